What follows belongs to an exercise in optimizing a design on an open flow for small area, a short achievable clock period and few clock cycles per item; a production flow would make more cautious choices. RTL that was checked went through simulation tests only; none was proved equivalent to the original. The runs stand in the order in which they began. Some may have run side by side, so a run need not build on the results above it, and the first need not be the original design. Some runs may be left out. An edit can pass the tests and still lose a function that they never use. For runs 2 to 5, 10 to 14, 18, 20 and 25, only the layout was checked, not whether the RTL still works. Power is estimated from default activity; no workload was simulated.

[flow/run.sh]
#!/bin/bash
# synth_recipe.tcl (not shown) runs the flow's synth.tcl, then flattens the netlist and writes it again
# the make line also repeats each setting of config.mk as NAME=value (left out here)
make -C /OpenROAD-flow-scripts/flow DESIGN_CONFIG=/design/flow/config.mk WORK_HOME=/design/flow/orfs CLKGATE_MAP_FILE= SYNTH_SCRIPT=/design/flow/synth_recipe.tcl finish
[flow/config.mk]
export PLATFORM = sky130hd
export DESIGN_NAME = lz77_decomp_stream
export DESIGN_NICKNAME = lz77_decomp_stream
export VERILOG_FILES = /design/flow/design.v
export SDC_FILE = /design/flow/constraint.sdc
export NUM_CORES = 4
export LEC_CHECK = 0
export CAP_MARGIN = 20
export CORE_MARGIN = 2
export CORE_UTILIZATION = 40
export SLEW_MARGIN = 20
[flow/constraint.sdc]
create_clock -name core_clock -period 7.0 [get_ports {clk}]
set_input_delay 1.4000 -clock core_clock [delete_from_list [all_inputs] [get_ports {clk}]]
set_output_delay 1.4000 -clock core_clock [all_outputs]
set_load 0.01 [all_outputs]
[flow/design.v]
`timescale 1ns / 1ps
module lz77_decomp_core (
    input  logic        clk,
    input  logic        rst_n,
    input  logic        tok_valid,
    input  logic [7:0]  tok_dist,
    input  logic [3:0]  tok_len,
    input  logic [7:0]  tok_lit,
    input  logic        tok_last,
    output logic        tok_pop,
    input  logic        out_room,      
    output logic        out_push,
    output logic [7:0]  out_byte,
    output logic        out_last
);
    localparam int GBITS = 5;                  
    localparam int NGRP  = 256 >> GBITS;
    logic [7:0] hist [0:255];
    logic       c1_v, c1_copy, c1_last, c1_d1;
    logic [7:0] c1_lit;
    logic [7:0] sel;
    logic [3:0] k;                             
    logic       c2_v, c2_copy, c2_last, c2_byp;
    logic [7:0] c2_lit;
    logic [7-GBITS:0] c2_hi;
    logic [7:0] part [0:NGRP-1];
    logic shift, f2, f1;
    assign shift = c2_v && out_room;           
    assign f2    = !c2_v || out_room;          
    assign f1    = !c1_v || f2;                
    logic c2v_next;
    assign c2v_next = f2 ? c1_v : c2_v;
    logic n_copy;
    assign n_copy  = (k < tok_len);
    assign tok_pop = f1 && tok_valid && !n_copy;
    always_ff @(posedge clk) begin
        if (!rst_n) begin
            c1_v <= 1'b0;
            c2_v <= 1'b0;
            k    <= '0;
        end else begin
            if (f1) begin
                c1_v <= tok_valid;
                if (tok_valid) begin
                    if (n_copy) k <= k + 1'b1;
                    else        k <= '0;
                end
            end
            if (f2) c2_v <= c1_v;
        end
    end
    always_ff @(posedge clk) begin
        if (f1) begin
            c1_copy <= n_copy;
            c1_last <= tok_last && !n_copy;
            c1_lit  <= tok_lit;
            c1_d1   <= (tok_dist == 8'd1);
            sel     <= tok_dist - 8'd1 - {7'd0, c2v_next};
        end
        if (f2) begin
            c2_copy <= c1_copy;
            c2_last <= c1_last;
            c2_lit  <= c1_lit;
            c2_byp  <= c1_d1 && c2_v;
            c2_hi   <= sel[7:GBITS];
            for (int g = 0; g < NGRP; g++)
                part[g] <= hist[(g << GBITS) + sel[GBITS-1:0]];
        end
    end
    logic [7:0] nbyte;
    always_comb begin
        if (!c2_copy)    nbyte = c2_lit;
        else if (c2_byp) nbyte = hist[0];
        else             nbyte = part[c2_hi];
    end
    always_ff @(posedge clk) begin
        if (shift) begin
            hist[0] <= nbyte;
            for (int i = 1; i < 256; i++) hist[i] <= hist[i-1];
        end
    end
    assign out_push = shift;
    assign out_byte = nbyte;
    assign out_last = c2_last;
endmodule
`timescale 1ns/1ps
module lz77_decomp_stream (
    input  logic        clk,
    input  logic        rst_n,
    input  logic [19:0] s_axis_tdata,
    input  logic        s_axis_tvalid,
    output logic        s_axis_tready,
    input  logic        s_axis_tlast,
    output logic [7:0]  m_axis_tdata,
    output logic        m_axis_tvalid,
    input  logic        m_axis_tready,
    output logic        m_axis_tlast
);
    logic [20:0] q [0:1];
    logic        wp, rp;
    logic [1:0]  qcount;
    logic        in_rdy;
    assign s_axis_tready = in_rdy;
    logic push_tok, pop_tok;
    assign push_tok = s_axis_tvalid && in_rdy;
    logic [1:0] qcount_next;
    always_comb begin
        qcount_next = qcount + {1'b0, push_tok} - {1'b0, pop_tok};
    end
    always_ff @(posedge clk) begin
        if (!rst_n) begin
            wp     <= 1'b0;
            rp     <= 1'b0;
            qcount <= '0;
            in_rdy <= 1'b0;
        end else begin
            if (push_tok) wp <= !wp;
            if (pop_tok)  rp <= !rp;
            qcount <= qcount_next;
            in_rdy <= (qcount_next != 2'd2);
        end
    end
    always_ff @(posedge clk) begin
        if (in_rdy && !wp) q[0] <= {s_axis_tlast, s_axis_tdata};
        if (in_rdy &&  wp) q[1] <= {s_axis_tlast, s_axis_tdata};
    end
    logic [20:0] head;
    assign head = q[rp];
    logic       out_room, out_push, out_last;
    logic [7:0] out_byte;
    lz77_decomp_core u_core (
        .clk       (clk),
        .rst_n     (rst_n),
        .tok_valid (qcount != 2'd0),
        .tok_dist  (head[19:12]),
        .tok_len   (head[11:8]),
        .tok_lit   (head[7:0]),
        .tok_last  (head[20]),
        .tok_pop   (pop_tok),
        .out_room  (out_room),
        .out_push  (out_push),
        .out_byte  (out_byte),
        .out_last  (out_last)
    );
    logic       o_v, s_v;
    logic [8:0] o_d, s_d;
    assign out_room      = !s_v;
    assign m_axis_tvalid = o_v;
    assign m_axis_tdata  = o_d[7:0];
    assign m_axis_tlast  = o_d[8];
    logic pop;
    assign pop = o_v && m_axis_tready;
    always_ff @(posedge clk) begin
        if (!rst_n) begin
            o_v <= 1'b0;
            s_v <= 1'b0;
        end else begin
            if (!o_v || pop) begin
                o_v <= s_v || out_push;
                s_v <= s_v && out_push;
            end else begin
                s_v <= s_v || out_push;
            end
        end
    end
    always_ff @(posedge clk) begin
        if (!o_v || pop) begin
            if (s_v) o_d <= s_d;
            else     o_d <= {out_last, out_byte};
        end
        if (out_push && (s_v || (o_v && !pop))) s_d <= {out_last, out_byte};
    end
endmodule
==> summary.md, run 1 <==
| Metric | Value |
|---|---|
| Clk buf depth | 3 |
| Setup violations, final | 0 |
| Dpl hpwl | 132000 um |
| Crit path max fanout | 38 |
| RSZ-0062 raised after global routing | false |
| Leak | 0.0298 uW |
| Netlist cell types | 59 |
| Initial antenna violation count | 13 |
| Final Cycle Share | 0.592 |
| 1st-iter DRT viols | 8946 |
| Number of fill cells | 17020 |
| CTS tree | done |
| Share of layout cells above drive strength 1 | 0.103 |
| Yosys warning count | 5 |
| Multi-input logic area | 13700 sq um |
| H-tree depth | 4 |
| DRC Markers | 0 |
| Routed len/inst | 33.7 um |
| Number of I/O pins | 36 |
| Peak supply drop | 349 uV |
| Die width | 455 um |
| GP Congestion | 0.863 |
| Clk root buf | clkbuf_16 |
| Clock power frac | 0.338 |
| Worst rel slew slack | 0.198 |
| Register area | 66500 sq um |
| Post-synth EDFFs | 2205 |
| Placed inst area | 84800 sq um |
| Gate power share | 0.176 |
| Area fraction of the dominant cell type after synthesis | 0.814 |
| Worst skew pair latency | 870 ps |
| Mapped Area | 81300 sq um |
| Layout Nets | 4560 |
| Mean Syn Cell Area | 18.1 sq um |
| Vias per Instance | 6.53 |
| Sw frac | 0.299 |
| GRT overflow | 0 |
| Fin Clk Skew | 37.0 ps |
| First-pass GRT wire length | 346000 um |
| Final hold vios | 0 |
| Largest net degree at the start of global routing | 183 |
| Worst EP required | 7740 ps |
| Port Buffers | 35 |
| Setup crit start kind | flip-flop |
| Max Slew Vio Count | 0 |
| Tot GR Track Use | 0.234 |
| Post-synthesis register bit count | 2218 |
| Effective utilization at floorplan | 0.402 |
| Synth Flop Type | edfxtp_1 |
| Synth Area in Compound Gates | 0.0868 |
| PwrDens | 374 nW/um^2 |
| Simple-gate share of the synthesized area | 0.0712 |
| Crit Path Category | reg2reg |
| Design area | 91700 sq um |
| Clk sinks | 2218 |
| Run status | complete, no violations |
| CTS Hold Bufs | 0 |
| Commonest cells post-synth | edfxtp_1 (2205), a22oi_1 (710), and3_1 (342) |
| Post-Syn Nets | 4525 |
| Hold/Removal Path Class | reg2reg |
| Post-DRT Antenna Nets | 0 |
| Least-Margin Pin Slew | 1200 ps |
| Post-Synth Adder-Cell Area | 0.00123 |
| Number of standard cells after synthesis | 4492 |
| Area Growth Syn to Fin | 12.8% |
| Area leader, netlist | edfxtp_1 |
| Placed Cells incl. Taps | 6981 |
| Die ar. | 207000 sq um |
| Final WL | 249000 um |
| Fmax | 241 MHz |
| CTS resizes | 0 |
| Max-Cap Viols | 0 |
| Xor-xnor portion of the synthesized cell area | 0.00140 |
| Post-synthesis sequential area ratio | 0.817 |
| Mux share of post-synthesis cell area | 0.00548 |
| Critical path arrival | 4890 ps |
| FP Rows | 165 |
| Non-Filler Instances | 7380 |
| Final Critical Period | 4140 ps |
| Post-synth ARST share | 0 |
| Sw power | 10200 uW |
| Sequential Power Share | 0.486 |
| First drt pass iteration count | 7 |
| Via count | 48228 |
| Count leader, synth | edfxtp_1 |
| Post CTS Setup Buffer Count | 0 |
| Largest family of logic cells by synthesized area | compound AO/OA/AOI/OAI gates |
| Synth top area cells | edfxtp_1 (81%), a22oi_1 (6.6%), and3_1 (2.6%), nand3_1 (1.5%), nand4_1 (1.2%) |
| Vias in the first global route | 45716 |
| Clock Pin Slew Worst Setup and Hold Paths | 60 ps |
| Pint | 24100 uW |
| Die Ht | 455 um |
| Endpoint class of the critical path | flip-flop |
| Setup TNS | 0 ps |
| Core Box Area | 202000 sq um |
| Num CTS Buffers | 216 |
==> final cells by class <==
type,count,share of cell area
Timing Repair Buffer,129,0.0133
Multi-Input combinational cell,1949,0.149
Sequential cell,2218,0.725
Clock buffer,273,0.0631
Clock inverter,120,0.0126
Tap cell,2672,0.0364
Inverter,13,0.000532
Antenna cell,6,0.000164
==> worst max-delay path, cell delays in order, from the launching register on <==
cell and delay, ps:
edfxtp_1 630, nor3_2 220, buf_4 470, buf_4 670
and2_4 970, buf_4 550, a2111oi_0 210, nand3_1 110
or4_1 120
==> through the flow <==
step	utilization	setup slack [ps]	total power [uW]	hold slack (ps)
after detailed placement	0.419	3000	22800	405
final	0.454	2860	34300	417
after CTS	0.454	2990	34200	419
after global routing	0.454	2880	35100	424
after floorplan	-	-24530	20500	400
after global placement	0.419	3090	22700	403
==> layer usage <==
metal,track usage,part of all wire,up-vias
li1,-,-,18834
met1,0.338,0.39,25105
met2,0.356,0.45,3800
met3,0.0477,0.13,485
met4,0.0761,0.033,4
met5,0,0.000068,-
==> cell usage in the layout (no fill, tap or decap), drive strengths merged, types with 20 or more instances in the layout <==
master	Yosys	routed
clkinv	0	87
and3	342	342
nor2	20	20
a2111oi	112	112
a21oi	22	22
nand2	21	21
mux2i	22	22
clkbuf	234	273
and2	39	39
or4	62	62
nand4	156	156
clkdlybuf4s50	0	35
buf	78	94
edfxtp	2205	2205
nand3b	34	34
a22oi	710	710
nand3	239	239
==> flip-flops by register name (all words and copies together) (netlist names), 2 cells and up <==
name,cells
u_core.hist,2048
u_core.part,64
q,42
o_d,9
s_d,9
u_core.c1_lit,8
u_core.c2_lit,8
u_core.sel,8
u_core.k,4
u_core.c2_hi,3
qcount,2
==> path summary, 6_finish.rpt <==
check	startpoint	to	slack, ps	depth (start not counted)
max	u_core.sel[4]	u_core.part[5][6]	2860	8
min	u_core.hist[105][1]	u_core.hist[106][1]	420	0
max reg2reg	u_core.sel[4]	u_core.part[5][6]	2860	8
min reg2reg	u_core.hist[105][1]	u_core.hist[106][1]	420	0
==> cell families (layout without fill, tap and decap cells) <==
kind of cell	count (synthesis)	count (layout)
other	0	6
flip-flops	2218	2218
buffers and inverters	325	535
AND/OR/NAND/NOR	966	966
adder cells (fa/ha/maj)	8	8
AO/OA/AOI/OAI	921	921
XOR/XNOR	13	13
multiplexers	41	41
==> power by group through the flow <==
stage / Sequential (uW) / Combinational, uW / Clock, uW
floorplan: 17300 / 3130 / 0
global placement: 16900 / 5840 / 0
detailed placement: 16900 / 5910 / 0
CTS: 16600 / 5900 / 11700
global route: 16700 / 6230 / 12200
finish: 16700 / 6040 / 11600
Testbench counts, summed over its fixed seeds: cycles 77,538, bytes 77,498.
==> run 2: changes to the inputs <==
--- a/flow/design.v
+++ b/flow/design.v
@@ -14,16 +14,20 @@
     output logic        out_last
 );
     localparam int GBITS = 5;                  
+    localparam int GSIZE = 1 << GBITS;
     localparam int NGRP  = 256 >> GBITS;
     logic [7:0] hist [0:255];
-    logic       c1_v, c1_copy, c1_last, c1_d1;
-    logic [7:0] c1_lit;
-    logic [7:0] sel;
-    logic [3:0] k;                             
-    logic       c2_v, c2_copy, c2_last, c2_byp;
-    logic [7:0] c2_lit;
-    logic [7-GBITS:0] c2_hi;
-    logic [7:0] part [0:NGRP-1];
+    logic             c1_v, c1_copy, c1_last, c1_d1;
+    logic [7:0]       c1_lit;
+    logic [GSIZE-1:0] lo_oh;                   
+    logic [7-GBITS:0] c1_hi;                   
+    logic [3:0]       k;                       
+    logic             c2_v, c2_last;
+    logic [NGRP-1:0]  c2_gsel;                 
+    logic             c2_psel;                 
+    logic             c2_lsel;                 
+    logic [7:0]       c2_lit;
+    logic [7:0]       part [0:NGRP-1];
     logic shift, f2, f1;
     assign shift = c2_v && out_room;           
     assign f2    = !c2_v || out_room;          
@@ -33,6 +37,8 @@
     logic n_copy;
     assign n_copy  = (k < tok_len);
     assign tok_pop = f1 && tok_valid && !n_copy;
+    logic [7:0] sel_n;
+    assign sel_n = tok_dist - 8'd1 - {7'd0, c2v_next};
     always_ff @(posedge clk) begin
         if (!rst_n) begin
             c1_v <= 1'b0;
@@ -55,23 +61,31 @@
             c1_last <= tok_last && !n_copy;
             c1_lit  <= tok_lit;
             c1_d1   <= (tok_dist == 8'd1);
-            sel     <= tok_dist - 8'd1 - {7'd0, c2v_next};
+            c1_hi   <= sel_n[7:GBITS];
+            for (int j = 0; j < GSIZE; j++)
+                lo_oh[j] <= (sel_n[GBITS-1:0] == j);
         end
         if (f2) begin
-            c2_copy <= c1_copy;
             c2_last <= c1_last;
             c2_lit  <= c1_lit;
-            c2_byp  <= c1_d1 && c2_v;
-            c2_hi   <= sel[7:GBITS];
+            c2_lsel <= !c1_copy;
+            c2_psel <= c1_copy && c1_d1 && c2_v;
             for (int g = 0; g < NGRP; g++)
-                part[g] <= hist[(g << GBITS) + sel[GBITS-1:0]];
+                c2_gsel[g] <= c1_copy && !(c1_d1 && c2_v) && (c1_hi == g);
+            for (int g = 0; g < NGRP; g++) begin
+                logic [7:0] acc;
+                acc = '0;
+                for (int j = 0; j < GSIZE; j++)
+                    acc = acc | (hist[g * GSIZE + j] & {8{lo_oh[j]}});
+                part[g] <= acc;
+            end
         end
     end
     logic [7:0] nbyte;
     always_comb begin
-        if (!c2_copy)    nbyte = c2_lit;
-        else if (c2_byp) nbyte = hist[0];
-        else             nbyte = part[c2_hi];
+        nbyte = (c2_lit & {8{c2_lsel}}) | (hist[0] & {8{c2_psel}});
+        for (int g = 0; g < NGRP; g++)
+            nbyte = nbyte | (part[g] & {8{c2_gsel[g]}});
     end
     always_ff @(posedge clk) begin
         if (shift) begin
--- a/flow/config.mk
+++ b/flow/config.mk
@@ -8,4 +8,5 @@
 export CAP_MARGIN = 20
 export CORE_MARGIN = 2
 export CORE_UTILIZATION = 40
+export SETUP_SLACK_MARGIN = 4.0
 export SLEW_MARGIN = 20
==> summary.md, run 2 <==
| Metric | Value |
|---|---|
| Run status | complete, no violations |
| Post-synthesis register bit count | 2250 |
| Worst skew pair latency | 860 ps |
| Critical path's slowest cell | edfxtp_1 |
| PwrDens | 342 nW/um^2 |
| Area fraction of the dominant cell type after synthesis | 0.840 |
| Clock Pin Slew Worst Setup and Hold Paths | 60 ps |
| Port Buffers | 35 |
| Worst EP required | 5600 ps |
| Share of layout cells above drive strength 1 | 0.109 |
| Largest Register | u_core.hist |
| CTS Hold Bufs | 0 |
| Vias in the first global route | 43027 |
| Synth Flop Type | edfxtp_1 |
| Mapped Area | 80000 sq um |
| Post-synth EDFFs | 2237 |
| Placed inst area | 83600 sq um |
| First-pass GRT wire length | 316000 um |
| Post-synthesis sequential area ratio | 0.843 |
| Worst hold slack | 403 ps |
| Design area | 90600 sq um |
| DRC Markers | 0 |
| Non-Filler Instances | 7014 |
| Yosys warning count | 5 |
| Largest register FFs | 2048 |
| H-tree depth | 4 |
| Number of I/O pins | 36 |
| Routed len/inst | 32.2 um |
| Die ar. | 204000 sq um |
| Placed Cells incl. Taps | 6608 |
| CP bufs+invs | 1 |
| GP Congestion | 0.808 |
| 1st-iter DRT viols | 7465 |
| Fmax | 337 MHz |
| Clk buf depth | 3 |
| First drt pass iteration count | 6 |
| Endpoint class of the critical path | output pin |
| Post-Syn Nets | 4100 |
| Leak | 0.0277 uW |
| Setup TNS | 0 ps |
| Critical path arrival | 1570 ps |
| Final hold vios | 0 |
| Vias per Instance | 6.37 |
| Tot GR Track Use | 0.215 |
| Max-Cap Viols | 0 |
| Commonest cells after routing, fill and taps aside | edfxtp_1 (2237), a22oi_1 (1048), nand4_1 (265), clkbuf_16 (215), buf_4 (85) |
| CTS tree | done |
| Crit-path cells | clkdlybuf4s15_1 |
| Number of standard cells after synthesis | 4067 |
| Synth top area cells | edfxtp_1 (84%), a22oi_1 (9.8%), nand4_1 (2.1%), or4_1 (0.63%), buf_1 (0.59%) |
| Fin Clk Skew | 69.1 ps |
| FP Rows | 164 |
| Family with the most delay on the worst path | flip-flops |
| Final Critical Period | 2970 ps |
| Peak supply drop | 238 uV |
| GRT overflow | 0 |
| Num CTS Buffers | 213 |
| Area Growth Syn to Fin | 13.2% |
| RSZ-0062 raised after global routing | true |
| Setup crit start kind | flip-flop |
| Layout Nets | 4208 |
| CP max stage delay | 370 ps |
| Final Cycle Share | 0.424 |
| Largest net degree at the start of global routing | 208 |
| Die width | 451 um |
| Clk sinks | 2250 |
| Netlist cell types | 53 |
| Mean Syn Cell Area | 19.7 sq um |
| Crit Path Category | reg2out |
| Worst rel slew slack | 0.191 |
| Final WL | 226000 um |
| Core Box Area | 199000 sq um |
| Top flop regs | u_core.hist (2048), u_core.part (64), q (42) |
| Crit path max fanout | 1 |
| Area leader, netlist | edfxtp_1 |
| Commonest cells post-synth | edfxtp_1 (2237), a22oi_1 (1048), nand4_1 (265) |
| Die Ht | 451 um |
| Most common cell after layout, fill and taps aside | edfxtp_1 |
| Max Slew Vio Count | 0 |
| Effective utilization at floorplan | 0.402 |
| Final Core Density | 0.455 |
| Setup violations, final | 0 |
| Post-DRT Antenna Nets | 0 |
| Via count | 44677 |
| Hold/Removal Path Class | reg2reg |
| Post-synth ARST share | 0 |
| Least-Margin Pin Slew | 1210 ps |
| Clk root buf | clkbuf_16 |
| Initial antenna violation count | 5 |
| Dpl hpwl | 114000 um |
| Count leader, synth | edfxtp_1 |
-- run 2: metrics by stage --
stage               setup slack, ps  total power [uW]
floorplan                    -24450             19000
global placement               3670             19700
detailed placement             3640             19700
CTS                            4000             31100
global route                   3910             31900
finish                         4030             31000
-- run 2: repair_timing --
| item | 4_1_cts | 5_1_grt |
|---|---|---|
| cloned | 0 | 1 |
| pin swaps | 3 | 1 |
| setup endpoints to repair | 175 | 750 |
| gates resized for setup | 26 | 3 |
| buffers inserted | 3 | 4 |
-- run 2: per-layer routing --
metal  GRT usage  up-vias  share of wire
met3      0.0404      407           0.11
met2       0.326     3018           0.46
met5           0        -        0.00023
met1       0.313    23579           0.40
li1            -    17665              -
met4      0.0673        8          0.031
-- run 2: final cells by class --
| class | count | area [sq um] |
|---|---|---|
| Fill cell | 16723 | 109000 |
| Sequential cell | 2250 | 67400 |
| Multi-Input combinational cell | 1566 | 11600 |
| Clock buffer | 251 | 5520 |
| Tap cell | 2656 | 3320 |
| Clock inverter | 145 | 1370 |
| Timing Repair Buffer | 136 | 1290 |
| Inverter | 8 | 35.0 |
| Antenna cell | 2 | 5.00 |
-- run 2: final timing paths --
kind                       startpoint                  end  slack [ps]  cells after the start
setup / recovery               o_d[1]      m_axis_tdata[1]        4030                      1
hold / removal    u_core.hist[234][1]  u_core.hist[235][1]         400                      0
setup reg to reg                   rp               in_rdy        4130                     13
hold reg to reg   u_core.hist[234][1]  u_core.hist[235][1]         400                      0
-- run 2: cells by family (layout without fill, tap and decap cells) --
family | after synthesis | after routing | share of synthesized area
fa+ha+maj | 8 | 8 | 0.00125
compound gates | 1089 | 1089 | 0.102
flops | 2250 | 2250 | 0.843
xor+xnor | 10 | 10 | 0.00161
simple gates | 427 | 428 | 0.0348
other cells | 0 | 2 | 0
mux | 31 | 31 | 0.00449
buf+inv | 252 | 540 | 0.0127
-- run 2: power breakdown --
group | internal (uW) | switching [uW] | total (uW)
Clock | 6350 | 5120 | 11500
Sequential | 16000 | 725 | 16800
Combinational | 821 | 1960 | 2780
Total | 23200 | 7800 | 31000
==> run 3: changes to the inputs <==
--- a/flow/config.mk
+++ b/flow/config.mk
@@ -8,5 +8,6 @@
 export CAP_MARGIN = 20
 export CORE_MARGIN = 2
 export CORE_UTILIZATION = 40
+export CTS_BUF_LIST = sky130_fd_sc_hd__clkbuf_4
 export SETUP_SLACK_MARGIN = 4.0
 export SLEW_MARGIN = 20
==> summary.md, run 3 <==
| Metric | Value |
|---|---|
| Mux share of post-synthesis cell area | 0.00449 |
| Final Critical Period | 3300 ps |
| Multi-input logic area | 11600 sq um |
| Die Ht | 451 um |
| Clock power frac | 0.359 |
| Die width | 451 um |
| Tot GR Track Use | 0.220 |
| Endpoint class of the critical path | output pin |
| First-pass GRT wire length | 325000 um |
| Num CTS Buffers | 582 |
| Vias in the first global route | 46482 |
| FP Rows | 164 |
| Post-synth EDFFs | 2237 |
| Netlist cell types | 53 |
| Crit-path cells | buf_6 |
| Core Box Area | 199000 sq um |
| Count leader, synth | edfxtp_1 |
| Clk buf depth | 4 |
| Area Growth Syn to Fin | 13.2% |
| Setup crit start kind | flip-flop |
| Mean Syn Cell Area | 19.7 sq um |
| Top flop regs | u_core.hist (2048), u_core.part (64), q (42) |
| Design area | 90600 sq um |
| Sw frac | 0.262 |
| Commonest cells after routing, fill and taps aside | edfxtp_1 (2237), a22oi_1 (1048), clkbuf_4 (794), nand4_1 (265), buf_4 (84) |
| Fin Clk Skew | 168 ps |
| Max Slew Vio Count | 0 |
| Setup slack, reg-to-reg | 4040 ps |
| Least-Margin Pin Slew | 1240 ps |
| Worst reg2reg endpoint | o_d[2] |
| Synth Area in Compound Gates | 0.102 |
| Clk sinks | 2250 |
| 1st-iter DRT viols | 7279 |
| Largest register FFs | 2048 |
| Post-synth ARST share | 0 |
| Largest net degree at the start of global routing | 191 |
| RSZ-0062 raised after global routing | true |
| Synth top area cells | edfxtp_1 (84%), a22oi_1 (9.8%), nand4_1 (2.1%), or4_1 (0.63%), buf_1 (0.59%) |
| Initial antenna violation count | 8 |
| CTS tree | done |
| Placed inst area | 83600 sq um |
| Setup violations, final | 0 |
| GRT overflow | 0 |
| Area leader, netlist | edfxtp_1 |
| R2R Path Start | u_core.c2_gsel[4] |
| Family with the most delay on the worst path | flip-flops |
| PwrDens | 337 nW/um^2 |
| DRC Markers | 0 |
| Number of fill cells | 17002 |
| Final hold vios | 0 |
| Sequential Power Share | 0.549 |
| H-tree depth | 6 |
| Mapped Area | 80000 sq um |
| Setup TNS | 0 ps |
| Effective utilization at floorplan | 0.402 |
| Largest Register | u_core.hist |
| Setup WS pre-CTS | 3640 ps |
| Share of layout cells above drive strength 1 | 0.207 |
| Max-Cap Viols | 0 |
| Crit. Startpoint | o_d[5] |
| Final WL | 231000 um |
| First drt pass iteration count | 6 |
| CP bufs+invs | 1 |
| Peak supply drop | 163 uV |
| Critical path's slowest cell | edfxtp_1 |
| Yosys warning count | 5 |
| Crit Path Category | reg2out |
| GP Congestion | 0.808 |
| Critical path arrival | 1900 ps |
| Run status | complete, no violations |
| Final Cycle Share | 0.471 |
| Commonest cells post-synth | edfxtp_1 (2237), a22oi_1 (1048), nand4_1 (265) |
| Post-route worst setup slack | 3700 ps |
| Register area | 67400 sq um |
| Fmax | 303 MHz |
| Simple-gate share of the synthesized area | 0.0348 |
| Post-DRT Antenna Nets | 0 |
| Leak | 0.0284 uW |
| Routed len/inst | 30.7 um |
| Layout Nets | 4581 |
| Total power | 30500 uW |
| Xor-xnor portion of the synthesized cell area | 0.00161 |
| Clk root buf | clkbuf_4 |
| Worst skew pair latency | 1400 ps |
| Largest family of logic cells by synthesized area | compound AO/OA/AOI/OAI gates |
| Via count | 46929 |
| Gate power share | 0.092 |
| Port Buffers | 35 |
| Worst rel slew slack | 0.175 |
| Area fraction of the dominant cell type after synthesis | 0.840 |
| Worst hold endpoint | u_core.hist[227][1] |
| Clock Pin Slew Worst Setup and Hold Paths | 70 ps |
| Pint | 22500 uW |
| Most common cell after layout, fill and taps aside | edfxtp_1 |
| Synth Flop Type | edfxtp_1 |
| CTS Hold Bufs | 0 |
| Post-synthesis sequential area ratio | 0.843 |
| Post-synthesis register bit count | 2250 |
| Dpl hpwl | 114000 um |
| Vias per Instance | 6.22 |
| FF-to-FF path depth | 4 |
| Hold/Removal Path Class | reg2reg |
| Crit path max fanout | 1 |
| Post-Syn Nets | 4100 |
| Hold Path Stages | 0 |
| Die ar. | 204000 sq um |
| CP max stage delay | 400 ps |
| Worst EP required | 5600 ps |
| Hold_sp | u_core.hist[226][1] |
| Number of standard cells after synthesis | 4067 |
| Post-Synth Adder-Cell Area | 0.00125 |
| Number of I/O pins | 36 |
| Sw power | 7980 uW |
-- run 3: cell counts after synthesis --
Identical to the previous run, type by type.
-- run 3: cells by family (layout without fill, tap and decap cells) --
| kind of cell | Yosys count | count (layout) |
|---|---|---|
| xor+xnor | 10 | 10 |
| compound gates | 1089 | 1089 |
| fa+ha+maj | 8 | 8 |
| buf+inv | 252 | 1062 |
| simple gates | 427 | 428 |
| other cells | 0 | 6 |
| flops | 2250 | 2250 |
| mux | 31 | 31 |
-- run 3: how the worst max path moves through the flow --
stage                             end  cells after the start  slack, ps
finish                m_axis_tdata[5]                      1       3700
global route          m_axis_tdata[5]                      1       3610
CTS                   m_axis_tdata[5]                      1       3540
detailed placement   u_core.lo_oh[21]                      8       3640
global placement               in_rdy                     11       3670
floorplan           u_core.hist[0][0]                      1     -24450
-- run 3: timing repair --
item | CTS | global route
setup endpoints to repair | 401 | 46
resized for setup | 68 | 3
buffers inserted | 10 | 0
cloned | 2 | 0
pin swaps | 3 | 0
-- run 3: metrics by stage --
| step | hold slack, ps | utilization | cells |
|---|---|---|---|
| 2_1_floorplan | 400 | - | 4067 |
| 3_5_place_dp | 408 | 0.419 | 6608 |
| 6_report | 325 | 0.455 | 7540 |
| 4_1_cts | 333 | 0.454 | 7534 |
| 3_3_place_gp | 404 | 0.419 | 6608 |
| 5_1_grt | 336 | 0.455 | 7539 |
-- run 3: power by group through the flow --
stage	Clock (uW)	Sequential, uW	Combinational (uW)
after floorplan	0	17400	1570
after global placement	0	17000	2710
after detailed placement	0	17000	2730
after CTS	11200	16700	2770
after global routing	11800	16800	2940
final	11000	16800	2800
-- run 3: routing by layer --
metal / GRT usage / vias to the layer above / routed length, um
met3: 0.0559 / 501 / 27900
met4: 0.0868 / 12 / 7720
met5: 0 / - / 77
met2: 0.329 / 3426 / 105000
li1: - / 18667 / -
met1: 0.310 / 24323 / 90800
-- run 3: final cells by class --
| type | instances | share of cell area |
|---|---|---|
| Timing Repair Buffer | 140 | 0.0151 |
| Clock inverter | 120 | 0.00905 |
| Sequential cell | 2250 | 0.745 |
| Inverter | 8 | 0.000387 |
| Tap cell | 2656 | 0.0367 |
| Multi-Input combinational cell | 1566 | 0.128 |
| Clock buffer | 794 | 0.0658 |
| Antenna cell | 6 | 0.000166 |
==> run 4: changes to the inputs <==
--- a/flow/design.v
+++ b/flow/design.v
@@ -35,7 +35,7 @@
     logic c2v_next;
     assign c2v_next = f2 ? c1_v : c2_v;
     logic n_copy;
-    assign n_copy  = (k < tok_len);
+    assign n_copy  = (k != tok_len);
     assign tok_pop = f1 && tok_valid && !n_copy;
     logic [7:0] sel_n;
     assign sel_n = tok_dist - 8'd1 - {7'd0, c2v_next};
@@ -110,55 +110,47 @@
     input  logic        m_axis_tready,
     output logic        m_axis_tlast
 );
-    logic [20:0] q [0:1];
-    logic        wp, rp;
-    logic [1:0]  qcount;
-    logic        in_rdy;
-    assign s_axis_tready = in_rdy;
-    logic push_tok, pop_tok;
-    assign push_tok = s_axis_tvalid && in_rdy;
-    logic [1:0] qcount_next;
-    always_comb begin
-        qcount_next = qcount + {1'b0, push_tok} - {1'b0, pop_tok};
-    end
+    logic [20:0] h_d, s_d;
+    logic        h_v, s_v;
+    assign s_axis_tready = !s_v;
+    logic acc, pop_tok;
+    assign acc = s_axis_tvalid && !s_v;
     always_ff @(posedge clk) begin
         if (!rst_n) begin
-            wp     <= 1'b0;
-            rp     <= 1'b0;
-            qcount <= '0;
-            in_rdy <= 1'b0;
+            h_v <= 1'b0;
+            s_v <= 1'b0;
         end else begin
-            if (push_tok) wp <= !wp;
-            if (pop_tok)  rp <= !rp;
-            qcount <= qcount_next;
-            in_rdy <= (qcount_next != 2'd2);
+            if (pop_tok || !h_v) begin
+                h_v <= s_v || acc;
+                s_v <= 1'b0;
+            end else begin
+                s_v <= s_v || acc;
+            end
         end
     end
     always_ff @(posedge clk) begin
-        if (in_rdy && !wp) q[0] <= {s_axis_tlast, s_axis_tdata};
-        if (in_rdy &&  wp) q[1] <= {s_axis_tlast, s_axis_tdata};
+        if (pop_tok || !h_v) h_d <= s_v ? s_d : {s_axis_tlast, s_axis_tdata};
+        if (!s_v)            s_d <= {s_axis_tlast, s_axis_tdata};
     end
-    logic [20:0] head;
-    assign head = q[rp];
     logic       out_room, out_push, out_last;
     logic [7:0] out_byte;
     lz77_decomp_core u_core (
         .clk       (clk),
         .rst_n     (rst_n),
-        .tok_valid (qcount != 2'd0),
-        .tok_dist  (head[19:12]),
-        .tok_len   (head[11:8]),
-        .tok_lit   (head[7:0]),
-        .tok_last  (head[20]),
+        .tok_valid (h_v),
+        .tok_dist  (h_d[19:12]),
+        .tok_len   (h_d[11:8]),
+        .tok_lit   (h_d[7:0]),
+        .tok_last  (h_d[20]),
         .tok_pop   (pop_tok),
         .out_room  (out_room),
         .out_push  (out_push),
         .out_byte  (out_byte),
         .out_last  (out_last)
     );
-    logic       o_v, s_v;
-    logic [8:0] o_d, s_d;
-    assign out_room      = !s_v;
+    logic       o_v, k_v;
+    logic [8:0] o_d, k_d;
+    assign out_room      = !k_v;
     assign m_axis_tvalid = o_v;
     assign m_axis_tdata  = o_d[7:0];
     assign m_axis_tlast  = o_d[8];
@@ -167,21 +159,18 @@
     always_ff @(posedge clk) begin
         if (!rst_n) begin
             o_v <= 1'b0;
-            s_v <= 1'b0;
+            k_v <= 1'b0;
         end else begin
             if (!o_v || pop) begin
-                o_v <= s_v || out_push;
-                s_v <= s_v && out_push;
+                o_v <= k_v || out_push;
+                k_v <= 1'b0;
             end else begin
-                s_v <= s_v || out_push;
+                k_v <= k_v || out_push;
             end
         end
     end
     always_ff @(posedge clk) begin
-        if (!o_v || pop) begin
-            if (s_v) o_d <= s_d;
-            else     o_d <= {out_last, out_byte};
-        end
-        if (out_push && (s_v || (o_v && !pop))) s_d <= {out_last, out_byte};
+        if (!o_v || pop) o_d <= k_v ? k_d : {out_last, out_byte};
+        if (!k_v)        k_d <= {out_last, out_byte};
     end
 endmodule
--- a/flow/config.mk
+++ b/flow/config.mk
@@ -8,6 +8,5 @@
 export CAP_MARGIN = 20
 export CORE_MARGIN = 2
 export CORE_UTILIZATION = 40
-export CTS_BUF_LIST = sky130_fd_sc_hd__clkbuf_4
-export SETUP_SLACK_MARGIN = 4.0
+export SETUP_SLACK_MARGIN = 4.4
 export SLEW_MARGIN = 20
==> summary.md, run 4 <==
| Metric | Value |
|---|---|
| Run status | complete, no violations |
| Synth top area cells | edfxtp_1 (83%), a22oi_1 (9.8%), nand4_1 (2.1%), buf_6 (1.5%), dfxtp_1 (1.0%) |
| 1st-iter DRT viols | 7346 |
| DRC Markers | 0 |
| Post-synthesis register bit count | 2247 |
| PwrDens | 322 nW/um^2 |
| Initial antenna violation count | 1 |
| Setup violations, final | 0 |
| Mapped Area | 80100 sq um |
| Xor-xnor portion of the synthesized cell area | 0.00131 |
| Final Cycle Share | 0.403 |
| H-tree depth | 4 |
| Largest family of logic cells by synthesized area | compound AO/OA/AOI/OAI gates |
| Port Buffers | 35 |
| Worst EP required | 5600 ps |
| Mean Syn Cell Area | 19.9 sq um |
| R2R Path Start | u_core.lo_oh[18] |
| Family with the most delay on the worst path | flip-flops |
| Tot GR Track Use | 0.212 |
| Setup TNS | 0 ps |
| Simple-gate share of the synthesized area | 0.0318 |
| Leak | 0.0278 uW |
| Area leader, netlist | edfxtp_1 |
| Share of layout cells above drive strength 1 | 0.106 |
| Post-Synth Adder-Cell Area | 0.000469 |
| Least-Margin Pin Slew | 1210 ps |
| Clk buf depth | 3 |
| Setup crit start kind | flip-flop |
| Commonest cells post-synth | edfxtp_1 (2207), a22oi_1 (1048), nand4_1 (265) |
| Crit-path cells | buf_12 -> inv_4 -> buf_6 |
| Worst hold slack | 422 ps |
| First-pass GRT wire length | 312000 um |
| Critical path's slowest cell | dfxtp_4 |
| Crit path max fanout | 5 |
| Final Critical Period | 2820 ps |
| Post-synth ARST share | 0 |
| Final WL | 224000 um |
| Die ar. | 204000 sq um |
| Critical path arrival | 1420 ps |
| Clk sinks | 2247 |
| Largest Register | u_core.hist |
| Endpoint class of the critical path | output pin |
| Num CTS Buffers | 213 |
| Clk root buf | clkbuf_16 |
| Die width | 452 um |
| Yosys warning count | 4 |
| First drt pass iteration count | 6 |
| CTS tree | done |
| RSZ-0062 raised after global routing | true |
| Via count | 44342 |
| Multi-input logic area | 11200 sq um |
| Worst rel slew slack | 0.196 |
| Post-synthesis sequential area ratio | 0.837 |
| Final hold vios | 0 |
| Crit. Startpoint | s_v |
| Post-Syn Nets | 4062 |
| Worst skew pair latency | 840 ps |
| CP max stage delay | 350 ps |
| Setup slack, reg-to-reg | 4410 ps |
| Fin Clk Skew | 28.4 ps |
| Largest register FFs | 2048 |
| Effective utilization at floorplan | 0.402 |
| Max Slew Vio Count | 0 |
| Most common cell after layout, fill and taps aside | edfxtp_1 |
| Area Growth Syn to Fin | 12.2% |
| Hold_sp | u_core.c1_lit[6] |
| Die Ht | 452 um |
| Synth Area in Compound Gates | 0.101 |
| FP Rows | 164 |
| Crit Path Category | reg2out |
| Routed len/inst | 32.0 um |
| Top flop regs | u_core.hist (2048), u_core.part (64), u_core.lo_oh (32) |
| GRT overflow | 0 |
| Placed Cells incl. Taps | 6576 |
| Max-Cap Viols | 0 |
| Dpl hpwl | 111000 um |
| Number of I/O pins | 36 |
| Post-DRT Antenna Nets | 0 |
| Fmax | 355 MHz |
| Number of fill cells | 16859 |
| Layout Nets | 4181 |
| Commonest cells after routing, fill and taps aside | edfxtp_1 (2207), a22oi_1 (1048), nand4_1 (265), clkbuf_16 (220), buf_4 (69) |
| Register area | 67100 sq um |
| Post-synth EDFFs | 2207 |
| Mux share of post-synthesis cell area | 0.00447 |
| Total power | 28900 uW |
| Area fraction of the dominant cell type after synthesis | 0.827 |
| Number of standard cells after synthesis | 4034 |
| Core Box Area | 199000 sq um |
| Netlist cell types | 35 |
| Clock Pin Slew Worst Setup and Hold Paths | 60 ps |
| Vias in the first global route | 42060 |
| Non-Filler Instances | 6987 |
| Hold/Removal Path Class | reg2reg |
| Count leader, synth | edfxtp_1 |
| Synth Flop Type | edfxtp_1 |
| Peak supply drop | 275 uV |
| CP bufs+invs | 3 |
| GP Congestion | 0.809 |
| Largest net degree at the start of global routing | 215 |
| Vias per Instance | 6.35 |
[run 4: changes by cell type in the layout (fill, tap and decap cells not counted), moves of 9 or more]
cell	previous run	this run
nor3_1	20	6
edfxtp_1	2237	2207
nor2_1	18	49
buf_4	84	69
dfxtp_1	8	36
clkinv_1	81	38
mux2_2	19	30
inv_2	17	0
clkbuf_1	0	50
mux2i_1	10	1
clkbuf_4	794	0
clkinv_2	6	38
nor3_2	11	0
clkbuf_16	0	220
[run 4: kinds of logic after synthesis]
| family | count (synthesis) |
|---|---|
| AOI/OAI and AO/OA | 1074 |
| xor gates and xnor gates | 12 |
| adders and majority gates | 3 |
| buffers and inverters | 245 |
| DFF | 2247 |
| muxes | 32 |
| and+or+nand+nor | 421 |
[run 4: per-stage QoR]
step | cell area (sq um) | worst slack [ps] | util
2_1_floorplan | 80100 | -24430 | -
3_3_place_gp | 82800 | 3910 | 0.415
3_5_place_dp | 82800 | 3830 | 0.415
4_1_cts | 89800 | 3850 | 0.450
5_1_grt | 89900 | 4120 | 0.451
6_report | 89900 | 4180 | 0.451
[run 4: what timing repair did]
| item | in CTS | in global routing |
|---|---|---|
| setup buffers | 11 | 5 |
| gates resized for setup | 58 | 19 |
| gates cloned | 0 | 1 |
| hold buffers | 0 | 0 |
| setup endpoints to repair | 1705 | 103 |
[run 4: worst paths after layout]
| kind | endpoint | cells past startpoint |
|---|---|---|
| hold / removal | u_core.c2_lit[6] | 0 |
| hold reg to reg | u_core.c2_lit[6] | 0 |
| setup / recovery | s_axis_tready | 3 |
| setup reg to reg | u_core.part[3][0] | 4 |
[run 4: power by group]
group,internal [uW],switching [uW]
clock network,6470,5010
logic,465,1020
registers,15400,532
[run 4: cell type report]
type                    instances  share of cell area
multi-input cells            1542               0.124
flip-flops and latches       2247               0.746
repair buffers                142              0.0163
clock buffers                 270              0.0632
diodes                          6            0.000167
clock inverters               117              0.0128
well taps                    2656              0.0370
inverters                       7            0.000320
[run 4: per-layer routing]
metal / GRT usage / vias to the layer above / wire length, um
met5: 0 / - / 0
met4: 0.0561 / 0 / 5800
met3: 0.0368 / 397 / 23700
met2: 0.335 / 2972 / 105000
met1: 0.305 / 23481 / 89400
li1: - / 17492 / -
[run 4: worst reg2reg max path, stage by stage, from the launching register on]
cell and delay [ps]:
edfxtp_1 840, buf_12 480, a22oi_1 350, nand4_1 120, or4_1 530
==> run 5: changes to the inputs <==
--- a/flow/design.v
+++ b/flow/design.v
@@ -16,7 +16,12 @@
     localparam int GBITS = 5;                  
     localparam int GSIZE = 1 << GBITS;
     localparam int NGRP  = 256 >> GBITS;
+    localparam int SEG = 16;
     logic [7:0] hist [0:255];
+    logic [$clog2(SEG)-1:0] rot;
+    logic                   started;   
+    logic                   ok;
+    assign ok = (rot == '0);
     logic             c1_v, c1_copy, c1_last, c1_d1;
     logic [7:0]       c1_lit;
     logic [GSIZE-1:0] lo_oh;                   
@@ -29,8 +34,8 @@
     logic [7:0]       c2_lit;
     logic [7:0]       part [0:NGRP-1];
     logic shift, f2, f1;
-    assign shift = c2_v && out_room;           
-    assign f2    = !c2_v || out_room;          
+    assign shift = c2_v && out_room && ok;     
+    assign f2    = ok && (!c2_v || out_room);  
     assign f1    = !c1_v || f2;                
     logic c2v_next;
     assign c2v_next = f2 ? c1_v : c2_v;
@@ -41,10 +46,14 @@
     assign sel_n = tok_dist - 8'd1 - {7'd0, c2v_next};
     always_ff @(posedge clk) begin
         if (!rst_n) begin
-            c1_v <= 1'b0;
-            c2_v <= 1'b0;
-            k    <= '0;
+            c1_v    <= 1'b0;
+            c2_v    <= 1'b0;
+            k       <= '0;
+            rot     <= '0;
+            started <= 1'b0;
         end else begin
+            if (shift)        started <= 1'b1;
+            if (!shift && started) rot <= rot + 1'b1;
             if (f1) begin
                 c1_v <= tok_valid;
                 if (tok_valid) begin
@@ -88,9 +97,11 @@
             nbyte = nbyte | (part[g] & {8{c2_gsel[g]}});
     end
     always_ff @(posedge clk) begin
-        if (shift) begin
-            hist[0] <= nbyte;
-            for (int i = 1; i < 256; i++) hist[i] <= hist[i-1];
+        for (int i = 0; i < 256; i++) begin
+            if (i % SEG != 0)  hist[i] <= hist[i-1];
+            else if (!shift)   hist[i] <= hist[i+SEG-1];
+            else if (i == 0)   hist[i] <= nbyte;
+            else               hist[i] <= hist[i-1];
         end
     end
     assign out_push = shift;
==> summary.md, run 5 <==
| Metric | Value |
|---|---|
| Placed Cells incl. Taps | 6076 |
| Final hold vios | 0 |
| Worst rel slew slack | 0.222 |
| Final Cycle Share | 0.394 |
| Initial antenna violation count | 2 |
| Setup TNS | 0 ps |
| Num CTS Buffers | 198 |
| Area leader, netlist | dfxtp_1 |
| GP Congestion | 0.812 |
| Setup crit start kind | flip-flop |
| Max Slew Vio Count | 0 |
| Hold/Removal Path Class | reg2reg |
| Leak | 0.0262 uW |
| Total power | 25300 uW |
| First-pass GRT wire length | 259000 um |
| Clk sinks | 2252 |
| Synth top area cells | dfxtp_1 (69%), a22oi_1 (13%), edfxtp_1 (7.9%), nand4_1 (2.8%), mux2_2 (1.7%) |
| Area fraction of the dominant cell type after synthesis | 0.692 |
| Number of antenna diodes | 0 |
| Share of layout cells above drive strength 1 | 0.120 |
| Port Buffers | 35 |
| Routed len/inst | 28.2 um |
| Die width | 393 um |
| Post-DRT Antenna Nets | 0 |
| Worst hold slack | 314 ps |
| Non-Filler Instances | 6458 |
| Max-Cap Viols | 0 |
| Crit Path Category | reg2out |
| Post-Syn Nets | 4238 |
| Worst reg2reg endpoint | u_core.part[2][7] |
| Clock Pin Slew Worst Setup and Hold Paths | 70 ps |
| Crit path max fanout | 1 |
| Fmax | 363 MHz |
| Final WL | 182000 um |
| Vias in the first global route | 37392 |
| Setup violations, final | 0 |
| Commonest cells after routing, fill and taps aside | dfxtp_1 (2089), a22oi_1 (1048), nand4_1 (267), clkbuf_16 (204), edfxtp_1 (159) |
| CTS Hold Bufs | 0 |
| CP max stage delay | 370 ps |
| PwrDens | 362 nW/um^2 |
| CP bufs+invs | 1 |
| Tot GR Track Use | 0.230 |
| Mapped Area | 60500 sq um |
| Count leader, synth | dfxtp_1 |
| Run status | complete, no violations |
| Via count | 37108 |
| Layout Nets | 4307 |
| Netlist cell types | 46 |
| Crit-path cells | buf_2 |
| CTS tree | done |
| Critical path arrival | 1360 ps |
| Routed wl met3 | 14600 um |
| Largest register FFs | 2048 |
| FF-to-FF path depth | 5 |
| Largest net degree at the start of global routing | 65 |
| Post-synth EDFFs | 159 |
| Number of standard cells after synthesis | 4208 |
| Post-synthesis register bit count | 2252 |
| Number of I/O pins | 36 |
| Family with the most delay on the worst path | flip-flops |
| Mean Syn Cell Area | 14.4 sq um |
| DRC Markers | 0 |
| Final Critical Period | 2760 ps |
| Dpl hpwl | 95100 um |
| Least-Margin Pin Slew | 1170 ps |
| Critical path's slowest cell | edfxtp_1 |
| FP Rows | 142 |
| Hold_sp | u_core.hist[238][2] |
| 1st-iter DRT viols | 4053 |
| WL met2 | 83300 um |
| Most common cell after layout, fill and taps aside | dfxtp_1 |
| First drt pass iteration count | 6 |
| GRT overflow | 0 |
| Area Growth Syn to Fin | 15.3% |
| Worst EP required | 5600 ps |
| Setup WS pre-CTS | 3960 ps |
| Fin Clk Skew | 41.6 ps |
| Effective utilization at floorplan | 0.404 |
| Routed met1 length | 78900 um |
| R2R Path Start | u_core.lo_oh[25] |
| Commonest cells post-synth | dfxtp_1 (2093), a22oi_1 (1049), nand4_1 (267) |
| Worst skew pair latency | 840 ps |
| Vias per Instance | 5.75 |
| Core Box Area | 150000 sq um |
| Setup slack, reg-to-reg | 4390 ps |
| Post-route worst setup slack | 4240 ps |
| Yosys warning count | 4 |
| Worst hold endpoint | u_core.hist[239][2] |
| Hold Path Stages | 0 |
| Top flop regs | u_core.hist (2048), u_core.part (64), u_core.lo_oh (32) |
| H-tree depth | 4 |
| Largest Register | u_core.hist |
| RSZ-0062 raised after global routing | true |
| Post-synth ARST share | 0 |
| Post-synthesis sequential area ratio | 0.771 |
| Die Ht | 393 um |
| Clk root buf | clkbuf_16 |
| Clk buf depth | 3 |
| Peak supply drop | 334 uV |
| Synth Flop Type | dfxtp_1 |
| Die ar. | 154000 sq um |
| Endpoint class of the critical path | output pin |
| Top Layer Used | met4 |
-- run 5: cells by family (layout without fill, tap and decap cells) --
kind of cell | Yosys count | count (layout) | synth area share
adder cells (fa/ha/maj) | 5 | 5 | 0.00103
XOR/XNOR | 15 | 15 | 0.00217
buffers and inverters | 264 | 496 | 0.0181
AND/OR/NAND/NOR | 434 | 436 | 0.0437
multiplexers | 158 | 158 | 0.0294
flip-flops | 2252 | 2252 | 0.771
AO/OA/AOI/OAI | 1080 | 1080 | 0.134
-- run 5: final cells by class --
cell class,instances,area [sq um]
clock buffers,306,5910
clock inverters,59,594
fillers,13157,80200
inverters,10,41.3
multi-input cells,1694,12900
flip-flops and latches,2252,46700
well taps,2016,2520
repair buffers,121,1100
-- run 5: per-layer routing --
metal | GRT usage | up-vias
met5 | 0 | -
met4 | 0.0798 | 0
met3 | 0.0394 | 369
met2 | 0.365 | 1789
met1 | 0.317 | 18921
li1 | - | 16029
-- run 5: worst max-delay path by stage --
stage,startpoint,end,slack [ps],cells after the start
2_1_floorplan,u_core.rot[0],u_core.c2_gsel[0],4310,4
3_3_place_gp,rst_n,u_core.k[3],3950,3
3_5_place_dp,rst_n,u_core.k[3],3960,3
4_1_cts,o_d[7],m_axis_tdata[7],4180,1
5_1_grt,o_d[7],m_axis_tdata[7],4190,1
6_report,o_d[2],m_axis_tdata[2],4240,1
-- run 5: what timing repair did --
action | in CTS | in global routing
cloned | 0 | 2
gates resized for setup | 70 | 42
buffers inserted | 5 | 10
pin swaps | 4 | 10
setup endpoints to repair | 189 | 141
-- run 5: power breakdown --
group	leakage (uW)	internal, uW	switching, uW
Combinational	0.00426	183	900
Clock	0.00321	6050	4780
Sequential	0.0187	13200	186
Total	0.0262	19400	5860
-- run 5: worst register-to-register path, stage by stage (launching register included) --
cell,delay [ps]
edfxtp_1,540
buf_4,390
buf_4,450
a22oi_1,310
nand4_1,130
or4_1,530
-- run 5: per-stage QoR --
step,util,instance area [sq um]
after floorplan,-,60500
after global placement,0.419,62900
after detailed placement,0.420,62900
after CTS,0.464,69500
after global routing,0.465,69800
final,0.465,69800
==> run 6: changes to the inputs <==
--- a/flow/design.v
+++ b/flow/design.v
@@ -18,7 +18,7 @@
     localparam int NGRP  = 256 >> GBITS;
     localparam int SEG = 16;
     logic [7:0] hist [0:255];
-    logic [$clog2(SEG)-1:0] rot;
+    logic [3:0]             rot;       
     logic                   started;   
     logic                   ok;
     assign ok = (rot == '0);
==> summary.md, run 6 <==
| Metric | Value |
|---|---|
| Crit path max fanout | 1 |
| Setup violations, final | 0 |
| Pint | 19400 uW |
| Fmax | 363 MHz |
| Largest register FFs | 2048 |
| Post-DRT Antenna Nets | 0 |
| Family with the most delay on the worst path | flip-flops |
| Setup crit start kind | flip-flop |
| Fin Clk Skew | 41.6 ps |
| Die ar. | 154000 sq um |
| Initial antenna violation count | 2 |
| CP max stage delay | 370 ps |
| Routed len/inst | 28.2 um |
| Top flop regs | u_core.hist (2048), u_core.part (64), u_core.lo_oh (32) |
| Number of antenna diodes | 0 |
| Die Ht | 393 um |
| Crit-path cells | buf_2 |
| Critical path's slowest cell | edfxtp_1 |
| Post-synth EDFFs | 159 |
| CP bufs+invs | 1 |
| Number of I/O pins | 36 |
| Port Buffers | 35 |
| CTS tree | done |
| Post-synthesis sequential area ratio | 0.771 |
| Worst reg2reg endpoint | u_core.part[2][7] |
| Least-Margin Pin Slew | 1170 ps |
| Hold Path Stages | 0 |
| Final hold vios | 0 |
| Gate power share | 0.043 |
| Leak | 0.0262 uW |
| Sequential Power Share | 0.529 |
| Clock power frac | 0.429 |
| Worst rel slew slack | 0.222 |
| CTS Hold Bufs | 0 |
| R2R Path Start | u_core.lo_oh[25] |
| Count leader, synth | dfxtp_1 |
| Non-Filler Instances | 6458 |
| Die width | 393 um |
| Dpl hpwl | 95100 um |
| Share of layout cells above drive strength 1 | 0.120 |
| Total power | 25300 uW |
| Setup slack, reg-to-reg | 4390 ps |
| Layout Nets | 4307 |
| Via count | 37108 |
| Worst hold slack | 314 ps |
| Peak supply drop | 334 uV |
| Num CTS Buffers | 198 |
| 1st-iter DRT viols | 4053 |
| Mean Syn Cell Area | 14.4 sq um |
| Final WL | 182000 um |
| Worst EP required | 5600 ps |
| Crit Path Category | reg2out |
| Area fraction of the dominant cell type after synthesis | 0.692 |
| Placed Cells incl. Taps | 6076 |
| Worst skew pair latency | 840 ps |
| Hold_sp | u_core.hist[238][2] |
| Critical path arrival | 1360 ps |
| Commonest cells after routing, fill and taps aside | dfxtp_1 (2089), a22oi_1 (1048), nand4_1 (267), clkbuf_16 (204), edfxtp_1 (159) |
| Tot GR Track Use | 0.230 |
| Most common cell after layout, fill and taps aside | dfxtp_1 |
| DRC Markers | 0 |
| Vias per Instance | 5.75 |
| RSZ-0062 raised after global routing | true |
| Clk root buf | clkbuf_16 |
| First-pass GRT wire length | 259000 um |
| Hold/Removal Path Class | reg2reg |
| Vias in the first global route | 37392 |
| Synth top area cells | dfxtp_1 (69%), a22oi_1 (13%), edfxtp_1 (7.9%), nand4_1 (2.8%), mux2_2 (1.7%) |
| Post-synthesis register bit count | 2252 |
| PwrDens | 362 nW/um^2 |
| FF-to-FF path depth | 5 |
| Final Cycle Share | 0.394 |
| Effective utilization at floorplan | 0.404 |
| Crit. Startpoint | o_d[2] |
| First drt pass iteration count | 6 |
| Sw power | 5860 uW |
| Setup TNS | 0 ps |
| Core Box Area | 150000 sq um |
| Final Critical Period | 2760 ps |
| Area leader, netlist | dfxtp_1 |
| H-tree depth | 4 |
| Clk buf depth | 3 |
| Run status | complete, no violations |
| Post-synth ARST share | 0 |
| Clk sinks | 2252 |
| Endpoint class of the critical path | output pin |
| Post-route worst setup slack | 4240 ps |
| Max-Cap Viols | 0 |
| FP Rows | 142 |
| Number of standard cells after synthesis | 4208 |
| Area Growth Syn to Fin | 15.3% |
| Largest net degree at the start of global routing | 65 |
| Yosys warning count | 4 |
| Post-Syn Nets | 4238 |
| Largest Register | u_core.hist |
| Sw frac | 0.232 |
| Clock Pin Slew Worst Setup and Hold Paths | 70 ps |
| GP Congestion | 0.812 |
| Setup WS pre-CTS | 3960 ps |
| Max Slew Vio Count | 0 |
| Mapped Area | 60500 sq um |
| GRT overflow | 0 |
| Worst hold endpoint | u_core.hist[239][2] |
| Synth Flop Type | dfxtp_1 |
| Netlist cell types | 46 |
| Commonest cells post-synth | dfxtp_1 (2093), a22oi_1 (1049), nand4_1 (267) |
run 6: cell counts after synthesis:
Identical to the previous run, type by type.
run 6: power groups by stage:
stage	logic (uW)	clock network [uW]	registers [uW]
floorplan	441	0	13500
global placement	1010	0	13600
detailed placement	1020	0	13600
CTS	1030	10900	13400
global route	1080	11400	13400
finish	1080	10800	13400
run 6: cell type report:
| class | instances | area (sq um) |
|---|---|---|
| clock buffer | 306 | 5910 |
| clock inverter | 59 | 594 |
| fill | 13157 | 80200 |
| inverter | 10 | 41.3 |
| multi-input combinational | 1694 | 12900 |
| sequential | 2252 | 46700 |
| tap | 2016 | 2520 |
| timing repair buffer | 121 | 1100 |
run 6: metal layers:
metal  global-route usage  vias up  part of all wire
li1                     -    16029                 -
met4               0.0798        0             0.031
met3               0.0394      369             0.080
met5                    0        -                 0
met1                0.317    18921              0.43
met2                0.365     1789              0.46
run 6: metrics by stage:
step,utilization,instance area (sq um)
after floorplan,-,60500
after global placement,0.419,62900
after detailed placement,0.420,62900
after CTS,0.464,69500
after global routing,0.465,69800
final,0.465,69800
run 6: how the worst max path moves through the flow:
stage	endpoint	slack, ps	cells after the start
after detailed placement	u_core.k[3]	3960	3
final	m_axis_tdata[2]	4240	1
after global placement	u_core.k[3]	3950	3
after global routing	m_axis_tdata[7]	4190	1
after floorplan	u_core.c2_gsel[0]	4310	4
after CTS	m_axis_tdata[7]	4180	1
run 6: kinds of logic (layout without fill, tap and decap cells):
logic type               after synthesis  in the layout  share of synthesized area
AO/OA/AOI/OAI                       1080           1080                      0.134
XOR/XNOR                              15             15                    0.00217
adder cells (fa/ha/maj)                5              5                    0.00103
buffers and inverters                264            496                     0.0181
flip-flops                          2252           2252                      0.771
multiplexers                         158            158                     0.0294
AND/OR/NAND/NOR                      434            436                     0.0437
run 6: repair_timing:
item | CTS | global route
endpoints found under the setup margin | 189 | 141
pin swaps | 4 | 10
setup buffers | 5 | 10
gates cloned | 0 | 2
resized for setup | 70 | 42
Testbench counts for the RTL of run 6, summed over its fixed seeds: cycles 77,530, bytes 77,498.
==> run 7: changes to the inputs <==
--- a/flow/config.mk
+++ b/flow/config.mk
@@ -8,5 +8,7 @@
 export CAP_MARGIN = 20
 export CORE_MARGIN = 2
 export CORE_UTILIZATION = 40
+export CTS_CLUSTER_DIAMETER = 100
+export CTS_CLUSTER_SIZE = 30
 export SETUP_SLACK_MARGIN = 4.4
 export SLEW_MARGIN = 20
==> summary.md, run 7 <==
| Metric | Value |
|---|---|
| Run status | complete, no violations |
| Fin Clk Skew | 31.9 ps |
| Post-route worst setup slack | 4310 ps |
| GP Congestion | 0.812 |
| Crit path max fanout | 1 |
| Area Growth Syn to Fin | 8.58% |
| Clk buf depth | 3 |
| Layout Nets | 4194 |
| Num CTS Buffers | 85 |
| Number of standard cells after synthesis | 4208 |
| Die Ht | 393 um |
| DRC Markers | 0 |
| PwrDens | 315 nW/um^2 |
| Vias per Instance | 5.80 |
| GR Util met3 | 0.0357 |
| Setup violations, final | 0 |
| Least-Margin Pin Slew | 1150 ps |
| Most common cell after layout, fill and taps aside | dfxtp_1 |
| Worst rel slew slack | 0.233 |
| Area leader, netlist | dfxtp_1 |
| Commonest cells post-synth | dfxtp_1 (2093), a22oi_1 (1049), nand4_1 (267) |
| Clk root buf | clkbuf_16 |
| Dpl hpwl | 95100 um |
| Post-synth ARST share | 0 |
| Die ar. | 154000 sq um |
| Endpoint class of the critical path | output pin |
| Largest Register | u_core.hist |
| Initial antenna violation count | 4 |
| Final Critical Period | 2690 ps |
| CTS tree | done |
| Non-Filler Instances | 6236 |
| Met1 usage | 0.316 |
| Crit Path Category | reg2out |
| GRT overflow | 0 |
| 1st-iter DRT viols | 3974 |
| Tot GR Track Use | 0.225 |
| CP max stage delay | 390 ps |
| Largest net degree at the start of global routing | 65 |
| Post-DRT Antenna Nets | 0 |
| Placed Cells incl. Taps | 6076 |
| Vias in the first global route | 36072 |
| Peak supply drop | 197 uV |
| Netlist cell types | 46 |
| FP Rows | 142 |
| RSZ-0062 raised after global routing | true |
| Setup crit start kind | flip-flop |
| Commonest cells after routing, fill and taps aside | dfxtp_1 (2088), a22oi_1 (1048), nand4_1 (267), edfxtp_1 (159), mux2_2 (89) |
| Worst skew pair latency | 750 ps |
| Post-synthesis register bit count | 2252 |
| Number of antenna diodes | 0 |
| First drt pass iteration count | 8 |
| CP bufs+invs | 1 |
| Yosys warning count | 4 |
| Setup WS pre-CTS | 3960 ps |
| Critical path's slowest cell | edfxtp_1 |
| H-tree depth | 3 |
| CTS Hold Bufs | 0 |
| Leak | 0.0241 uW |
| Number of I/O pins | 36 |
| Post-Syn Nets | 4238 |
| Share of layout cells above drive strength 1 | 0.0763 |
| Final Core Density | 0.438 |
| Max Slew Vio Count | 0 |
| Port Buffers | 35 |
| Count leader, synth | dfxtp_1 |
| Clk sinks | 2252 |
| Synth Flop Type | dfxtp_1 |
| First-pass GRT wire length | 254000 um |
| Final WL | 179000 um |
| Effective utilization at floorplan | 0.404 |
| Worst EP required | 5600 ps |
| Setup TNS | 0 ps |
| Crit-path cells | buf_2 |
| Mean Syn Cell Area | 14.4 sq um |
| Synth top area cells | dfxtp_1 (69%), a22oi_1 (13%), edfxtp_1 (7.9%), nand4_1 (2.8%), mux2_2 (1.7%) |
| Mapped Area | 60500 sq um |
| Family with the most delay on the worst path | flip-flops |
| GR peak layer | met2 |
| Met2 Track Usage GR | 0.361 |
| Final hold vios | 0 |
| Top flop regs | u_core.hist (2048), u_core.part (64), u_core.lo_oh (32) |
| Routed len/inst | 28.7 um |
| Post-synth EDFFs | 159 |
| Critical path arrival | 1290 ps |
| Clock Pin Slew Worst Setup and Hold Paths | 110 ps |
| Core Box Area | 150000 sq um |
| Via count | 36180 |
| Die width | 393 um |
| Final Cycle Share | 0.384 |
| Max-Cap Viols | 0 |
| Largest register FFs | 2048 |
| Hold/Removal Path Class | reg2reg |
| Area fraction of the dominant cell type after synthesis | 0.692 |
| Post-synthesis sequential area ratio | 0.771 |
| Fmax | 372 MHz |
==> run 7: cell count changes in the layout (fill, tap and decap cells not counted), sizes merged <==
| cell | previous run | this run |
|---|---|---|
| clkinvlp | 3 | 1 |
| clkinv | 43 | 3 |
| bufinv | 6 | 0 |
| inv | 17 | 12 |
| clkbuf | 306 | 137 |
==> run 7: metal layers <==
| layer | up-vias | wire, um | part of all wire |
|---|---|---|---|
| li1 | 15670 | - | - |
| met1 | 18629 | 78500 | 0.44 |
| met2 | 1599 | 82600 | 0.46 |
| met3 | 282 | 13100 | 0.073 |
| met5 | - | 0 | 0 |
| met4 | 0 | 4970 | 0.028 |
==> run 7: report_power, final <==
part / switching [uW] / leakage, uW / internal [uW] / total (uW)
Combinational: 902 / 0.00426 / 185 / 1090
Clock: 3850 / 0.00117 / 2380 / 6230
Sequential: 186 / 0.0187 / 13200 / 13400
==> run 7: layout make-up <==
class	instances	area, sq um
fillers	13521	84200
well taps	2016	2520
flip-flops and latches	2252	46700
inverters	10	41.3
clock buffers	137	2360
repair buffers	121	1080
clock inverters	6	85.1
multi-input cells	1694	12900
==> run 7: stage by stage <==
stage	hold slack (ps)	instance area [sq um]	power (uW)
after global routing	335	65700	21200
final	334	65700	20700
after global placement	333	62900	14700
after detailed placement	336	62900	14700
after floorplan	331	60500	14000
after CTS	331	65500	20700
==> run 7: logic make-up after synthesis <==
group,after synthesis,synth area share
mux,158,0.0294
fa+ha+maj,5,0.00103
flops,2252,0.771
compound gates,1080,0.134
simple gates,434,0.0437
xor+xnor,15,0.00217
buf+inv,264,0.0181
==> run 7: final timing paths <==
| kind | from | endpoint | slack, ps | cells past startpoint |
|---|---|---|---|---|
| setup / recovery | o_d[2] | m_axis_tdata[2] | 4310 | 1 |
| hold / removal | u_core.hist[132][4] | u_core.hist[133][4] | 330 | 0 |
| setup reg to reg | u_core.rot[0] | u_core.lo_oh[25] | 4390 | 12 |
| hold reg to reg | u_core.hist[132][4] | u_core.hist[133][4] | 330 | 0 |
==> run 7: what timing repair did <==
action,CTS,global route
buffers inserted,5,10
gates resized for setup,69,41
pin swaps,4,11
endpoints found under the setup margin,190,147
cloned,0,2
==> run 8: changes to the inputs <==
--- a/flow/config.mk
+++ b/flow/config.mk
@@ -7,7 +7,7 @@
 export LEC_CHECK = 0
 export CAP_MARGIN = 20
 export CORE_MARGIN = 2
-export CORE_UTILIZATION = 40
+export CORE_UTILIZATION = 55
 export CTS_CLUSTER_DIAMETER = 100
 export CTS_CLUSTER_SIZE = 30
 export SETUP_SLACK_MARGIN = 4.4
==> summary.md, run 8 <==
| Metric | Value |
|---|---|
| Synth top area cells | dfxtp_1 (69%), a22oi_1 (13%), edfxtp_1 (7.9%), nand4_1 (2.8%), mux2_2 (1.7%) |
| Non-Filler Instances | 5629 |
| Largest register FFs | 2048 |
| Post-Syn Nets | 4238 |
| Setup TNS | 0 ps |
| Yosys warning count | 4 |
| Worst reg2reg endpoint | o_d[5] |
| Hold Path Stages | 0 |
| Count leader, synth | dfxtp_1 |
| Num CTS Buffers | 85 |
| Final Core Density | 0.596 |
| Dpl hpwl | 93300 um |
| Post-synth EDFFs | 159 |
| Mapped Area | 60500 sq um |
| Clk buf depth | 3 |
| Placed Cells incl. Taps | 5480 |
| FP Rows | 121 |
| Final Critical Period | 2770 ps |
| RSZ-0062 raised after global routing | true |
| Mean Syn Cell Area | 14.4 sq um |
| Initial antenna violation count | 2 |
| Max-Cap Viols | 0 |
| Area Growth Syn to Fin | 7.27% |
| Commonest cells after routing, fill and taps aside | dfxtp_1 (2088), a22oi_1 (1048), nand4_1 (267), edfxtp_1 (159), mux2_2 (89) |
| Worst skew pair latency | 730 ps |
| Worst hold endpoint | u_core.hist[216][1] |
| Routed len/inst | 31.4 um |
| Leak | 0.0241 uW |
| CTS Hold Bufs | 0 |
| Vias in the first global route | 35639 |
| Effective utilization at floorplan | 0.555 |
| Share of layout cells above drive strength 1 | 0.0757 |
| GRT overflow | 0 |
| Commonest cells post-synth | dfxtp_1 (2093), a22oi_1 (1049), nand4_1 (267) |
| Tot GR Track Use | 0.308 |
| Netlist cell types | 46 |
| Post-synth ARST share | 0 |
| Area leader, netlist | dfxtp_1 |
| Final hold vios | 0 |
| Port Buffers | 35 |
| Area fraction of the dominant cell type after synthesis | 0.692 |
| FF-to-FF path depth | 3 |
| H-tree depth | 3 |
| Worst EP required | 5600 ps |
| Post-synthesis sequential area ratio | 0.771 |
| Post-synthesis register bit count | 2252 |
| First drt pass iteration count | 6 |
| Vias per Instance | 6.37 |
| Die Ht | 336 um |
| Peak supply drop | 268 uV |
| Critical path arrival | 1370 ps |
| R2R Path Start | u_core.c2_gsel[5] |
| Setup slack, reg-to-reg | 4380 ps |
| Family with the most delay on the worst path | flip-flops |
| Number of I/O pins | 36 |
| DRC Markers | 0 |
| Final Cycle Share | 0.395 |
| Largest Register | u_core.hist |
| Fin Clk Skew | 28.6 ps |
| Design area | 64900 sq um |
| Core Box Area | 109000 sq um |
| Layout Nets | 4197 |
| CTS tree | done |
| Worst rel slew slack | 0.201 |
| Number of fill cells | 8573 |
| Hold_sp | u_core.hist[215][1] |
| Via count | 35865 |
| Crit path max fanout | 1 |
| Crit-path cells | buf_6 |
| Hold/Removal Path Class | reg2reg |
| PwrDens | 318 nW/um^2 |
| Fmax | 362 MHz |
| Die ar. | 113000 sq um |
| CP max stage delay | 490 ps |
| Synth Flop Type | dfxtp_1 |
| Largest net degree at the start of global routing | 61 |
| Setup crit start kind | flip-flop |
| Endpoint class of the critical path | output pin |
| GP Congestion | 0.797 |
| Clock Pin Slew Worst Setup and Hold Paths | 110 ps |
| Clk sinks | 2252 |
| Most common cell after layout, fill and taps aside | dfxtp_1 |
| Clk root buf | clkbuf_16 |
| Run status | complete, no violations |
| Least-Margin Pin Slew | 1200 ps |
| Final WL | 177000 um |
| Top flop regs | u_core.hist (2048), u_core.part (64), u_core.lo_oh (32) |
| Critical path's slowest cell | edfxtp_1 |
| Setup violations, final | 0 |
| First-pass GRT wire length | 251000 um |
| 1st-iter DRT viols | 4128 |
| Post-DRT Antenna Nets | 0 |
| Die width | 336 um |
| Max Slew Vio Count | 0 |
| Number of standard cells after synthesis | 4208 |
| CP bufs+invs | 1 |
| Placed inst area | 62200 sq um |
| Crit Path Category | reg2out |
==> run 8: cell counts after synthesis <==
No cell type changed its count.
==> run 8: how the worst max path moves through the flow <==
stage / start / endpoint / slack, ps / cells past startpoint
2_1_floorplan: u_core.rot[0] / u_core.c2_gsel[0] / 4310 / 4
3_3_place_gp: rst_n / u_core.k[3] / 3920 / 3
3_5_place_dp: rst_n / u_core.k[3] / 3920 / 3
4_1_cts: o_d[7] / m_axis_tdata[7] / 4210 / 1
5_1_grt: o_d[7] / m_axis_tdata[7] / 4210 / 1
6_report: o_d[7] / m_axis_tdata[7] / 4230 / 1
==> run 8: metrics by stage <==
step	power [uW]	hold slack (ps)	setup WS [ps]
4_1_cts	20600	326	4210
5_1_grt	21100	333	4210
2_1_floorplan	14000	331	4310
3_3_place_gp	14700	333	3920
6_report	20600	326	4230
3_5_place_dp	14700	336	3920
==> run 8: logic make-up (layout without fill, tap and decap cells) <==
logic type / after synthesis / in the layout / synth area share
xor+xnor: 15 / 15 / 0.00217
buf+inv: 264 / 270 / 0.0181
mux: 158 / 158 / 0.0294
other cells: 0 / 1 / 0
compound gates: 1080 / 1080 / 0.134
fa+ha+maj: 5 / 5 / 0.00103
flops: 2252 / 2252 / 0.771
simple gates: 434 / 434 / 0.0437
==> run 8: layer usage <==
layer	track usage	up-vias	share of wire
li1	-	15649	-
met1	0.439	18455	0.44
met2	0.498	1458	0.46
met3	0.0377	301	0.065
met4	0.0834	2	0.029
met5	0	-	0.000045
==> run 8: what timing repair did <==
item	CTS	global route
pin swaps	1	8
setup buffers	11	2
gates cloned	1	0
endpoints found under the setup margin	187	59
resized for setup	74	37
==> run 8: final cells by class <==
cell class                      instances  area [sq um]  area share
Clock buffer                          128          2330      0.0359
Clock inverter                          6          73.8     0.00114
Sequential cell                      2252         46700       0.719
Antenna cell                            1          2.50   0.0000385
Timing Repair Buffer                  126          1150      0.0177
Tap cell                             1414          1770      0.0273
Multi-Input combinational cell       1692         12900       0.198
Inverter                               10          41.3    0.000636
==> run 8: where the power goes <==
group          internal, uW  switching, uW
registers             13200            124
logic                   198            967
clock network          2360           3800
==> run 9: changes to the inputs <==
--- a/flow/config.mk
+++ b/flow/config.mk
@@ -7,8 +7,8 @@
 export LEC_CHECK = 0
 export CAP_MARGIN = 20
 export CORE_MARGIN = 2
-export CORE_UTILIZATION = 55
+export CORE_UTILIZATION = 40
 export CTS_CLUSTER_DIAMETER = 100
-export CTS_CLUSTER_SIZE = 30
+export CTS_CLUSTER_SIZE = 24
 export SETUP_SLACK_MARGIN = 4.4
 export SLEW_MARGIN = 20
==> summary.md, run 9 <==
| Metric | Value |
|---|---|
| Worst rel slew slack | 0.245 |
| Final Core Density | 0.441 |
| Tot GR Track Use | 0.227 |
| First-pass GRT wire length | 256000 um |
| Sw power | 4990 uW |
| Layout Nets | 4207 |
| Simple-gate share of the synthesized area | 0.0437 |
| Post-synthesis sequential area ratio | 0.771 |
| Crit Path Category | reg2out |
| Top flop regs | u_core.hist (2048), u_core.part (64), u_core.lo_oh (32) |
| RSZ-0062 raised after global routing | true |
| Post-synth EDFFs | 159 |
| Yosys warning count | 4 |
| GRT overflow | 0 |
| FP Rows | 142 |
| Largest family of logic cells by synthesized area | compound AO/OA/AOI/OAI gates |
| CP max stage delay | 380 ps |
| Worst hold slack | 323 ps |
| Critical path's slowest cell | edfxtp_1 |
| Number of fill cells | 13473 |
| 1st-iter DRT viols | 3981 |
| Met1 usage | 0.317 |
| Post-DRT Antenna Nets | 0 |
| Least-Margin Pin Slew | 1130 ps |
| Sequential Power Share | 0.631 |
| Family with the most delay on the worst path | flip-flops |
| Clk sinks | 2252 |
| GR peak layer | met2 |
| R2R Path Start | u_core.rot[0] |
| Post-synth ARST share | 0 |
| Port Buffers | 35 |
| Crit path max fanout | 1 |
| Post-route worst setup slack | 4310 ps |
| Leak | 0.0243 uW |
| Synth Flop Type | dfxtp_1 |
| GP Congestion | 0.812 |
| Hold/Removal Path Class | reg2reg |
| GR Util met3 | 0.0362 |
| Synth top area cells | dfxtp_1 (69%), a22oi_1 (13%), edfxtp_1 (7.9%), nand4_1 (2.8%), mux2_2 (1.7%) |
| Setup slack, reg-to-reg | 4360 ps |
| Pint | 16200 uW |
| Commonest cells post-synth | dfxtp_1 (2093), a22oi_1 (1049), nand4_1 (267) |
| Netlist cell types | 46 |
| Clock power frac | 0.318 |
| Hold_sp | u_core.hist[132][4] |
| Mux share of post-synthesis cell area | 0.0294 |
| Setup violations, final | 0 |
| Fin Clk Skew | 32.2 ps |
| Most common cell after layout, fill and taps aside | dfxtp_1 |
| Met2 Track Usage GR | 0.361 |
| Area leader, netlist | dfxtp_1 |
| Vias per Instance | 5.80 |
| Commonest cells after routing, fill and taps aside | dfxtp_1 (2089), a22oi_1 (1048), nand4_1 (267), edfxtp_1 (159), clkbuf_16 (104) |
| Xor-xnor portion of the synthesized cell area | 0.00217 |
| Sw frac | 0.236 |
| CP bufs+invs | 1 |
| Final WL | 180000 um |
| Core Box Area | 150000 sq um |
| Critical path arrival | 1290 ps |
| Fmax | 372 MHz |
| Vias in the first global route | 36432 |
| Endpoint class of the critical path | output pin |
| Worst hold endpoint | u_core.hist[133][4] |
| Setup TNS | 0 ps |
| Clk root buf | clkbuf_16 |
| Crit-path cells | buf_2 |
| FF-to-FF path depth | 12 |
| Placed Cells incl. Taps | 6076 |
| Number of antenna diodes | 0 |
| DRC Markers | 0 |
| Worst skew pair latency | 760 ps |
| Num CTS Buffers | 103 |
| Die width | 393 um |
| Hold Path Stages | 0 |
| Worst EP required | 5600 ps |
| Initial antenna violation count | 3 |
| Run status | complete, no violations |
| Synth Area in Compound Gates | 0.134 |
| PwrDens | 320 nW/um^2 |
| Routed len/inst | 28.7 um |
| Largest net degree at the start of global routing | 65 |
| Peak supply drop | 193 uV |
| Largest register FFs | 2048 |
| Non-Filler Instances | 6250 |
| Mean Syn Cell Area | 14.4 sq um |
| Setup crit start kind | flip-flop |
| Clk buf depth | 3 |
| Worst reg2reg endpoint | u_core.lo_oh[12] |
| Mapped Area | 60500 sq um |
| Area Growth Syn to Fin | 9.21% |
| Count leader, synth | dfxtp_1 |
| Post-Synth Adder-Cell Area | 0.00103 |
| Share of layout cells above drive strength 1 | 0.0798 |
| Die ar. | 154000 sq um |
| Final Cycle Share | 0.384 |
| Dpl hpwl | 95100 um |
| Largest Register | u_core.hist |
| Post-synthesis register bit count | 2252 |
| Die Ht | 393 um |
| Post-Syn Nets | 4238 |
| Final hold vios | 0 |
| Area fraction of the dominant cell type after synthesis | 0.692 |
| Number of standard cells after synthesis | 4208 |
| H-tree depth | 3 |
| CTS tree | done |
| Via count | 36280 |
| Setup WS pre-CTS | 3960 ps |
| Max Slew Vio Count | 0 |
| Max-Cap Viols | 0 |
| Number of I/O pins | 36 |
| Final Critical Period | 2690 ps |
| Effective utilization at floorplan | 0.404 |
| Gate power share | 0.051 |
| Clock Pin Slew Worst Setup and Hold Paths | 90 ps |
| First drt pass iteration count | 6 |
run 9: changes by cell type in the layout (fill, tap and decap cells not counted), sizes merged:
cell,before,now
and2,3,5
buf,101,91
bufbuf,1,0
bufinv,0,1
clkbuf,128,159
clkinv,1,2
diode,1,0
inv,14,10
run 9: layout make-up:
class | count | area (sq um) | area share
timing repair buffer | 116 | 1040 | 0.0157
multi-input combinational | 1694 | 12900 | 0.195
tap | 2016 | 2520 | 0.0382
sequential | 2252 | 46700 | 0.706
clock inverter | 4 | 77.6 | 0.00117
inverter | 10 | 41.3 | 0.000625
clock buffer | 158 | 2810 | 0.0424
run 9: metal layers:
metal,vias up,part of all wire
li1,15694,-
met1,18618,0.44
met2,1629,0.46
met3,337,0.076
met4,2,0.033
met5,-,0.000072
run 9: power groups by stage:
stage	logic [uW]	clock network, uW	registers, uW
after CTS	1030	6780	13300
after global placement	1010	0	13600
after detailed placement	1020	0	13600
after global routing	1080	7250	13400
after floorplan	441	0	13500
final	1080	6720	13300
run 9: logic make-up (layout without fill, tap and decap cells):
logic type               after synthesis  count (layout)
buffers and inverters                264             288
adder cells (fa/ha/maj)                5               5
multiplexers                         158             158
AND/OR/NAND/NOR                      434             436
XOR/XNOR                              15              15
flip-flops                          2252            2252
AO/OA/AOI/OAI                       1080            1080
run 9: repair_timing:
| item | CTS | global route |
|---|---|---|
| resized for setup | 68 | 41 |
| setup buffers | 5 | 5 |
| endpoints found under the setup margin | 190 | 61 |
| cloned | 2 | 0 |
| hold buffers | 0 | 0 |
| pin swaps | 1 | 22 |
run 9: how the worst max path moves through the flow:
stage / start / to / slack [ps] / depth (start not counted)
4_1_cts: s_v / s_axis_tready / 4180 / 2
5_1_grt: o_d[7] / m_axis_tdata[7] / 4230 / 1
3_3_place_gp: rst_n / u_core.k[3] / 3950 / 3
6_report: o_d[2] / m_axis_tdata[2] / 4310 / 1
2_1_floorplan: u_core.rot[0] / u_core.c2_gsel[0] / 4310 / 4
3_5_place_dp: rst_n / u_core.k[3] / 3960 / 3
run 9: metrics by stage:
stage	instance area (sq um)	total power, uW
2_1_floorplan	60500	14000
3_3_place_gp	62900	14700
3_5_place_dp	62900	14700
4_1_cts	65900	21200
5_1_grt	66100	21700
6_report	66100	21100
==> run 10: changes to the inputs <==
--- a/flow/design.v
+++ b/flow/design.v
@@ -16,9 +16,9 @@
     localparam int GBITS = 5;                  
     localparam int GSIZE = 1 << GBITS;
     localparam int NGRP  = 256 >> GBITS;
-    localparam int SEG = 16;
+    localparam int SEG = 32;
     logic [7:0] hist [0:255];
-    logic [3:0]             rot;       
+    logic [4:0]             rot;       
     logic                   started;   
     logic                   ok;
     assign ok = (rot == '0);
@@ -30,9 +30,7 @@
     logic             c2_v, c2_last;
     logic [NGRP-1:0]  c2_gsel;                 
     logic             c2_psel;                 
-    logic             c2_lsel;                 
-    logic [7:0]       c2_lit;
-    logic [7:0]       part [0:NGRP-1];
+    logic [7:0]       part [0:NGRP-1];         
     logic shift, f2, f1;
     assign shift = c2_v && out_room && ok;     
     assign f2    = ok && (!c2_v || out_room);  
@@ -42,8 +40,12 @@
     logic n_copy;
     assign n_copy  = (k != tok_len);
     assign tok_pop = f1 && tok_valid && !n_copy;
-    logic [7:0] sel_n;
-    assign sel_n = tok_dist - 8'd1 - {7'd0, c2v_next};
+    logic [7:0]       dm1, dm2;
+    logic [GSIZE-1:0] oh1;
+    assign dm1 = tok_dist - 8'd1;
+    assign dm2 = tok_dist - 8'd2;
+    always_comb
+        for (int j = 0; j < GSIZE; j++) oh1[j] = (dm1[GBITS-1:0] == j);
     always_ff @(posedge clk) begin
         if (!rst_n) begin
             c1_v    <= 1'b0;
@@ -70,29 +72,27 @@
             c1_last <= tok_last && !n_copy;
             c1_lit  <= tok_lit;
             c1_d1   <= (tok_dist == 8'd1);
-            c1_hi   <= sel_n[7:GBITS];
-            for (int j = 0; j < GSIZE; j++)
-                lo_oh[j] <= (sel_n[GBITS-1:0] == j);
+            c1_hi   <= c2v_next ? dm2[7:GBITS] : dm1[7:GBITS];
+            lo_oh   <= c2v_next ? {oh1[0], oh1[GSIZE-1:1]} : oh1;
         end
         if (f2) begin
             c2_last <= c1_last;
-            c2_lit  <= c1_lit;
-            c2_lsel <= !c1_copy;
             c2_psel <= c1_copy && c1_d1 && c2_v;
             for (int g = 0; g < NGRP; g++)
-                c2_gsel[g] <= c1_copy && !(c1_d1 && c2_v) && (c1_hi == g);
+                c2_gsel[g] <= c1_copy ? (!(c1_d1 && c2_v) && (c1_hi == g)) : (g == 0);
             for (int g = 0; g < NGRP; g++) begin
                 logic [7:0] acc;
                 acc = '0;
                 for (int j = 0; j < GSIZE; j++)
                     acc = acc | (hist[g * GSIZE + j] & {8{lo_oh[j]}});
-                part[g] <= acc;
+                if (g == 0 && !c1_copy) part[g] <= c1_lit;
+                else                    part[g] <= acc;
             end
         end
     end
     logic [7:0] nbyte;
     always_comb begin
-        nbyte = (c2_lit & {8{c2_lsel}}) | (hist[0] & {8{c2_psel}});
+        nbyte = hist[0] & {8{c2_psel}};
         for (int g = 0; g < NGRP; g++)
             nbyte = nbyte | (part[g] & {8{c2_gsel[g]}});
     end
@@ -123,19 +123,23 @@
 );
     logic [20:0] h_d, s_d;
     logic        h_v, s_v;
-    assign s_axis_tready = !s_v;
+    logic        in_rdy;                  
+    assign s_axis_tready = in_rdy;
     logic acc, pop_tok;
-    assign acc = s_axis_tvalid && !s_v;
+    assign acc = s_axis_tvalid && in_rdy;
     always_ff @(posedge clk) begin
         if (!rst_n) begin
-            h_v <= 1'b0;
-            s_v <= 1'b0;
+            h_v    <= 1'b0;
+            s_v    <= 1'b0;
+            in_rdy <= 1'b1;
         end else begin
             if (pop_tok || !h_v) begin
-                h_v <= s_v || acc;
-                s_v <= 1'b0;
+                h_v    <= s_v || acc;
+                s_v    <= 1'b0;
+                in_rdy <= 1'b1;
             end else begin
-                s_v <= s_v || acc;
+                s_v    <= s_v || acc;
+                in_rdy <= !(s_v || acc);
             end
         end
     end
--- a/flow/config.mk
+++ b/flow/config.mk
@@ -10,5 +10,5 @@
 export CORE_UTILIZATION = 40
 export CTS_CLUSTER_DIAMETER = 100
 export CTS_CLUSTER_SIZE = 24
-export SETUP_SLACK_MARGIN = 4.4
+export SETUP_SLACK_MARGIN = 4.6
 export SLEW_MARGIN = 20
==> summary.md, run 10 <==
| Metric | Value |
|---|---|
| Run status | complete, no violations |
| Via count | 35785 |
| Worst hold slack | 338 ps |
| Post-synth EDFFs | 150 |
| Setup TNS | 0 ps |
| Post-DRT Antenna Nets | 0 |
| Setup crit start kind | flip-flop |
| Number of I/O pins | 36 |
| Area fraction of the dominant cell type after synthesis | 0.703 |
| Hold Path Stages | 0 |
| Routed len/inst | 28.5 um |
| Clk sinks | 2245 |
| RSZ-0062 raised after global routing | true |
| Num CTS Buffers | 103 |
| Die Ht | 390 um |
| Core Box Area | 148000 sq um |
| Area leader, netlist | dfxtp_1 |
| GP Congestion | 0.827 |
| Synth Flop Type | dfxtp_1 |
| Fin Clk Skew | 22.2 ps |
| Vias in the first global route | 35939 |
| Vias per Instance | 5.83 |
| Final WL | 175000 um |
| Fmax | 376 MHz |
| FP Rows | 141 |
| Mean Syn Cell Area | 14.3 sq um |
| Worst EP required | 5600 ps |
| PwrDens | 317 nW/um^2 |
| Commonest cells after routing, fill and taps aside | dfxtp_1 (2090), a22oi_1 (1016), nand4_1 (248), edfxtp_1 (150), clkbuf_16 (104) |
| H-tree depth | 3 |
| Port Buffers | 35 |
| Number of standard cells after synthesis | 4173 |
| Setup WS pre-CTS | 3950 ps |
| Critical Path Stages | 1 |
| Hold/Removal Path Class | reg2reg |
| Final Core Density | 0.441 |
| Post-synth ARST share | 0 |
| Final Cycle Share | 0.380 |
| Post-route worst setup slack | 4340 ps |
| Max Slew Vio Count | 0 |
| Die width | 390 um |
| Tot GR Track Use | 0.224 |
| Netlist cell types | 50 |
| Least-Margin Pin Slew | 1150 ps |
| GRT overflow | 0 |
| Layout Nets | 4173 |
| Count leader, synth | dfxtp_1 |
| Final hold vios | 0 |
| Crit-path cells | buf_2 |
| CP bufs+invs | 1 |
| Effective utilization at floorplan | 0.403 |
| Largest Register | u_core.hist |
| Number of antenna diodes | 0 |
| Post-Syn Nets | 4201 |
| FF-to-FF path depth | 6 |
| Largest net degree at the start of global routing | 49 |
| Mapped Area | 59700 sq um |
| Final Critical Period | 2660 ps |
| Dpl hpwl | 93800 um |
| Setup violations, final | 0 |
| First drt pass iteration count | 9 |
| Most common cell after layout, fill and taps aside | dfxtp_1 |
| Synth top area cells | dfxtp_1 (70%), a22oi_1 (13%), edfxtp_1 (7.5%), nand4_1 (2.6%), mux2_2 (1.8%) |
| Initial antenna violation count | 0 |
| Area Growth Syn to Fin | 9.34% |
| Commonest cells post-synth | dfxtp_1 (2095), a22oi_1 (1016), nand4_1 (248) |
| Family with the most delay on the worst path | flip-flops |
| 1st-iter DRT viols | 4220 |
| Leak | 0.0239 uW |
| Crit path max fanout | 1 |
| Post-synthesis sequential area ratio | 0.778 |
| Critical path's slowest cell | edfxtp_1 |
| Clk root buf | clkbuf_16 |
| Crit Path Category | reg2out |
| CTS Hold Bufs | 0 |
| Top flop regs | u_core.hist (2048), u_core.part (64), u_core.lo_oh (32) |
| Critical path arrival | 1260 ps |
| Share of layout cells above drive strength 1 | 0.0787 |
| CTS tree | done |
| Clock Pin Slew Worst Setup and Hold Paths | 100 ps |
| Largest register FFs | 2048 |
| Clk buf depth | 3 |
| CP max stage delay | 380 ps |
| Post-synthesis register bit count | 2245 |
| Endpoint class of the critical path | output pin |
| First-pass GRT wire length | 252000 um |
| Die ar. | 152000 sq um |
| Peak supply drop | 236 uV |
| Number of fill cells | 13096 |
| Worst rel slew slack | 0.230 |
| Worst skew pair latency | 730 ps |
| DRC Markers | 0 |
| Max-Cap Viols | 0 |
| Yosys warning count | 4 |
==> run 10: per-stage QoR <==
| stage | power [uW] | cell area (sq um) | cells |
|---|---|---|---|
| final | 20700 | 65300 | 6134 |
| after global routing | 21200 | 65300 | 6134 |
| after floorplan | 13800 | 59700 | 4173 |
| after CTS | 20700 | 65100 | 6129 |
| after detailed placement | 14300 | 62100 | 5959 |
| after global placement | 14300 | 62100 | 5959 |
==> run 10: cells by family after synthesis <==
logic type      synth area share
flops                      0.778
compound gates             0.141
simple gates              0.0442
buf+inv                   0.0169
mux                       0.0177
xor+xnor                 0.00132
fa+ha+maj               0.000629
==> run 10: what timing repair did <==
item	CTS	global route
endpoints found under the setup margin	253	166
setup buffers	3	4
cloned	3	1
pin swaps	1	1
resized for setup	86	31
==> run 10: final timing paths <==
path                        end  slack [ps]                from
max             m_axis_tdata[5]        4340              o_d[5]
min          u_core.hist[56][0]         340  u_core.hist[55][0]
max reg2reg    u_core.lo_oh[10]        4610       u_core.rot[0]
min reg2reg  u_core.hist[56][0]         340  u_core.hist[55][0]
==> run 10: final cells by class <==
class / instances / area, sq um / area share
Clock inverter: 4 / 56.3 / 0.000863
Sequential cell: 2245 / 46500 / 0.712
Inverter: 8 / 33.8 / 0.000518
Timing Repair inverter: 3 / 22.5 / 0.000345
Tap cell: 1930 / 2410 / 0.0370
Multi-Input combinational cell: 1665 / 12300 / 0.189
Timing Repair Buffer: 119 / 1120 / 0.0171
Clock buffer: 160 / 2820 / 0.0433
==> run 10: power breakdown <==
part | internal, uW | switching [uW] | total, uW
combinational | 147 | 614 | 761
clock | 2800 | 3890 | 6690
sequential | 13100 | 177 | 13300
==> run 10: per-layer routing <==
layer | part of all wire | track usage | vias up
li1 | - | - | 15605
met1 | 0.44 | 0.313 | 18226
met2 | 0.46 | 0.362 | 1632
met3 | 0.071 | 0.0313 | 322
met4 | 0.032 | 0.0644 | 0
met5 | 0 | 0 | -
==> run 11: changes to the inputs <==
--- a/flow/config.mk
+++ b/flow/config.mk
@@ -9,6 +9,6 @@
 export CORE_MARGIN = 2
 export CORE_UTILIZATION = 40
 export CTS_CLUSTER_DIAMETER = 100
-export CTS_CLUSTER_SIZE = 24
-export SETUP_SLACK_MARGIN = 4.6
+export CTS_CLUSTER_SIZE = 30
+export SETUP_SLACK_MARGIN = 4.4
 export SLEW_MARGIN = 20
==> summary.md, run 11 <==
| Metric | Value |
|---|---|
| Final WL | 175000 um |
| Routed len/inst | 28.7 um |
| CP max stage delay | 390 ps |
| Tot GR Track Use | 0.223 |
| Post-synth ARST share | 0 |
| Largest net degree at the start of global routing | 56 |
| Final Critical Period | 2670 ps |
| First-pass GRT wire length | 250000 um |
| RSZ-0062 raised after global routing | true |
| Synth Flop Type | dfxtp_1 |
| Final Core Density | 0.437 |
| Final Cycle Share | 0.382 |
| FP Rows | 141 |
| Clock Pin Slew Worst Setup and Hold Paths | 120 ps |
| Area Growth Syn to Fin | 8.30% |
| Count leader, synth | dfxtp_1 |
| Worst skew pair latency | 750 ps |
| Clk buf depth | 3 |
| Share of layout cells above drive strength 1 | 0.0720 |
| Fmax | 374 MHz |
| Post-synthesis register bit count | 2245 |
| Least-Margin Pin Slew | 1140 ps |
| Vias in the first global route | 35762 |
| Dpl hpwl | 93700 um |
| Top flop regs | u_core.hist (2048), u_core.part (64), u_core.lo_oh (32) |
| CTS tree | done |
| PwrDens | 313 nW/um^2 |
| Num CTS Buffers | 85 |
| Final hold vios | 0 |
| GRT overflow | 0 |
| Critical path arrival | 1270 ps |
| Run status | complete, no violations |
| Die width | 390 um |
| Setup TNS | 0 ps |
| Endpoint class of the critical path | output pin |
| Hold/Removal Path Class | reg2reg |
| Setup crit start kind | flip-flop |
| Mean Syn Cell Area | 14.3 sq um |
| Critical Path Stages | 1 |
| CTS Hold Bufs | 0 |
| Core Box Area | 148000 sq um |
| Peak supply drop | 222 uV |
| Die ar. | 152000 sq um |
| Leak | 0.0236 uW |
| Number of antenna diodes | 0 |
| Fin Clk Skew | 35.4 ps |
| Via count | 35906 |
| 1st-iter DRT viols | 3989 |
| Placed inst area | 62000 sq um |
| Vias per Instance | 5.88 |
| Largest register FFs | 2048 |
| Critical path's slowest cell | edfxtp_1 |
| Clk root buf | clkbuf_16 |
| Clk sinks | 2245 |
| Area fraction of the dominant cell type after synthesis | 0.703 |
| Port Buffers | 35 |
| FF-to-FF path depth | 5 |
| Synth top area cells | dfxtp_1 (70%), a22oi_1 (13%), edfxtp_1 (7.5%), nand4_1 (2.6%), mux2_2 (1.8%) |
| Netlist cell types | 50 |
| Max Slew Vio Count | 0 |
| GP Congestion | 0.805 |
| Yosys warning count | 4 |
| Hold Path Stages | 0 |
| H-tree depth | 3 |
| Design area | 64600 sq um |
| Setup violations, final | 0 |
| CP bufs+invs | 1 |
| Post-synthesis sequential area ratio | 0.778 |
| Mapped Area | 59700 sq um |
| Largest Register | u_core.hist |
| Crit Path Category | reg2out |
| Layout Nets | 4149 |
| Post-synth EDFFs | 150 |
| Commonest cells after routing, fill and taps aside | dfxtp_1 (2092), a22oi_1 (1016), nand4_1 (248), edfxtp_1 (150), mux2_2 (94) |
| DRC Markers | 0 |
| Post-Syn Nets | 4201 |
| Post-DRT Antenna Nets | 0 |
| Worst rel slew slack | 0.240 |
| Crit path max fanout | 1 |
| Area leader, netlist | dfxtp_1 |
| Most common cell after layout, fill and taps aside | dfxtp_1 |
| Crit-path cells | buf_2 |
| First drt pass iteration count | 7 |
| Max-Cap Viols | 0 |
| Die Ht | 390 um |
| Initial antenna violation count | 2 |
| Family with the most delay on the worst path | flip-flops |
| Number of standard cells after synthesis | 4173 |
| Effective utilization at floorplan | 0.403 |
| Commonest cells post-synth | dfxtp_1 (2095), a22oi_1 (1016), nand4_1 (248) |
| Worst EP required | 5600 ps |
| Number of I/O pins | 36 |
[run 11: repair_timing]
| item | CTS | global route |
|---|---|---|
| buffers inserted | 7 | 3 |
| gates cloned | 3 | 0 |
| gates resized for setup | 57 | 10 |
| endpoints found under the setup margin | 212 | 107 |
[run 11: layer usage]
layer  track usage  routed length (um)  part of all wire  vias to the layer above
li1              -                   -                 -                    15541
met1         0.313               76800              0.44                    18285
met2         0.357               79900              0.46                     1744
met3        0.0319               13000             0.074                      334
met4        0.0650                5500             0.031                        2
met5             0                  12          0.000068                        -
[run 11: final timing paths]
| kind | start | end | slack [ps] |
|---|---|---|---|
| worst max-delay path | o_d[6] | m_axis_tdata[6] | 4330 |
| worst min-delay path | u_core.hist[221][0] | u_core.hist[222][0] | 320 |
| worst min register to register | u_core.hist[221][0] | u_core.hist[222][0] | 320 |
| worst max register to register | u_core.lo_oh[10] | u_core.part[1][7] | 4420 |
[run 11: where the power goes]
part	internal [uW]	switching [uW]	total, uW
registers	13100	183	13300
logic	133	606	739
clock network	2400	3800	6200
total	15600	4590	20200
[run 11: cell families after synthesis]
kind of cell,share of synthesized area
AO/OA/AOI/OAI,0.141
XOR/XNOR,0.00132
adder cells (fa/ha/maj),0.000629
buffers and inverters,0.0169
flip-flops,0.778
multiplexers,0.0177
AND/OR/NAND/NOR,0.0442
[run 11: area by class of cell]
type	instances	area, sq um
fill	13202	83400
sequential	2245	46400
multi-input combinational	1664	12300
tap	1930	2410
clock buffer	136	2380
timing repair buffer	114	977
clock inverter	8	83.8
inverter	8	33.8
timing repair inverter	3	22.5
[run 11: per-stage QoR]
stage / cells / power (uW) / worst slack, ps / hold slack (ps)
after detailed placement: 5951 / 14300 / 3970 / 336
after floorplan: 4173 / 13800 / 4220 / 330
after CTS: 6105 / 20200 / 4120 / 319
final: 6108 / 20200 / 4330 / 323
after global routing: 6108 / 20700 / 4260 / 329
after global placement: 5951 / 14300 / 4000 / 332
==> run 12: changes to the inputs <==
--- a/flow/design.v
+++ b/flow/design.v
@@ -163,29 +163,17 @@
         .out_byte  (out_byte),
         .out_last  (out_last)
     );
-    logic       o_v, k_v;
-    logic [8:0] o_d, k_d;
-    assign out_room      = !k_v;
+    logic       o_v;
+    logic [8:0] o_d;
+    assign out_room      = !o_v || m_axis_tready;
     assign m_axis_tvalid = o_v;
     assign m_axis_tdata  = o_d[7:0];
     assign m_axis_tlast  = o_d[8];
-    logic pop;
-    assign pop = o_v && m_axis_tready;
     always_ff @(posedge clk) begin
-        if (!rst_n) begin
-            o_v <= 1'b0;
-            k_v <= 1'b0;
-        end else begin
-            if (!o_v || pop) begin
-                o_v <= k_v || out_push;
-                k_v <= 1'b0;
-            end else begin
-                k_v <= k_v || out_push;
-            end
-        end
+        if (!rst_n)        o_v <= 1'b0;
+        else if (out_room) o_v <= out_push;
     end
     always_ff @(posedge clk) begin
-        if (!o_v || pop) o_d <= k_v ? k_d : {out_last, out_byte};
-        if (!k_v)        k_d <= {out_last, out_byte};
+        if (out_push) o_d <= {out_last, out_byte};
     end
 endmodule
==> summary.md, run 12 <==
| Metric | Value |
|---|---|
| Netlist cell types | 50 |
| Via count | 36143 |
| Clk root buf | clkbuf_16 |
| Leak | 0.0237 uW |
| Final Cycle Share | 0.406 |
| Mapped Area | 59400 sq um |
| Run status | complete, no violations |
| CP bufs+invs | 1 |
| Effective utilization at floorplan | 0.402 |
| Worst rel slew slack | 0.321 |
| Critical path arrival | 1440 ps |
| H-tree depth | 3 |
| Die Ht | 389 um |
| Peak supply drop | 210 uV |
| Critical path's slowest cell | edfxtp_1 |
| Number of standard cells after synthesis | 4269 |
| Die ar. | 152000 sq um |
| GRT overflow | 0 |
| Largest net degree at the start of global routing | 65 |
| Synth top area cells | dfxtp_1 (70%), a22oi_1 (13%), edfxtp_1 (7.6%), nand4_1 (2.7%), nand2_1 (1.3%) |
| Fmax | 352 MHz |
| CP max stage delay | 510 ps |
| First-pass GRT wire length | 252000 um |
| Area Growth Syn to Fin | 8.66% |
| Dpl hpwl | 91600 um |
| Post-Syn Nets | 4297 |
| Clk sinks | 2235 |
| GP Congestion | 0.811 |
| Max Slew Vio Count | 0 |
| Count leader, synth | dfxtp_1 |
| Final WL | 175000 um |
| Commonest cells post-synth | dfxtp_1 (2085), a22oi_1 (1016), nand4_1 (253) |
| Share of layout cells above drive strength 1 | 0.0581 |
| PwrDens | 311 nW/um^2 |
| Layout Nets | 4251 |
| Post-synthesis register bit count | 2235 |
| Most common cell after layout, fill and taps aside | dfxtp_1 |
| CTS Hold Bufs | 0 |
| Vias per Instance | 5.84 |
| Yosys warning count | 4 |
| Fin Clk Skew | 32.0 ps |
| Setup TNS | 0 ps |
| DRC Markers | 0 |
| Port Buffers | 35 |
| Number of I/O pins | 36 |
| Die width | 389 um |
| Routed len/inst | 28.3 um |
| Hold_sp | u_core.hist[227][7] |
| Largest register FFs | 2048 |
| Final Critical Period | 2840 ps |
| Post-DRT Antenna Nets | 0 |
| Least-Margin Pin Slew | 1020 ps |
| Hold/Removal Path Class | reg2reg |
| Max-Cap Viols | 0 |
| Post-synth EDFFs | 150 |
| Number of fill cells | 13217 |
| Clk buf depth | 3 |
| Family with the most delay on the worst path | flip-flops |
| Setup violations, final | 0 |
| Top flop regs | u_core.hist (2048), u_core.part (64), u_core.lo_oh (32) |
| 1st-iter DRT viols | 4360 |
| Largest Register | u_core.hist |
| Clock Pin Slew Worst Setup and Hold Paths | 110 ps |
| Crit path max fanout | 1 |
| Core Box Area | 148000 sq um |
| Final hold vios | 0 |
| Crit Path Category | reg2out |
| Endpoint class of the critical path | output pin |
| Area leader, netlist | dfxtp_1 |
| Post-synthesis sequential area ratio | 0.779 |
| FP Rows | 141 |
| Tot GR Track Use | 0.225 |
| First drt pass iteration count | 6 |
| Crit. Startpoint | o_d[1] |
| CTS tree | done |
| Synth Flop Type | dfxtp_1 |
| R2R Path Start | u_core.lo_oh[3] |
| Worst EP required | 5600 ps |
| RSZ-0062 raised after global routing | true |
| Worst skew pair latency | 750 ps |
| Final Core Density | 0.437 |
| Vias in the first global route | 35825 |
| Crit-path cells | buf_2 |
| Num CTS Buffers | 84 |
| Commonest cells after routing, fill and taps aside | dfxtp_1 (2083), a22oi_1 (1016), nand4_1 (253), nand2_1 (209), edfxtp_1 (150) |
| Post-synth ARST share | 0 |
| Initial antenna violation count | 4 |
| Mean Syn Cell Area | 13.9 sq um |
| Setup crit start kind | flip-flop |
| Area fraction of the dominant cell type after synthesis | 0.703 |
[run 12: changes by cell type in the layout (fill, tap and decap cells not counted), moves of 5 or more]
cell | previous run | this run
a21boi_0 | 7 | 0
buf_12 | 4 | 13
buf_4 | 69 | 56
buf_6 | 7 | 18
clkbuf_1 | 48 | 26
dfxtp_1 | 2092 | 2083
mux2_2 | 94 | 29
nand2_1 | 49 | 209
nand4_1 | 248 | 253
nor2_1 | 21 | 32
[run 12: what timing repair did]
| action | CTS | global route |
|---|---|---|
| pin swaps | 2 | 2 |
| gates resized for setup | 74 | 22 |
| cloned | 3 | 2 |
| setup buffers | 14 | 10 |
| endpoints found under the setup margin | 206 | 122 |
[run 12: kinds of logic (layout without fill, tap and decap cells)]
group	Yosys count	in the layout	synth area share
xor gates and xnor gates	10	10	0.00147
muxes	30	30	0.00567
DFF	2235	2235	0.779
buffers and inverters	270	253	0.0172
AOI/OAI and AO/OA	1117	1118	0.141
adders and majority gates	3	3	0.000632
other	0	1	0
and+or+nand+nor	604	605	0.0549
[run 12: path summary, 6_finish.rpt]
check | slack, ps | to | cells past startpoint
setup / recovery | 4160 | m_axis_tdata[1] | 1
hold / removal | 330 | u_core.hist[228][7] | 0
setup reg to reg | 4360 | u_core.part[6][6] | 4
hold reg to reg | 330 | u_core.hist[228][7] | 0
[run 12: area by class of cell]
cell class,count,area [sq um],area share
multi-input cells,1766,12200,0.189
inverters,10,57.6,0.000892
well taps,1930,2410,0.0374
diodes,1,2.50,0.0000388
clock inverters,5,103,0.00159
repair inverters,3,22.5,0.000349
repair buffers,123,1220,0.0190
flip-flops and latches,2235,46200,0.717
clock buffers,112,2250,0.0349
[run 12: where the power goes]
part	internal [uW]	switching (uW)
logic	139	631
registers	13000	155
clock network	2340	3750
[run 12: worst register-to-register path: stages, from the launching register on]
cell and delay, ps:
edfxtp_1 620, buf_4 510, a22oi_1 350, nand4_1 140
or4_1 710
[run 12: per-stage QoR]
step	total power [uW]	instance area (sq um)	setup WS [ps]	hold WS, ps	cells
after floorplan	13700	59400	3890	330	4269
after global placement	14200	61800	3060	332	6038
after detailed placement	14200	61800	3000	336	6038
after CTS	20100	64300	4150	337	6172
after global routing	20600	64500	4150	345	6184
final	20000	64500	4160	335	6185
[run 12: routing by layer]
layer | GRT usage | share of wire
met1 | 0.319 | 0.44
met2 | 0.358 | 0.45
met3 | 0.0299 | 0.075
met4 | 0.0688 | 0.030
met5 | 0 | 0.00021
==> run 13: changes to the inputs <==
--- a/flow/design.v
+++ b/flow/design.v
@@ -163,17 +163,29 @@
         .out_byte  (out_byte),
         .out_last  (out_last)
     );
-    logic       o_v;
-    logic [8:0] o_d;
-    assign out_room      = !o_v || m_axis_tready;
+    logic       o_v, k_v;
+    logic [8:0] o_d, k_d;
+    assign out_room      = !k_v;
     assign m_axis_tvalid = o_v;
     assign m_axis_tdata  = o_d[7:0];
     assign m_axis_tlast  = o_d[8];
+    logic pop;
+    assign pop = o_v && m_axis_tready;
     always_ff @(posedge clk) begin
-        if (!rst_n)        o_v <= 1'b0;
-        else if (out_room) o_v <= out_push;
+        if (!rst_n) begin
+            o_v <= 1'b0;
+            k_v <= 1'b0;
+        end else begin
+            if (!o_v || pop) begin
+                o_v <= k_v || out_push;
+                k_v <= 1'b0;
+            end else begin
+                k_v <= k_v || out_push;
+            end
+        end
     end
     always_ff @(posedge clk) begin
-        if (out_push) o_d <= {out_last, out_byte};
+        if (!o_v || pop) o_d <= k_v ? k_d : {out_last, out_byte};
+        if (!k_v)        k_d <= {out_last, out_byte};
     end
 endmodule
--- a/flow/config.mk
+++ b/flow/config.mk
@@ -5,6 +5,7 @@
 export SDC_FILE = /design/flow/constraint.sdc
 export NUM_CORES = 4
 export LEC_CHECK = 0
+export ABC_AREA = 1
 export CAP_MARGIN = 20
 export CORE_MARGIN = 2
 export CORE_UTILIZATION = 40
==> summary.md, run 13 <==
| Metric | Value |
|---|---|
| Run status | complete, no violations |
| Port Buffers | 35 |
| Peak supply drop | 218 uV |
| Setup TNS | 0 ps |
| Area leader, netlist | dfxtp_1 |
| Layout Nets | 6671 |
| CP bufs+invs | 1 |
| Commonest cells after routing, fill and taps aside | nand2_1 (3081), dfxtp_1 (2093), nor2_1 (335), nand4_1 (251), inv_1 (207) |
| Most common cell after layout, fill and taps aside | nand2_1 |
| Top flop regs | u_core.hist (2048), u_core.part (64), u_core.lo_oh (32) |
| First-pass GRT wire length | 276000 um |
| Effective utilization at floorplan | 0.403 |
| GP Congestion | 0.828 |
| Post-route worst setup slack | 4170 ps |
| Post-synthesis sequential area ratio | 0.719 |
| Dpl hpwl | 105000 um |
| Post-synth EDFFs | 150 |
| Setup crit start kind | flip-flop |
| Post-Synth Adder-Cell Area | 0.000581 |
| FP Rows | 147 |
| Worst EP required | 5600 ps |
| Largest Register | u_core.hist |
| Design area | 69500 sq um |
| Synth Area in Compound Gates | 0.00860 |
| H-tree depth | 3 |
| Synth top area cells | dfxtp_1 (65%), nand2_1 (18%), edfxtp_1 (7.0%), nand4_1 (2.4%), nor2_1 (1.9%) |
| Endpoint class of the critical path | output pin |
| Crit path max fanout | 1 |
| Setup WS pre-CTS | 4090 ps |
| Die ar. | 165000 sq um |
| Fmax | 354 MHz |
| CTS tree | done |
| CTS Hold Bufs | 0 |
| Vias per Instance | 4.90 |
| Critical path arrival | 1430 ps |
| Total power | 28300 uW |
| Die Ht | 406 um |
| Mux share of post-synthesis cell area | 0 |
| Post-DRT Antenna Nets | 0 |
| Netlist cell types | 33 |
| Mapped Area | 64600 sq um |
| Clk buf depth | 3 |
| Max Slew Vio Count | 0 |
| Hold/Removal Path Class | reg2reg |
| Largest net degree at the start of global routing | 67 |
| Area Growth Syn to Fin | 7.60% |
| Setup violations, final | 0 |
| Number of I/O pins | 36 |
| First drt pass iteration count | 6 |
| Largest family of logic cells by synthesized area | simple AND/OR/NAND/NOR gates |
| Post-Syn Nets | 6743 |
| Vias in the first global route | 41850 |
| Post-synthesis register bit count | 2245 |
| 1st-iter DRT viols | 4115 |
| Initial antenna violation count | 2 |
| Routed len/inst | 21.3 um |
| Commonest cells post-synth | nand2_1 (3082), dfxtp_1 (2095), nor2_1 (335) |
| Yosys warning count | 4 |
| Simple-gate share of the synthesized area | 0.240 |
| Final Cycle Share | 0.404 |
| Mean Syn Cell Area | 9.63 sq um |
| Number of fill cells | 15436 |
| Via count | 43419 |
| Core Box Area | 161000 sq um |
| Post-synth ARST share | 0 |
| Worst rel slew slack | 0.246 |
| Final Core Density | 0.433 |
| Multi-input logic area | 16200 sq um |
| Crit Path Category | reg2out |
| Critical path's slowest cell | edfxtp_1 |
| Crit-path cells | buf_2 |
| Synth Flop Type | dfxtp_1 |
| Num CTS Buffers | 84 |
| Final WL | 189000 um |
| Number of standard cells after synthesis | 6715 |
| Max-Cap Viols | 0 |
| Family with the most delay on the worst path | flip-flops |
| Xor-xnor portion of the synthesized cell area | 0.000949 |
| Least-Margin Pin Slew | 1130 ps |
| Clock Pin Slew Worst Setup and Hold Paths | 120 ps |
| Register area | 46400 sq um |
| Final hold vios | 0 |
| Share of layout cells above drive strength 1 | 0.0310 |
| Tot GR Track Use | 0.227 |
| Placed inst area | 67000 sq um |
| DRC Markers | 0 |
| Die width | 406 um |
| CP max stage delay | 500 ps |
| Largest register FFs | 2048 |
| Final Critical Period | 2830 ps |
| RSZ-0062 raised after global routing | true |
| Fin Clk Skew | 40.0 ps |
| GRT overflow | 0 |
| Clk sinks | 2245 |
| Area fraction of the dominant cell type after synthesis | 0.649 |
| Clk root buf | clkbuf_16 |
| Count leader, synth | nand2_1 |
| PwrDens | 408 nW/um^2 |
| Leak | 0.0301 uW |
| Worst skew pair latency | 750 ps |
==> run 13: changes by cell type in the layout (fill, tap and decap cells not counted), moves of 42 or more <==
| cell | delta |
|---|---|
| or4_1 | -57 |
| nor2_1 | +303 |
| nand2_1 | +2872 |
| nor3_1 | +42 |
| o21ai_0 | +80 |
| a22oi_1 | -1016 |
| inv_1 | +199 |
| nand3_1 | +93 |
==> run 13: cell type report <==
class / instances / share of cell area
Sequential cell: 2245 / 0.668
Clock inverter: 4 / 0.000720
Clock buffer: 139 / 0.0344
Tap cell: 2160 / 0.0389
Multi-Input combinational cell: 3990 / 0.233
Timing Repair Buffer: 107 / 0.0137
Antenna cell: 2 / 0.0000720
Inverter: 215 / 0.0117
==> run 13: where the power goes <==
part           switching [uW]  internal (uW)  leakage (uW)
registers                2030          16500        0.0188
logic                    2700            904        0.0101
clock network            3840           2400       0.00117
==> run 13: per-layer routing <==
metal / part of all wire / routed length (um) / GRT usage / vias to the layer above
li1: - / - / - / 20707
met1: 0.45 / 85200 / 0.316 / 20999
met2: 0.46 / 86200 / 0.372 / 1451
met3: 0.067 / 12700 / 0.0276 / 260
met4: 0.027 / 5090 / 0.0637 / 2
met5: 0.000069 / 13 / 0 / -
==> run 13: worst paths after layout <==
kind	endpoint	start	slack (ps)	depth (start not counted)
max	m_axis_tdata[2]	o_d[2]	4170	1
max reg2reg	u_core.part[1][4]	u_core.rot[0]	4440	8
min reg2reg	u_core.hist[7][5]	u_core.hist[6][5]	330	0
min	u_core.hist[7][5]	u_core.hist[6][5]	330	0
==> run 13: kinds of logic after synthesis <==
logic type,after synthesis
xor gates and xnor gates,7
adders and majority gates,3
AOI/OAI and AO/OA,105
buffers and inverters,481
and+or+nand+nor,3874
DFF,2245
==> run 13: timing repair <==
item,4_1_cts,5_1_grt
resized for setup,56,7
gates cloned,0,1
pin swaps,0,1
buffers inserted,1,1
endpoints found under the setup margin,123,44
==> run 13: stage by stage <==
stage | hold slack (ps) | instances
6_report | 329 | 8862
5_1_grt | 338 | 8860
4_1_cts | 337 | 8858
3_5_place_dp | 335 | 8714
3_3_place_gp | 332 | 8713
2_1_floorplan | 331 | 6715
==> run 14: changes to the inputs <==
--- a/flow/design.v
+++ b/flow/design.v
@@ -9,6 +9,9 @@
     input  logic        tok_last,
     output logic        tok_pop,
     input  logic        out_room,      
+    input  logic        out_room_nx,   
+    output logic        f1_nx,         
+    output logic [3:0]  k_nx,          
     output logic        out_push,
     output logic [7:0]  out_byte,
     output logic        out_last
@@ -40,6 +43,13 @@
     logic n_copy;
     assign n_copy  = (k != tok_len);
     assign tok_pop = f1 && tok_valid && !n_copy;
+    logic       c1v_next, ok_next;
+    logic [4:0] rot_next;
+    assign c1v_next = f1 ? tok_valid : c1_v;
+    assign rot_next = (!shift && started) ? rot + 1'b1 : rot;
+    assign ok_next  = (rot_next == '0);
+    assign f1_nx    = !c1v_next || (ok_next && (!c2v_next || out_room_nx));
+    assign k_nx     = (f1 && tok_valid) ? (n_copy ? k + 1'b1 : 4'd0) : k;
     logic [7:0]       dm1, dm2;
     logic [GSIZE-1:0] oh1;
     assign dm1 = tok_dist - 8'd1;
@@ -55,15 +65,10 @@
             started <= 1'b0;
         end else begin
             if (shift)        started <= 1'b1;
-            if (!shift && started) rot <= rot + 1'b1;
-            if (f1) begin
-                c1_v <= tok_valid;
-                if (tok_valid) begin
-                    if (n_copy) k <= k + 1'b1;
-                    else        k <= '0;
-                end
-            end
-            if (f2) c2_v <= c1_v;
+            rot  <= rot_next;
+            k    <= k_nx;
+            c1_v <= c1v_next;
+            c2_v <= c2v_next;
         end
     end
     always_ff @(posedge clk) begin
@@ -121,31 +126,29 @@
     input  logic        m_axis_tready,
     output logic        m_axis_tlast
 );
-    logic [20:0] h_d, s_d;
-    logic        h_v, s_v;
-    logic        in_rdy;                  
+    logic [20:0] h_d;
+    logic        h_v;
+    logic        in_rdy;
     assign s_axis_tready = in_rdy;
     logic acc, pop_tok;
     assign acc = s_axis_tvalid && in_rdy;
+    logic        h_v_nx;
+    logic [3:0]  h_len_nx;
+    logic        out_room_nx, f1_nx;
+    logic [3:0]  k_nx;
+    assign h_v_nx   = acc || (h_v && !pop_tok);
+    assign h_len_nx = acc ? s_axis_tdata[11:8] : h_d[11:8];
     always_ff @(posedge clk) begin
         if (!rst_n) begin
             h_v    <= 1'b0;
-            s_v    <= 1'b0;
             in_rdy <= 1'b1;
         end else begin
-            if (pop_tok || !h_v) begin
-                h_v    <= s_v || acc;
-                s_v    <= 1'b0;
-                in_rdy <= 1'b1;
-            end else begin
-                s_v    <= s_v || acc;
-                in_rdy <= !(s_v || acc);
-            end
-        end
-    end
-    always_ff @(posedge clk) begin
-        if (pop_tok || !h_v) h_d <= s_v ? s_d : {s_axis_tlast, s_axis_tdata};
-        if (!s_v)            s_d <= {s_axis_tlast, s_axis_tdata};
+            h_v    <= h_v_nx;
+            in_rdy <= !h_v_nx || (f1_nx && (k_nx == h_len_nx));
+        end
+    end
+    always_ff @(posedge clk) begin
+        if (acc) h_d <= {s_axis_tlast, s_axis_tdata};
     end
     logic       out_room, out_push, out_last;
     logic [7:0] out_byte;
@@ -159,6 +162,9 @@
         .tok_last  (h_d[20]),
         .tok_pop   (pop_tok),
         .out_room  (out_room),
+        .out_room_nx (out_room_nx),
+        .f1_nx     (f1_nx),
+        .k_nx      (k_nx),
         .out_push  (out_push),
         .out_byte  (out_byte),
         .out_last  (out_last)
@@ -166,6 +172,7 @@
     logic       o_v, k_v;
     logic [8:0] o_d, k_d;
     assign out_room      = !k_v;
+    assign out_room_nx   = !((o_v && !pop) && (k_v || out_push));
     assign m_axis_tvalid = o_v;
     assign m_axis_tdata  = o_d[7:0];
     assign m_axis_tlast  = o_d[8];
@@ -184,8 +191,12 @@
             end
         end
     end
-    always_ff @(posedge clk) begin
-        if (!o_v || pop) o_d <= k_v ? k_d : {out_last, out_byte};
-        if (!k_v)        k_d <= {out_last, out_byte};
+    logic       o_ld;
+    logic [8:0] o_new;
+    assign o_ld  = !o_v || pop;
+    assign o_new = k_v ? k_d : {out_last, out_byte};
+    always_ff @(posedge clk) begin
+        o_d <= (o_new & {9{o_ld}}) | (o_d & {9{!o_ld}});
+        if (!k_v) k_d <= {out_last, out_byte};
     end
 endmodule
--- a/flow/config.mk
+++ b/flow/config.mk
@@ -5,11 +5,10 @@
 export SDC_FILE = /design/flow/constraint.sdc
 export NUM_CORES = 4
 export LEC_CHECK = 0
-export ABC_AREA = 1
 export CAP_MARGIN = 20
 export CORE_MARGIN = 2
 export CORE_UTILIZATION = 40
 export CTS_CLUSTER_DIAMETER = 100
-export CTS_CLUSTER_SIZE = 30
+export CTS_CLUSTER_SIZE = 26
 export SETUP_SLACK_MARGIN = 4.4
 export SLEW_MARGIN = 20
==> summary.md, run 14 <==
| Metric | Value |
|---|---|
| Post-synthesis register bit count | 2223 |
| Vias in the first global route | 35663 |
| Largest Register | u_core.hist |
| Family with the most delay on the worst path | flip-flops |
| Setup violations, final | 0 |
| Post-route worst setup slack | 4320 ps |
| CP max stage delay | 390 ps |
| FF-to-FF path depth | 3 |
| Most common cell after layout, fill and taps aside | dfxtp_1 |
| Post-DRT Antenna Nets | 0 |
| Top flop regs | u_core.hist (2048), u_core.part (64), u_core.lo_oh (32) |
| R2R Path Start | u_core.c2_gsel[6] |
| Post-synth ARST share | 0 |
| Worst rel slew slack | 0.215 |
| Worst EP required | 5600 ps |
| Vias per Instance | 5.85 |
| Area leader, netlist | dfxtp_1 |
| Area fraction of the dominant cell type after synthesis | 0.701 |
| Crit-path cells | buf_2 |
| Post-synth EDFFs | 150 |
| Non-Filler Instances | 6219 |
| Design area | 64700 sq um |
| Initial antenna violation count | 3 |
| Post-synthesis sequential area ratio | 0.777 |
| GP Congestion | 0.825 |
| CP bufs+invs | 1 |
| Die ar. | 151000 sq um |
| Hold/Removal Path Class | reg2reg |
| Effective utilization at floorplan | 0.402 |
| Crit Path Category | reg2out |
| CTS Hold Bufs | 0 |
| Fmax | 373 MHz |
| Via count | 36388 |
| Final Core Density | 0.439 |
| Number of fill cells | 13188 |
| Die width | 389 um |
| Max-Cap Viols | 0 |
| Share of layout cells above drive strength 1 | 0.0536 |
| Final hold vios | 0 |
| Largest net degree at the start of global routing | 65 |
| Synth Flop Type | dfxtp_1 |
| Number of standard cells after synthesis | 4267 |
| Layout Nets | 4257 |
| Count leader, synth | dfxtp_1 |
| 1st-iter DRT viols | 4283 |
| Yosys warning count | 4 |
| Worst hold endpoint | u_core.hist[58][6] |
| Endpoint class of the critical path | output pin |
| Setup crit start kind | flip-flop |
| Placed Cells incl. Taps | 6043 |
| Critical path's slowest cell | edfxtp_1 |
| Number of I/O pins | 36 |
| Placed inst area | 61600 sq um |
| DRC Markers | 0 |
| Final Critical Period | 2680 ps |
| CTS tree | done |
| Die Ht | 389 um |
| Clk sinks | 2223 |
| Netlist cell types | 50 |
| First drt pass iteration count | 6 |
| Clk root buf | clkbuf_16 |
| Run status | complete, no violations |
| Num CTS Buffers | 95 |
| Post-Syn Nets | 4295 |
| Mean Syn Cell Area | 13.9 sq um |
| Core Box Area | 147000 sq um |
| Tot GR Track Use | 0.228 |
| Crit path max fanout | 1 |
| First-pass GRT wire length | 253000 um |
| Commonest cells after routing, fill and taps aside | dfxtp_1 (2071), a22oi_1 (737), nand2_1 (223), a221oi_1 (150), edfxtp_1 (150) |
| Critical path arrival | 1280 ps |
| Hold Path Stages | 0 |
| GRT overflow | 0 |
| Fin Clk Skew | 32.8 ps |
| Largest register FFs | 2048 |
| Leak | 0.0243 uW |
| Clock Pin Slew Worst Setup and Hold Paths | 110 ps |
| Hold_sp | u_core.hist[57][6] |
| Setup WS pre-CTS | 3740 ps |
| Final Cycle Share | 0.383 |
| H-tree depth | 3 |
| Final WL | 178000 um |
| Peak supply drop | 258 uV |
| PwrDens | 308 nW/um^2 |
| Commonest cells post-synth | dfxtp_1 (2073), a22oi_1 (737), nand2_1 (226) |
| Max Slew Vio Count | 0 |
| Port Buffers | 35 |
| Synth top area cells | dfxtp_1 (70%), a22oi_1 (9.3%), edfxtp_1 (7.6%), a221oi_1 (2.2%), a22o_1 (2.2%) |
| Routed len/inst | 28.7 um |
| Setup TNS | 0 ps |
| Area Growth Syn to Fin | 9.24% |
| Mapped Area | 59200 sq um |
| FP Rows | 141 |
| Worst skew pair latency | 730 ps |
| Dpl hpwl | 94200 um |
| Clk buf depth | 3 |
| RSZ-0062 raised after global routing | true |
| Setup slack, reg-to-reg | 4380 ps |
| Least-Margin Pin Slew | 1180 ps |
[run 14: worst max path at each step]
stage	slack (ps)	to	startpoint	cells past startpoint
final	4320	m_axis_tdata[6]	flip-flop	1
after global routing	4250	u_core.hist[224][4]	u_core.rot[0]	7
after CTS	4210	u_core.c1_lit[3]	u_core.rot[0]	5
after detailed placement	3740	u_core.part[5][6]	u_core.rot[0]	6
after global placement	3770	u_core.part[5][6]	u_core.rot[0]	6
after floorplan	4470	in_rdy	s_axis_tvalid	6
[run 14: repair_timing]
action,CTS,global route
endpoints found under the hold margin,0,0
endpoints found under the setup margin,181,201
gates resized for setup,78,50
gates cloned,1,2
pin swaps,1,1
buffers inserted,9,7
[run 14: through the flow]
stage	hold WS [ps]	power, uW
after detailed placement	336	13800
after global placement	332	13800
after global routing	337	20500
after floorplan	330	13400
after CTS	331	20000
final	328	20000
[run 14: cell families after synthesis]
| group | after synthesis | share of synthesized area |
|---|---|---|
| xor gates and xnor gates | 12 | 0.00177 |
| adders and majority gates | 4 | 0.000803 |
| and+or+nand+nor | 654 | 0.0563 |
| muxes | 17 | 0.00308 |
| DFF | 2223 | 0.777 |
| buffers and inverters | 273 | 0.0173 |
| AOI/OAI and AO/OA | 1084 | 0.144 |
[run 14: final cells by class]
type | instances | area [sq um] | share of cell area
timing repair buffer | 125 | 1280 | 0.0198
antenna | 1 | 2.50 | 0.0000387
timing repair inverter | 1 | 7.51 | 0.000116
multi-input combinational | 1771 | 12300 | 0.190
inverter | 12 | 48.8 | 0.000754
clock buffer | 151 | 2610 | 0.0403
tap | 1930 | 2410 | 0.0373
sequential | 2223 | 46000 | 0.711
clock inverter | 5 | 58.8 | 0.000909
[run 14: power breakdown]
group | total (uW) | internal, uW | switching, uW | leakage [uW]
clock network | 6400 | 2600 | 3800 | 0.00128
logic | 564 | 110 | 454 | 0.00459
registers | 13000 | 12900 | 106 | 0.0184
[run 14: routing by layer]
metal	global-route usage	vias up	wire [um]
li1	-	15759	-
met1	0.331	18603	79900
met2	0.355	1716	79100
met3	0.0339	306	14400
met4	0.0617	4	4690
met5	0	-	27
==> run 15: changes to the inputs <==
--- a/flow/design.v
+++ b/flow/design.v
@@ -191,12 +191,8 @@
             end
         end
     end
-    logic       o_ld;
-    logic [8:0] o_new;
-    assign o_ld  = !o_v || pop;
-    assign o_new = k_v ? k_d : {out_last, out_byte};
     always_ff @(posedge clk) begin
-        o_d <= (o_new & {9{o_ld}}) | (o_d & {9{!o_ld}});
-        if (!k_v) k_d <= {out_last, out_byte};
+        if (!o_v || pop) o_d <= k_v ? k_d : {out_last, out_byte};
+        if (!k_v)        k_d <= {out_last, out_byte};
     end
 endmodule
==> summary.md, run 15 <==
| Metric | Value |
|---|---|
| Run status | complete, no violations |
| Area fraction of the dominant cell type after synthesis | 0.700 |
| Vias in the first global route | 35356 |
| Crit Path Category | reg2out |
| Crit path max fanout | 1 |
| Dpl hpwl | 89400 um |
| Fin Clk Skew | 32.4 ps |
| PwrDens | 309 nW/um^2 |
| Layout Nets | 4126 |
| Clk root buf | clkbuf_16 |
| CP max stage delay | 380 ps |
| Die ar. | 151000 sq um |
| Multi-input logic area | 12300 sq um |
| Number of I/O pins | 36 |
| Peak supply drop | 189 uV |
| Vias per Instance | 5.86 |
| Max-Cap Viols | 0 |
| Commonest cells after routing, fill and taps aside | dfxtp_1 (2071), a22oi_1 (738), a221oi_1 (153), nand3_1 (152), edfxtp_1 (150) |
| Setup TNS | 0 ps |
| Share of layout cells above drive strength 1 | 0.0676 |
| Routed len/inst | 28.4 um |
| Fmax | 377 MHz |
| Clock power frac | 0.324 |
| Post-synth EDFFs | 150 |
| GRT overflow | 0 |
| Most common cell after layout, fill and taps aside | dfxtp_1 |
| Max Slew Vio Count | 0 |
| Sw frac | 0.217 |
| Post-DRT Antenna Nets | 0 |
| Critical path arrival | 1250 ps |
| Top flop regs | u_core.hist (2048), u_core.part (64), u_core.lo_oh (32) |
| CTS Hold Bufs | 0 |
| Area Growth Syn to Fin | 9.20% |
| Count leader, synth | dfxtp_1 |
| Setup violations, final | 0 |
| Clk buf depth | 3 |
| CTS tree | done |
| Largest register FFs | 2048 |
| Mean Syn Cell Area | 14.3 sq um |
| Post-synth ARST share | 0 |
| Clk sinks | 2223 |
| Yosys warning count | 4 |
| Port Buffers | 35 |
| GP Congestion | 0.825 |
| Register area | 46000 sq um |
| Final hold vios | 0 |
| Synth Flop Type | dfxtp_1 |
| Family with the most delay on the worst path | flip-flops |
| GR peak layer | met2 |
| Setup crit start kind | flip-flop |
| Final Critical Period | 2650 ps |
| Worst rel slew slack | 0.292 |
| Worst EP required | 5600 ps |
| Final Cycle Share | 0.379 |
| First-pass GRT wire length | 248000 um |
| Post-synthesis sequential area ratio | 0.776 |
| Die Ht | 389 um |
| RSZ-0062 raised after global routing | true |
| Design area | 64800 sq um |
| Tot GR Track Use | 0.221 |
| Largest Register | u_core.hist |
| Number of fill cells | 13198 |
| Largest net degree at the start of global routing | 65 |
| Hold/Removal Path Class | reg2reg |
| Least-Margin Pin Slew | 1060 ps |
| Mapped Area | 59300 sq um |
| Leak | 0.0241 uW |
| 1st-iter DRT viols | 4324 |
| Commonest cells post-synth | dfxtp_1 (2073), a22oi_1 (738), clkbuf_1 (170) |
| Gate power share | 0.027 |
| GR Util met3 | 0.0314 |
| Via count | 35689 |
| Clock Pin Slew Worst Setup and Hold Paths | 100 ps |
| Pint | 15700 uW |
| Post-synthesis register bit count | 2223 |
| Endpoint class of the critical path | output pin |
| Synth top area cells | dfxtp_1 (70%), a22oi_1 (9.3%), edfxtp_1 (7.6%), a221oi_1 (2.3%), a22o_1 (2.1%) |
| Met2 Track Usage GR | 0.354 |
| Area leader, netlist | dfxtp_1 |
| DRC Markers | 0 |
| Num CTS Buffers | 95 |
| Crit-path cells | buf_2 |
| Netlist cell types | 53 |
| Worst skew pair latency | 730 ps |
| Met1 usage | 0.315 |
| Initial antenna violation count | 1 |
| H-tree depth | 3 |
| Critical path's slowest cell | edfxtp_1 |
| Number of standard cells after synthesis | 4147 |
| First drt pass iteration count | 6 |
| Effective utilization at floorplan | 0.402 |
| Post-Syn Nets | 4175 |
| FP Rows | 141 |
| Core Box Area | 147000 sq um |
| Sw power | 4350 uW |
| CP bufs+invs | 1 |
| Die width | 389 um |
| Placed inst area | 61700 sq um |
| Sequential Power Share | 0.648 |
| Final WL | 173000 um |
==> run 15: kinds of logic after synthesis <==
logic type,Yosys count,share of synthesized area
DFF,2223,0.776
xor gates and xnor gates,14,0.00207
muxes,81,0.0152
buffers and inverters,265,0.0171
and+or+nand+nor,471,0.0446
adders and majority gates,4,0.000802
AOI/OAI and AO/OA,1089,0.145
==> run 15: timing repair <==
action,4_1_cts,5_1_grt
resized for setup,82,39
cloned,1,1
setup buffers,6,0
pin swaps,1,0
endpoints found under the setup margin,172,92
==> run 15: worst paths after layout <==
kind	startpoint	endpoint	slack, ps	cells after the start
hold reg to reg	u_core.hist[166][7]	u_core.hist[167][7]	330	0
hold / removal	u_core.hist[166][7]	u_core.hist[167][7]	330	0
setup / recovery	o_d[8]	m_axis_tlast	4350	1
setup reg to reg	u_core.lo_oh[12]	u_core.part[1][0]	4430	6
==> run 15: metrics by stage <==
step / setup WS, ps / util / power, uW / cells / hold WS [ps]
after global routing: 4290 / 0.439 / 20600 / 6089 / 350
after floorplan: 4450 / - / 13400 / 4147 / 330
after detailed placement: 3710 / 0.418 / 13800 / 5923 / 336
final: 4350 / 0.439 / 20000 / 6090 / 335
after global placement: 3740 / 0.418 / 13800 / 5922 / 332
after CTS: 4300 / 0.438 / 20100 / 6088 / 330
==> run 15: cell type report <==
| cell class | count | area share |
|---|---|---|
| antenna | 1 | 0.0000386 |
| multi-input combinational | 1660 | 0.191 |
| clock inverter | 5 | 0.000927 |
| tap | 1930 | 0.0373 |
| inverter | 13 | 0.000811 |
| clock buffer | 153 | 0.0414 |
| sequential | 2223 | 0.710 |
| timing repair buffer | 105 | 0.0185 |
==> run 15: power groups by stage <==
stage          Clock [uW]  Combinational, uW  Sequential [uW]
4_1_cts              6560                529            13000
6_report             6500                547            13000
3_3_place_gp            0                516            13300
2_1_floorplan           0                233            13200
5_1_grt              7010                549            13000
3_5_place_dp            0                519            13300
==> run 15: routing by layer <==
metal	share of wire	up-vias
li1	-	15433
met1	0.44	18343
met2	0.46	1611
met3	0.073	300
met4	0.029	2
met5	0.00011	-
Testbench counts for the RTL of run 15, summed over its fixed seeds: cycles 77,530, bytes 77,498.
==> run 16: changes to the inputs <==
--- a/flow/config.mk
+++ b/flow/config.mk
@@ -10,5 +10,5 @@
 export CORE_UTILIZATION = 40
 export CTS_CLUSTER_DIAMETER = 100
 export CTS_CLUSTER_SIZE = 26
-export SETUP_SLACK_MARGIN = 4.4
+export SETUP_SLACK_MARGIN = 4.6
 export SLEW_MARGIN = 20
==> summary.md, run 16 <==
| Metric | Value |
|---|---|
| Setup slack, reg-to-reg | 4540 ps |
| Family with the most delay on the worst path | flip-flops |
| Fin Clk Skew | 36.1 ps |
| Setup TNS | 0 ps |
| CTS Hold Bufs | 0 |
| Area fraction of the dominant cell type after synthesis | 0.700 |
| Clk buf depth | 3 |
| First-pass GRT wire length | 251000 um |
| Layout Nets | 4212 |
| Clk sinks | 2223 |
| Max Slew Vio Count | 0 |
| Num CTS Buffers | 96 |
| Die Ht | 389 um |
| Via count | 36342 |
| Max-Cap Viols | 0 |
| Count leader, synth | dfxtp_1 |
| Pint | 15700 uW |
| CTS tree | done |
| Worst skew pair latency | 760 ps |
| PwrDens | 304 nW/um^2 |
| CP bufs+invs | 1 |
| Gate power share | 0.034 |
| Die ar. | 151000 sq um |
| Post-Syn Nets | 4175 |
| Die width | 389 um |
| Netlist cell types | 53 |
| Mean Syn Cell Area | 14.3 sq um |
| Commonest cells after routing, fill and taps aside | dfxtp_1 (2068), a22oi_1 (737), nand3_1 (150), edfxtp_1 (150), a221oi_1 (146) |
| H-tree depth | 3 |
| Total power | 20200 uW |
| Commonest cells post-synth | dfxtp_1 (2073), a22oi_1 (738), clkbuf_1 (170) |
| GP Congestion | 0.829 |
| Vias in the first global route | 35677 |
| Run status | complete, no violations |
| Yosys warning count | 4 |
| Crit path max fanout | 1 |
| Crit Path Category | reg2out |
| Critical path's slowest cell | edfxtp_1 |
| Top flop regs | u_core.hist (2048), u_core.part (64), u_core.lo_oh (32) |
| Clk root buf | clkbuf_16 |
| Post-synthesis sequential area ratio | 0.776 |
| Final Critical Period | 2670 ps |
| Tot GR Track Use | 0.226 |
| Number of standard cells after synthesis | 4147 |
| Synth top area cells | dfxtp_1 (70%), a22oi_1 (9.3%), edfxtp_1 (7.6%), a221oi_1 (2.3%), a22o_1 (2.1%) |
| Initial antenna violation count | 5 |
| Peak supply drop | 200 uV |
| Routed len/inst | 29.7 um |
| Clock power frac | 0.322 |
| Worst rel slew slack | 0.378 |
| Crit-path cells | buf_2 |
| Vias per Instance | 5.89 |
| Leak | 0.0248 uW |
| 1st-iter DRT viols | 4325 |
| Setup crit start kind | flip-flop |
| Sw power | 4470 uW |
| Largest Register | u_core.hist |
| Sequential Power Share | 0.644 |
| Worst EP required | 5600 ps |
| Final hold vios | 0 |
| Core Box Area | 147000 sq um |
| Mapped Area | 59300 sq um |
| Sw frac | 0.222 |
| Setup violations, final | 0 |
| Clock Pin Slew Worst Setup and Hold Paths | 110 ps |
| Area leader, netlist | dfxtp_1 |
| Final Core Density | 0.450 |
| Placed Cells incl. Taps | 5932 |
| FP Rows | 141 |
| CP max stage delay | 380 ps |
| Endpoint class of the critical path | output pin |
| RSZ-0062 raised after global routing | true |
| Largest register FFs | 2048 |
| Fmax | 374 MHz |
| Port Buffers | 35 |
| Post-synth EDFFs | 150 |
| Critical path arrival | 1270 ps |
| Post-synthesis register bit count | 2223 |
| Synth Flop Type | dfxtp_1 |
| Final Cycle Share | 0.382 |
| GRT overflow | 0 |
| Largest net degree at the start of global routing | 65 |
| Post-DRT Antenna Nets | 0 |
| DRC Markers | 0 |
| Area Growth Syn to Fin | 11.8% |
| First drt pass iteration count | 6 |
| Hold/Removal Path Class | reg2reg |
| Effective utilization at floorplan | 0.402 |
| Most common cell after layout, fill and taps aside | dfxtp_1 |
| Worst hold slack | 323 ps |
| Least-Margin Pin Slew | 933 ps |
| Non-Filler Instances | 6166 |
| Share of layout cells above drive strength 1 | 0.0950 |
| Number of I/O pins | 36 |
| Dpl hpwl | 91400 um |
| Final WL | 183000 um |
| Post-synth ARST share | 0 |
[run 16: area by class of cell]
class                           instances  area [sq um]
Antenna cell                            4          10.0
Clock buffer                          138          2580
Clock inverter                          8           123
Fill cell                           13096         81200
Inverter                               13          52.6
Multi-Input combinational cell       1659         12500
Sequential cell                      2223         46000
Tap cell                             1930          2410
Timing Repair Buffer                  191          2560
[run 16: kinds of logic after synthesis]
kind of cell / synth area share
buf+inv: 0.0171
mux: 0.0152
fa+ha+maj: 0.000802
flops: 0.776
simple gates: 0.0446
xor+xnor: 0.00207
compound gates: 0.145
[run 16: metrics by stage]
step	setup slack (ps)	cell area, sq um
floorplan	4570	59400
global placement	3690	61700
detailed placement	3650	61800
CTS	4280	65300
global route	4250	66300
finish	4330	66300
[run 16: power groups by stage]
stage	combinational [uW]	clock (uW)	sequential [uW]
detailed placement	511	0	13300
finish	683	6500	13000
global route	679	7000	13000
floorplan	237	0	13200
CTS	607	6520	13000
global placement	508	0	13300
[run 16: what timing repair did]
action | CTS | global route
gates resized for setup | 147 | 105
setup buffers | 31 | 33
gates cloned | 6 | 14
pin swaps | 3 | 8
endpoints found under the setup margin | 230 | 104
endpoints found under the hold margin | 0 | 0
[run 16: final timing paths]
kind,startpoint,to,depth (start not counted)
max,o_d[8],m_axis_tlast,1
min,u_core.hist[126][0],u_core.hist[127][0],0
max reg2reg,u_core.lo_oh[21],u_core.part[6][4],6
min reg2reg,u_core.hist[126][0],u_core.hist[127][0],0
[run 16: metal layers]
metal / GRT usage / part of all wire / routed length [um]
met1: 0.320 / 0.43 / 79500
met2: 0.363 / 0.45 / 83300
met3: 0.0351 / 0.086 / 15700
met4: 0.0562 / 0.026 / 4850
met5: 0 / 0.000055 / 10
==> run 17: changes to the inputs <==
--- a/flow/config.mk
+++ b/flow/config.mk
@@ -7,8 +7,8 @@
 export LEC_CHECK = 0
 export CAP_MARGIN = 20
 export CORE_MARGIN = 2
-export CORE_UTILIZATION = 40
+export CORE_UTILIZATION = 48
 export CTS_CLUSTER_DIAMETER = 100
 export CTS_CLUSTER_SIZE = 26
-export SETUP_SLACK_MARGIN = 4.6
+export SETUP_SLACK_MARGIN = 4.5
 export SLEW_MARGIN = 20
==> summary.md, run 17 <==
| Metric | Value |
|---|---|
| Run status | complete, no violations |
| Clk buf depth | 3 |
| Share of layout cells above drive strength 1 | 0.0833 |
| Post-synth EDFFs | 150 |
| Effective utilization at floorplan | 0.485 |
| Number of standard cells after synthesis | 4147 |
| Crit path max fanout | 1 |
| Num CTS Buffers | 95 |
| Most common cell after layout, fill and taps aside | dfxtp_1 |
| Final WL | 174000 um |
| Commonest cells after routing, fill and taps aside | dfxtp_1 (2071), a22oi_1 (738), a221oi_1 (153), nand3_1 (152), edfxtp_1 (150) |
| Vias in the first global route | 35667 |
| Mean Syn Cell Area | 14.3 sq um |
| Crit. Startpoint | o_d[3] |
| Largest Register | u_core.hist |
| Clk sinks | 2223 |
| GP Congestion | 0.820 |
| R2R Path Start | u_core.rot[0] |
| CP max stage delay | 380 ps |
| CTS tree | done |
| Area fraction of the dominant cell type after synthesis | 0.700 |
| Tot GR Track Use | 0.269 |
| Netlist cell types | 53 |
| Sw power | 4400 uW |
| Hold/Removal Path Class | reg2reg |
| H-tree depth | 3 |
| Design area | 64900 sq um |
| Core Box Area | 122000 sq um |
| Peak supply drop | 267 uV |
| Max-Cap Viols | 0 |
| Yosys warning count | 4 |
| Worst skew pair latency | 750 ps |
| Setup slack, reg-to-reg | 4520 ps |
| Routed len/inst | 29.9 um |
| PwrDens | 309 nW/um^2 |
| Worst hold endpoint | u_core.hist[108][0] |
| Final Critical Period | 2680 ps |
| First-pass GRT wire length | 249000 um |
| Clk root buf | clkbuf_16 |
| 1st-iter DRT viols | 4113 |
| Largest net degree at the start of global routing | 65 |
| Area leader, netlist | dfxtp_1 |
| Die Ht | 356 um |
| Critical path arrival | 1280 ps |
| Number of I/O pins | 36 |
| Hold_sp | u_core.hist[107][0] |
| Sequential Power Share | 0.647 |
| Area Growth Syn to Fin | 9.45% |
| Final hold vios | 0 |
| Via count | 35746 |
| FP Rows | 128 |
| Vias per Instance | 6.12 |
| Worst reg2reg endpoint | u_core.hist[128][5] |
| First drt pass iteration count | 6 |
| Crit Path Category | reg2out |
| FF-to-FF path depth | 7 |
| Count leader, synth | dfxtp_1 |
| Post-synthesis sequential area ratio | 0.776 |
| Crit-path cells | buf_2 |
| Final Cycle Share | 0.382 |
| Clock power frac | 0.322 |
| Commonest cells post-synth | dfxtp_1 (2073), a22oi_1 (738), clkbuf_1 (170) |
| Least-Margin Pin Slew | 996 ps |
| Top flop regs | u_core.hist (2048), u_core.part (64), u_core.lo_oh (32) |
| Die width | 356 um |
| Initial antenna violation count | 1 |
| Largest register FFs | 2048 |
| GRT overflow | 0 |
| Synth top area cells | dfxtp_1 (70%), a22oi_1 (9.3%), edfxtp_1 (7.6%), a221oi_1 (2.3%), a22o_1 (2.1%) |
| Mapped Area | 59300 sq um |
| DRC Markers | 0 |
| Placed inst area | 61400 sq um |
| Sw frac | 0.220 |
| Synth Flop Type | dfxtp_1 |
| Critical path's slowest cell | edfxtp_1 |
| Leak | 0.0244 uW |
| Pint | 15600 uW |
| Max Slew Vio Count | 0 |
| Setup violations, final | 0 |
| Family with the most delay on the worst path | flip-flops |
| Dpl hpwl | 93400 um |
| Clock Pin Slew Worst Setup and Hold Paths | 100 ps |
| Fin Clk Skew | 40.9 ps |
| Post-synthesis register bit count | 2223 |
| Setup crit start kind | flip-flop |
| Post-DRT Antenna Nets | 0 |
| Port Buffers | 35 |
| Setup TNS | 0 ps |
| Hold Path Stages | 0 |
| Endpoint class of the critical path | output pin |
| Worst EP required | 5600 ps |
| Worst rel slew slack | 0.336 |
| Post-Syn Nets | 4175 |
| Post-synth ARST share | 0 |
| RSZ-0062 raised after global routing | true |
| Layout Nets | 4189 |
| Die ar. | 126000 sq um |
| Fmax | 374 MHz |
| Gate power share | 0.031 |
| CP bufs+invs | 1 |
[run 17: cell counts after synthesis]
Identical to the previous run, type by type.
[run 17: what timing repair did]
action,CTS,global route
hold buffers,0,0
buffers inserted,36,11
cloned,1,3
resized for setup,90,42
endpoints found under the setup margin,166,95
pin swaps,2,1
[run 17: worst max-delay path by stage]
| stage | endpoint | slack [ps] | cells after the start |
|---|---|---|---|
| after detailed placement | u_core.hist[224][7] | 3600 | 7 |
| after CTS | m_axis_tdata[3] | 4280 | 1 |
| after global routing | m_axis_tdata[3] | 4280 | 1 |
| after global placement | u_core.hist[192][7] | 3660 | 7 |
| after floorplan | u_core.c1_copy | 4510 | 5 |
| final | m_axis_tdata[3] | 4320 | 1 |
[run 17: power groups by stage]
stage | registers, uW | logic, uW | clock network, uW
finish | 13000 | 624 | 6450
global route | 13000 | 622 | 6950
CTS | 13000 | 592 | 6490
global placement | 13300 | 521 | 0
detailed placement | 13300 | 525 | 0
floorplan | 13200 | 235 | 0
[run 17: logic make-up (layout without fill, tap and decap cells)]
logic type                 count (synthesis)  after routing  share of synthesized area
AOI/OAI and AO/OA                       1089           1089                      0.145
muxes                                     81             81                     0.0152
adders and majority gates                  4              4                   0.000802
buffers and inverters                    265            333                     0.0171
and+or+nand+nor                          471            471                     0.0446
DFF                                     2223           2223                      0.776
xor gates and xnor gates                  14             14                    0.00207
other                                      0              1                          0
[run 17: per-stage QoR]
step,util,worst slack [ps],instances,hold slack (ps),power (uW)
3_3_place_gp,0.502,3660,5637,332,13800
4_1_cts,0.529,4280,5826,343,20000
6_report,0.531,4320,5841,334,20000
2_1_floorplan,-,4510,4147,330,13400
3_5_place_dp,0.503,3600,5638,336,13800
5_1_grt,0.531,4280,5840,344,20500
[run 17: final cells by class]
cell class              count  area, sq um
flip-flops and latches   2223        46000
well taps                1625         2030
repair buffers            169         1730
diodes                      1         2.50
clock buffers             144         2580
multi-input cells        1659        12400
fillers                 10141        57300
inverters                  13         52.6
clock inverters             7         98.8
[run 17: routing by layer]
layer / vias up / wire (um) / track usage
met5: - / 0 / 0
met4: 0 / 6260 / 0.0889
met3: 328 / 12400 / 0.0377
met2: 1594 / 79200 / 0.426
met1: 18267 / 76600 / 0.381
li1: 15557 / - / -
==> run 18: changes to the inputs <==
--- a/flow/design.v
+++ b/flow/design.v
@@ -19,9 +19,9 @@
     localparam int GBITS = 5;                  
     localparam int GSIZE = 1 << GBITS;
     localparam int NGRP  = 256 >> GBITS;
-    localparam int SEG = 32;
+    localparam int SEG = 64;
     logic [7:0] hist [0:255];
-    logic [4:0]             rot;       
+    logic [5:0]             rot;       
     logic                   started;   
     logic                   ok;
     assign ok = (rot == '0);
@@ -44,7 +44,7 @@
     assign n_copy  = (k != tok_len);
     assign tok_pop = f1 && tok_valid && !n_copy;
     logic       c1v_next, ok_next;
-    logic [4:0] rot_next;
+    logic [5:0] rot_next;
     assign c1v_next = f1 ? tok_valid : c1_v;
     assign rot_next = (!shift && started) ? rot + 1'b1 : rot;
     assign ok_next  = (rot_next == '0);
--- a/flow/config.mk
+++ b/flow/config.mk
@@ -7,8 +7,8 @@
 export LEC_CHECK = 0
 export CAP_MARGIN = 20
 export CORE_MARGIN = 2
-export CORE_UTILIZATION = 48
+export CORE_UTILIZATION = 40
 export CTS_CLUSTER_DIAMETER = 100
 export CTS_CLUSTER_SIZE = 26
-export SETUP_SLACK_MARGIN = 4.5
+export SETUP_SLACK_MARGIN = 4.4
 export SLEW_MARGIN = 20
==> summary.md, run 18 <==
| Metric | Value |
|---|---|
| CP bufs+invs | 1 |
| Setup violations, final | 0 |
| Peak supply drop | 243 uV |
| Vias in the first global route | 35206 |
| Family with the most delay on the worst path | flip-flops |
| H-tree depth | 3 |
| GR peak layer | met2 |
| Max-Cap Viols | 0 |
| Met1 usage | 0.315 |
| Worst reg2reg endpoint | u_core.part[6][4] |
| FP Rows | 140 |
| Post-synthesis register bit count | 2224 |
| R2R Path Start | u_core.lo_oh[11] |
| DRC Markers | 0 |
| Commonest cells after routing, fill and taps aside | dfxtp_1 (2072), a22oi_1 (740), a221oi_1 (151), edfxtp_1 (150), nand3_1 (149) |
| Initial antenna violation count | 0 |
| GR Util met3 | 0.0315 |
| Register area | 46000 sq um |
| Post-synth EDFFs | 150 |
| Crit. Startpoint | o_d[6] |
| Number of antenna diodes | 0 |
| Post-Syn Nets | 4185 |
| CTS tree | done |
| Fin Clk Skew | 30.1 ps |
| Non-Filler Instances | 6100 |
| 1st-iter DRT viols | 4386 |
| Critical Path Sink | m_axis_tdata[6] |
| Worst rel slew slack | 0.288 |
| Worst skew pair latency | 740 ps |
| Effective utilization at floorplan | 0.404 |
| Layout Nets | 4149 |
| Crit-path cells | buf_2 |
| Synth Flop Type | dfxtp_1 |
| PwrDens | 313 nW/um^2 |
| Clk root buf | clkbuf_16 |
| Yosys warning count | 4 |
| Share of layout cells above drive strength 1 | 0.0571 |
| Final Cycle Share | 0.385 |
| Mean Syn Cell Area | 14.2 sq um |
| Number of standard cells after synthesis | 4157 |
| Setup crit start kind | flip-flop |
| Setup WS pre-CTS | 3730 ps |
| Max Slew Vio Count | 0 |
| Top flop regs | u_core.hist (2048), u_core.part (64), u_core.lo_oh (32) |
| Fmax | 371 MHz |
| Clk buf depth | 3 |
| Number of I/O pins | 36 |
| First-pass GRT wire length | 247000 um |
| Post-synthesis sequential area ratio | 0.780 |
| Final Critical Period | 2690 ps |
| Largest net degree at the start of global routing | 65 |
| Die Ht | 388 um |
| Largest register FFs | 2048 |
| Least-Margin Pin Slew | 1070 ps |
| Clock Pin Slew Worst Setup and Hold Paths | 100 ps |
| Critical Path Stages | 1 |
| Vias per Instance | 5.82 |
| Hold Path Stages | 0 |
| Setup TNS | 0 ps |
| Area Growth Syn to Fin | 9.03% |
| Number of fill cells | 13167 |
| GP Congestion | 0.806 |
| Most common cell after layout, fill and taps aside | dfxtp_1 |
| Crit path max fanout | 1 |
| Met2 Track Usage GR | 0.352 |
| Endpoint class of the critical path | output pin |
| RSZ-0062 raised after global routing | true |
| Count leader, synth | dfxtp_1 |
| Critical path arrival | 1290 ps |
| FF-to-FF path depth | 6 |
| Mapped Area | 59000 sq um |
| Commonest cells post-synth | dfxtp_1 (2074), a22oi_1 (740), clkbuf_1 (158) |
| Largest Register | u_core.hist |
| Area fraction of the dominant cell type after synthesis | 0.704 |
| Final hold vios | 0 |
| Worst EP required | 5600 ps |
| Area leader, netlist | dfxtp_1 |
| Total power | 20100 uW |
| Final WL | 173000 um |
| Die ar. | 151000 sq um |
| Crit Path Category | reg2out |
| Post-DRT Antenna Nets | 0 |
| Hold/Removal Path Class | reg2reg |
| First drt pass iteration count | 6 |
| Tot GR Track Use | 0.223 |
| Core Box Area | 146000 sq um |
| Clk sinks | 2224 |
| Placed Cells incl. Taps | 5930 |
| Die width | 388 um |
| Multi-input logic area | 12000 sq um |
| Num CTS Buffers | 95 |
| CP max stage delay | 410 ps |
| Port Buffers | 35 |
| Post-synth ARST share | 0 |
| Via count | 35527 |
| Routed len/inst | 28.3 um |
| Setup slack, reg-to-reg | 4390 ps |
| Leak | 0.0239 uW |
| Run status | complete, no violations |
| Critical path's slowest cell | edfxtp_1 |
| Final Core Density | 0.440 |
| Synth top area cells | dfxtp_1 (70%), a22oi_1 (9.4%), edfxtp_1 (7.6%), a221oi_1 (2.2%), a22o_1 (2.1%) |
| Post-route worst setup slack | 4310 ps |
| Dpl hpwl | 89500 um |
| Netlist cell types | 54 |
| GRT overflow | 0 |
run 18: where the power goes:
group	leakage (uW)	internal [uW]	switching (uW)
combinational	0.00422	129	517
sequential	0.0184	12900	114
clock	0.00129	2590	3850
run 18: cells by family after synthesis:
kind of cell | count (synthesis) | share of synthesized area
AOI/OAI and AO/OA | 1095 | 0.146
xor gates and xnor gates | 15 | 0.00236
and+or+nand+nor | 533 | 0.0494
buffers and inverters | 263 | 0.0168
DFF | 2224 | 0.780
adders and majority gates | 4 | 0.000806
muxes | 23 | 0.00429
run 18: area by class of cell:
type,instances,share of cell area
tap,1917,0.0373
sequential,2224,0.716
multi-input combinational,1671,0.187
timing repair buffer,118,0.0177
inverter,11,0.000701
clock inverter,8,0.00156
clock buffer,151,0.0402
run 18: per-layer routing:
layer	vias up	part of all wire
met4	0	0.032
met5	-	0
li1	15463	-
met2	1629	0.45
met1	18141	0.44
met3	294	0.076
run 18: worst register-to-register path, delay by kind of cell, from the launching register on:
family | cells | cell delay, ps
buffers and inverters | 2 | 830
AO/OA/AOI/OAI | 2 | 490
AND/OR/NAND/NOR | 2 | 630
flip-flops | 1 | 370
run 18: how the worst min path moves through the flow:
| stage | from | to | slack (ps) |
|---|---|---|---|
| global placement | u_core.hist[28][7] | u_core.hist[29][7] | 330 |
| detailed placement | u_core.hist[44][7] | u_core.hist[45][7] | 340 |
| CTS | u_core.hist[54][4] | u_core.hist[55][4] | 340 |
| floorplan | u_core.hist[26][4] | u_core.hist[27][4] | 330 |
| global route | u_core.hist[46][5] | u_core.hist[47][5] | 340 |
| finish | u_core.hist[46][5] | u_core.hist[47][5] | 340 |
run 18: what timing repair did:
| action | in CTS | in global routing |
|---|---|---|
| cloned | 1 | 0 |
| pin swaps | 2 | 1 |
| setup endpoints to repair | 90 | 64 |
| endpoints found under the hold margin | 0 | 0 |
| buffers inserted | 8 | 2 |
| gates resized for setup | 67 | 29 |
| hold buffers | 0 | 0 |
run 18: through the flow:
step	hold WS (ps)	instance area (sq um)
3_5_place_dp	336	61400
4_1_cts	342	64200
6_report	335	64300
3_3_place_gp	332	61400
5_1_grt	341	64300
2_1_floorplan	330	59000
==> run 19: changes to the inputs <==
--- a/flow/design.v
+++ b/flow/design.v
@@ -19,9 +19,9 @@
     localparam int GBITS = 5;                  
     localparam int GSIZE = 1 << GBITS;
     localparam int NGRP  = 256 >> GBITS;
-    localparam int SEG = 64;
+    localparam int SEG = 32;
     logic [7:0] hist [0:255];
-    logic [5:0]             rot;       
+    logic [4:0]             rot;       
     logic                   started;   
     logic                   ok;
     assign ok = (rot == '0);
@@ -44,7 +44,7 @@
     assign n_copy  = (k != tok_len);
     assign tok_pop = f1 && tok_valid && !n_copy;
     logic       c1v_next, ok_next;
-    logic [5:0] rot_next;
+    logic [4:0] rot_next;
     assign c1v_next = f1 ? tok_valid : c1_v;
     assign rot_next = (!shift && started) ? rot + 1'b1 : rot;
     assign ok_next  = (rot_next == '0);
--- a/flow/config.mk
+++ b/flow/config.mk
@@ -10,5 +10,5 @@
 export CORE_UTILIZATION = 40
 export CTS_CLUSTER_DIAMETER = 100
 export CTS_CLUSTER_SIZE = 26
-export SETUP_SLACK_MARGIN = 4.4
+export SETUP_SLACK_MARGIN = 4.2
 export SLEW_MARGIN = 20
==> summary.md, run 19 <==
| Metric | Value |
|---|---|
| Post-synth EDFFs | 150 |
| Setup violations, final | 0 |
| Max Slew Vio Count | 0 |
| PwrDens | 310 nW/um^2 |
| Synth top area cells | dfxtp_1 (70%), a22oi_1 (9.3%), edfxtp_1 (7.6%), a221oi_1 (2.3%), a22o_1 (2.1%) |
| FP Rows | 141 |
| Critical Path Sink | u_core.c2_last |
| First-pass GRT wire length | 246000 um |
| Largest net degree at the start of global routing | 65 |
| Die width | 389 um |
| Num CTS Buffers | 95 |
| Post-Syn Nets | 4175 |
| Crit path max fanout | 12 |
| CTS Hold Bufs | 0 |
| Peak supply drop | 206 uV |
| Critical path arrival | 3140 ps |
| Largest register FFs | 2048 |
| Sw power | 4330 uW |
| Worst reg2reg endpoint | u_core.c2_last |
| Crit Path Category | reg2reg |
| Final Core Density | 0.438 |
| Post-synthesis sequential area ratio | 0.776 |
| Area leader, netlist | dfxtp_1 |
| Worst hold slack | 341 ps |
| Tot GR Track Use | 0.221 |
| R2R Path Start | u_core.rot[0] |
| Share of layout cells above drive strength 1 | 0.0674 |
| Post-synth ARST share | 0 |
| Setup slack, reg-to-reg | 4010 ps |
| Netlist cell types | 53 |
| H-tree depth | 3 |
| RSZ-0062 raised after global routing | true |
| Clk buf depth | 3 |
| Number of antenna diodes | 0 |
| Setup TNS | 0 ps |
| Port Buffers | 35 |
| DRC Markers | 0 |
| Run status | complete, no violations |
| Max-Cap Viols | 0 |
| Routed wl met3 | 13100 um |
| Number of I/O pins | 36 |
| Setup crit start kind | flip-flop |
| Number of standard cells after synthesis | 4147 |
| Dpl hpwl | 92200 um |
| Commonest cells post-synth | dfxtp_1 (2073), a22oi_1 (738), clkbuf_1 (170) |
| GP Congestion | 0.817 |
| Largest Register | u_core.hist |
| Routed len/inst | 28.3 um |
| Number of fill cells | 13236 |
| Endpoint class of the critical path | flip-flop |
| Yosys warning count | 4 |
| GRT overflow | 0 |
| Effective utilization at floorplan | 0.402 |
| Die ar. | 151000 sq um |
| Clk root buf | clkbuf_16 |
| Sequential Power Share | 0.650 |
| Vias in the first global route | 35211 |
| FF-to-FF path depth | 5 |
| Count leader, synth | dfxtp_1 |
| Mapped Area | 59300 sq um |
| Fin Clk Skew | 24.8 ps |
| Most common cell after layout, fill and taps aside | dfxtp_1 |
| Least-Margin Pin Slew | 1100 ps |
| Crit. Startpoint | u_core.rot[0] |
| Final hold vios | 0 |
| Multi-input logic area | 12300 sq um |
| Gate power share | 0.027 |
| Register area | 46000 sq um |
| Post-synthesis register bit count | 2223 |
| Fmax | 334 MHz |
| Mean Syn Cell Area | 14.3 sq um |
| Placed Cells incl. Taps | 5937 |
| Die Ht | 389 um |
| Worst EP required | 7150 ps |
| Hold/Removal Path Class | reg2reg |
| Clock Pin Slew Worst Setup and Hold Paths | 100 ps |
| Final WL | 173000 um |
| Clk sinks | 2223 |
| Worst skew pair latency | 740 ps |
| Pint | 15700 uW |
| 1st-iter DRT viols | 4443 |
| Commonest cells after routing, fill and taps aside | dfxtp_1 (2073), a22oi_1 (738), a221oi_1 (153), nand3_1 (152), edfxtp_1 (150) |
| Vias per Instance | 5.84 |
| Synth Flop Type | dfxtp_1 |
| Final Critical Period | 2990 ps |
| Leak | 0.0241 uW |
| Worst rel slew slack | 0.264 |
| Top flop regs | u_core.hist (2048), u_core.part (64), u_core.lo_oh (32) |
| Initial antenna violation count | 2 |
| Final Cycle Share | 0.427 |
| Clock power frac | 0.323 |
| Area Growth Syn to Fin | 8.83% |
| Routed met1 length | 76100 um |
| WL met2 | 77800 um |
| First drt pass iteration count | 8 |
| CTS tree | done |
| Non-Filler Instances | 6101 |
| Post-DRT Antenna Nets | 0 |
| Via count | 35617 |
| Top Layer Used | met4 |
| Layout Nets | 4141 |
| Sw frac | 0.217 |
| Core Box Area | 147000 sq um |
| Area fraction of the dominant cell type after synthesis | 0.700 |
run 19: changes by cell type in the layout (fill, tap and decap cells not counted), sizes merged, moves of 3 or more:
cell           before  now
o21ai               9    6
clkdlybuf4s15       0    5
mux2               18   74
nand3             149  152
or2                 7    2
nor3               18   22
buf                94   89
nor2b              10    7
nand2              87   34
nand4b              3    0
nor2               46   43
run 19: what timing repair did:
action / in CTS / in global routing
cloned: 0 / 1
setup buffers: 2 / 6
gates resized for setup: 30 / 9
endpoints found under the setup margin: 116 / 102
run 19: per-layer routing:
metal  GRT usage  up-vias
li1            -    15458
met1       0.313    18183
met2       0.348     1654
met3      0.0331      322
met4      0.0687        0
met5           0        -
run 19: kinds of logic after synthesis:
kind of cell / count (synthesis) / share of synthesized area
multiplexers: 81 / 0.0152
AO/OA/AOI/OAI: 1089 / 0.145
XOR/XNOR: 14 / 0.00207
adder cells (fa/ha/maj): 4 / 0.000802
AND/OR/NAND/NOR: 471 / 0.0446
buffers and inverters: 265 / 0.0171
flip-flops: 2223 / 0.776
run 19: cell type report:
cell class / count / share of cell area
Timing Repair inverter: 1 / 0.0000775
Tap cell: 1930 / 0.0374
Multi-Input combinational cell: 1659 / 0.191
Inverter: 13 / 0.000814
Sequential cell: 2223 / 0.713
Clock buffer: 151 / 0.0414
Clock inverter: 4 / 0.000659
Timing Repair Buffer: 120 / 0.0161
run 19: metrics by stage:
| stage | cell area [sq um] | setup slack, ps | power, uW |
|---|---|---|---|
| after floorplan | 59300 | 4380 | 13400 |
| after global placement | 61700 | 3710 | 13800 |
| after detailed placement | 61700 | 3770 | 13800 |
| after CTS | 64500 | 3990 | 20000 |
| after global routing | 64500 | 3970 | 20500 |
| final | 64500 | 4010 | 20000 |
run 19: worst min-delay path by stage:
stage | from | end | slack, ps | cells past startpoint
after floorplan | u_core.hist[20][2] | u_core.hist[21][2] | 330 | 0
after detailed placement | u_core.hist[129][5] | u_core.hist[130][5] | 340 | 0
after global placement | u_core.hist[176][3] | u_core.hist[177][3] | 330 | 0
after global routing | u_core.hist[146][6] | u_core.hist[147][6] | 350 | 0
after CTS | u_core.hist[49][0] | u_core.hist[50][0] | 340 | 0
final | u_core.hist[163][2] | u_core.hist[164][2] | 340 | 0
run 19: worst max-delay path: stages, from the launching register on:
cell and delay, ps:
dfxtp_1 460, inv_1 90, ha_1 230, nor4b_2 190
nand2_1 390, clkinvlp_2 1040
run 19: power by group through the flow:
stage,Combinational [uW],Clock (uW),Sequential [uW]
after floorplan,233,0,13200
after global placement,519,0,13300
after detailed placement,519,0,13300
after CTS,520,6540,13000
after global routing,538,6990,13000
final,535,6460,13000
Testbench counts for the RTL of run 19, summed over its fixed seeds: cycles 77,530, bytes 77,498.
==> run 20: changes to the inputs <==
--- a/flow/design.v
+++ b/flow/design.v
@@ -19,9 +19,9 @@
     localparam int GBITS = 5;                  
     localparam int GSIZE = 1 << GBITS;
     localparam int NGRP  = 256 >> GBITS;
-    localparam int SEG = 32;
+    localparam int SEG = 64;
     logic [7:0] hist [0:255];
-    logic [4:0]             rot;       
+    logic [5:0]             rot;       
     logic                   started;   
     logic                   ok;
     assign ok = (rot == '0);
@@ -44,7 +44,7 @@
     assign n_copy  = (k != tok_len);
     assign tok_pop = f1 && tok_valid && !n_copy;
     logic       c1v_next, ok_next;
-    logic [4:0] rot_next;
+    logic [5:0] rot_next;
     assign c1v_next = f1 ? tok_valid : c1_v;
     assign rot_next = (!shift && started) ? rot + 1'b1 : rot;
     assign ok_next  = (rot_next == '0);
--- a/flow/config.mk
+++ b/flow/config.mk
@@ -9,6 +9,6 @@
 export CORE_MARGIN = 2
 export CORE_UTILIZATION = 40
 export CTS_CLUSTER_DIAMETER = 100
-export CTS_CLUSTER_SIZE = 26
-export SETUP_SLACK_MARGIN = 4.2
+export CTS_CLUSTER_SIZE = 30
+export SETUP_SLACK_MARGIN = 4.4
 export SLEW_MARGIN = 20
==> summary.md, run 20 <==
| Metric | Value |
|---|---|
| Sw frac | 0.223 |
| GP Congestion | 0.806 |
| Final Cycle Share | 0.386 |
| Endpoint class of the critical path | output pin |
| Setup WS pre-CTS | 3730 ps |
| Post-DRT Antenna Nets | 0 |
| Placed inst area | 61400 sq um |
| Hold/Removal Path Class | reg2reg |
| H-tree depth | 3 |
| Worst EP required | 5600 ps |
| Die Ht | 388 um |
| Sequential Power Share | 0.656 |
| Commonest cells after routing, fill and taps aside | dfxtp_1 (2072), a22oi_1 (740), a221oi_1 (151), edfxtp_1 (150), nand3_1 (149) |
| CTS Hold Bufs | 0 |
| Placed Cells incl. Taps | 5930 |
| Largest Register | u_core.hist |
| Clk buf depth | 3 |
| Die width | 388 um |
| Clk root buf | clkbuf_16 |
| Post-synth EDFFs | 150 |
| FP Rows | 140 |
| DRC Markers | 0 |
| Number of I/O pins | 36 |
| Worst rel slew slack | 0.334 |
| Share of layout cells above drive strength 1 | 0.0550 |
| R2R Path Start | u_core.lo_oh[11] |
| RSZ-0062 raised after global routing | true |
| Area leader, netlist | dfxtp_1 |
| Post-synth ARST share | 0 |
| Layout Nets | 4138 |
| Crit Path Category | reg2out |
| Leak | 0.0238 uW |
| Max-Cap Viols | 0 |
| Crit-path cells | buf_2 |
| CP max stage delay | 410 ps |
| Num CTS Buffers | 85 |
| Clock power frac | 0.312 |
| Top flop regs | u_core.hist (2048), u_core.part (64), u_core.lo_oh (32) |
| Least-Margin Pin Slew | 998 ps |
| Worst hold endpoint | u_core.hist[254][3] |
| Pint | 15500 uW |
| Core Box Area | 146000 sq um |
| FF-to-FF path depth | 6 |
| Setup violations, final | 0 |
| Post-route worst setup slack | 4300 ps |
| Setup crit start kind | flip-flop |
| Most common cell after layout, fill and taps aside | dfxtp_1 |
| Setup TNS | 0 ps |
| Hold Path Stages | 0 |
| Mean Syn Cell Area | 14.2 sq um |
| CP bufs+invs | 1 |
| Design area | 64100 sq um |
| Setup slack, reg-to-reg | 4440 ps |
| Area fraction of the dominant cell type after synthesis | 0.704 |
| Area Growth Syn to Fin | 8.68% |
| Mapped Area | 59000 sq um |
| Clk sinks | 2224 |
| Worst reg2reg endpoint | u_core.part[6][4] |
| Final hold vios | 0 |
| Commonest cells post-synth | dfxtp_1 (2074), a22oi_1 (740), clkbuf_1 (158) |
| Post-Syn Nets | 4185 |
| Number of standard cells after synthesis | 4157 |
| 1st-iter DRT viols | 4237 |
| Critical path arrival | 1300 ps |
| Hold_sp | u_core.hist[253][3] |
| Synth top area cells | dfxtp_1 (70%), a22oi_1 (9.4%), edfxtp_1 (7.6%), a221oi_1 (2.2%), a22o_1 (2.1%) |
| Clock Pin Slew Worst Setup and Hold Paths | 110 ps |
| First drt pass iteration count | 6 |
| Synth Flop Type | dfxtp_1 |
| Final Critical Period | 2700 ps |
| Count leader, synth | dfxtp_1 |
| Fin Clk Skew | 43.2 ps |
| Non-Filler Instances | 6082 |
| Sw power | 4440 uW |
| Post-synthesis sequential area ratio | 0.780 |
| Port Buffers | 35 |
| Post-synthesis register bit count | 2224 |
| Max Slew Vio Count | 0 |
| Worst skew pair latency | 720 ps |
| Gate power share | 0.032 |
| Dpl hpwl | 89500 um |
| Largest net degree at the start of global routing | 65 |
| Initial antenna violation count | 0 |
| Vias per Instance | 5.83 |
| Routed len/inst | 28.4 um |
| Run status | complete, no violations |
| Fmax | 370 MHz |
| First-pass GRT wire length | 247000 um |
| Vias in the first global route | 34988 |
| Family with the most delay on the worst path | flip-flops |
| Crit path max fanout | 1 |
| Via count | 35454 |
| Effective utilization at floorplan | 0.404 |
| Peak supply drop | 244 uV |
| GRT overflow | 0 |
| CTS tree | done |
| Critical path's slowest cell | edfxtp_1 |
| Final WL | 173000 um |
| Netlist cell types | 54 |
| PwrDens | 311 nW/um^2 |
| Largest register FFs | 2048 |
| Yosys warning count | 4 |
| Number of antenna diodes | 0 |
| Tot GR Track Use | 0.223 |
| Die ar. | 151000 sq um |
## run 20: cell count changes in the layout (fill, tap and decap cells not counted), sizes merged, moves of 5 or more
cell,change
clkdlybuf4s15,-5
inv,-5
mux2,-56
clkinv,+5
clkbuf,-15
or2,+5
nand2,+53
## run 20: worst max path at each step
| stage | start | to | slack (ps) | cells after the start |
|---|---|---|---|---|
| finish | o_d[6] | m_axis_tdata[6] | 4300 | 1 |
| global route | o_d[6] | m_axis_tdata[6] | 4240 | 1 |
| CTS | o_d[6] | m_axis_tdata[6] | 4260 | 1 |
| detailed placement | s_axis_tvalid | in_rdy | 3730 | 7 |
| global placement | s_axis_tvalid | in_rdy | 3600 | 7 |
| floorplan | s_axis_tvalid | in_rdy | 4400 | 6 |
## run 20: area by class of cell
class	instances	area, sq um
fillers	13175	82000
clock buffers	136	2370
well taps	1917	2400
clock inverters	6	121
repair buffers	117	1120
flip-flops and latches	2224	46000
inverters	11	47.5
multi-input cells	1671	12000
## run 20: power groups by stage
stage	Sequential [uW]	Combinational, uW	Clock (uW)
floorplan	13300	266	0
global placement	13400	618	0
detailed placement	13400	620	0
CTS	13100	626	6280
global route	13100	645	6720
finish	13100	641	6210
## run 20: cell families (layout without fill, tap and decap cells)
logic type,Yosys count,count (layout),synth area share
adder cells (fa/ha/maj),4,4,0.000806
flip-flops,2224,2224,0.780
AO/OA/AOI/OAI,1095,1095,0.146
XOR/XNOR,15,15,0.00236
AND/OR/NAND/NOR,533,534,0.0494
multiplexers,23,23,0.00429
buffers and inverters,263,270,0.0168
## run 20: stage by stage
step,utilization,hold slack [ps],power (uW)
2_1_floorplan,-,330,13600
3_3_place_gp,0.420,332,14000
3_5_place_dp,0.420,336,14000
4_1_cts,0.438,328,20000
5_1_grt,0.439,327,20400
6_report,0.439,328,19900
## run 20: repair_timing
action	in CTS	in global routing
buffers inserted	8	1
pin swaps	2	0
gates resized for setup	67	30
cloned	1	0
setup endpoints to repair	90	107
## run 20: routing by layer
metal / part of all wire / vias to the layer above / GRT usage / wire length [um]
met5: 0 / - / 0 / 0
met4: 0.032 / 0 / 0.0710 / 5520
met3: 0.079 / 285 / 0.0344 / 13600
met2: 0.45 / 1645 / 0.350 / 77800
met1: 0.44 / 18107 / 0.315 / 75800
li1: - / 15417 / - / -
==> run 21: changes to the inputs <==
--- a/flow/design.v
+++ b/flow/design.v
@@ -191,8 +191,14 @@
             end
         end
     end
-    always_ff @(posedge clk) begin
-        if (!o_v || pop) o_d <= k_v ? k_d : {out_last, out_byte};
-        if (!k_v)        k_d <= {out_last, out_byte};
+    logic [8:0] o_h;
+    logic       o_ld;
+    logic [8:0] o_new;
+    assign o_ld  = !o_v || pop;
+    assign o_new = k_v ? k_d : {out_last, out_byte};
+    always_ff @(posedge clk) begin
+        o_d <= o_ld ? o_new : o_h;
+        o_h <= o_ld ? o_new : o_d;
+        if (!k_v) k_d <= {out_last, out_byte};
     end
 endmodule
--- a/flow/config.mk
+++ b/flow/config.mk
@@ -9,6 +9,6 @@
 export CORE_MARGIN = 2
 export CORE_UTILIZATION = 40
 export CTS_CLUSTER_DIAMETER = 100
-export CTS_CLUSTER_SIZE = 30
-export SETUP_SLACK_MARGIN = 4.4
+export CTS_CLUSTER_SIZE = 26
+export SETUP_SLACK_MARGIN = 4.5
 export SLEW_MARGIN = 20
==> summary.md, run 21 <==
| Metric | Value |
|---|---|
| H-tree depth | 3 |
| Area leader, netlist | dfxtp_1 |
| Hold/Removal Path Class | reg2reg |
| DRC Markers | 0 |
| Commonest cells post-synth | dfxtp_1 (2092), a22oi_1 (736), clkbuf_1 (162) |
| CP max stage delay | 360 ps |
| Fin Clk Skew | 22.5 ps |
| Setup TNS | 0 ps |
| Mean Syn Cell Area | 14.1 sq um |
| Number of I/O pins | 36 |
| Final Core Density | 0.441 |
| Final hold vios | 0 |
| Clock Pin Slew Worst Setup and Hold Paths | 90 ps |
| Placed inst area | 61700 sq um |
| Worst EP required | 5600 ps |
| Dpl hpwl | 92400 um |
| Synth top area cells | dfxtp_1 (71%), a22oi_1 (9.3%), edfxtp_1 (7.1%), a221oi_1 (2.2%), a22o_1 (2.2%) |
| Mapped Area | 59300 sq um |
| Max Slew Vio Count | 0 |
| Number of antenna diodes | 0 |
| Routed len/inst | 28.6 um |
| Die ar. | 151000 sq um |
| Critical path's slowest cell | dfxtp_4 |
| Crit Path Category | reg2out |
| GRT overflow | 0 |
| First-pass GRT wire length | 250000 um |
| Worst hold endpoint | u_core.hist[249][3] |
| Peak supply drop | 224 uV |
| FF-to-FF path depth | 6 |
| FP Rows | 141 |
| First drt pass iteration count | 5 |
| Count leader, synth | dfxtp_1 |
| Hold Path Stages | 0 |
| Core Box Area | 147000 sq um |
| CTS tree | done |
| Post-synthesis sequential area ratio | 0.778 |
| Num CTS Buffers | 96 |
| CP bufs+invs | 1 |
| Via count | 36042 |
| Synth Flop Type | dfxtp_1 |
| Hold_sp | u_core.hist[248][3] |
| Most common cell after layout, fill and taps aside | dfxtp_1 |
| Worst hold slack | 337 ps |
| Worst rel slew slack | 0.380 |
| Critical path arrival | 1180 ps |
| PwrDens | 311 nW/um^2 |
| Layout Nets | 4226 |
| Post-DRT Antenna Nets | 0 |
| Clk root buf | clkbuf_16 |
| Largest Register | u_core.hist |
| Family with the most delay on the worst path | flip-flops |
| Max-Cap Viols | 0 |
| Worst skew pair latency | 720 ps |
| Clk buf depth | 3 |
| GP Congestion | 0.825 |
| Area Growth Syn to Fin | 9.75% |
| Post-synthesis register bit count | 2233 |
| Worst reg2reg endpoint | o_d[5] |
| Initial antenna violation count | 1 |
| Largest register FFs | 2048 |
| Leak | 0.0243 uW |
| Die Ht | 389 um |
| CTS Hold Bufs | 0 |
| Number of fill cells | 13243 |
| Final Critical Period | 2580 ps |
| Largest net degree at the start of global routing | 65 |
| Endpoint class of the critical path | output pin |
| Setup violations, final | 0 |
| Crit-path cells | buf_6 |
| Post-synth EDFFs | 141 |
| Design area | 65000 sq um |
| Post-route worst setup slack | 4420 ps |
| Setup crit start kind | flip-flop |
| Register area | 46100 sq um |
| Fmax | 388 MHz |
| Area fraction of the dominant cell type after synthesis | 0.707 |
| Number of standard cells after synthesis | 4216 |
| Tot GR Track Use | 0.224 |
| Multi-input logic area | 12300 sq um |
| Top flop regs | u_core.hist (2048), u_core.part (64), u_core.lo_oh (32) |
| Final Cycle Share | 0.368 |
| Clk sinks | 2233 |
| R2R Path Start | u_core.c2_gsel[4] |
| Post-Syn Nets | 4244 |
| Port Buffers | 35 |
| Effective utilization at floorplan | 0.402 |
| Die width | 389 um |
| Vias per Instance | 5.83 |
| Setup WS pre-CTS | 3670 ps |
| Run status | complete, no violations |
| Least-Margin Pin Slew | 930 ps |
| Vias in the first global route | 35804 |
| Final WL | 177000 um |
| Setup slack, reg-to-reg | 4510 ps |
| 1st-iter DRT viols | 4221 |
| Commonest cells after routing, fill and taps aside | dfxtp_1 (2079), a22oi_1 (736), a221oi_1 (151), nand3_1 (150), a22o_1 (146) |
| Post-synth ARST share | 0 |
| RSZ-0062 raised after global routing | true |
| Netlist cell types | 57 |
| Crit path max fanout | 2 |
| Yosys warning count | 4 |
| Share of layout cells above drive strength 1 | 0.0644 |
## run 21: cell count changes after synthesis, moves of 5 or more
cell | before | now
or2_2 | 7 | 2
nor2_1 | 46 | 52
dfxtp_1 | 2074 | 2092
buf_1 | 93 | 84
edfxtp_1 | 150 | 141
o21a_1 | 1 | 6
nand2_1 | 87 | 136
## run 21: worst max path at each step
| stage | start | end | slack [ps] | cells past startpoint |
|---|---|---|---|---|
| after detailed placement | s_axis_tvalid | in_rdy | 3670 | 7 |
| final | in_rdy | s_axis_tready | 4420 | 1 |
| after floorplan | s_axis_tvalid | in_rdy | 4440 | 6 |
| after global routing | o_d[7] | m_axis_tdata[7] | 4360 | 1 |
| after global placement | s_axis_tvalid | in_rdy | 3690 | 7 |
| after CTS | in_rdy | s_axis_tready | 4370 | 1 |
## run 21: cell families after synthesis
logic type,Yosys count,share of synthesized area
compound gates,1102,0.146
xor+xnor,15,0.00234
fa+ha+maj,3,0.000634
buf+inv,261,0.0166
flops,2233,0.778
mux,20,0.00374
simple gates,582,0.0520
## run 21: layout make-up
class	count	area share
Tap cell	1930	0.0371
Timing Repair inverter	1	0.000115
Clock buffer	148	0.0403
Multi-Input combinational cell	1724	0.189
Inverter	11	0.000693
Sequential cell	2233	0.709
Clock inverter	7	0.00106
Timing Repair Buffer	131	0.0222
## run 21: report_power, final
part	switching (uW)	total (uW)	leakage [uW]	internal (uW)
clock	3830	6450	0.00129	2620
sequential	134	13100	0.0185	13000
combinational	508	658	0.00451	150
## run 21: stage by stage
| stage | cells | power, uW |
|---|---|---|
| after floorplan | 4216 | 13600 |
| after global placement | 6000 | 14000 |
| after detailed placement | 6000 | 14000 |
| after CTS | 6171 | 20200 |
| after global routing | 6185 | 20700 |
| final | 6185 | 20200 |
## run 21: repair_timing
item / 4_1_cts / 5_1_grt
setup buffers: 13 / 10
cloned: 3 / 4
pin swaps: 1 / 3
endpoints found under the setup margin: 155 / 95
resized for setup: 116 / 34
## run 21: per-layer routing
| layer | GRT usage | part of all wire | up-vias | wire length (um) |
|---|---|---|---|---|
| met5 | 0.00861 | 0.0011 | - | 200 |
| met1 | 0.308 | 0.44 | 18509 | 77400 |
| met2 | 0.362 | 0.46 | 1567 | 81500 |
| met4 | 0.0772 | 0.034 | 4 | 6020 |
| li1 | - | - | 15660 | - |
| met3 | 0.0319 | 0.067 | 302 | 11800 |
Testbench counts for the RTL of run 21, summed over its fixed seeds: cycles 77,530, bytes 77,498.
==> run 22: changes to the inputs <==
--- a/flow/config.mk
+++ b/flow/config.mk
@@ -10,5 +10,5 @@
 export CORE_UTILIZATION = 40
 export CTS_CLUSTER_DIAMETER = 100
 export CTS_CLUSTER_SIZE = 26
-export SETUP_SLACK_MARGIN = 4.5
+export SETUP_SLACK_MARGIN = 4.6
 export SLEW_MARGIN = 20
==> summary.md, run 22 <==
| Metric | Value |
|---|---|
| Max-Cap Viols | 0 |
| Mean Syn Cell Area | 14.1 sq um |
| Setup crit start kind | flip-flop |
| First-pass GRT wire length | 252000 um |
| Least-Margin Pin Slew | 933 ps |
| CP bufs+invs | 1 |
| Number of standard cells after synthesis | 4216 |
| Die width | 389 um |
| Crit-path cells | buf_6 |
| Final WL | 183000 um |
| FP Rows | 141 |
| Layout Nets | 4268 |
| Worst skew pair latency | 720 ps |
| Setup TNS | 0 ps |
| Count leader, synth | dfxtp_1 |
| 1st-iter DRT viols | 4466 |
| GP Congestion | 0.825 |
| Commonest cells after routing, fill and taps aside | dfxtp_1 (2077), a22oi_1 (736), nand3_1 (148), a22o_1 (146), a221oi_1 (145) |
| Dpl hpwl | 92400 um |
| Yosys warning count | 4 |
| Effective utilization at floorplan | 0.402 |
| Share of layout cells above drive strength 1 | 0.0777 |
| Clk root buf | clkbuf_16 |
| Number of I/O pins | 36 |
| R2R Path Start | u_core.c2_gsel[1] |
| Clk buf depth | 3 |
| Most common cell after layout, fill and taps aside | dfxtp_1 |
| Worst EP required | 5600 ps |
| Area fraction of the dominant cell type after synthesis | 0.707 |
| Via count | 36547 |
| Clock Pin Slew Worst Setup and Hold Paths | 100 ps |
| Worst rel slew slack | 0.377 |
| Number of antenna diodes | 0 |
| Area Growth Syn to Fin | 11.2% |
| Die ar. | 151000 sq um |
| Clk sinks | 2233 |
| Setup WS pre-CTS | 3670 ps |
| Synth Flop Type | dfxtp_1 |
| PwrDens | 308 nW/um^2 |
| Vias in the first global route | 35884 |
| Port Buffers | 35 |
| Critical path arrival | 1180 ps |
| Register area | 46100 sq um |
| Area leader, netlist | dfxtp_1 |
| GRT overflow | 0 |
| Post-DRT Antenna Nets | 0 |
| Post-Syn Nets | 4244 |
| Commonest cells post-synth | dfxtp_1 (2092), a22oi_1 (736), clkbuf_1 (162) |
| Peak supply drop | 224 uV |
| CTS Hold Bufs | 0 |
| Number of fill cells | 13165 |
| CP max stage delay | 340 ps |
| Crit path max fanout | 2 |
| Die Ht | 389 um |
| Routed len/inst | 29.4 um |
| Post-synth EDFFs | 141 |
| Post-synthesis register bit count | 2233 |
| Vias per Instance | 5.87 |
| Top flop regs | u_core.hist (2048), u_core.part (64), u_core.lo_oh (32) |
| Final Cycle Share | 0.369 |
| Tot GR Track Use | 0.227 |
| Run status | complete, no violations |
| Num CTS Buffers | 96 |
| Crit Path Category | reg2out |
| Netlist cell types | 57 |
| DRC Markers | 0 |
| Post-synthesis sequential area ratio | 0.778 |
| Initial antenna violation count | 6 |
| Multi-input logic area | 12400 sq um |
| Final hold vios | 0 |
| First drt pass iteration count | 6 |
| Fmax | 387 MHz |
| Crit. Startpoint | o_d[7] |
| H-tree depth | 3 |
| Post-route worst setup slack | 4420 ps |
| Worst hold slack | 337 ps |
| Critical path's slowest cell | dfxtp_2 |
| Mapped Area | 59300 sq um |
| Core Box Area | 147000 sq um |
| Family with the most delay on the worst path | flip-flops |
| Non-Filler Instances | 6227 |
| Final Critical Period | 2580 ps |
| Hold/Removal Path Class | reg2reg |
| Endpoint class of the critical path | output pin |
| Hold_sp | u_core.hist[248][3] |
| Setup violations, final | 0 |
| Largest Register | u_core.hist |
| Max Slew Vio Count | 0 |
| Post-synth ARST share | 0 |
| Placed Cells incl. Taps | 6000 |
| Synth top area cells | dfxtp_1 (71%), a22oi_1 (9.3%), edfxtp_1 (7.1%), a221oi_1 (2.2%), a22o_1 (2.2%) |
| Largest register FFs | 2048 |
| RSZ-0062 raised after global routing | true |
| Largest net degree at the start of global routing | 65 |
| CTS tree | done |
| Leak | 0.0247 uW |
| Fin Clk Skew | 30.0 ps |
## run 22: worst paths after layout
path / to / slack (ps) / cells after the start
max: m_axis_tdata[7] / 4420 / 1
min reg2reg: u_core.hist[249][3] / 340 / 0
min: u_core.hist[249][3] / 340 / 0
max reg2reg: o_d[5] / 4540 / 6
## run 22: per-layer routing
layer	up-vias	GRT usage	wire length [um]
met1	18650	0.311	78300
met4	6	0.0779	6470
met3	348	0.0336	14100
met2	1796	0.365	83800
met5	-	0.00861	42
li1	15747	-	-
## run 22: timing repair
action                                  4_1_cts  5_1_grt
buffers inserted                             16       36
pin swaps                                     4       10
gates cloned                                  7       13
endpoints found under the hold margin         0        0
endpoints found under the setup margin      200      120
gates resized for setup                     145       75
## run 22: power by group
part | switching (uW) | internal [uW] | leakage (uW)
Sequential | 133 | 13000 | 0.0185
Clock | 3830 | 2620 | 0.00129
Combinational | 538 | 187 | 0.00488
Total | 4500 | 15800 | 0.0247
## run 22: final cells by class
| type | count | area share |
|---|---|---|
| repair inverters | 3 | 0.000342 |
| flip-flops and latches | 2233 | 0.700 |
| clock inverters | 7 | 0.00104 |
| clock buffers | 148 | 0.0398 |
| well taps | 1930 | 0.0367 |
| inverters | 11 | 0.000722 |
| repair buffers | 171 | 0.0328 |
| multi-input cells | 1724 | 0.188 |
## run 22: logic make-up after synthesis
kind of cell | count (synthesis) | synth area share
flops | 2233 | 0.778
compound gates | 1102 | 0.146
simple gates | 582 | 0.0520
buf+inv | 261 | 0.0166
mux | 20 | 0.00374
xor+xnor | 15 | 0.00234
fa+ha+maj | 3 | 0.000634
## run 22: stage by stage
step | total power, uW | utilization | cell area (sq um)
final | 20300 | 0.447 | 65900
after global placement | 14000 | 0.418 | 61700
after floorplan | 13600 | - | 59300
after CTS | 20200 | 0.441 | 65000
after global routing | 20800 | 0.447 | 65900
after detailed placement | 14000 | 0.418 | 61700
==> run 23: changes to the inputs <==
--- a/flow/config.mk
+++ b/flow/config.mk
@@ -5,10 +5,10 @@
 export SDC_FILE = /design/flow/constraint.sdc
 export NUM_CORES = 4
 export LEC_CHECK = 0
-export CAP_MARGIN = 20
+export CAP_MARGIN = 5
 export CORE_MARGIN = 2
 export CORE_UTILIZATION = 40
 export CTS_CLUSTER_DIAMETER = 100
 export CTS_CLUSTER_SIZE = 26
-export SETUP_SLACK_MARGIN = 4.6
-export SLEW_MARGIN = 20
+export SETUP_SLACK_MARGIN = 4.5
+export SLEW_MARGIN = 5
==> summary.md, run 23 <==
| Metric | Value |
|---|---|
| First drt pass iteration count | 5 |
| CTS tree | done |
| Sw power | 4470 uW |
| Endpoint class of the critical path | output pin |
| Post-DRT Antenna Nets | 0 |
| Synth top area cells | dfxtp_1 (71%), a22oi_1 (9.3%), edfxtp_1 (7.1%), a221oi_1 (2.2%), a22o_1 (2.2%) |
| Clock Pin Slew Worst Setup and Hold Paths | 90 ps |
| Setup crit start kind | flip-flop |
| Vias per Instance | 5.83 |
| Largest Register | u_core.hist |
| Number of antenna diodes | 0 |
| Top flop regs | u_core.hist (2048), u_core.part (64), u_core.lo_oh (32) |
| First-pass GRT wire length | 250000 um |
| DRC Markers | 0 |
| Final Critical Period | 2580 ps |
| Largest register FFs | 2048 |
| Final Cycle Share | 0.368 |
| Fmax | 388 MHz |
| Setup WS pre-CTS | 3670 ps |
| Post-synthesis sequential area ratio | 0.778 |
| Run status | complete, no violations |
| Final hold vios | 0 |
| Crit. Startpoint | in_rdy |
| Die width | 389 um |
| Vias in the first global route | 35804 |
| Post-synth EDFFs | 141 |
| Area fraction of the dominant cell type after synthesis | 0.707 |
| Fin Clk Skew | 22.5 ps |
| Port Buffers | 35 |
| Gate power share | 0.033 |
| GR Util met3 | 0.0319 |
| Crit path max fanout | 2 |
| Max-Cap Viols | 0 |
| Crit-path cells | buf_6 |
| Family with the most delay on the worst path | flip-flops |
| Placed inst area | 61700 sq um |
| Number of standard cells after synthesis | 4216 |
| Total power | 20200 uW |
| Share of layout cells above drive strength 1 | 0.0644 |
| Dpl hpwl | 92400 um |
| Design area | 65000 sq um |
| Clk buf depth | 3 |
| Clk root buf | clkbuf_16 |
| Sequential Power Share | 0.648 |
| Number of I/O pins | 36 |
| Hold/Removal Path Class | reg2reg |
| Worst EP required | 5600 ps |
| Core Box Area | 147000 sq um |
| Clk sinks | 2233 |
| CP max stage delay | 360 ps |
| Critical path's slowest cell | dfxtp_4 |
| Peak supply drop | 224 uV |
| Via count | 36042 |
| R2R Path Start | u_core.c2_gsel[4] |
| Effective utilization at floorplan | 0.402 |
| Netlist cell types | 57 |
| Num CTS Buffers | 96 |
| Least-Margin Pin Slew | 930 ps |
| Most common cell after layout, fill and taps aside | dfxtp_1 |
| Hold_sp | u_core.hist[248][3] |
| Initial antenna violation count | 1 |
| Commonest cells after routing, fill and taps aside | dfxtp_1 (2079), a22oi_1 (736), a221oi_1 (151), nand3_1 (150), a22o_1 (146) |
| Post-synth ARST share | 0 |
| Critical path arrival | 1180 ps |
| RSZ-0062 raised after global routing | true |
| Met2 Track Usage GR | 0.362 |
| Mean Syn Cell Area | 14.1 sq um |
| Crit Path Category | reg2out |
| Layout Nets | 4226 |
| Count leader, synth | dfxtp_1 |
| Met1 usage | 0.308 |
| GP Congestion | 0.825 |
| Max Slew Vio Count | 0 |
| Area leader, netlist | dfxtp_1 |
| Synth Flop Type | dfxtp_1 |
| Clock power frac | 0.319 |
| Worst skew pair latency | 720 ps |
| 1st-iter DRT viols | 4221 |
| Die ar. | 151000 sq um |
| GRT overflow | 0 |
| Die Ht | 389 um |
| Largest net degree at the start of global routing | 65 |
| GR peak layer | met2 |
| H-tree depth | 3 |
| Worst hold slack | 337 ps |
| Worst rel slew slack | 0.380 |
| Routed len/inst | 28.6 um |
| CTS Hold Bufs | 0 |
| Post-route worst setup slack | 4420 ps |
| Area Growth Syn to Fin | 9.75% |
| PwrDens | 311 nW/um^2 |
| FP Rows | 141 |
| Post-synthesis register bit count | 2233 |
| CP bufs+invs | 1 |
| Setup violations, final | 0 |
| Commonest cells post-synth | dfxtp_1 (2092), a22oi_1 (736), clkbuf_1 (162) |
| Pint | 15700 uW |
| Setup TNS | 0 ps |
| Tot GR Track Use | 0.224 |
| Final WL | 177000 um |
| Mapped Area | 59300 sq um |
| Leak | 0.0243 uW |
| Post-Syn Nets | 4244 |
| Sw frac | 0.221 |
| Yosys warning count | 4 |
run 23: changes by cell type in the layout (fill, tap and decap cells not counted), moves of 3 or more:
cell       before  now
buf_12         14   11
a221oi_1      145  151
buf_6          31   27
buf_4          71   56
clkbuf_16     108  101
bufbuf_16       4    0
buf_16          9    2
a221oi_2        7    1
run 23: power groups by stage:
stage | Clock (uW) | Sequential [uW] | Combinational, uW
2_1_floorplan | 0 | 13300 | 278
3_3_place_gp | 0 | 13400 | 594
3_5_place_dp | 0 | 13400 | 596
4_1_cts | 6490 | 13100 | 625
5_1_grt | 6940 | 13100 | 663
6_report | 6450 | 13100 | 658
run 23: path summary, 6_finish.rpt:
check / to / slack [ps] / cells past startpoint
hold / removal: u_core.hist[249][3] / 340 / 0
setup / recovery: s_axis_tready / 4420 / 1
setup reg to reg: o_d[5] / 4510 / 6
hold reg to reg: u_core.hist[249][3] / 340 / 0
run 23: routing by layer:
layer  share of wire  wire [um]  vias up
met2            0.46      81500     1567
met1            0.44      77400    18509
met3           0.067      11800      302
li1                -          -    15660
met4           0.034       6020        4
met5          0.0011        200        -
run 23: kinds of logic after synthesis:
logic type / count (synthesis) / synth area share
buffers and inverters: 261 / 0.0166
adders and majority gates: 3 / 0.000634
xor gates and xnor gates: 15 / 0.00234
AOI/OAI and AO/OA: 1102 / 0.146
DFF: 2233 / 0.778
and+or+nand+nor: 582 / 0.0520
muxes: 20 / 0.00374
run 23: area by class of cell:
type	instances	area (sq um)
Clock buffer	148	2620
Clock inverter	7	68.8
Fill cell	13243	82500
Inverter	11	45.0
Multi-Input combinational cell	1724	12300
Sequential cell	2233	46100
Tap cell	1930	2410
Timing Repair Buffer	131	1440
Timing Repair inverter	1	7.51
run 23: stage by stage:
stage | instances | utilization
finish | 6185 | 0.441
global route | 6185 | 0.441
CTS | 6171 | 0.439
detailed placement | 6000 | 0.418
global placement | 6000 | 0.418
floorplan | 4216 | -
run 23: what timing repair did:
action / in CTS / in global routing
gates cloned: 3 / 4
pin swaps: 1 / 3
resized for setup: 116 / 34
setup buffers: 13 / 10
setup endpoints to repair: 155 / 95
==> run 24: changes to the inputs <==
==> flow/config.mk (replaced) <==
export PLATFORM = sky130hd
export DESIGN_NAME = lz77_decomp_stream
export DESIGN_NICKNAME = lz77_decomp_stream
export VERILOG_FILES = /design/flow/design.v
export SDC_FILE = /design/flow/constraint.sdc
export NUM_CORES = 4
export LEC_CHECK = 0
export CAP_MARGIN = 20
export CORE_MARGIN = 2
export CORE_UTILIZATION = 40
export CTS_CLUSTER_DIAMETER = 80
export CTS_CLUSTER_SIZE = 20
export SETUP_SLACK_MARGIN = 4.5
export SLEW_MARGIN = 20
==> summary.md, run 24 <==
| Metric | Value |
|---|---|
| Via count | 36175 |
| Fmax | 383 MHz |
| Post-Syn Nets | 4244 |
| Routed len/inst | 28.7 um |
| Post-synthesis sequential area ratio | 0.778 |
| Setup TNS | 0 ps |
| 1st-iter DRT viols | 3983 |
| RSZ-0062 raised after global routing | true |
| Fin Clk Skew | 33.6 ps |
| Number of standard cells after synthesis | 4216 |
| Final WL | 178000 um |
| First-pass GRT wire length | 252000 um |
| Leak | 0.0245 uW |
| Final Cycle Share | 0.373 |
| Sw power | 4600 uW |
| Worst hold slack | 336 ps |
| Worst rel slew slack | 0.356 |
| Synth Flop Type | dfxtp_1 |
| Endpoint class of the critical path | output pin |
| Multi-input logic area | 12300 sq um |
| Share of layout cells above drive strength 1 | 0.0681 |
| Most common cell after layout, fill and taps aside | dfxtp_1 |
| Max-Cap Viols | 0 |
| Sequential Power Share | 0.625 |
| Tot GR Track Use | 0.226 |
| Critical path's slowest cell | dfxtp_4 |
| Setup crit start kind | flip-flop |
| Max Slew Vio Count | 0 |
| GP Congestion | 0.825 |
| Pint | 16400 uW |
| FP Rows | 141 |
| Final Critical Period | 2610 ps |
| Number of I/O pins | 36 |
| Setup WS pre-CTS | 3670 ps |
| Worst EP required | 5600 ps |
| Clk sinks | 2233 |
| Number of fill cells | 13194 |
| Count leader, synth | dfxtp_1 |
| Clock Pin Slew Worst Setup and Hold Paths | 80 ps |
| Commonest cells after routing, fill and taps aside | dfxtp_1 (2078), a22oi_1 (736), nand3_1 (150), a221oi_1 (150), a22o_1 (146) |
| Crit Path Category | reg2out |
| Setup violations, final | 0 |
| Non-Filler Instances | 6204 |
| Core Box Area | 147000 sq um |
| Post-synthesis register bit count | 2233 |
| Largest net degree at the start of global routing | 65 |
| Area Growth Syn to Fin | 10.7% |
| CP max stage delay | 350 ps |
| Die width | 389 um |
| CP bufs+invs | 1 |
| Mapped Area | 59300 sq um |
| Crit-path cells | buf_6 |
| Worst skew pair latency | 770 ps |
| Hold Path Stages | 0 |
| H-tree depth | 3 |
| Sw frac | 0.220 |
| Commonest cells post-synth | dfxtp_1 (2092), a22oi_1 (736), clkbuf_1 (162) |
| Post-route worst setup slack | 4390 ps |
| Effective utilization at floorplan | 0.402 |
| Clock power frac | 0.344 |
| Vias per Instance | 5.83 |
| Layout Nets | 4243 |
| Port Buffers | 35 |
| Initial antenna violation count | 1 |
| PwrDens | 319 nW/um^2 |
| Crit path max fanout | 2 |
| Clk root buf | clkbuf_16 |
| CTS Hold Bufs | 0 |
| Post-synth ARST share | 0 |
| DRC Markers | 0 |
| Post-DRT Antenna Nets | 0 |
| Netlist cell types | 57 |
| FF-to-FF path depth | 6 |
| First drt pass iteration count | 6 |
| Synth top area cells | dfxtp_1 (71%), a22oi_1 (9.3%), edfxtp_1 (7.1%), a221oi_1 (2.2%), a22o_1 (2.2%) |
| Least-Margin Pin Slew | 966 ps |
| Hold/Removal Path Class | reg2reg |
| Critical Path Stages | 1 |
| Largest register FFs | 2048 |
| Mean Syn Cell Area | 14.1 sq um |
| Yosys warning count | 4 |
| GRT overflow | 0 |
| Critical path arrival | 1210 ps |
| Peak supply drop | 290 uV |
| Dpl hpwl | 92400 um |
| Num CTS Buffers | 121 |
| Gate power share | 0.031 |
| Post-synth EDFFs | 141 |
| Run status | complete, no violations |
| Family with the most delay on the worst path | flip-flops |
| Final Core Density | 0.445 |
| Final hold vios | 0 |
| Area fraction of the dominant cell type after synthesis | 0.707 |
| Number of antenna diodes | 0 |
| Register area | 46100 sq um |
| Vias in the first global route | 36076 |
| Die ar. | 151000 sq um |
| Largest Register | u_core.hist |
| Die Ht | 389 um |
| CTS tree | done |
| Top flop regs | u_core.hist (2048), u_core.part (64), u_core.lo_oh (32) |
| Placed Cells incl. Taps | 6000 |
| Clk buf depth | 3 |
| Area leader, netlist | dfxtp_1 |
==> run 24: cell counts after synthesis <==
No cell type changed its count.
==> run 24: cell type report <==
type	count	share of cell area
clock buffer	177	0.0497
inverter	11	0.000686
sequential	2233	0.703
tap	1930	0.0368
timing repair inverter	3	0.000343
multi-input combinational	1724	0.187
clock inverter	5	0.00105
timing repair buffer	121	0.0209
==> run 24: metrics by stage <==
step | power (uW) | instance area (sq um)
finish | 21000 | 65600
global route | 21500 | 65600
CTS | 21000 | 65400
detailed placement | 14000 | 61700
global placement | 14000 | 61700
floorplan | 13600 | 59300
==> run 24: logic make-up (layout without fill, tap and decap cells) <==
family / after synthesis / count (layout) / share of synthesized area
xor gates and xnor gates: 15 / 15 / 0.00234
adders and majority gates: 3 / 3 / 0.000634
muxes: 20 / 20 / 0.00374
and+or+nand+nor: 582 / 584 / 0.0520
AOI/OAI and AO/OA: 1102 / 1102 / 0.146
DFF: 2233 / 2233 / 0.778
buffers and inverters: 261 / 317 / 0.0166
==> run 24: worst paths after layout <==
check	from	endpoint	slack, ps
worst min register to register	u_core.hist[163][0]	u_core.hist[164][0]	340
worst min-delay path	u_core.hist[163][0]	u_core.hist[164][0]	340
worst max-delay path	in_rdy	s_axis_tready	4390
worst max register to register	u_core.lo_oh[5]	u_core.part[2][5]	4490
==> run 24: timing repair <==
action                     CTS  global route
setup endpoints to repair  153            76
cloned                       5             3
setup buffers               10             4
pin swaps                    1             2
resized for setup          115            38
==> run 24: power groups by stage <==
stage / Sequential, uW / Clock [uW] / Combinational, uW
2_1_floorplan: 13300 / 0 / 278
3_3_place_gp: 13400 / 0 / 594
3_5_place_dp: 13400 / 0 / 596
4_1_cts: 13100 / 7270 / 624
5_1_grt: 13100 / 7730 / 659
6_report: 13100 / 7200 / 653
==> run 24: routing by layer <==
layer | GRT usage | up-vias | share of wire
met5 | 0 | - | 0
met4 | 0.0789 | 0 | 0.035
met3 | 0.0354 | 360 | 0.078
met2 | 0.364 | 1725 | 0.46
met1 | 0.310 | 18346 | 0.43
li1 | - | 15744 | -
==> run 25: changes to the inputs <==
--- a/flow/design.v
+++ b/flow/design.v
@@ -16,7 +16,7 @@
     output logic [7:0]  out_byte,
     output logic        out_last
 );
-    localparam int GBITS = 5;                  
+    localparam int GBITS = 6;                  
     localparam int GSIZE = 1 << GBITS;
     localparam int NGRP  = 256 >> GBITS;
     localparam int SEG = 64;
--- a/flow/config.mk
+++ b/flow/config.mk
@@ -8,7 +8,7 @@
 export CAP_MARGIN = 20
 export CORE_MARGIN = 2
 export CORE_UTILIZATION = 40
-export CTS_CLUSTER_DIAMETER = 80
-export CTS_CLUSTER_SIZE = 20
+export CTS_CLUSTER_DIAMETER = 100
+export CTS_CLUSTER_SIZE = 26
 export SETUP_SLACK_MARGIN = 4.5
 export SLEW_MARGIN = 20
==> summary.md, run 25 <==
| Metric | Value |
|---|---|
| CP bufs+invs | 1 |
| Die ar. | 151000 sq um |
| WL met2 | 93400 um |
| Routed met1 length | 84100 um |
| Clock power frac | 0.320 |
| Setup TNS | 0 ps |
| Max Slew Vio Count | 0 |
| Least-Margin Pin Slew | 1110 ps |
| Routed wl met3 | 23900 um |
| Post-synthesis sequential area ratio | 0.778 |
| Post-synthesis register bit count | 2228 |
| Crit Path Category | reg2out |
| Setup crit start kind | flip-flop |
| FP Rows | 141 |
| Crit path max fanout | 2 |
| Critical path's slowest cell | dfxtp_2 |
| Hold/Removal Path Class | reg2reg |
| Tot GR Track Use | 0.271 |
| Layout Nets | 4097 |
| Largest register FFs | 2048 |
| Top Layer Used | met5 |
| Post-Synth Adder-Cell Area | 0.000635 |
| Fmax | 385 MHz |
| Critical path arrival | 1200 ps |
| GP Congestion | 0.884 |
| Core Box Area | 147000 sq um |
| Max-Cap Viols | 0 |
| Num CTS Buffers | 95 |
| Crit-path cells | buf_6 |
| Number of standard cells after synthesis | 4019 |
| Die Ht | 388 um |
| GRT overflow | 0 |
| Gate power share | 0.033 |
| Port Buffers | 35 |
| Routed len/inst | 35.1 um |
| Final Cycle Share | 0.371 |
| Initial antenna violation count | 7 |
| Count leader, synth | dfxtp_1 |
| Final Critical Period | 2600 ps |
| Synth Flop Type | dfxtp_1 |
| Final WL | 212000 um |
| Largest net degree at the start of global routing | 78 |
| Endpoint class of the critical path | output pin |
| Clk root buf | clkbuf_16 |
| Sw frac | 0.222 |
| Mean Syn Cell Area | 14.7 sq um |
| Sequential Power Share | 0.648 |
| Post-synth EDFFs | 136 |
| Xor-xnor portion of the synthesized cell area | 0.00220 |
| Most common cell after layout, fill and taps aside | dfxtp_1 |
| Vias per Instance | 6.23 |
| Largest family of logic cells by synthesized area | compound AO/OA/AOI/OAI gates |
| Top flop regs | u_core.hist (2048), u_core.lo_oh (64), u_core.part (32) |
| Final hold vios | 0 |
| Share of layout cells above drive strength 1 | 0.0876 |
| Netlist cell types | 60 |
| Setup violations, final | 0 |
| Number of fill cells | 13187 |
| Clk sinks | 2228 |
| Yosys warning count | 4 |
| First-pass GRT wire length | 288000 um |
| Worst rel slew slack | 0.262 |
| Area Growth Syn to Fin | 10.4% |
| Largest Register | u_core.hist |
| Family with the most delay on the worst path | flip-flops |
| Area leader, netlist | dfxtp_1 |
| PwrDens | 308 nW/um^2 |
| Worst EP required | 5600 ps |
| Post-Syn Nets | 4047 |
| Commonest cells after routing, fill and taps aside | dfxtp_1 (2079), a221oi_1 (408), a22o_1 (405), a22oi_1 (198), nand4_1 (153) |
| Synth top area cells | dfxtp_1 (71%), edfxtp_1 (6.9%), a221oi_1 (6.1%), a22o_1 (6.0%), a22oi_1 (2.5%) |
| Setup WS pre-CTS | 3690 ps |
| Effective utilization at floorplan | 0.402 |
| CP max stage delay | 370 ps |
| First drt pass iteration count | 6 |
| Commonest cells post-synth | dfxtp_1 (2092), a221oi_1 (413), a22o_1 (405) |
| DRC Markers | 0 |
| Area fraction of the dominant cell type after synthesis | 0.709 |
| Die width | 388 um |
| Pint | 15600 uW |
| Post-DRT Antenna Nets | 0 |
| CTS Hold Bufs | 0 |
| Worst skew pair latency | 730 ps |
| Simple-gate share of the synthesized area | 0.0372 |
| H-tree depth | 3 |
| Peak supply drop | 235 uV |
| Via count | 37605 |
| Clock Pin Slew Worst Setup and Hold Paths | 100 ps |
| Sw power | 4460 uW |
| Number of I/O pins | 36 |
| Clk buf depth | 3 |
| Post-route worst setup slack | 4400 ps |
| Post-synth ARST share | 0 |
| Mux share of post-synthesis cell area | 0.00974 |
| RSZ-0062 raised after global routing | true |
| Run status | complete, no violations |
| Fin Clk Skew | 26.3 ps |
| Dpl hpwl | 119000 um |
| Mapped Area | 59100 sq um |
| Synth Area in Compound Gates | 0.157 |
| 1st-iter DRT viols | 5724 |
| CTS tree | done |
| Leak | 0.0244 uW |
| Vias in the first global route | 36373 |
[run 25: changes by cell type after synthesis, sizes merged, moves of 6 or more]
cell,previous run,this run
a21o,0,18
a221oi,152,413
a22o,146,405
a22oi,736,198
and2,7,16
buf,88,35
clkbuf,162,188
mux2,17,44
nand2,136,41
nand3,150,22
nand4,124,153
nor2,52,75
nor4,4,10
or4,57,25
[run 25: metal layers]
metal / up-vias / global-route usage
met5: - / 0
met3: 594 / 0.0641
met1: 18992 / 0.362
li1: 15331 / -
met4: 4 / 0.118
met2: 2684 / 0.421
[run 25: repair_timing]
action	in CTS	in global routing
gates cloned	0	2
pin swaps	1	7
setup endpoints to repair	189	187
setup buffers	19	8
gates resized for setup	129	75
[run 25: cell families (layout without fill, tap and decap cells)]
family	count (synthesis)	in the layout
flip-flops	2228	2228
buffers and inverters	235	324
AO/OA/AOI/OAI	1095	1095
AND/OR/NAND/NOR	392	393
adder cells (fa/ha/maj)	3	3
XOR/XNOR	14	14
other	0	1
multiplexers	52	52
[run 25: cell type report]
type / instances / area (sq um) / area share
clock buffer: 132 / 2560 / 0.0392
inverter: 12 / 53.8 / 0.000825
antenna: 1 / 2.50 / 0.0000384
clock inverter: 5 / 48.8 / 0.000748
timing repair buffer: 174 / 1740 / 0.0266
multi-input combinational: 1557 / 12400 / 0.190
sequential: 2228 / 46000 / 0.705
timing repair inverter: 1 / 5.00 / 0.0000767
tap: 1930 / 2410 / 0.0370
[run 25: per-stage QoR]
| step | power, uW | instance area, sq um | utilization | std cells | hold WS [ps] |
|---|---|---|---|---|---|
| global placement | 13900 | 61800 | 0.420 | 5872 | 333 |
| finish | 20100 | 65200 | 0.443 | 6040 | 336 |
| global route | 20500 | 65200 | 0.443 | 6039 | 344 |
| CTS | 20000 | 64900 | 0.441 | 6029 | 334 |
| detailed placement | 13900 | 61800 | 0.420 | 5873 | 336 |
| floorplan | 13500 | 59100 | - | 4019 | 330 |
[run 25: path summary, 6_finish.rpt]
| path | start | end | slack [ps] | depth (start not counted) |
|---|---|---|---|---|
| setup / recovery | o_d[6] | m_axis_tdata[6] | 4400 | 1 |
| hold / removal | u_core.hist[51][7] | u_core.hist[52][7] | 340 | 0 |
| setup reg to reg | u_core.lo_oh[26] | u_core.part[2][7] | 4480 | 6 |
| hold reg to reg | u_core.hist[51][7] | u_core.hist[52][7] | 340 | 0 |
[run 25: power groups by stage]
stage / registers [uW] / clock network, uW / logic (uW)
2_1_floorplan: 13200 / 0 / 231
3_3_place_gp: 13300 / 0 / 573
3_5_place_dp: 13300 / 0 / 576
4_1_cts: 13000 / 6420 / 609
5_1_grt: 13000 / 6870 / 646
6_report: 13000 / 6430 / 657

separate check: timing with driven ports:
The flow's constraints put no driver on any port. The routed layouts listed below were extracted and timed again, unchanged, in two steps. Step 1, drivers: a clkbuf_16 drives clk and a buf_2 each remaining input, both assumed. Step 2 also shifts input and output timing later by t, the mid clock arrival at the registers, as if the neighbouring blocks saw the same clock. a / b / c = ideal / step 1 / step 2; a / b = the first two.
run | t, ns | slack for setup (ns) | worst setup path at the end | latest minus earliest clock arrival (ns) | cell pins on the clock port's net
run 1 | 0.933 | 2.855 / 2.855 / 2.855 | register to register | 0.051 / 0.050 | 1
run 2 | 0.918 | 4.033 / 3.945 / 3.768 | input to register | 0.081 / 0.081 | 1
run 3 | 1.401 | 3.703 / 3.620 / 3.780 | input to register | 0.180 / 0.180 | 1
run 4 | 0.911 | 4.180 / 4.089 / 4.339 | input to register | 0.033 / 0.033 | 1
run 5 | 0.894 | 4.242 / 4.166 / 3.945 | input to register | 0.044 / 0.044 | 1
run 6 | 0.894 | 4.242 / 4.166 / 3.945 | input to register | 0.044 / 0.044 | 1
run 7 | 0.805 | 4.309 / 4.234 / 3.944 | input to register | 0.047 / 0.047 | 1
run 8 | 0.793 | 4.235 / 4.155 / 3.926 | input to register | 0.034 / 0.034 | 1
run 9 | 0.816 | 4.313 / 4.237 / 3.911 | input to register | 0.042 / 0.041 | 1
run 10 | 0.804 | 4.339 / 4.253 / 4.085 | input to register | 0.028 / 0.028 | 1
run 11 | 0.800 | 4.327 / 4.254 / 4.109 | input to register | 0.037 / 0.037 | 1
run 12 | 0.808 | 4.160 / 4.082 / 3.637 | input to register | 0.041 / 0.041 | 1
run 13 | 0.810 | 4.173 / 4.094 / 4.220 | input to register | 0.046 / 0.046 | 1
run 14 | 0.792 | 4.321 / 4.243 / 3.844 | input to register | 0.034 / 0.035 | 1
run 15 | 0.786 | 4.349 / 4.271 / 3.819 | input to register | 0.037 / 0.036 | 1
run 16 | 0.822 | 4.327 / 4.248 / 4.017 | input to register | 0.038 / 0.038 | 1
run 17 | 0.807 | 4.324 / 4.244 / 3.876 | input to register | 0.042 / 0.041 | 1
run 18 | 0.800 | 4.306 / 4.224 / 3.728 | input to register | 0.035 / 0.035 | 1
run 19 | 0.805 | 4.008 / 4.008 / 3.730 | input to register | 0.035 / 0.035 | 1
run 20 | 0.782 | 4.299 / 4.220 / 3.731 | input to register | 0.065 / 0.065 | 1
run 21 | 0.790 | 4.422 / 4.344 / 3.888 | input to register | 0.027 / 0.027 | 1
run 22 | 0.782 | 4.418 / 4.344 / 3.948 | input to register | 0.034 / 0.033 | 1
run 23 | 0.790 | 4.422 / 4.344 / 3.888 | input to register | 0.027 / 0.027 | 1
run 24 | 0.832 | 4.390 / 4.312 / 3.801 | input to register | 0.041 / 0.041 | 1
run 25 | 0.797 | 4.401 / 4.322 / 3.857 | input to register | 0.031 / 0.031 | 1
After both steps every run listed still meets setup and hold. The setup slack of run 24, which loses most, moves by -0.078 ns with the drivers and by -0.589 ns with both steps.
